From an optimization exercise on the open Yosys and OpenROAD flow, aimed at small area and a short achievable clock period; shortcuts taken in it are not production practice.
At most, simulation tests tie the RTL to the original design; equivalence was not proved.
Order is by start time. A run may have started before the one above it ended, and the first run may already hold edits.
The series may have gaps, and a smaller design here may also do less where the tests do not look.
The RTL of runs 8 to 12 and 14 was laid out without a check of its function.
No activity file was given, so power comes from the tool's default toggle rates.

==> design/flow/design.v <==
module sensor_trace # (parameter DW=512)
(
    input clk, resetn,
    input[31:0] cycles_per_frame,
    input[31:0] frame_header,
    input[7:0]  tracer_value,
    input[7:0]  tracer_enable,
    input[2:0]  tracer_index,
    output[31:0] rd_tracer_cell,
    input[31:0] wr_tracer_cell,
    input       wr_tracer_cell_wstrobe,
    input      [DW-1:0] lvds_in,
    output reg [DW-1:0] lvds_out,
    output sof
);
localparam TRACER_COUNT = 8;
reg[31:0] tracer_cell[0:TRACER_COUNT-1];
assign rd_tracer_cell = tracer_cell[tracer_index];
always @(posedge clk) begin
    if (wr_tracer_cell_wstrobe)
        tracer_cell[tracer_index] <= wr_tracer_cell;
end
wire[31:0] tracer_cycle[0:TRACER_COUNT-1];
wire[10:0] tracer_offset[0:TRACER_COUNT-1];
genvar i;
for (i=0; i<TRACER_COUNT; i=i+1) begin
    assign tracer_cycle[i] = tracer_cell[i] / (DW/8);
    assign tracer_offset[i] = (tracer_cell[i] % (DW/8)) * 8;
end
wire[DW-1:0] fh0={(DW/8){frame_header[07:00]}};
wire[DW-1:0] fh1={(DW/8){frame_header[15:08]}};
wire[DW-1:0] fh2={(DW/8){frame_header[23:16]}};
wire[DW-1:0] fh3={(DW/8){frame_header[31:24]}};
reg [31:0] frame_cycle;
always @(posedge clk) begin
    if (resetn == 0) begin
        frame_cycle <= 0;
    end
    else case (frame_cycle)
        0:  frame_cycle <= (lvds_in == fh0) ? 1 : 0;
        1:  frame_cycle <= (lvds_in == fh1) ? 2 : 0;
        2:  frame_cycle <= (lvds_in == fh2) ? 3 : 0;
        3:  frame_cycle <= (lvds_in == fh3) ? 4 : 0;
        default:
            if (frame_cycle == cycles_per_frame - 1)
                frame_cycle <= 0;
            else
                frame_cycle <= frame_cycle + 1;
    endcase
end
always @* begin
    lvds_out = lvds_in;
    if (tracer_enable[0] && frame_cycle == tracer_cycle[0])
        lvds_out[tracer_offset[0] +: 8] = tracer_value;
    if (tracer_enable[1] && frame_cycle == tracer_cycle[1])
        lvds_out[tracer_offset[1] +: 8] = tracer_value;
    if (tracer_enable[2] && frame_cycle == tracer_cycle[2])
        lvds_out[tracer_offset[2] +: 8] = tracer_value;
    if (tracer_enable[3] && frame_cycle == tracer_cycle[3])
        lvds_out[tracer_offset[3] +: 8] = tracer_value;
    if (tracer_enable[4] && frame_cycle == tracer_cycle[4])
        lvds_out[tracer_offset[4] +: 8] = tracer_value;
    if (tracer_enable[5] && frame_cycle == tracer_cycle[5])
        lvds_out[tracer_offset[5] +: 8] = tracer_value;
    if (tracer_enable[6] && frame_cycle == tracer_cycle[6])
        lvds_out[tracer_offset[6] +: 8] = tracer_value;
    if (tracer_enable[7] && frame_cycle == tracer_cycle[7])
        lvds_out[tracer_offset[7] +: 8] = tracer_value;
end
assign sof = (frame_cycle == 4);
endmodule
==> design/flow/run.sh <==
#!/bin/bash
# synth_recipe.tcl (not shown) runs the flow's synth.tcl, then flattens the netlist and writes it again
# the make line also repeats each setting of config.mk as NAME=value (left out here)
make -C /OpenROAD-flow-scripts/flow DESIGN_CONFIG=/design/flow/config.mk WORK_HOME=/design/flow/orfs CLKGATE_MAP_FILE= SYNTH_SCRIPT=/design/flow/synth_recipe.tcl finish
==> design/flow/config.mk <==
export PLATFORM = sky130hd
export DESIGN_NAME = sensor_trace
export DESIGN_NICKNAME = sensor_trace
export VERILOG_FILES = /design/flow/design.v
export SDC_FILE = /design/flow/constraint.sdc
export NUM_CORES = 4
export LEC_CHECK = 0
export CAP_MARGIN = 20
export CORE_MARGIN = 2
export CORE_UTILIZATION = 20
export PLACE_DENSITY = 0.35
export SLEW_MARGIN = 20
==> design/flow/constraint.sdc <==
create_clock -name core_clock -period 10.0 [get_ports {clk}]
set_input_delay 2.0000 -clock core_clock [delete_from_list [all_inputs] [get_ports {clk}]]
set_output_delay 2.0000 -clock core_clock [all_outputs]
set_load 0.01 [all_outputs]
==> impl_summary.log, run 1 <==
[metrics] wire length of the first global-routing pass: between 700000 and 800000 µm
[metrics] hold buffer count at CTS: 0
[metrics] total number of nets in the final design: 7809
[metrics] total via count after detailed routing: between 60000 and 70000
[metrics] CTS HTree Levels: 1
[metrics] worst slack at placement: 1230 ps
[metrics] max cap viols: 0
[metrics] initial standard-cell utilization of the core: 0.201
[metrics] Die Wd: between 400 and 500 µm
[metrics] CP max FO: 8
[metrics] post-placement cell count: a little over 10000
[metrics] vias in the first global route: approximately 61000
[metrics] portion of total power attributed to sequential cells: 0.277
[metrics] status: complete, no violations
[metrics] GRT Max-Usage Layer: met2
[metrics] largest buffer count on any clock path: 3
[metrics] post-DP HPWL: 489000 µm
[metrics] synthesized instance count: 6126
[metrics] maximum ir drop on the vdd rail: approximately 0.13 mV
[metrics] hold violation count in the final report: 0
[metrics] sequential-to-total area share from yosys stat: 0.181
[metrics] setup slack after layout: roughly 1000 ps
[metrics] cell-internal power: 0.00281 W
[metrics] net switching power of the design: approximately 0.0022 W
[metrics] number of register bits inferred by synthesis: 288
[metrics] TritonCTS clock tree: yes
[metrics] number of buffer and inverter instances along the worst setup path: 3
[metrics] DR DRC count: 0
[metrics] clock latency on the worst-skew pair: 640 ps
[metrics] Max Clock Skew: between 6 and 7 ps
[metrics] # IOs: 1175
[metrics] met3 demand-to-capacity share in global routing: 0.130
[metrics] total track usage: 0.484
[metrics] starting DRC count in detailed routing: between 10000 and 15000
[metrics] Final setup viols: 0
[metrics] minimum clock period: about 9000 ps
[metrics] path type of the worst setup path: input pin to primary output
[metrics] share of the clock period used by the worst path after layout: 0.902
[metrics] area of the core: between 0.2 and 0.25 mm²
[metrics] Post-Synthesis Cell Area: between 0.04 and 0.05 mm²
[metrics] maximum number of pins on one net before global-route repair: 80
[metrics] total length of routed wires: slightly below 600000 µm
[metrics] Clock Pin Slew Worst Setup and Hold Paths: roughly 70 ps
[metrics] CP max-delay cell: sky130_fd_sc_hd__nor4_1
[metrics] Die Y: between 400 and 500 µm
[metrics] required time at the endpoint of the critical path: about 8000 ps
[metrics] dominant cell type by count on the critical path: sky130_fd_sc_hd__clkdlybuf4s50_1
[metrics] Pleak: roughly 21 nW
[metrics] # rows: 176
[metrics] port buffer count: between 1000 and 1500
[metrics] EDFF count, synth: around 260
[metrics] Slew Limit Headroom: 0.0753
[metrics] most frequent cells in the layout: sky130_fd_sc_hd__clkdlybuf4s50_1 (1155), sky130_fd_sc_hd__nor2_1 (500), sky130_fd_sc_hd__buf_4 (446)
[metrics] ratio of total power to cell area: approximately 77 mW/mm²
[metrics] Worst Hold Class: flop to flop
[metrics] Max Clk Rate: roughly 110 MHz
[metrics] most used flip-flop cell after synthesis: sky130_fd_sc_hd__edfxtp_1
[metrics] placer congestion estimate: between 1 and 1.5
[metrics] clock buffers created by TritonCTS: 28
[metrics] max-slew violation total from the final report: 0
[metrics] antenna violations before repair: roughly 120
[metrics] remaining global-route overflow: 0
[metrics] via/cell ratio: roughly 6.7
[metrics] crit-path max cell delay: around 940 ps
[metrics] power share of the clock group: 0.250
[metrics] post-cts resize count: 0
[metrics] area growth from synthesis to final layout: 39.6%
[metrics] met1 track utilization from global routing: 0.561
[metrics] Slew @ Worst Pin: between 1000 and 1500 ps
[metrics] core utilization of the finished layout: 0.280
[metrics] global-route track usage on met2: 0.729
[metrics] number of non-filler instances in the completed layout: 10300
[metrics] clock sinks: between 200 and 300
[metrics] proportion of total power due to net switching: 0.437
[metrics] mean instance size in the synthesized netlist: 7.53 µm²
[metrics] post-synthesis cell type count: 120
[metrics] routed wire length per instance: ~58 µm
[metrics] post-CTS setup repair buffer count: 0
[metrics] total negative setup slack: 0 ps
[metrics] Post-Synthesis Net Count: just under 7000
[metrics] leading cell type in the layout, fill and taps excluded: sky130_fd_sc_hd__clkdlybuf4s50_1
[metrics] Antenna Nets Post-Route: 0
[metrics] Async SR Flop Fraction: 0
[metrics] clock root buffer: sky130_fd_sc_hd__clkbuf_16
[metrics] fraction of layout cells with a size suffix above 1: 0.158
[metrics] dominant delay contributor by cell family on the critical path: simple AND/OR/NAND/NOR gates
[metrics] number of warnings printed during yosys synthesis: 1
[metrics] data arrival time of the critical path: 7020 ps
[metrics] RSZ-0062 raised after global routing: false
[metrics] Setup crit start kind: input pin
[metrics] total die area: roughly 0.23 mm²
[metrics] ordered list of cells on the worst path: clkdlybuf4s50_1 > o21ai_0 > or4_1 > nor4_1 > a222oi_1 > o2111ai_4 > a221o_1 > buf_4 > mux2_2 > clkdlybuf4s50_1
[metrics] combinational power share: 0.474
[metrics] total iterations of the first detailed-routing run: 8
[metrics] Crit. End Element: primary output
## cell usage after synthesis (44+ instances only)
cell / instances / area [µm²]
sky130_fd_sc_hd__or4_1: 234 / 1760
sky130_fd_sc_hd__a22oi_1: 65 / 488
sky130_fd_sc_hd__a21oi_1: 240 / 1200
sky130_fd_sc_hd__xor2_1: 175 / 1530
sky130_fd_sc_hd__nand4_1: 344 / 2150
sky130_fd_sc_hd__nand2_1: 408 / 1530
sky130_fd_sc_hd__mux2i_1: 44 / 440
sky130_fd_sc_hd__mux4_2: 64 / 1440
sky130_fd_sc_hd__clkbuf_1: 494 / 1850
sky130_fd_sc_hd__edfxtp_1: 256 / 7690
sky130_fd_sc_hd__a31oi_1: 50 / 313
sky130_fd_sc_hd__o2111ai_1: 47 / 412
sky130_fd_sc_hd__buf_2: 61 / 305
sky130_fd_sc_hd__inv_1: 111 / 417
sky130_fd_sc_hd__and4_1: 47 / 412
sky130_fd_sc_hd__o22ai_1: 129 / 807
sky130_fd_sc_hd__buf_1: 51 / 191
sky130_fd_sc_hd__nor2_1: 508 / 1910
sky130_fd_sc_hd__nor4_1: 350 / 2190
sky130_fd_sc_hd__mux2_2: 336 / 3780
sky130_fd_sc_hd__and3_1: 99 / 619
sky130_fd_sc_hd__a21o_1: 141 / 1060
sky130_fd_sc_hd__o21ai_0: 217 / 1090
sky130_fd_sc_hd__nor3_1: 291 / 1460
sky130_fd_sc_hd__xnor2_1: 179 / 1570
sky130_fd_sc_hd__or3_1: 87 / 544
sky130_fd_sc_hd__nand3_1: 343 / 1720
sky130_fd_sc_hd__a32oi_1: 45 / 394
## metrics by stage
stage               total power (W)  hold WS, ps  area (µm²)
finish                      0.00499          641       64400
CTS                         0.00490          644       64200
global placement            0.00366          618       63000
detailed placement          0.00365          624       63100
floorplan                   0.00213          566       46100
global route                0.00499          701       64300
## registers in the layout, summed over array words and instances (netlist names)
signal,flops
frame_cycle,32
tracer_cell,256
## layout make-up
cell class / instances / area (µm²)
Clock inverter: 22 / 333
Sequential cell: 288 / 8330
Multi-Input combinational cell: 5100 / 35500
Antenna cell: 74 / 185
Fill cell: 25000 / 165000
Tap cell: 3026 / 3790
Clock buffer: 30 / 708
Timing Repair Buffer: 1626 / 15100
Inverter: 114 / 428
## cells by family after synthesis
family,synth area share
flops,0.181
xor+xnor,0.0672
buf+inv,0.0635
fa+ha+maj,0.00570
mux,0.126
compound gates,0.203
simple gates,0.354
## worst min-delay path: cells and delay by family (launching register included)
family	cells	cell delay [ps]
AND/OR/NAND/NOR	1	70
flip-flops	1	390
XOR/XNOR	1	160
## metal layers
metal / routed length (µm) / vias to the layer above
li1: - / 26200
met5: 342 / -
met2: 253000 / 5971
met3: 56800 / 1681
met1: 221000 / 34900
met4: 65200 / 48
## power by group through the flow
| stage | Clock (W) | Combinational, W | Sequential (W) |
|---|---|---|---|
| floorplan | 0 | 0.000742 | 0.00139 |
| global placement | 0 | 0.00225 | 0.00141 |
| detailed placement | 0 | 0.00224 | 0.00141 |
| CTS | 0.00127 | 0.00225 | 0.00138 |
| global route | 0.00130 | 0.00232 | 0.00138 |
| finish | 0.00125 | 0.00236 | 0.00138 |
## path summary, 6_finish.rpt
check / from / endpoint / slack [ps] / depth (start not counted)
hold reg to reg: frame_cycle[29]$_SDFF_PN0_ / frame_cycle[29]$_SDFF_PN0_ / 640 / 2
setup / recovery: tracer_enable[4] / lvds_out[502] / 980 / 10
setup reg to reg: frame_cycle[0]$_SDFF_PN0_ / frame_cycle[1]$_SDFF_PN0_ / 5850 / 8
hold / removal: frame_cycle[29]$_SDFF_PN0_ / frame_cycle[29]$_SDFF_PN0_ / 640 / 2
==> inputs of run 2 (changes only) <==
==> design/flow/design.v (replaced) <==
module sensor_trace # (parameter DW=512)
(
    input clk, resetn,
    input[31:0] cycles_per_frame,
    input[31:0] frame_header,
    input[7:0]  tracer_value,
    input[7:0]  tracer_enable,
    input[2:0]  tracer_index,
    output[31:0] rd_tracer_cell,
    input[31:0] wr_tracer_cell,
    input       wr_tracer_cell_wstrobe,
    input      [DW-1:0] lvds_in,
    output reg [DW-1:0] lvds_out,
    output sof
);
localparam NB = DW/8;
reg [31:0] cell0, cell1, cell2, cell3, cell4, cell5, cell6, cell7;
wire [7:0] idx_hot = 8'd1 << tracer_index;
always @(posedge clk) begin
    if (wr_tracer_cell_wstrobe & idx_hot[0]) cell0 <= wr_tracer_cell;
    if (wr_tracer_cell_wstrobe & idx_hot[1]) cell1 <= wr_tracer_cell;
    if (wr_tracer_cell_wstrobe & idx_hot[2]) cell2 <= wr_tracer_cell;
    if (wr_tracer_cell_wstrobe & idx_hot[3]) cell3 <= wr_tracer_cell;
    if (wr_tracer_cell_wstrobe & idx_hot[4]) cell4 <= wr_tracer_cell;
    if (wr_tracer_cell_wstrobe & idx_hot[5]) cell5 <= wr_tracer_cell;
    if (wr_tracer_cell_wstrobe & idx_hot[6]) cell6 <= wr_tracer_cell;
    if (wr_tracer_cell_wstrobe & idx_hot[7]) cell7 <= wr_tracer_cell;
end
assign rd_tracer_cell = ({32{idx_hot[0]}} & cell0) | ({32{idx_hot[1]}} & cell1)
                      | ({32{idx_hot[2]}} & cell2) | ({32{idx_hot[3]}} & cell3)
                      | ({32{idx_hot[4]}} & cell4) | ({32{idx_hot[5]}} & cell5)
                      | ({32{idx_hot[6]}} & cell6) | ({32{idx_hot[7]}} & cell7);
reg [31:0] fc;
wire fc_lo = (fc[31:2] == 30'd0);
reg [7:0] hb;
always @* begin
    case (fc[1:0])
        2'd0: hb = frame_header[7:0];
        2'd1: hb = frame_header[15:8];
        2'd2: hb = frame_header[23:16];
        default: hb = frame_header[31:24];
    endcase
end
wire [7:0] lane_all1, lane_all0;
genvar k, b;
for (k = 0; k < 8; k = k + 1) begin : g_lane
    wire [NB-1:0] lane;
    for (b = 0; b < NB; b = b + 1) begin : g_bit
        assign lane[b] = lvds_in[8*b + k];
    end
    assign lane_all1[k] = &lane;
    assign lane_all0[k] = ~|lane;
end
wire hmatch = &((hb & lane_all1) | (~hb & lane_all0));
wire [31:0] fc_inc = fc + 32'd1;
wire fc_clear = fc_lo ? ~hmatch : (fc_inc == cycles_per_frame);
always @(posedge clk) begin
    if (~resetn | fc_clear)
        fc <= 32'd0;
    else
        fc <= fc_inc;
end
assign sof = (fc == 32'd4);
wire fc_hi0 = (fc[31:26] == 6'd0);
wire [31:0] cells [0:7];
assign cells[0] = cell0; assign cells[1] = cell1;
assign cells[2] = cell2; assign cells[3] = cell3;
assign cells[4] = cell4; assign cells[5] = cell5;
assign cells[6] = cell6; assign cells[7] = cell7;
wire [7:0] act;
wire [7:0] hi_hot [0:7];
wire [7:0] lo_hot [0:7];
genvar i;
for (i = 0; i < 8; i = i + 1) begin : g_tr
    assign act[i] = tracer_enable[i] & fc_hi0 & (fc[25:0] == cells[i][31:6]);
    assign hi_hot[i] = {8{act[i]}} & (8'd1 << cells[i][5:3]);
    assign lo_hot[i] = 8'd1 << cells[i][2:0];
end
wire [NB-1:0] sel;
for (b = 0; b < NB; b = b + 1) begin : g_sel
    assign sel[b] = (hi_hot[0][b/8] & lo_hot[0][b%8]) | (hi_hot[1][b/8] & lo_hot[1][b%8])
                  | (hi_hot[2][b/8] & lo_hot[2][b%8]) | (hi_hot[3][b/8] & lo_hot[3][b%8])
                  | (hi_hot[4][b/8] & lo_hot[4][b%8]) | (hi_hot[5][b/8] & lo_hot[5][b%8])
                  | (hi_hot[6][b/8] & lo_hot[6][b%8]) | (hi_hot[7][b/8] & lo_hot[7][b%8]);
end
integer j;
always @* begin
    for (j = 0; j < NB; j = j + 1)
        lvds_out[8*j +: 8] = sel[j] ? tracer_value : lvds_in[8*j +: 8];
end
endmodule
==> design/flow/flow/run.sh (new file) <==
#!/bin/bash
# Standard ORFS layout, with the port buffers made from the smallest buffer cell
# instead of the delay cell buffer_ports picks by default.
set -euo pipefail
export BUFFER_PORTS_ARGS="-buffer_cell sky130_fd_sc_hd__buf_1"
bash standard.sh > standard_flow.log 2>&1
==> design/flow/standard.sh (new file) <==
#!/bin/bash
# synth_recipe.tcl (not shown) runs the flow's synth.tcl, then flattens the netlist and writes it again
# the make line also repeats each setting of config.mk as NAME=value (left out here)
make -C /OpenROAD-flow-scripts/flow DESIGN_CONFIG=/design/flow/config.mk WORK_HOME=/design/flow/orfs CLKGATE_MAP_FILE= SYNTH_SCRIPT=/design/flow/synth_recipe.tcl "${@:-finish}"
--- a/design/flow/config.mk
+++ b/design/flow/config.mk
@@ -9,4 +9,4 @@
 export CORE_MARGIN = 2
-export CORE_UTILIZATION = 20
-export PLACE_DENSITY = 0.35
+export CORE_UTILIZATION = 40
+export PLACE_DENSITY = 0.55
 export SLEW_MARGIN = 20
removed: design/flow/run.sh
==> impl_summary.log, run 2 <==
[metrics] status: aborted with a tool error
[metrics] failing step: I/O pin placement (3_2_place_iop)
[metrics] Error Message: [ERROR PPL-0024] Number of IO pins (1175) exceeds maximum number of available positions (944). Increase the die perimeter from 1049.70um to 1598.00um.
[metrics] mean instance size in the synthesized netlist: around 10 µm²
[metrics] fraction of the mapped netlist area in compound gates: 0.132
[metrics] Synth Area in XOR/XNOR: 0.0829
[metrics] Die Y: between 200 and 300 µm
[metrics] dominant combinational cell family by area after synthesis: multiplexers
[metrics] Post-Synthesis Cell Area: 0.0267 mm²
[metrics] post-synthesis cell type count: 82
[metrics] fraction of synthesized area in multiplexers: 0.217
[metrics] number of register bits inferred by synthesis: 288
[metrics] Die Wd: between 200 and 300 µm
[metrics] most area-consuming cells after synthesis: sky130_fd_sc_hd__edfxtp_1 (29%), sky130_fd_sc_hd__mux2_2 (21%), sky130_fd_sc_hd__nand4_1 (6.4%)
[metrics] synthesized instance count: between 2000 and 3000
[metrics] proportion of netlist area held by the largest area contributor: 0.288
[metrics] EDFF count, synth: about 260
[metrics] most used flip-flop cell after synthesis: sky130_fd_sc_hd__edfxtp_1
[metrics] initial standard-cell utilization of the core: 0.405
[metrics] most used standard cells in the synthesized netlist: sky130_fd_sc_hd__mux2_2 (501), sky130_fd_sc_hd__nand4_1 (274), sky130_fd_sc_hd__edfxtp_1 (256), sky130_fd_sc_hd__nor4_1 (210), sky130_fd_sc_hd__xnor2_1 (195)
[metrics] Post-Synthesis Net Count: about 3300
[metrics] number of warnings printed during yosys synthesis: 1
[metrics] sequential-to-total area share from yosys stat: 0.312
[metrics] area share of fa/ha/maj cells after synthesis: 0.00234
[metrics] library cell with the largest summed area after synthesis: sky130_fd_sc_hd__edfxtp_1
[metrics] # rows: 94
[metrics] Post-Synth Simple-Gate Area: 0.216
[metrics] most numerous cell in the Yosys netlist: sky130_fd_sc_hd__mux2_2
[metrics] Async SR Flop Fraction: 0
## run 2: cell count changes after synthesis, sizes merged, moves of 206 or more
| cell | before | now |
|---|---|---|
| nor2 | 511 | 106 |
| clkbuf | 497 | 128 |
| nand2 | 411 | 97 |
| nand3 | 345 | 62 |
| nor3 | 295 | 42 |
| or4 | 237 | 11 |
| a21oi | 240 | 15 |
| o21ai | 222 | 16 |
## run 2: kinds of logic after synthesis
logic type      after synthesis
compound gates              404
xor+xnor                    248
fa+ha+maj                     5
buf+inv                     238
flops                       288
mux                         516
simple gates                953
==> inputs of run 3 (changes only) <==
==> design/flow/flow/run.sh (replaced) <==
#!/bin/bash
# Standard ORFS layout, with the port buffers made from the smallest buffer
# cell (buffer_ports otherwise picks a delay cell) and IO pins allowed on
# every routing track, so the die need not grow to fit 1175 pins.
set -euo pipefail
export BUFFER_PORTS_ARGS="-buffer_cell sky130_fd_sc_hd__buf_1"
export PLACE_PINS_ARGS="-min_distance 1 -min_distance_in_tracks"
bash standard.sh > standard_flow.log 2>&1
==> impl_summary.log, run 3 <==
[metrics] number of register bits inferred by synthesis: 288
[metrics] library cell with the largest summed area after synthesis: sky130_fd_sc_hd__edfxtp_1
[metrics] Post-Synthesis Net Count: roughly 3300
[metrics] proportion of netlist area held by the largest area contributor: 0.288
[metrics] hold buffer count at CTS: 0
[metrics] CTS HTree Levels: 1
[metrics] post-DP HPWL: around 200000 µm
[metrics] most numerous cell in the Yosys netlist: sky130_fd_sc_hd__mux2_2
[metrics] total track usage: 0.731
[metrics] port buffer count: 1174
[metrics] failing step: global routing (5_1_grt)
[metrics] Error Message: [ERROR GRT-0116] Global routing finished with congestion. Check the congestion regions in the DRC Viewer.
[metrics] post-CTS setup repair buffer count: 0
[metrics] most area-consuming cells after synthesis: sky130_fd_sc_hd__edfxtp_1 (29%), sky130_fd_sc_hd__mux2_2 (21%), sky130_fd_sc_hd__nand4_1 (6.4%)
[metrics] most used standard cells in the synthesized netlist: sky130_fd_sc_hd__mux2_2 (501), sky130_fd_sc_hd__nand4_1 (274), sky130_fd_sc_hd__edfxtp_1 (256), sky130_fd_sc_hd__nor4_1 (210), sky130_fd_sc_hd__xnor2_1 (195)
[metrics] clock root buffer: sky130_fd_sc_hd__clkbuf_16
[metrics] clock buffers created by TritonCTS: 26
[metrics] post-synthesis cell type count: 82
[metrics] worst slack at placement: roughly 2200 ps
[metrics] post-cts resize count: 0
[metrics] vias in the first global route: around 38000
[metrics] most used flip-flop cell after synthesis: sky130_fd_sc_hd__edfxtp_1
[metrics] # IOs: roughly 1200
[metrics] maximum number of pins on one net before global-route repair: 65
[metrics] # rows: 94
[metrics] Die Y: ~260 µm
[metrics] placer congestion estimate: 1.41
[metrics] clock sinks: 288
[metrics] remaining global-route overflow: 113
[metrics] Die Wd: about 260 µm
[metrics] wire length of the first global-routing pass: 343000 µm
[metrics] Async SR Flop Fraction: 0
[metrics] Post-Synthesis Cell Area: 0.0267 mm²
[metrics] sequential-to-total area share from yosys stat: 0.312
[metrics] EDFF count, synth: roughly 260
[metrics] synthesized instance count: approximately 2700
[metrics] mean instance size in the synthesized netlist: ~10 µm²
[metrics] largest buffer count on any clock path: 3
[metrics] number of warnings printed during yosys synthesis: 1
[metrics] status: aborted with a tool error
[metrics] initial standard-cell utilization of the core: 0.405
==> run 3: cell counts after synthesis <==
Identical to the previous run, type by type.
==> run 3: layer usage <==
metal,GRT overflow,track usage
met5,0,0.254
met4,32,0.709
met3,3,0.567
met2,74,0.873
met1,4,0.766
==> run 3: worst max-delay path by stage <==
stage                         end  depth (start not counted)
floorplan           lvds_out[249]                          8
global placement    lvds_out[238]                          8
detailed placement  lvds_out[375]                          9
CTS                 lvds_out[375]                          9
==> run 3: cells by family after synthesis <==
group	share of synthesized area
AOI/OAI and AO/OA	0.132
xor gates and xnor gates	0.0829
and+or+nand+nor	0.216
DFF	0.312
muxes	0.217
adders and majority gates	0.00234
buffers and inverters	0.0374
==> run 3: power by group through the flow <==
| stage | sequential, W | combinational, W | clock [W] |
|---|---|---|---|
| 2_1_floorplan | 0.00139 | 0.000318 | 0 |
| 3_3_place_gp | 0.00140 | 0.000836 | 0 |
| 3_5_place_dp | 0.00141 | 0.000833 | 0 |
| 4_1_cts | 0.00138 | 0.000842 | 0.00104 |
==> run 3: metrics by stage <==
step	area (µm²)	power [W]	util	std cells	hold slack, ps
2_1_floorplan	26700	0.00171	-	2652	562
3_3_place_gp	32000	0.00224	0.485	4562	581
4_1_cts	32900	0.00327	0.498	4609	623
3_5_place_dp	32000	0.00224	0.485	4562	608
==> inputs of run 4 (changes only) <==
--- a/design/flow/config.mk
+++ b/design/flow/config.mk
@@ -11,2 +11,3 @@
 export PLACE_DENSITY = 0.55
+export SETUP_SLACK_MARGIN = 4
 export SLEW_MARGIN = 20
==> impl_summary.log, run 4 <==
[metrics] status: aborted with a tool error
[metrics] failing step: global routing (5_1_grt)
[metrics] Error Message: [ERROR GRT-0116] Global routing finished with congestion. Check the congestion regions in the DRC Viewer.
[metrics] library cell with the largest summed area after synthesis: sky130_fd_sc_hd__edfxtp_1
[metrics] maximum number of pins on one net before global-route repair: between 60 and 70
[metrics] CTS HTree Levels: 1
[metrics] number of warnings printed during yosys synthesis: 1
[metrics] post-DP HPWL: just under 200000 µm
[metrics] number of register bits inferred by synthesis: about 290
[metrics] port buffer count: 1174
[metrics] # rows: 94
[metrics] Post-Synthesis Cell Area: 0.0267 mm²
[metrics] most area-consuming cells after synthesis: sky130_fd_sc_hd__edfxtp_1 (29%), sky130_fd_sc_hd__mux2_2 (21%), sky130_fd_sc_hd__nand4_1 (6.4%)
[metrics] # IOs: roughly 1200
[metrics] initial standard-cell utilization of the core: 0.405
[metrics] clock root buffer: sky130_fd_sc_hd__clkbuf_16
[metrics] vias in the first global route: ~39000
[metrics] largest buffer count on any clock path: 3
[metrics] post-synthesis cell type count: 82
[metrics] Post-Synthesis Net Count: ~3300
[metrics] EDFF count, synth: around 260
[metrics] total track usage: 0.754
[metrics] wire length of the first global-routing pass: about 350000 µm
[metrics] most numerous cell in the Yosys netlist: sky130_fd_sc_hd__mux2_2
[metrics] mean instance size in the synthesized netlist: roughly 10 µm²
[metrics] Die Y: approximately 260 µm
[metrics] placer congestion estimate: between 1.5 and 2
[metrics] clock sinks: approximately 290
[metrics] most used standard cells in the synthesized netlist: sky130_fd_sc_hd__mux2_2 (501), sky130_fd_sc_hd__nand4_1 (274), sky130_fd_sc_hd__edfxtp_1 (256), sky130_fd_sc_hd__nor4_1 (210), sky130_fd_sc_hd__xnor2_1 (195)
[metrics] most used flip-flop cell after synthesis: sky130_fd_sc_hd__edfxtp_1
[metrics] remaining global-route overflow: 94
[metrics] Async SR Flop Fraction: 0
[metrics] clock buffers created by TritonCTS: 27
[metrics] post-placement cell count: 4552
[metrics] proportion of netlist area held by the largest area contributor: 0.288
[metrics] Die Wd: between 200 and 300 µm
[metrics] synthesized instance count: ~2700
[metrics] sequential-to-total area share from yosys stat: 0.312
[run 4: routing by layer]
layer | GRT usage | overflow
met1 | 0.768 | 4
met2 | 0.888 | 63
met3 | 0.642 | 1
met4 | 0.712 | 26
met5 | 0.322 | 0
[run 4: power groups by stage]
stage | combinational, W | sequential (W) | clock, W
3_3_place_gp | 0.000858 | 0.00140 | 0
2_1_floorplan | 0.000352 | 0.00139 | 0
4_1_cts | 0.00101 | 0.00138 | 0.00117
3_5_place_dp | 0.000858 | 0.00141 | 0
[run 4: through the flow]
stage          cell area [µm²]  utilization  setup slack (ps)
3_5_place_dp             33200        0.503              2380
3_3_place_gp             33100        0.502              2300
4_1_cts                  39800        0.603              3070
2_1_floorplan            27900            -              3680
[run 4: cell families after synthesis]
group           share of synthesized area
simple gates                        0.216
flops                               0.312
buf+inv                            0.0374
compound gates                      0.132
fa+ha+maj                         0.00234
mux                                 0.217
xor+xnor                           0.0829
[run 4: how the worst min path moves through the flow]
stage | from | to | slack [ps] | cells after the start
2_1_floorplan | fc[28]$_SDFF_PP0_ | fc[28]$_SDFF_PP0_ | 560 | 2
3_3_place_gp | fc[6]$_SDFF_PP0_ | fc[6]$_SDFF_PP0_ | 560 | 3
3_5_place_dp | fc[6]$_SDFF_PP0_ | fc[6]$_SDFF_PP0_ | 570 | 3
4_1_cts | fc[6]$_SDFF_PP0_ | fc[6]$_SDFF_PP0_ | 590 | 3
[run 4: what timing repair did]
| item | CTS |
|---|---|
| pin swaps | 85 |
| gates cloned | 0 |
| resized for setup | 1189 |
| buffers inserted | 114 |
| setup endpoints to repair | 512 |
| hold buffers | 0 |
==> inputs of run 5 (changes only) <==
--- a/design/flow/design.v
+++ b/design/flow/design.v
@@ -74,3 +74,5 @@
 for (i = 0; i < 8; i = i + 1) begin : g_tr
-    assign act[i] = tracer_enable[i] & fc_hi0 & (fc[25:0] == cells[i][31:6]);
+    wire m;
+    sensor_trace_match u_match (.fc(fc[25:0]), .fc_hi0(fc_hi0), .c(cells[i][31:6]), .m(m));
+    assign act[i] = tracer_enable[i] & m;
     assign hi_hot[i] = {8{act[i]}} & (8'd1 << cells[i][5:3]);
@@ -91 +93,10 @@
 endmodule
+module sensor_trace_match
+(
+    input [25:0] fc,
+    input        fc_hi0,
+    input [25:0] c,
+    output       m
+);
+assign m = fc_hi0 & (fc == c);
+endmodule
--- a/design/flow/config.mk
+++ b/design/flow/config.mk
@@ -9,5 +9,7 @@
 export CORE_MARGIN = 2
-export CORE_UTILIZATION = 40
-export PLACE_DENSITY = 0.55
-export SETUP_SLACK_MARGIN = 4
+export CORE_UTILIZATION = 30
+export PLACE_DENSITY = 0.45
+export SETUP_SLACK_MARGIN = 3
 export SLEW_MARGIN = 20
+export SYNTH_HIERARCHICAL = 1
+export SYNTH_MINIMUM_KEEP_SIZE = 0
==> impl_summary.log, run 5 <==
[metrics] total track usage: 0.596
[metrics] failing step: global routing (5_1_grt)
[metrics] most used standard cells in the synthesized netlist: sky130_fd_sc_hd__mux2_2 (513), sky130_fd_sc_hd__nand4_1 (291), sky130_fd_sc_hd__a22oi_1 (258), sky130_fd_sc_hd__edfxtp_1 (256), sky130_fd_sc_hd__xnor2_1 (243)
[metrics] post-placement cell count: 4944
[metrics] clock root buffer: sky130_fd_sc_hd__clkbuf_16
[metrics] mean instance size in the synthesized netlist: approximately 9.8 µm²
[metrics] EDFF count, synth: around 260
[metrics] Async SR Flop Fraction: 0
[metrics] # IOs: between 1000 and 1500
[metrics] post-DP HPWL: 203000 µm
[metrics] largest buffer count on any clock path: 3
[metrics] library cell with the largest summed area after synthesis: sky130_fd_sc_hd__edfxtp_1
[metrics] remaining global-route overflow: between 80 and 90
[metrics] clock sinks: 288
[metrics] most used flip-flop cell after synthesis: sky130_fd_sc_hd__edfxtp_1
[metrics] Error Message: [ERROR GRT-0116] Global routing finished with congestion. Check the congestion regions in the DRC Viewer.
[metrics] synthesized instance count: between 2000 and 3000
[metrics] sequential-to-total area share from yosys stat: 0.316
[metrics] number of register bits inferred by synthesis: 288
[metrics] placed inst area: 0.0325 mm²
[metrics] proportion of netlist area held by the largest area contributor: 0.291
[metrics] Die Wd: 301 µm
[metrics] placer congestion estimate: approximately 1.2
[metrics] number of warnings printed during yosys synthesis: 7
[metrics] wire length of the first global-routing pass: approximately 360000 µm
[metrics] port buffer count: around 1200
[metrics] status: aborted with a tool error
[metrics] most area-consuming cells after synthesis: sky130_fd_sc_hd__edfxtp_1 (29%), sky130_fd_sc_hd__mux2_2 (22%), sky130_fd_sc_hd__xnor2_1 (8.1%)
[metrics] Post-Synthesis Net Count: approximately 3300
[metrics] maximum number of pins on one net before global-route repair: between 60 and 70
[metrics] initial standard-cell utilization of the core: 0.304
[metrics] # rows: ~110
[metrics] clock buffers created by TritonCTS: 30
[metrics] Post-Synthesis Cell Area: roughly 0.026 mm²
[metrics] vias in the first global route: roughly 36000
[metrics] Die Y: 301 µm
[metrics] most numerous cell in the Yosys netlist: sky130_fd_sc_hd__mux2_2
[metrics] CTS HTree Levels: 1
[metrics] post-synthesis cell type count: between 60 and 70
[metrics] hold buffer count at CTS: 0
[run 5: cell types whose count changed after synthesis, moves of 27 or more]
cell and change:
sky130_fd_sc_hd__o22ai_1 +126, sky130_fd_sc_hd__a222oi_1 -109, sky130_fd_sc_hd__a22oi_1 +72, sky130_fd_sc_hd__xnor2_1 +48, sky130_fd_sc_hd__buf_1 -34, sky130_fd_sc_hd__nor2_2 -28, sky130_fd_sc_hd__nor2_1 +27, sky130_fd_sc_hd__xor2_1 -27
[run 5: cells by family after synthesis]
logic type | after synthesis | share of synthesized area
AO/OA/AOI/OAI | 443 | 0.120
flip-flops | 288 | 0.316
multiplexers | 522 | 0.222
adder cells (fa/ha/maj) | 5 | 0.00237
XOR/XNOR | 267 | 0.0892
buffers and inverters | 178 | 0.0276
AND/OR/NAND/NOR | 987 | 0.223
[run 5: worst min-delay path by stage]
stage | slack (ps) | depth (start not counted) | to
after CTS | 610 | 3 | fc[31]$_SDFF_PP0_
after detailed placement | 600 | 3 | fc[31]$_SDFF_PP0_
after global placement | 580 | 3 | fc[28]$_SDFF_PP0_
after floorplan | 540 | 3 | fc[31]$_SDFF_PP0_
[run 5: per-layer routing]
metal,GRT overflow,track usage
met2,51,0.775
met3,3,0.409
met4,26,0.485
met5,0,0.0947
met1,3,0.651
[run 5: timing repair]
action	in CTS
gates resized for setup	45
setup buffers	61
setup endpoints to repair	509
hold endpoints to repair	0
pin swaps	24
[run 5: through the flow]
step / setup WS, ps / hold slack, ps
4_1_cts: 2620 / 612
3_5_place_dp: 2540 / 603
3_3_place_gp: 2570 / 585
2_1_floorplan: 4070 / 538
[run 5: power by group through the flow]
stage | registers [W] | clock network (W) | logic [W]
floorplan | 0.00139 | 0 | 0.000319
global placement | 0.00141 | 0 | 0.000821
detailed placement | 0.00141 | 0 | 0.000813
CTS | 0.00139 | 0.00108 | 0.000819
[run 5: per-module statistics from Yosys, one instance, submodules excluded]
module	area, µm²	cells inside	copies in the design	flops+latches
sensor_trace	24100	2410	1	288
sensor_trace_match	290	35	8	0
==> inputs of run 6 (changes only) <==
--- a/design/flow/config.mk
+++ b/design/flow/config.mk
@@ -11,3 +11,2 @@
 export PLACE_DENSITY = 0.45
-export SETUP_SLACK_MARGIN = 3
 export SLEW_MARGIN = 20
==> impl_summary.log, run 6 <==
[metrics] status: aborted with a tool error
[metrics] failing step: global routing (5_1_grt)
[metrics] Error Message: [ERROR GRT-0116] Global routing finished with congestion. Check the congestion regions in the DRC Viewer.
[metrics] Post-Synthesis Cell Area: between 0.02 and 0.03 mm²
[metrics] Async SR Flop Fraction: 0
[metrics] # rows: 108
[metrics] synthesized instance count: 2690
[metrics] vias in the first global route: 35300
[metrics] wire length of the first global-routing pass: around 350000 µm
[metrics] placer congestion estimate: between 1 and 1.5
[metrics] total track usage: 0.591
[metrics] maximum number of pins on one net before global-route repair: 65
[metrics] mean instance size in the synthesized netlist: ~9.8 µm²
[metrics] post-DP HPWL: between 200000 and 250000 µm
[metrics] largest buffer count on any clock path: 3
[metrics] proportion of netlist area held by the largest area contributor: 0.291
[metrics] initial standard-cell utilization of the core: 0.304
[metrics] Die Wd: 301 µm
[metrics] Post-Synthesis Net Count: 3325
[metrics] post-synthesis cell type count: 62
[metrics] CTS HTree Levels: 1
[metrics] most used standard cells in the synthesized netlist: sky130_fd_sc_hd__mux2_2 (513), sky130_fd_sc_hd__nand4_1 (291), sky130_fd_sc_hd__a22oi_1 (258), sky130_fd_sc_hd__edfxtp_1 (256), sky130_fd_sc_hd__xnor2_1 (243)
[metrics] clock sinks: about 290
[metrics] # IOs: 1175
[metrics] number of register bits inferred by synthesis: 288
[metrics] remaining global-route overflow: 83
[metrics] sequential-to-total area share from yosys stat: 0.316
[metrics] most numerous cell in the Yosys netlist: sky130_fd_sc_hd__mux2_2
[metrics] EDFF count, synth: about 260
[metrics] clock root buffer: sky130_fd_sc_hd__clkbuf_16
[metrics] number of warnings printed during yosys synthesis: 7
[metrics] clock buffers created by TritonCTS: 30
[metrics] library cell with the largest summed area after synthesis: sky130_fd_sc_hd__edfxtp_1
[metrics] Die Y: between 300 and 400 µm
[metrics] post-cts resize count: 0
[metrics] hold buffer count at CTS: 0
[metrics] most used flip-flop cell after synthesis: sky130_fd_sc_hd__edfxtp_1
[metrics] port buffer count: ~1200
[metrics] most area-consuming cells after synthesis: sky130_fd_sc_hd__edfxtp_1 (29%), sky130_fd_sc_hd__mux2_2 (22%), sky130_fd_sc_hd__xnor2_1 (8.1%)
[metrics] post-CTS setup repair buffer count: 0
[run 6: cell counts after synthesis]
No cell type changed its count.
[run 6: logic make-up after synthesis]
kind of cell	count (synthesis)	share of synthesized area
muxes	522	0.222
adders and majority gates	5	0.00237
and+or+nand+nor	987	0.223
xor gates and xnor gates	267	0.0892
buffers and inverters	178	0.0276
AOI/OAI and AO/OA	443	0.120
DFF	288	0.316
[run 6: layer usage]
layer	track usage	overflow
met5	0.0841	2
met4	0.502	27
met3	0.398	6
met2	0.765	40
met1	0.645	8
[run 6: stage by stage]
| step | hold WS [ps] | cell area [µm²] | util | std cells | worst slack, ps |
|---|---|---|---|---|---|
| floorplan | 538 | 26400 | - | 2690 | 4070 |
| global placement | 585 | 32400 | 0.373 | 4941 | 2570 |
| detailed placement | 603 | 32500 | 0.374 | 4944 | 2540 |
| CTS | 612 | 33500 | 0.385 | 4997 | 1920 |
[run 6: Yosys stat by module (local to each module, per instance)]
| module | flops+latches | cell area (µm²) | cells inside | copies in the design |
|---|---|---|---|---|
| sensor_trace | 288 | 24100 | 2410 | 1 |
| sensor_trace_match | 0 | 290 | 35 | 8 |
[run 6: how the worst max path moves through the flow]
| stage | to | slack [ps] | cells past startpoint |
|---|---|---|---|
| after floorplan | lvds_out[100] | 4070 | 6 |
| after global placement | lvds_out[208] | 2570 | 12 |
| after detailed placement | lvds_out[195] | 2540 | 12 |
| after CTS | lvds_out[195] | 1920 | 12 |
[run 6: power by group through the flow]
stage,clock [W],combinational [W],sequential (W)
after floorplan,0,0.000319,0.00139
after global placement,0,0.000821,0.00141
after detailed placement,0,0.000813,0.00141
after CTS,0.00108,0.000817,0.00139
==> inputs of run 7 (changes only) <==
==> design/flow/flow/run.sh (replaced) <==
#!/bin/bash
# Standard ORFS layout, with the port buffers made from the smallest buffer
# cell instead of the delay cell buffer_ports picks by default.
set -euo pipefail
export BUFFER_PORTS_ARGS="-buffer_cell sky130_fd_sc_hd__buf_1"
bash standard.sh > standard_flow.log 2>&1
--- a/design/flow/config.mk
+++ b/design/flow/config.mk
@@ -9,4 +9,5 @@
 export CORE_MARGIN = 2
-export CORE_UTILIZATION = 30
-export PLACE_DENSITY = 0.45
+export CORE_UTILIZATION = 20
+export PLACE_DENSITY = 0.35
+export SETUP_SLACK_MARGIN = 2.5
 export SLEW_MARGIN = 20
==> impl_summary.log, run 7 <==
[metrics] total non-filler cell area in the finished layout: between 0.03 and 0.04 mm²
[metrics] proportion of netlist area held by the largest area contributor: 0.291
[metrics] post-DP HPWL: roughly 280000 µm
[metrics] mean instance size in the synthesized netlist: roughly 9.8 µm²
[metrics] Post-Synthesis Cell Area: 0.0264 mm²
[metrics] hold violation count in the final report: 0
[metrics] share of the clock period used by the worst path after layout: 0.749
[metrics] area of the core: ~0.13 mm²
[metrics] max-slew violation total from the final report: 0
[metrics] most frequent cells in the layout: sky130_fd_sc_hd__buf_1 (1156), sky130_fd_sc_hd__mux2_2 (513), sky130_fd_sc_hd__nand4_1 (291)
[metrics] Slew @ Worst Pin: ~1300 ps
[metrics] antenna violations before repair: roughly 140
[metrics] # IOs: 1175
[metrics] worst hold slack: ~620 ps
[metrics] TritonCTS clock tree: yes
[metrics] clock root buffer: sky130_fd_sc_hd__clkbuf_16
[metrics] Setup crit start kind: flop
[metrics] Slew Limit Headroom: 0.145
[metrics] Die Wd: about 370 µm
[metrics] total via count after detailed routing: ~36000
[metrics] number of non-filler instances in the completed layout: roughly 5800
[metrics] maximum ir drop on the vdd rail: a little over 0.1 mV
[metrics] EDFF count, synth: around 260
[metrics] fraction of layout cells with a size suffix above 1: 0.230
[metrics] clock sinks: 288
[metrics] most used standard cells in the synthesized netlist: sky130_fd_sc_hd__mux2_2 (513), sky130_fd_sc_hd__nand4_1 (291), sky130_fd_sc_hd__a22oi_1 (258), sky130_fd_sc_hd__edfxtp_1 (256), sky130_fd_sc_hd__xnor2_1 (243)
[metrics] Antenna Nets Post-Route: 0
[metrics] number of register bits inferred by synthesis: between 200 and 300
[metrics] data arrival time of the critical path: about 5500 ps
[metrics] minimum clock period: 7490 ps
[metrics] total die area: 0.135 mm²
[metrics] hold buffer count at CTS: 0
[metrics] post-synthesis cell type count: 62
[metrics] # rows: roughly 130
[metrics] remaining global-route overflow: 0
[metrics] path type of the worst setup path: flop to primary output
[metrics] total iterations of the first detailed-routing run: 8
[metrics] Max Clock Skew: approximately 19 ps
[metrics] Clock Pin Slew Worst Setup and Hold Paths: roughly 50 ps
[metrics] total number of nets in the final design: approximately 4600
[metrics] initial standard-cell utilization of the core: 0.201
[metrics] ratio of total power to cell area: roughly 110 mW/mm²
[metrics] DR DRC count: 0
[metrics] Max Clk Rate: ~130 MHz
[metrics] Pleak: 10.3 nW
[metrics] post-placement cell count: 5596
[metrics] most numerous cell in the Yosys netlist: sky130_fd_sc_hd__mux2_2
[metrics] Async SR Flop Fraction: 0
[metrics] most area-consuming cells after synthesis: sky130_fd_sc_hd__edfxtp_1 (29%), sky130_fd_sc_hd__mux2_2 (22%), sky130_fd_sc_hd__xnor2_1 (8.1%)
[metrics] total length of routed wires: 329000 µm
[metrics] via/cell ratio: just over 6
[metrics] total negative setup slack: 0 ps
[metrics] routed wire length per instance: about 57 µm
[metrics] placer congestion estimate: 1.19
[metrics] area growth from synthesis to final layout: 35.8%
[metrics] core utilization of the finished layout: 0.273
[metrics] library cell with the largest summed area after synthesis: sky130_fd_sc_hd__edfxtp_1
[metrics] most used flip-flop cell after synthesis: sky130_fd_sc_hd__edfxtp_1
[metrics] CP max FO: 8
[metrics] filler cell count: about 15000
[metrics] leading cell type in the layout, fill and taps excluded: sky130_fd_sc_hd__buf_1
[metrics] clock buffers created by TritonCTS: 35
[metrics] port buffer count: ~1200
[metrics] starting DRC count in detailed routing: ~6000
[metrics] placed inst area: between 0.03 and 0.04 mm²
[metrics] status: complete, no violations
[metrics] synthesized instance count: ~2700
[metrics] clock latency on the worst-skew pair: 570 ps
[metrics] Worst Hold Class: flop to flop
[metrics] Die Y: about 370 µm
[metrics] largest buffer count on any clock path: 3
[metrics] RSZ-0062 raised after global routing: false
[metrics] vias in the first global route: 32900
[metrics] wire length of the first global-routing pass: around 400000 µm
[metrics] Crit. End Element: primary output
[metrics] Post-Synthesis Net Count: around 3300
[metrics] max cap viols: 0
[metrics] maximum number of pins on one net before global-route repair: 65
[metrics] sequential-to-total area share from yosys stat: 0.316
[metrics] number of warnings printed during yosys synthesis: 7
[metrics] CTS HTree Levels: 2
[metrics] Final setup viols: 0
[metrics] required time at the endpoint of the critical path: ~8000 ps
[metrics] total track usage: 0.464
run 7: routing by layer:
metal	track usage	share of wire
met5	0.0128	0.00088
met4	0.277	0.076
met3	0.228	0.13
met2	0.653	0.40
met1	0.563	0.39
run 7: path summary, 6_finish.rpt:
path	startpoint	slack, ps	cells after the start	endpoint
worst max-delay path	fc[28]$_SDFF_PP0_	2510	13	lvds_out[166]
worst min-delay path	fc[28]$_SDFF_PP0_	620	3	fc[28]$_SDFF_PP0_
worst max register to register	fc[0]$_SDFF_PP0_	5010	10	fc[0]$_SDFF_PP0_
worst min register to register	fc[28]$_SDFF_PP0_	620	3	fc[28]$_SDFF_PP0_
run 7: logic make-up after synthesis:
kind of cell | Yosys count | share of synthesized area
AO/OA/AOI/OAI | 443 | 0.120
XOR/XNOR | 267 | 0.0892
adder cells (fa/ha/maj) | 5 | 0.00237
buffers and inverters | 178 | 0.0276
flip-flops | 288 | 0.316
multiplexers | 522 | 0.222
AND/OR/NAND/NOR | 987 | 0.223
run 7: layout make-up:
cell class / instances / area, µm² / share of cell area
inverter: 15 / 56.3 / 0.00157
clock buffer: 42 / 912 / 0.0255
timing repair buffer: 1370 / 6080 / 0.170
clock inverter: 22 / 283 / 0.00789
tap: 1755 / 2200 / 0.0613
sequential: 288 / 8330 / 0.232
multi-input combinational: 2224 / 17800 / 0.498
antenna: 54 / 135 / 0.00377
run 7: power breakdown:
part           switching [W]  internal [W]
sequential         0.0000433       0.00135
clock               0.000575      0.000794
combinational       0.000828      0.000250
run 7: metrics by stage:
stage,setup slack [ps],total power [W]
6_report,2510,0.00384
5_1_grt,2530,0.00387
4_1_cts,2310,0.00378
3_5_place_dp,2480,0.00242
3_3_place_gp,2290,0.00243
2_1_floorplan,4070,0.00171
run 7: worst max-delay path, cell delays in order, from the launching register on:
cell                      delay (ps)
sky130_fd_sc_hd__dfxtp_1         340
sky130_fd_sc_hd__or4_1           510
sky130_fd_sc_hd__or3_1           410
sky130_fd_sc_hd__inv_2           210
sky130_fd_sc_hd__nand4_1          90
sky130_fd_sc_hd__or4_1           430
sky130_fd_sc_hd__nor4_2          550
sky130_fd_sc_hd__nand2_1         210
sky130_fd_sc_hd__or3_1           680
sky130_fd_sc_hd__o22ai_1         330
sky130_fd_sc_hd__nor4_4          160
sky130_fd_sc_hd__buf_4           220
sky130_fd_sc_hd__mux2_2          230
sky130_fd_sc_hd__buf_1           520
run 7: what timing repair did:
action	4_1_cts	5_1_grt
buffers inserted	52	4
pin swaps	22	2
endpoints found under the hold margin	0	0
endpoints found under the setup margin	348	258
resized for setup	30	23
run 7: Yosys stat by module (local to each module, per instance):
module	copies in the design	flip-flops and latches
sensor_trace	1	288
sensor_trace_match	8	0
==> inputs of run 8 (changes only) <==
--- a/design/flow/design.v
+++ b/design/flow/design.v
@@ -18,11 +18,12 @@
 wire [7:0] idx_hot = 8'd1 << tracer_index;
+wire [7:0] we = {8{wr_tracer_cell_wstrobe}} & idx_hot;
 always @(posedge clk) begin
-    if (wr_tracer_cell_wstrobe & idx_hot[0]) cell0 <= wr_tracer_cell;
-    if (wr_tracer_cell_wstrobe & idx_hot[1]) cell1 <= wr_tracer_cell;
-    if (wr_tracer_cell_wstrobe & idx_hot[2]) cell2 <= wr_tracer_cell;
-    if (wr_tracer_cell_wstrobe & idx_hot[3]) cell3 <= wr_tracer_cell;
-    if (wr_tracer_cell_wstrobe & idx_hot[4]) cell4 <= wr_tracer_cell;
-    if (wr_tracer_cell_wstrobe & idx_hot[5]) cell5 <= wr_tracer_cell;
-    if (wr_tracer_cell_wstrobe & idx_hot[6]) cell6 <= wr_tracer_cell;
-    if (wr_tracer_cell_wstrobe & idx_hot[7]) cell7 <= wr_tracer_cell;
+    if (we[0]) cell0 <= wr_tracer_cell;
+    if (we[1]) cell1 <= wr_tracer_cell;
+    if (we[2]) cell2 <= wr_tracer_cell;
+    if (we[3]) cell3 <= wr_tracer_cell;
+    if (we[4]) cell4 <= wr_tracer_cell;
+    if (we[5]) cell5 <= wr_tracer_cell;
+    if (we[6]) cell6 <= wr_tracer_cell;
+    if (we[7]) cell7 <= wr_tracer_cell;
 end
@@ -32,2 +33,7 @@
                       | ({32{idx_hot[6]}} & cell6) | ({32{idx_hot[7]}} & cell7);
+wire [31:0] cells [0:7];
+assign cells[0] = cell0; assign cells[1] = cell1;
+assign cells[2] = cell2; assign cells[3] = cell3;
+assign cells[4] = cell4; assign cells[5] = cell5;
+assign cells[6] = cell6; assign cells[7] = cell7;
 reg [31:0] fc;
@@ -55,25 +61,22 @@
 wire [31:0] fc_inc = fc + 32'd1;
-wire fc_clear = fc_lo ? ~hmatch : (fc_inc == cycles_per_frame);
-always @(posedge clk) begin
-    if (~resetn | fc_clear)
-        fc <= 32'd0;
-    else
-        fc <= fc_inc;
+wire fc_clear = ~resetn | (fc_lo ? ~hmatch : (fc_inc == cycles_per_frame));
+wire [31:0] fc_next = fc_clear ? 32'd0 : fc_inc;
+always @(posedge clk)
+    fc <= fc_next;
+assign sof = (fc == 32'd4);
+wire fcn_hi0 = (fc_next[31:26] == 6'd0);
+wire mw;
+sensor_trace_match u_match_wr (.fc(fc_next[25:0]), .fc_hi0(fcn_hi0), .c(wr_tracer_cell[31:6]), .m(mw));
+reg [7:0] mq;
+genvar i;
+for (i = 0; i < 8; i = i + 1) begin : g_mq
+    wire m;
+    sensor_trace_match u_match (.fc(fc_next[25:0]), .fc_hi0(fcn_hi0), .c(cells[i][31:6]), .m(m));
+    always @(posedge clk)
+        mq[i] <= we[i] ? mw : m;
 end
-assign sof = (fc == 32'd4);
-wire fc_hi0 = (fc[31:26] == 6'd0);
-wire [31:0] cells [0:7];
-assign cells[0] = cell0; assign cells[1] = cell1;
-assign cells[2] = cell2; assign cells[3] = cell3;
-assign cells[4] = cell4; assign cells[5] = cell5;
-assign cells[6] = cell6; assign cells[7] = cell7;
-wire [7:0] act;
 wire [7:0] hi_hot [0:7];
 wire [7:0] lo_hot [0:7];
-genvar i;
 for (i = 0; i < 8; i = i + 1) begin : g_tr
-    wire m;
-    sensor_trace_match u_match (.fc(fc[25:0]), .fc_hi0(fc_hi0), .c(cells[i][31:6]), .m(m));
-    assign act[i] = tracer_enable[i] & m;
-    assign hi_hot[i] = {8{act[i]}} & (8'd1 << cells[i][5:3]);
+    assign hi_hot[i] = {8{tracer_enable[i] & mq[i]}} & (8'd1 << cells[i][5:3]);
     assign lo_hot[i] = 8'd1 << cells[i][2:0];
==> design/flow/flow/run.sh (replaced) <==
#!/bin/bash
# Standard ORFS layout, with the port buffers made from the smallest buffer
# cell (buffer_ports otherwise picks a delay cell), IO pins allowed on every
# routing track, and the data bus pins ordered byte by byte (flow/pins.tcl).
set -euo pipefail
export BUFFER_PORTS_ARGS="-buffer_cell sky130_fd_sc_hd__buf_1"
export PLACE_PINS_ARGS="-min_distance 1 -min_distance_in_tracks"
export PRE_IO_PLACEMENT_TCL="$PWD/flow/pins.tcl"
bash standard.sh > standard_flow.log 2>&1
==> design/flow/flow/pins.tcl (new file) <==
# Byte-sliced IO pin order: 16 bytes of the data bus per die edge, each bit's
# input pin next to its output pin, so every byte's stamping mux can sit
# right behind its own pins.
set sides {bottom right top left}
for {set s 0} {$s < 4} {incr s} {
  set names {}
  for {set b [expr {16 * $s}]} {$b < 16 * ($s + 1)} {incr b} {
    for {set k 0} {$k < 8} {incr k} {
      set j [expr {8 * $b + $k}]
      lappend names "lvds_in\[$j\]" "lvds_out\[$j\]"
    }
  }
  set_io_pin_constraint -region [lindex $sides $s]:* -pin_names $names -group -order
}
--- a/design/flow/config.mk
+++ b/design/flow/config.mk
@@ -9,5 +9,5 @@
 export CORE_MARGIN = 2
-export CORE_UTILIZATION = 20
-export PLACE_DENSITY = 0.35
-export SETUP_SLACK_MARGIN = 2.5
+export CORE_UTILIZATION = 30
+export PLACE_DENSITY = 0.45
+export SETUP_SLACK_MARGIN = 5
 export SLEW_MARGIN = 20
==> impl_summary.log, run 8 <==
[metrics] post-DP HPWL: ~170000 µm
[metrics] initial standard-cell utilization of the core: 0.303
[metrics] # IOs: between 1000 and 1500
[metrics] sequential-to-total area share from yosys stat: 0.317
[metrics] Async SR Flop Fraction: 0
[metrics] largest buffer count on any clock path: 3
[metrics] post-synthesis cell type count: 60
[metrics] clock buffers created by TritonCTS: 35
[metrics] clock root buffer: sky130_fd_sc_hd__clkbuf_16
[metrics] remaining global-route overflow: 1
[metrics] total track usage: 0.473
[metrics] Post-Synthesis Cell Area: 0.0267 mm²
[metrics] number of warnings printed during yosys synthesis: 7
[metrics] Post-Synthesis Net Count: 3357
[metrics] Die Y: around 300 µm
[metrics] synthesized instance count: approximately 2700
[metrics] mean instance size in the synthesized netlist: between 9 and 10 µm²
[metrics] most area-consuming cells after synthesis: sky130_fd_sc_hd__edfxtp_1 (29%), sky130_fd_sc_hd__mux2_2 (22%), sky130_fd_sc_hd__xnor2_1 (9.0%)
[metrics] failing step: global routing (5_1_grt)
[metrics] clock sinks: around 300
[metrics] EDFF count, synth: ~260
[metrics] number of register bits inferred by synthesis: 296
[metrics] worst slack at placement: around 3000 ps
[metrics] most used flip-flop cell after synthesis: sky130_fd_sc_hd__edfxtp_1
[metrics] port buffer count: 1174
[metrics] Die Wd: between 300 and 400 µm
[metrics] most numerous cell in the Yosys netlist: sky130_fd_sc_hd__mux2_2
[metrics] # rows: roughly 110
[metrics] CTS HTree Levels: 2
[metrics] status: aborted with a tool error
[metrics] library cell with the largest summed area after synthesis: sky130_fd_sc_hd__edfxtp_1
[metrics] maximum number of pins on one net before global-route repair: 65
[metrics] placer congestion estimate: around 1.1
[metrics] proportion of netlist area held by the largest area contributor: 0.287
[metrics] most used standard cells in the synthesized netlist: sky130_fd_sc_hd__mux2_2 (521), sky130_fd_sc_hd__nand4_1 (304), sky130_fd_sc_hd__xnor2_1 (274), sky130_fd_sc_hd__a22oi_1 (260), sky130_fd_sc_hd__edfxtp_1 (256)
[metrics] Error Message: [ERROR GRT-0232] Routing congestion too high. Check the congestion heatmap in the GUI.
[metrics] hold buffer count at CTS: 0
[metrics] post-placement cell count: between 4000 and 5000
==> run 8: changes by cell type after synthesis, sizes merged, moves of 9 or more <==
cell,before,now
nand4,294,305
xnor2,243,274
nor4,213,223
nor3b,33,24
nand2,101,77
o22ai,130,121
==> run 8: power groups by stage <==
| stage | Combinational [W] | Sequential, W | Clock [W] |
|---|---|---|---|
| floorplan | 0.000339 | 0.00142 | 0 |
| global placement | 0.000829 | 0.00145 | 0 |
| detailed placement | 0.000822 | 0.00145 | 0 |
| CTS | 0.00104 | 0.00142 | 0.00133 |
==> run 8: kinds of logic after synthesis <==
group	count (synthesis)	share of synthesized area
and+or+nand+nor	978	0.216
buffers and inverters	176	0.0261
muxes	522	0.220
DFF	296	0.317
xor gates and xnor gates	299	0.0979
AOI/OAI and AO/OA	448	0.121
adders and majority gates	4	0.00187
==> run 8: through the flow <==
stage,utilization,cell area [µm²],power (W)
4_1_cts,0.490,43300,0.00379
3_3_place_gp,0.380,33600,0.00227
2_1_floorplan,-,28000,0.00176
3_5_place_dp,0.380,33600,0.00227
==> run 8: Yosys stat by module (local to each module, per instance) <==
| module | cells inside | copies in the design | flops+latches |
|---|---|---|---|
| sensor_trace | 2408 | 1 | 296 |
| sensor_trace_match | 35 | 9 | 0 |
==> run 8: how the worst max path moves through the flow <==
stage                         end  slack, ps  cells after the start
floorplan           lvds_out[100]       4590                      6
global placement    mq[2]$_DFF_P_       2980                     13
detailed placement  mq[2]$_DFF_P_       3050                     13
CTS                 lvds_out[316]       4200                      7
==> run 8: layer usage <==
metal / global-route usage / GRT overflow
met5: 0.00362 / 0
met4: 0.311 / 0
met2: 0.658 / 1
met3: 0.240 / 0
met1: 0.567 / 0
==> run 8: repair_timing <==
item | CTS
setup buffers | 189
cloned | 8
resized for setup | 1486
setup endpoints to repair | 553
pin swaps | 217
==> inputs of run 9 (changes only) <==
--- a/design/flow/design.v
+++ b/design/flow/design.v
@@ -12,3 +12,3 @@
     input      [DW-1:0] lvds_in,
-    output reg [DW-1:0] lvds_out,
+    output     [DW-1:0] lvds_out,
     output sof
@@ -66,5 +66,6 @@
 assign sof = (fc == 32'd4);
-wire fcn_hi0 = (fc_next[31:26] == 6'd0);
-wire mw;
-sensor_trace_match u_match_wr (.fc(fc_next[25:0]), .fc_hi0(fcn_hi0), .c(wr_tracer_cell[31:6]), .m(mw));
+wire fci_hi0 = (fc_inc[31:26] == 6'd0);
+wire mw_inc, mw_zero;
+sensor_trace_match u_match_wr (.fc(fc_inc[25:0]), .fc_hi0(fci_hi0), .c(wr_tracer_cell[31:6]), .m(mw_inc));
+assign mw_zero = (wr_tracer_cell[31:6] == 26'd0);
 reg [7:0] mq;
@@ -72,6 +73,7 @@
 for (i = 0; i < 8; i = i + 1) begin : g_mq
-    wire m;
-    sensor_trace_match u_match (.fc(fc_next[25:0]), .fc_hi0(fcn_hi0), .c(cells[i][31:6]), .m(m));
+    wire m_inc, m_zero;
+    sensor_trace_match u_match (.fc(fc_inc[25:0]), .fc_hi0(fci_hi0), .c(cells[i][31:6]), .m(m_inc));
+    assign m_zero = (cells[i][31:6] == 26'd0);
     always @(posedge clk)
-        mq[i] <= we[i] ? mw : m;
+        mq[i] <= we[i] ? (fc_clear ? mw_zero : mw_inc) : (fc_clear ? m_zero : m_inc);
 end
@@ -83,13 +85,10 @@
 end
-wire [NB-1:0] sel;
-for (b = 0; b < NB; b = b + 1) begin : g_sel
-    assign sel[b] = (hi_hot[0][b/8] & lo_hot[0][b%8]) | (hi_hot[1][b/8] & lo_hot[1][b%8])
-                  | (hi_hot[2][b/8] & lo_hot[2][b%8]) | (hi_hot[3][b/8] & lo_hot[3][b%8])
-                  | (hi_hot[4][b/8] & lo_hot[4][b%8]) | (hi_hot[5][b/8] & lo_hot[5][b%8])
-                  | (hi_hot[6][b/8] & lo_hot[6][b%8]) | (hi_hot[7][b/8] & lo_hot[7][b%8]);
-end
-integer j;
-always @* begin
-    for (j = 0; j < NB; j = j + 1)
-        lvds_out[8*j +: 8] = sel[j] ? tracer_value : lvds_in[8*j +: 8];
+for (b = 0; b < NB; b = b + 1) begin : g_byte
+    sensor_trace_byte u_byte (
+        .hi({hi_hot[7][b/8], hi_hot[6][b/8], hi_hot[5][b/8], hi_hot[4][b/8],
+             hi_hot[3][b/8], hi_hot[2][b/8], hi_hot[1][b/8], hi_hot[0][b/8]}),
+        .lo({lo_hot[7][b%8], lo_hot[6][b%8], lo_hot[5][b%8], lo_hot[4][b%8],
+             lo_hot[3][b%8], lo_hot[2][b%8], lo_hot[1][b%8], lo_hot[0][b%8]}),
+        .tv(tracer_value), .din(lvds_in[8*b +: 8]), .dout(lvds_out[8*b +: 8])
+    );
 end
@@ -105 +104,12 @@
 endmodule
+module sensor_trace_byte
+(
+    input [7:0] hi,
+    input [7:0] lo,
+    input [7:0] tv,
+    input [7:0] din,
+    output [7:0] dout
+);
+wire s = |(hi & lo);
+assign dout = s ? tv : din;
+endmodule
==> design/flow/flow/run.sh (replaced) <==
#!/bin/bash
# ORFS layout through standard.sh, with these changes:
# - synthesis: the standard script, with ABC's mapping script swapped
#   for an area-oriented one on some modules (flow/abc_override.tcl);
# - port buffers made from the smallest buffer cell (buffer_ports otherwise
#   picks a delay cell);
# - IO pins allowed on every routing track, and the data bus pins ordered
#   byte by byte (flow/pins.tcl).
set -euo pipefail
here=$PWD
export MY_ABC_AREA="$here/flow/abc_area.script"
export BUFFER_PORTS_ARGS="-buffer_cell sky130_fd_sc_hd__buf_1"
export PLACE_PINS_ARGS="-min_distance 1 -min_distance_in_tracks"
export PRE_IO_PLACEMENT_TCL="$here/flow/pins.tcl"
cat flow/abc_override.tcl synth_recipe.tcl > my_synth.tcl
sed "s#SYNTH_SCRIPT=[^ ]*#SYNTH_SCRIPT=$here/my_synth.tcl#" standard.sh > my_standard.sh
grep -q "SYNTH_SCRIPT=$here/my_synth.tcl" my_standard.sh
bash my_standard.sh > standard_flow.log 2>&1
==> design/flow/flow/abc_area.script (new file) <==
strash
dch
amap
topo
stime -c
==> design/flow/flow/abc_override.tcl (new file) <==
# Prepended to the standard synthesis script: the technology mapping of
# the combinational logic uses an area-oriented ABC script for the top module
# and the per-byte stamping module, and ORFS's own speed script for the
# frame-cycle comparators. Flip-flop mapping and everything else is unchanged.
proc abc {args} {
  set i [lsearch $args -script]
  if {$i < 0} { yosys abc {*}$args; return }
  foreach {sel script} [list \
      sensor_trace_match {} \
      sensor_trace_byte $::env(MY_ABC_AREA) \
      sensor_trace $::env(MY_ABC_AREA)] {
    set a $args
    if {$script ne {}} { lset a [expr {$i + 1}] $script }
    yosys abc {*}$a $sel
  }
}
--- a/design/flow/config.mk
+++ b/design/flow/config.mk
@@ -11,3 +11,3 @@
 export PLACE_DENSITY = 0.45
-export SETUP_SLACK_MARGIN = 5
+export SETUP_SLACK_MARGIN = 3.5
 export SLEW_MARGIN = 20
==> impl_summary.log, run 9 <==
[metrics] Crit. End Element: primary output
[metrics] RSZ-0062 raised after global routing: true
[metrics] Slew @ Worst Pin: around 1300 ps
[metrics] CP max-delay cell: sky130_fd_sc_hd__nand3_1
[metrics] total number of nets in the final design: around 4800
[metrics] TritonCTS clock tree: yes
[metrics] leading cell type in the layout, fill and taps excluded: sky130_fd_sc_hd__buf_1
[metrics] CP max FO: 9
[metrics] synthesized instance count: 2709
[metrics] fraction of layout cells with a size suffix above 1: 0.0980
[metrics] most numerous cell in the Yosys netlist: sky130_fd_sc_hd__a22o_1
[metrics] minimum clock period: about 6500 ps
[metrics] number of warnings printed during yosys synthesis: 7
[metrics] number of register bits inferred by synthesis: roughly 300
[metrics] area of the core: 0.0822 mm²
[metrics] clock root buffer: sky130_fd_sc_hd__clkbuf_16
[metrics] total track usage: 0.448
[metrics] library cell with the largest summed area after synthesis: sky130_fd_sc_hd__edfxtp_1
[metrics] clock latency on the worst-skew pair: roughly 580 ps
[metrics] # IOs: ~1200
[metrics] routed wire length per instance: roughly 39 µm
[metrics] data arrival time of the critical path: approximately 4500 ps
[metrics] share of the clock period used by the worst path after layout: 0.652
[metrics] total length of routed wires: 204000 µm
[metrics] most used flip-flop cell after synthesis: sky130_fd_sc_hd__edfxtp_1
[metrics] filler cell count: about 8600
[metrics] Pleak: 9.61 nW
[metrics] maximum number of pins on one net before global-route repair: 65
[metrics] vias in the first global route: roughly 32000
[metrics] ordered list of cells on the worst path: buf_1 > nand3_1 > nor2_4 > a22oi_1 > nand4_1 > clkinv_1 > a22o_1 > buf_1
[metrics] status: complete, no violations
[metrics] Max Clk Rate: about 150 MHz
[metrics] EDFF count, synth: ~260
[metrics] wire length of the first global-routing pass: 269000 µm
[metrics] total power draw: 0.00354 W
[metrics] path type of the worst setup path: input pin to primary output
[metrics] remaining global-route overflow: 0
[metrics] dominant cell type by count on the critical path: sky130_fd_sc_hd__buf_1
[metrics] ratio of total power to cell area: a little over 100 mW/mm²
[metrics] # rows: roughly 110
[metrics] required time at the endpoint of the critical path: 8000 ps
[metrics] most used standard cells in the synthesized netlist: sky130_fd_sc_hd__a22o_1 (514), sky130_fd_sc_hd__nand4_1 (289), sky130_fd_sc_hd__a22oi_1 (273), sky130_fd_sc_hd__edfxtp_1 (256), sky130_fd_sc_hd__xnor2_1 (234)
[metrics] clock buffers created by TritonCTS: 37
[metrics] Setup crit start kind: input pin
[metrics] antenna violations before repair: 29
[metrics] proportion of netlist area held by the largest area contributor: 0.308
[metrics] most area-consuming cells after synthesis: sky130_fd_sc_hd__edfxtp_1 (31%), sky130_fd_sc_hd__a22o_1 (18%), sky130_fd_sc_hd__a22oi_1 (8.2%)
[metrics] Async SR Flop Fraction: 0
[metrics] total negative setup slack: 0 ps
[metrics] maximum ir drop on the vdd rail: between 0.1 and 0.15 mV
[metrics] hold violation count in the final report: 0
[metrics] total die area: between 0.08 and 0.09 mm²
[metrics] CTS HTree Levels: 2
[metrics] crit-path max cell delay: 460 ps
[metrics] Antenna Nets Post-Route: 0
[metrics] Post-Synthesis Cell Area: 0.0250 mm²
[metrics] max-slew violation total from the final report: 0
[metrics] total via count after detailed routing: between 30000 and 40000
[metrics] Post-Synthesis Net Count: 3344
[metrics] starting DRC count in detailed routing: 5972
[metrics] most frequent cells in the layout: sky130_fd_sc_hd__buf_1 (1166), sky130_fd_sc_hd__a22o_1 (514), sky130_fd_sc_hd__nand4_1 (289)
[metrics] placer congestion estimate: around 1.1
[metrics] port buffer count: 1174
[metrics] mean instance size in the synthesized netlist: just over 9 µm²
[metrics] post-synthesis cell type count: 41
[metrics] max cap viols: 0
[metrics] Die Wd: just under 300 µm
[metrics] total non-filler cell area in the finished layout: 0.0344 mm²
[metrics] Worst Hold Class: flop to flop
[metrics] hold buffer count at CTS: 0
[metrics] area growth from synthesis to final layout: 37.9%
[metrics] Die Y: approximately 290 µm
[metrics] DR DRC count: 0
[metrics] Clock Pin Slew Worst Setup and Hold Paths: about 60 ps
[metrics] placed inst area: 0.0317 mm²
[metrics] Max Clock Skew: about 34 ps
[metrics] post-DP HPWL: ~160000 µm
[metrics] Slew Limit Headroom: 0.135
[metrics] clock sinks: 296
[metrics] sequential-to-total area share from yosys stat: 0.340
[metrics] total iterations of the first detailed-routing run: 14
[metrics] via/cell ratio: 6.90
[metrics] largest buffer count on any clock path: 3
[metrics] Final setup viols: 0
[metrics] initial standard-cell utilization of the core: 0.304
[run 9: cell types whose count changed after synthesis, moves of 40 or more]
cell / change
sky130_fd_sc_hd__nor4_1: -119
sky130_fd_sc_hd__a22o_1: +513
sky130_fd_sc_hd__clkinv_1: +167
sky130_fd_sc_hd__o22ai_1: -111
sky130_fd_sc_hd__or4_1: +140
sky130_fd_sc_hd__clkbuf_1: -142
sky130_fd_sc_hd__mux2_2: -521
sky130_fd_sc_hd__xnor2_1: -40
sky130_fd_sc_hd__nand2_1: +49
sky130_fd_sc_hd__nor3_1: +69
sky130_fd_sc_hd__a222oi_1: +49
sky130_fd_sc_hd__nor2_1: +75
[run 9: metal layers]
metal / track usage / up-vias / part of all wire
met5: 0 / - / 0.00078
met4: 0.288 / 20 / 0.081
met3: 0.162 / 868 / 0.14
met2: 0.664 / 3493 / 0.41
met1: 0.548 / 17200 / 0.37
li1: - / 14500 / -
[run 9: kinds of logic after synthesis]
| group | count (synthesis) | share of synthesized area |
|---|---|---|
| AO/OA/AOI/OAI | 966 | 0.316 |
| XOR/XNOR | 236 | 0.0827 |
| adder cells (fa/ha/maj) | 5 | 0.00250 |
| buffers and inverters | 167 | 0.0251 |
| flip-flops | 296 | 0.340 |
| AND/OR/NAND/NOR | 1039 | 0.234 |
[run 9: path summary, 6_finish.rpt]
path | start | end | slack (ps) | cells past startpoint
worst max-delay path | tracer_enable[0] | lvds_out[373] | 3480 | 8
worst min-delay path | fc[0]$_SDFF_PN0_ | fc[0]$_SDFF_PN0_ | 550 | 1
worst max register to register | fc[0]$_SDFF_PN0_ | mq[6]$_DFF_P_ | 4310 | 20
worst min register to register | fc[0]$_SDFF_PN0_ | fc[0]$_SDFF_PN0_ | 550 | 1
[run 9: critical path, delay by kind of cell]
| family | cells | cell delay, ps |
|---|---|---|
| simple gates | 3 | 1260 |
| buf+inv | 3 | 790 |
| compound gates | 2 | 450 |
[run 9: repair_timing]
| action | in CTS | in global routing |
|---|---|---|
| pin swaps | 24 | 30 |
| buffers inserted | 46 | 75 |
| setup endpoints to repair | 552 | 364 |
| resized for setup | 56 | 56 |
[run 9: modules after synthesis (local to each module, per instance)]
| module | area (µm²) | copies in the design | cells | flops+latches |
|---|---|---|---|---|
| sensor_trace | 15300 | 1 | 1498 | 296 |
| sensor_trace_byte | 110 | 64 | 14 | 0 |
| sensor_trace_match | 290 | 9 | 35 | 0 |
[run 9: layout make-up]
type                       count  area [µm²]  share of cell area
clock buffer                  45         977              0.0284
inverter                     167         634              0.0184
sequential                   296        8490               0.246
tap                         1070        1340              0.0389
antenna                       21        52.6             0.00153
timing repair buffer        1368        6160               0.179
clock inverter                21         174             0.00505
multi-input combinational   2246       16600               0.483
[run 9: stage by stage]
step                setup WS [ps]   util  std cells  hold slack, ps
floorplan                    3540      -       2709             475
global placement             2630  0.385       5025             501
detailed placement           2730  0.385       5026             512
CTS                          3190  0.408       5138             526
global route                 3480  0.418       5220             611
finish                       3480  0.419       5234             547
[run 9: power by group]
group	leakage, nW	switching, W	internal, W
registers	2.65	0.0000566	0.00138
logic	6.42	0.000547	0.000255
clock network	0.541	0.000575	0.000729
total	9.61	0.00118	0.00237
==> inputs of run 10 (changes only) <==
--- a/design/flow/design.v
+++ b/design/flow/design.v
@@ -29,6 +29,8 @@
 end
-assign rd_tracer_cell = ({32{idx_hot[0]}} & cell0) | ({32{idx_hot[1]}} & cell1)
-                      | ({32{idx_hot[2]}} & cell2) | ({32{idx_hot[3]}} & cell3)
-                      | ({32{idx_hot[4]}} & cell4) | ({32{idx_hot[5]}} & cell5)
-                      | ({32{idx_hot[6]}} & cell6) | ({32{idx_hot[7]}} & cell7);
+sensor_trace_rdmux u_rdmux (
+    .hot(idx_hot),
+    .c0(cell0), .c1(cell1), .c2(cell2), .c3(cell3),
+    .c4(cell4), .c5(cell5), .c6(cell6), .c7(cell7),
+    .rd(rd_tracer_cell)
+);
 wire [31:0] cells [0:7];
@@ -49,12 +51,5 @@
 end
+genvar b;
 wire [7:0] lane_all1, lane_all0;
-genvar k, b;
-for (k = 0; k < 8; k = k + 1) begin : g_lane
-    wire [NB-1:0] lane;
-    for (b = 0; b < NB; b = b + 1) begin : g_bit
-        assign lane[b] = lvds_in[8*b + k];
-    end
-    assign lane_all1[k] = &lane;
-    assign lane_all0[k] = ~|lane;
-end
+sensor_trace_lanes u_lanes (.w(lvds_in), .all1(lane_all1), .all0(lane_all0));
 wire hmatch = &((hb & lane_all1) | (~hb & lane_all0));
@@ -115 +110,28 @@
 endmodule
+module sensor_trace_lanes
+(
+    input  [511:0] w,
+    output [7:0]   all1,
+    output [7:0]   all0
+);
+genvar k, b;
+for (k = 0; k < 8; k = k + 1) begin : g_lane
+    wire [63:0] lane;
+    for (b = 0; b < 64; b = b + 1) begin : g_bit
+        assign lane[b] = w[8*b + k];
+    end
+    assign all1[k] = &lane;
+    assign all0[k] = ~|lane;
+end
+endmodule
+module sensor_trace_rdmux
+(
+    input  [7:0]  hot,
+    input  [31:0] c0, c1, c2, c3, c4, c5, c6, c7,
+    output [31:0] rd
+);
+assign rd = ({32{hot[0]}} & c0) | ({32{hot[1]}} & c1)
+          | ({32{hot[2]}} & c2) | ({32{hot[3]}} & c3)
+          | ({32{hot[4]}} & c4) | ({32{hot[5]}} & c5)
+          | ({32{hot[6]}} & c6) | ({32{hot[7]}} & c7);
+endmodule
--- a/design/flow/flow/run.sh
+++ b/design/flow/flow/run.sh
@@ -3,3 +3,3 @@
 # - synthesis: the standard script, with ABC's mapping script swapped
-#   for an area-oriented one on some modules (flow/abc_override.tcl);
+#   per module (flow/abc_override.tcl);
 # - port buffers made from the smallest buffer cell (buffer_ports otherwise
@@ -11,2 +11,3 @@
 export MY_ABC_AREA="$here/flow/abc_area.script"
+export MY_ABC_MAP="$here/flow/abc_map.script"
 export BUFFER_PORTS_ARGS="-buffer_cell sky130_fd_sc_hd__buf_1"
==> design/flow/flow/abc_map.script (new file) <==
&get -n
&st
&dch
&nf
&put
topo
stime -c
==> design/flow/flow/abc_override.tcl (replaced) <==
# Prepended to the standard synthesis script: the technology mapping of
# the combinational logic uses an area-oriented ABC script (MY_ABC_AREA) for
# the top module, the read mux and the per-byte stamping module, a plain
# delay-oriented mapping without gate sizing (MY_ABC_MAP) for the header
# lane trees, and ORFS's own speed script for the comparators. Flip-flop
# mapping and everything else is unchanged.
proc abc {args} {
  set i [lsearch $args -script]
  if {$i < 0} { yosys abc {*}$args; return }
  foreach {sel script} [list \
      sensor_trace_match {} \
      sensor_trace_lanes $::env(MY_ABC_MAP) \
      sensor_trace_rdmux $::env(MY_ABC_AREA) \
      sensor_trace_byte $::env(MY_ABC_AREA) \
      sensor_trace $::env(MY_ABC_AREA)] {
    set a $args
    if {$script ne {}} { lset a [expr {$i + 1}] $script }
    yosys abc {*}$a $sel
  }
}
--- a/design/flow/config.mk
+++ b/design/flow/config.mk
@@ -11,3 +11,3 @@
 export PLACE_DENSITY = 0.45
-export SETUP_SLACK_MARGIN = 3.5
+export SETUP_SLACK_MARGIN = 4
 export SLEW_MARGIN = 20
==> impl_summary.log, run 10 <==
[metrics] ordered list of cells on the worst path: buf_1 > nand4_1 > nor4_1 > and4_1 > o22ai_1 > nor4_1 > a21boi_0 > nand3b_1 > buf_4 > clkinv_1 > nor4_1 > o32a_1
[metrics] ratio of total power to cell area: approximately 100 mW/mm²
[metrics] CP max FO: 22
[metrics] Setup crit start kind: input pin
[metrics] Max Clock Skew: between 30 and 40 ps
[metrics] Antenna Nets Post-Route: 0
[metrics] total negative setup slack: 0 ps
[metrics] port buffer count: around 1200
[metrics] number of warnings printed during yosys synthesis: 7
[metrics] area growth from synthesis to final layout: 40.7%
[metrics] Clock Pin Slew Worst Setup and Hold Paths: 60 ps
[metrics] Post-Synthesis Cell Area: between 0.02 and 0.025 mm²
[metrics] worst-case hold path end point: fc[0]$_SDFF_PN0_
[metrics] Max Clk Rate: roughly 170 MHz
[metrics] total track usage: 0.424
[metrics] Worst Hold Class: flop to flop
[metrics] post-placement cell count: 5002
[metrics] setup slack of the worst register-to-register path: about 4700 ps
[metrics] required time at the endpoint of the critical path: between 10000 and 15000 ps
[metrics] net switching power of the design: 0.00117 W
[metrics] share of the clock period used by the worst path after layout: 0.602
[metrics] mean instance size in the synthesized netlist: around 9.3 µm²
[metrics] number of register bits inferred by synthesis: about 300
[metrics] largest buffer count on any clock path: 3
[metrics] max cap viols: 0
[metrics] proportion of total power due to net switching: 0.330
[metrics] fraction of layout cells with a size suffix above 1: 0.112
[metrics] leading cell type in the layout, fill and taps excluded: sky130_fd_sc_hd__buf_1
[metrics] sequential-to-total area share from yosys stat: 0.342
[metrics] area of the core: 0.0820 mm²
[metrics] wire length of the first global-routing pass: roughly 260000 µm
[metrics] total number of nets in the final design: 4742
[metrics] filler cell count: 8454
[metrics] via/cell ratio: between 6 and 7
[metrics] dominant cell type by count on the critical path: sky130_fd_sc_hd__nor4_1
[metrics] total iterations of the first detailed-routing run: 9
[metrics] Die Wd: roughly 290 µm
[metrics] Pleak: 9.89 nW
[metrics] CP max-delay cell: sky130_fd_sc_hd__nor4_1
[metrics] portion of total power attributed to sequential cells: 0.404
[metrics] cell-internal power: 0.00238 W
[metrics] synthesized instance count: between 2000 and 3000
[metrics] EDFF count, synth: approximately 260
[metrics] dominant delay contributor by cell family on the critical path: simple AND/OR/NAND/NOR gates
[metrics] hold violation count in the final report: 0
[metrics] vias in the first global route: 32300
[metrics] RSZ-0062 raised after global routing: true
[metrics] clock buffers created by TritonCTS: 36
[metrics] clock sinks: a little under 300
[metrics] remaining global-route overflow: 0
[metrics] startpoint of the worst register-to-register path: fc[0]$_SDFF_PN0_
[metrics] # rows: 105
[metrics] number of non-filler instances in the completed layout: 5212
[metrics] minimum clock period: 6020 ps
[metrics] library cell with the largest summed area after synthesis: sky130_fd_sc_hd__edfxtp_1
[metrics] Async SR Flop Fraction: 0
[metrics] maximum ir drop on the vdd rail: between 0.1 and 0.15 mV
[metrics] # IOs: ~1200
[metrics] Die Y: a little under 300 µm
[metrics] hold-critical path depth: 1
[metrics] most frequent cells in the layout: sky130_fd_sc_hd__buf_1 (1158), sky130_fd_sc_hd__a22o_1 (552), sky130_fd_sc_hd__a22oi_1 (326)
[metrics] Worst Reg-to-Reg Cells: 19
[metrics] most area-consuming cells after synthesis: sky130_fd_sc_hd__edfxtp_1 (31%), sky130_fd_sc_hd__a22o_1 (19%), sky130_fd_sc_hd__a22oi_1 (9.9%)
[metrics] post-synthesis cell type count: 37
[metrics] Crit. End Element: flop
[metrics] most numerous cell in the Yosys netlist: sky130_fd_sc_hd__a22o_1
[metrics] R2R Path End: mq[1]$_DFF_P_
[metrics] power share of the clock group: 0.371
[metrics] status: complete, no violations
[metrics] CTS HTree Levels: 2
[metrics] core utilization of the finished layout: 0.426
[metrics] Slew Limit Headroom: 0.0276
[metrics] number of buffer and inverter instances along the worst setup path: 3
[metrics] total die area: roughly 0.085 mm²
[metrics] hold buffer count at CTS: 0
[metrics] initial standard-cell utilization of the core: 0.303
[metrics] routed wire length per instance: about 37 µm
[metrics] proportion of netlist area held by the largest area contributor: 0.309
[metrics] max-slew violation total from the final report: 0
[metrics] post-DP HPWL: ~150000 µm
[metrics] DR DRC count: 0
[metrics] worst hold slack: 549 ps
[metrics] total length of routed wires: between 150000 and 200000 µm
[metrics] crit-path max cell delay: ~1200 ps
[metrics] starting DRC count in detailed routing: ~5400
[metrics] most used standard cells in the synthesized netlist: sky130_fd_sc_hd__a22o_1 (552), sky130_fd_sc_hd__a22oi_1 (326), sky130_fd_sc_hd__nand4_1 (305), sky130_fd_sc_hd__edfxtp_1 (256), sky130_fd_sc_hd__nor4_1 (235)
[metrics] combinational power share: 0.225
[metrics] Slew @ Worst Pin: roughly 1400 ps
[metrics] maximum number of pins on one net before global-route repair: 65
[metrics] most used flip-flop cell after synthesis: sky130_fd_sc_hd__edfxtp_1
[metrics] placer congestion estimate: between 1 and 1.5
[metrics] hold path startpoint: fc[0]$_SDFF_PN0_
[metrics] total via count after detailed routing: approximately 36000
[metrics] TritonCTS clock tree: yes
[metrics] antenna violations before repair: 18
[metrics] clock root buffer: sky130_fd_sc_hd__clkbuf_16
[metrics] path type of the worst setup path: input pin to flop
[metrics] clock latency on the worst-skew pair: 590 ps
[metrics] Final setup viols: 0
[metrics] Post-Synthesis Net Count: roughly 3300
[metrics] data arrival time of the critical path: 6450 ps
==> run 10: changes by cell type after synthesis, moves of 16 or more <==
| cell | before | now |
|---|---|---|
| sky130_fd_sc_hd__nand3_1 | 35 | 55 |
| sky130_fd_sc_hd__or4_1 | 155 | 20 |
| sky130_fd_sc_hd__nand2_1 | 126 | 71 |
| sky130_fd_sc_hd__a22o_1 | 514 | 552 |
| sky130_fd_sc_hd__a221oi_1 | 6 | 32 |
| sky130_fd_sc_hd__nor4_1 | 93 | 235 |
| sky130_fd_sc_hd__a222oi_1 | 57 | 0 |
| sky130_fd_sc_hd__nor2_1 | 187 | 147 |
| sky130_fd_sc_hd__a22oi_1 | 273 | 326 |
| sky130_fd_sc_hd__nand4_1 | 289 | 305 |
==> run 10: how the worst max path moves through the flow <==
stage                     start       endpoint  slack (ps)  depth (start not counted)
6_report           lvds_in[384]  mq[0]$_DFF_P_        3980                         12
5_1_grt        tracer_enable[4]  lvds_out[105]        3930                         10
4_1_cts        tracer_enable[5]  lvds_out[194]        3750                          8
3_5_place_dp   fc[0]$_SDFF_PN0_  mq[5]$_DFF_P_        2580                         20
3_3_place_gp   fc[0]$_SDFF_PN0_  mq[2]$_DFF_P_        2700                         21
2_1_floorplan  fc[0]$_SDFF_PN0_  mq[1]$_DFF_P_        4040                         18
==> run 10: stage by stage <==
step	setup slack (ps)	total power, W	instance area [µm²]
after CTS	3750	0.00352	34300
after global placement	2700	0.00222	31600
after floorplan	4040	0.00173	24900
after detailed placement	2580	0.00221	31700
final	3980	0.00355	35000
after global routing	3930	0.00363	34900
==> run 10: cells by family after synthesis <==
group | after synthesis | share of synthesized area
XOR/XNOR | 235 | 0.0829
AND/OR/NAND/NOR | 984 | 0.224
AO/OA/AOI/OAI | 997 | 0.326
buffers and inverters | 153 | 0.0231
adder cells (fa/ha/maj) | 5 | 0.00252
flip-flops | 296 | 0.342
==> run 10: cell type report <==
cell class              instances  area, µm²  area share
diodes                          7       17.5    0.000501
inverters                     153        602      0.0172
flip-flops and latches        296       8490       0.243
well taps                    1070       1340      0.0383
clock buffers                  45        986      0.0282
clock inverters                21        175     0.00501
repair buffers               1398       6620       0.189
multi-input cells            2222      16700       0.479
==> run 10: what timing repair did <==
item / in CTS / in global routing
gates resized for setup: 124 / 51
pin swaps: 56 / 25
setup buffers: 103 / 32
cloned: 1 / 0
endpoints found under the setup margin: 565 / 512
==> run 10: routing by layer <==
layer	track usage	routed length [µm]	vias up
met5	0.00624	176	-
met4	0.232	12700	18
met3	0.187	30500	703
met2	0.588	75600	3333
met1	0.547	72700	17100
li1	-	-	14400
==> run 10: Yosys stat by module, one instance, submodules excluded <==
module | area (µm²) | flip-flops and latches | cells | copies in the design
sensor_trace_lanes | 2130 | 0 | 337 | 1
sensor_trace_match | 290 | 0 | 35 | 9
sensor_trace_byte | 110 | 0 | 14 | 64
sensor_trace_rdmux | 1200 | 0 | 160 | 1
sensor_trace | 11900 | 296 | 962 | 1
==> run 10: power by group through the flow <==
stage	clock network, W	registers [W]	logic, W
after floorplan	0	0.00143	0.000302
after global placement	0	0.00146	0.000765
after detailed placement	0	0.00146	0.000754
after CTS	0.00132	0.00143	0.000764
after global routing	0.00137	0.00143	0.000824
final	0.00132	0.00143	0.000801
==> inputs of run 11 (changes only) <==
--- a/design/flow/config.mk
+++ b/design/flow/config.mk
@@ -10,2 +10,3 @@
 export CORE_UTILIZATION = 30
+export CTS_BUF_LIST = sky130_fd_sc_hd__clkbuf_8
 export PLACE_DENSITY = 0.45
==> impl_summary.log, run 11 <==
[metrics] Worst Reg-to-Reg Cells: 19
[metrics] worst-case hold path end point: fc[0]$_SDFF_PN0_
[metrics] Die Y: 292 µm
[metrics] startpoint of the worst register-to-register path: fc[0]$_SDFF_PN0_
[metrics] most frequent cells in the layout: sky130_fd_sc_hd__buf_1 (1157), sky130_fd_sc_hd__a22o_1 (552), sky130_fd_sc_hd__a22oi_1 (326)
[metrics] number of warnings printed during yosys synthesis: 7
[metrics] share of the clock period used by the worst path after layout: 0.600
[metrics] Post-Synthesis Net Count: roughly 3300
[metrics] antenna violations before repair: 18
[metrics] EDFF count, synth: ~260
[metrics] minimum clock period: between 6000 and 7000 ps
[metrics] dominant combinational cell family by area after synthesis: compound AO/OA/AOI/OAI gates
[metrics] starting DRC count in detailed routing: 5300
[metrics] fraction of the mapped netlist area in compound gates: 0.326
[metrics] Pleak: 9.93 nW
[metrics] max-slew violation total from the final report: 0
[metrics] area share of fa/ha/maj cells after synthesis: 0.00252
[metrics] sequential-to-total area share from yosys stat: 0.342
[metrics] port buffer count: around 1200
[metrics] hold path startpoint: fc[0]$_SDFF_PN0_
[metrics] Slew @ Worst Pin: about 1300 ps
[metrics] number of register bits inferred by synthesis: just under 300
[metrics] most used standard cells in the synthesized netlist: sky130_fd_sc_hd__a22o_1 (552), sky130_fd_sc_hd__a22oi_1 (326), sky130_fd_sc_hd__nand4_1 (305), sky130_fd_sc_hd__edfxtp_1 (256), sky130_fd_sc_hd__nor4_1 (235)
[metrics] Max Clk Rate: between 150 and 200 MHz
[metrics] largest buffer count on any clock path: 3
[metrics] Crit. End Element: primary output
[metrics] mean instance size in the synthesized netlist: just over 9 µm²
[metrics] leading cell type in the layout, fill and taps excluded: sky130_fd_sc_hd__buf_1
[metrics] synthesized instance count: 2670
[metrics] metal3 WL: approximately 30000 µm
[metrics] top layer reached by signal wires: met5
[metrics] met2 layer wire length in the routed design: 76200 µm
[metrics] setup slack of the worst register-to-register path: 4690 ps
[metrics] most used flip-flop cell after synthesis: sky130_fd_sc_hd__edfxtp_1
[metrics] routed wire length per instance: around 37 µm
[metrics] Setup crit start kind: input pin
[metrics] TritonCTS clock tree: yes
[metrics] placer congestion estimate: between 1 and 1.5
[metrics] R2R Path End: mq[1]$_DFF_P_
[metrics] Post-Synthesis Cell Area: between 0.02 and 0.025 mm²
[metrics] required time at the endpoint of the critical path: approximately 8000 ps
[metrics] post-DP HPWL: approximately 150000 µm
[metrics] proportion of netlist area held by the largest area contributor: 0.309
[metrics] Async SR Flop Fraction: 0
[metrics] Final setup viols: 0
[metrics] area of the core: 0.0820 mm²
[metrics] Post-Synth Simple-Gate Area: 0.224
[metrics] clock sinks: approximately 300
[metrics] fraction of layout cells with a size suffix above 1: 0.118
[metrics] Die Wd: about 290 µm
[metrics] total number of nets in the final design: 4757
[metrics] total track usage: 0.425
[metrics] data arrival time of the critical path: ~4000 ps
[metrics] Max Clock Skew: about 70 ps
[metrics] ratio of total power to cell area: roughly 100 mW/mm²
[metrics] # rows: roughly 110
[metrics] clock latency on the worst-skew pair: about 690 ps
[metrics] # IOs: ~1200
[metrics] M1 wire length: ~73000 µm
[metrics] CP max FO: 8
[metrics] most area-consuming cells after synthesis: sky130_fd_sc_hd__edfxtp_1 (31%), sky130_fd_sc_hd__a22o_1 (19%), sky130_fd_sc_hd__a22oi_1 (9.9%)
[metrics] DR DRC count: 0
[metrics] hold-critical path depth: 1
[metrics] most numerous cell in the Yosys netlist: sky130_fd_sc_hd__a22o_1
[metrics] total iterations of the first detailed-routing run: 9
[metrics] worst hold slack: around 550 ps
[metrics] filler cell count: around 8500
[metrics] Worst Hold Class: flop to flop
[metrics] wire length of the first global-routing pass: 258000 µm
[metrics] vias in the first global route: 32600
[metrics] Slew Limit Headroom: 0.108
[metrics] clock root buffer: sky130_fd_sc_hd__clkbuf_8
[metrics] post-synthesis cell type count: 37
[metrics] initial standard-cell utilization of the core: 0.303
[metrics] via/cell ratio: 6.80
[metrics] total length of routed wires: 192000 µm
[metrics] CTS HTree Levels: 2
[metrics] maximum ir drop on the vdd rail: roughly 0.09 mV
[metrics] Clock Pin Slew Worst Setup and Hold Paths: approximately 60 ps
[metrics] library cell with the largest summed area after synthesis: sky130_fd_sc_hd__edfxtp_1
[metrics] fraction of synthesized area in multiplexers: 0
[metrics] total die area: between 0.08 and 0.09 mm²
[metrics] RSZ-0062 raised after global routing: true
[metrics] hold violation count in the final report: 0
[metrics] maximum number of pins on one net before global-route repair: 65
[metrics] status: complete, no violations
[metrics] max cap viols: 0
[metrics] Antenna Nets Post-Route: 0
[metrics] clock buffers created by TritonCTS: 53
[metrics] Synth Area in XOR/XNOR: 0.0829
[metrics] total via count after detailed routing: approximately 36000
[metrics] area growth from synthesis to final layout: 40.6%
[metrics] path type of the worst setup path: input pin to primary output
[metrics] total negative setup slack: 0 ps
[metrics] remaining global-route overflow: 0
## run 11: layer usage
| metal | GRT usage | up-vias |
|---|---|---|
| met5 | 0.00624 | - |
| met4 | 0.225 | 26 |
| met3 | 0.186 | 710 |
| met2 | 0.595 | 3323 |
| met1 | 0.545 | 17100 |
| li1 | - | 14500 |
## run 11: per-stage QoR
step | setup slack (ps) | utilization | instances | total power, W | cell area, µm²
floorplan | 4040 | - | 2670 | 0.00173 | 24900
finish | 4000 | 0.426 | 5243 | 0.00349 | 34900
global placement | 2700 | 0.386 | 5001 | 0.00222 | 31600
detailed placement | 2580 | 0.386 | 5002 | 0.00221 | 31700
CTS | 3750 | 0.418 | 5204 | 0.00346 | 34300
global route | 3940 | 0.426 | 5236 | 0.00357 | 34900
## run 11: timing repair
action | 4_1_cts | 5_1_grt
pin swaps | 56 | 27
setup endpoints to repair | 565 | 512
gates cloned | 1 | 0
hold buffers | 0 | 0
hold endpoints to repair | 0 | 0
resized for setup | 123 | 58
setup buffers | 104 | 29
## run 11: kinds of logic (layout without fill, tap and decap cells)
logic type      Yosys count  count (layout)
xor+xnor                235             235
flops                   296             296
other cells               0               9
fa+ha+maj                 5               5
simple gates            984             985
buf+inv                 153            1646
compound gates          997             997
## run 11: where the power goes
part           internal [W]  switching (W)  leakage (nW)
Combinational      0.000263       0.000538          6.67
Sequential          0.00138      0.0000537          2.65
Clock              0.000675       0.000579         0.614
Total               0.00232        0.00117          9.93
## run 11: area by class of cell
type,count,area [µm²],area share
clock buffers,59,812,0.0232
clock inverters,38,314,0.00899
well taps,1070,1340,0.0383
multi-input cells,2222,16700,0.479
inverters,153,609,0.0174
repair buffers,1396,6600,0.189
flip-flops and latches,296,8490,0.243
diodes,9,22.5,0.000645
## run 11: worst max-delay path, stage by stage
cell,delay [ps]
sky130_fd_sc_hd__buf_1,110
sky130_fd_sc_hd__nand3_2,280
sky130_fd_sc_hd__nor2_4,370
sky130_fd_sc_hd__a22oi_1,140
sky130_fd_sc_hd__nand4_1,250
sky130_fd_sc_hd__clkinv_1,320
sky130_fd_sc_hd__a22o_1,340
sky130_fd_sc_hd__buf_1,170
## run 11: modules after synthesis (local to each module, per instance)
module	copies in the design	cells inside	flip-flops and latches
sensor_trace	1	962	296
sensor_trace_rdmux	1	160	0
sensor_trace_lanes	1	337	0
sensor_trace_match	9	35	0
sensor_trace_byte	64	14	0
## run 11: how the worst max path moves through the flow
stage,start,end,slack [ps],cells after the start
after floorplan,fc[0]$_SDFF_PN0_,mq[1]$_DFF_P_,4040,18
after global placement,fc[0]$_SDFF_PN0_,mq[2]$_DFF_P_,2700,21
after detailed placement,fc[0]$_SDFF_PN0_,mq[5]$_DFF_P_,2580,20
after CTS,tracer_enable[5],lvds_out[194],3750,8
after global routing,tracer_enable[6],lvds_out[156],3940,10
final,tracer_enable[0],lvds_out[371],4000,8
==> inputs of run 12 (changes only) <==
--- a/design/flow/config.mk
+++ b/design/flow/config.mk
@@ -9,5 +9,5 @@
 export CORE_MARGIN = 2
-export CORE_UTILIZATION = 30
+export CORE_UTILIZATION = 40
 export CTS_BUF_LIST = sky130_fd_sc_hd__clkbuf_8
-export PLACE_DENSITY = 0.45
+export PLACE_DENSITY = 0.55
 export SETUP_SLACK_MARGIN = 4
==> impl_summary.log, run 12 <==
[metrics] status: aborted with a tool error
[metrics] failing step: global routing (5_1_grt)
[metrics] Error Message: [ERROR GRT-0116] Global routing finished with congestion. Check the congestion regions in the DRC Viewer.
[metrics] # IOs: approximately 1200
[metrics] Die Y: 253 µm
[metrics] clock buffers created by TritonCTS: between 40 and 50
[metrics] fraction of the mapped netlist area in compound gates: 0.326
[metrics] library cell with the largest summed area after synthesis: sky130_fd_sc_hd__edfxtp_1
[metrics] clock root buffer: sky130_fd_sc_hd__clkbuf_8
[metrics] mean instance size in the synthesized netlist: around 9.3 µm²
[metrics] CTS HTree Levels: 2
[metrics] hold buffer count at CTS: 0
[metrics] most used standard cells in the synthesized netlist: sky130_fd_sc_hd__a22o_1 (552), sky130_fd_sc_hd__a22oi_1 (326), sky130_fd_sc_hd__nand4_1 (305), sky130_fd_sc_hd__edfxtp_1 (256), sky130_fd_sc_hd__nor4_1 (235)
[metrics] Post-Synthesis Net Count: roughly 3300
[metrics] Async SR Flop Fraction: 0
[metrics] synthesized instance count: approximately 2700
[metrics] Post-Synth Simple-Gate Area: 0.224
[metrics] sequential-to-total area share from yosys stat: 0.342
[metrics] most numerous cell in the Yosys netlist: sky130_fd_sc_hd__a22o_1
[metrics] Post-Synthesis Cell Area: approximately 0.025 mm²
[metrics] wire length of the first global-routing pass: ~250000 µm
[metrics] EDFF count, synth: about 260
[metrics] most used flip-flop cell after synthesis: sky130_fd_sc_hd__edfxtp_1
[metrics] vias in the first global route: approximately 36000
[metrics] maximum number of pins on one net before global-route repair: 65
[metrics] total track usage: 0.552
[metrics] Synth Area in XOR/XNOR: 0.0829
[metrics] port buffer count: around 1200
[metrics] number of warnings printed during yosys synthesis: 7
[metrics] number of register bits inferred by synthesis: 296
[metrics] post-DP HPWL: approximately 140000 µm
[metrics] initial standard-cell utilization of the core: 0.403
[metrics] post-synthesis cell type count: 37
[metrics] placer congestion estimate: approximately 1.2
[metrics] area share of fa/ha/maj cells after synthesis: 0.00252
[metrics] dominant combinational cell family by area after synthesis: compound AO/OA/AOI/OAI gates
[metrics] most area-consuming cells after synthesis: sky130_fd_sc_hd__edfxtp_1 (31%), sky130_fd_sc_hd__a22o_1 (19%), sky130_fd_sc_hd__a22oi_1 (9.9%)
[metrics] Die Wd: 253 µm
[metrics] fraction of synthesized area in multiplexers: 0
[metrics] remaining global-route overflow: 10
[metrics] # rows: 91
[metrics] largest buffer count on any clock path: 3
[metrics] proportion of netlist area held by the largest area contributor: 0.309
[metrics] clock sinks: between 200 and 300
[run 12: cell counts after synthesis]
No cell type changed its count.
[run 12: logic make-up after synthesis]
family          Yosys count
buf+inv                 153
compound gates          997
simple gates            984
flops                   296
xor+xnor                235
fa+ha+maj                 5
[run 12: power by group through the flow]
stage / Combinational [W] / Clock (W) / Sequential [W]
2_1_floorplan: 0.000302 / 0 / 0.00143
3_3_place_gp: 0.000745 / 0 / 0.00145
3_5_place_dp: 0.000745 / 0 / 0.00145
4_1_cts: 0.000753 / 0.00112 / 0.00143
[run 12: worst max path at each step]
stage,from,endpoint,slack [ps]
floorplan,fc[0]$_SDFF_PN0_,mq[1]$_DFF_P_,4040
global placement,tracer_enable[5],lvds_out[334],3340
detailed placement,tracer_enable[0],lvds_out[134],3350
CTS,tracer_enable[7],lvds_out[93],3620
[run 12: stage by stage]
stage           util  setup WS [ps]  instance area, µm²  instances  hold slack, ps
2_1_floorplan      -           4040               24900       2670             475
3_3_place_gp   0.507           3340               31200       4765             532
3_5_place_dp   0.507           3350               31200       4765             547
4_1_cts        0.538           3620               33100       4937             571
[run 12: modules after synthesis, one instance, submodules excluded]
module	flip-flops and latches	cell area, µm²	cells	times used
sensor_trace_match	0	290	35	9
sensor_trace_rdmux	0	1200	160	1
sensor_trace_byte	0	110	14	64
sensor_trace_lanes	0	2130	337	1
sensor_trace	296	11900	962	1
[run 12: what timing repair did]
item,CTS
pin swaps,32
endpoints found under the hold margin,0
gates resized for setup,95
setup endpoints to repair,552
buffers inserted,80
[run 12: routing by layer]
metal  overflow  track usage
met2          7        0.727
met1          1        0.625
met5          0       0.0494
met3          0        0.333
met4          2        0.453
==> inputs of run 13 (changes only) <==
--- a/design/flow/design.v
+++ b/design/flow/design.v
@@ -66,3 +66,3 @@
 reg [7:0] mq;
-genvar i;
+genvar i, h;
 for (i = 0; i < 8; i = i + 1) begin : g_mq
@@ -74,15 +74,15 @@
 end
-wire [7:0] hi_hot [0:7];
-wire [7:0] lo_hot [0:7];
+wire [63:0] nhi, nlo;
 for (i = 0; i < 8; i = i + 1) begin : g_tr
-    assign hi_hot[i] = {8{tracer_enable[i] & mq[i]}} & (8'd1 << cells[i][5:3]);
-    assign lo_hot[i] = 8'd1 << cells[i][2:0];
+    for (h = 0; h < 8; h = h + 1) begin : g_hl
+        wire grp = mq[i] & (cells[i][5:3] == h);
+        assign nhi[8*h + i] = ~(tracer_enable[i] & grp);
+        assign nlo[8*h + i] = ~(cells[i][2:0] == h);
+    end
 end
+wire [7:0] ntv = ~tracer_value;
 for (b = 0; b < NB; b = b + 1) begin : g_byte
     sensor_trace_byte u_byte (
-        .hi({hi_hot[7][b/8], hi_hot[6][b/8], hi_hot[5][b/8], hi_hot[4][b/8],
-             hi_hot[3][b/8], hi_hot[2][b/8], hi_hot[1][b/8], hi_hot[0][b/8]}),
-        .lo({lo_hot[7][b%8], lo_hot[6][b%8], lo_hot[5][b%8], lo_hot[4][b%8],
-             lo_hot[3][b%8], lo_hot[2][b%8], lo_hot[1][b%8], lo_hot[0][b%8]}),
-        .tv(tracer_value), .din(lvds_in[8*b +: 8]), .dout(lvds_out[8*b +: 8])
+        .nhi(nhi[8*(b/8) +: 8]), .nlo(nlo[8*(b%8) +: 8]),
+        .ntv(ntv), .din(lvds_in[8*b +: 8]), .dout(lvds_out[8*b +: 8])
     );
@@ -101,5 +101,5 @@
 (
-    input [7:0] hi,
-    input [7:0] lo,
-    input [7:0] tv,
+    input [7:0] nhi,
+    input [7:0] nlo,
+    input [7:0] ntv,
     input [7:0] din,
@@ -107,4 +107,4 @@
 );
-wire s = |(hi & lo);
-assign dout = s ? tv : din;
+wire s = |(~nhi & ~nlo);
+assign dout = s ? ~ntv : din;
 endmodule
--- a/design/flow/config.mk
+++ b/design/flow/config.mk
@@ -9,5 +9,5 @@
 export CORE_MARGIN = 2
-export CORE_UTILIZATION = 40
+export CORE_UTILIZATION = 30
 export CTS_BUF_LIST = sky130_fd_sc_hd__clkbuf_8
-export PLACE_DENSITY = 0.55
+export PLACE_DENSITY = 0.45
 export SETUP_SLACK_MARGIN = 4
==> impl_summary.log, run 13 <==
[metrics] ratio of total power to cell area: roughly 100 mW/mm²
[metrics] CTS HTree Levels: 2
[metrics] Async SR Flop Fraction: 0
[metrics] most numerous cell in the Yosys netlist: sky130_fd_sc_hd__nor2_1
[metrics] wire length of the first global-routing pass: between 200000 and 250000 µm
[metrics] ordered list of cells on the worst path: buf_1 > nand3b_1 > or3_1 > o22ai_1 > or4_4 > nor2_1 > a21oi_1 > buf_1
[metrics] Final setup viols: 0
[metrics] cell-internal power: approximately 0.0022 W
[metrics] hold path startpoint: fc[31]$_SDFF_PN0_
[metrics] mean instance size in the synthesized netlist: between 7 and 8 µm²
[metrics] Antenna Nets Post-Route: 0
[metrics] fraction of layout cells with a size suffix above 1: 0.0632
[metrics] worst-case hold path end point: fc[31]$_SDFF_PN0_
[metrics] hold violation count in the final report: 0
[metrics] dominant cell type by count on the critical path: sky130_fd_sc_hd__buf_1
[metrics] total length of routed wires: between 150000 and 200000 µm
[metrics] most area-consuming cells after synthesis: sky130_fd_sc_hd__edfxtp_1 (31%), sky130_fd_sc_hd__a21oi_1 (11%), sky130_fd_sc_hd__nor2_1 (9.0%)
[metrics] library cell with the largest summed area after synthesis: sky130_fd_sc_hd__edfxtp_1
[metrics] port buffer count: between 1000 and 1500
[metrics] core utilization of the finished layout: 0.402
[metrics] area share of fa/ha/maj cells after synthesis: 0.00256
[metrics] post-DP HPWL: about 140000 µm
[metrics] maximum number of pins on one net before global-route repair: 65
[metrics] clock latency on the worst-skew pair: between 600 and 700 ps
[metrics] # rows: approximately 100
[metrics] sequential-to-total area share from yosys stat: 0.347
[metrics] Clock Pin Slew Worst Setup and Hold Paths: 50 ps
[metrics] placer congestion estimate: 1.12
[metrics] Die Wd: 289 µm
[metrics] via/cell ratio: 6.42
[metrics] clock sinks: between 200 and 300
[metrics] Pleak: about 8.9 nW
[metrics] hold buffer count at CTS: 0
[metrics] Setup crit start kind: input pin
[metrics] RSZ-0062 raised after global routing: true
[metrics] number of warnings printed during yosys synthesis: 7
[metrics] R2R Path End: mq[5]$_DFF_P_
[metrics] clock buffers created by TritonCTS: between 50 and 60
[metrics] CP max-delay cell: sky130_fd_sc_hd__or3_1
[metrics] Synth Area in XOR/XNOR: 0.0846
[metrics] Crit. End Element: primary output
[metrics] synthesized instance count: roughly 3100
[metrics] largest buffer count on any clock path: 3
[metrics] net switching power of the design: roughly 0.0011 W
[metrics] setup slack after layout: ~4000 ps
[metrics] Post-Synthesis Net Count: 3719
[metrics] post-placement cell count: 5375
[metrics] Die Y: a little under 300 µm
[metrics] required time at the endpoint of the critical path: ~8000 ps
[metrics] post-synthesis cell type count: 39
[metrics] CP max FO: 16
[metrics] area growth from synthesis to final layout: 32.3%
[metrics] antenna violations before repair: 17
[metrics] dominant combinational cell family by area after synthesis: simple AND/OR/NAND/NOR gates
[metrics] Slew @ Worst Pin: roughly 1300 ps
[metrics] remaining global-route overflow: 0
[metrics] maximum ir drop on the vdd rail: about 0.081 mV
[metrics] most frequent cells in the layout: sky130_fd_sc_hd__buf_1 (1168), sky130_fd_sc_hd__nor2_1 (584), sky130_fd_sc_hd__a21oi_1 (533)
[metrics] portion of total power attributed to sequential cells: 0.429
[metrics] status: complete, no violations
[metrics] initial standard-cell utilization of the core: 0.303
[metrics] max-slew violation total from the final report: 0
[metrics] routed wire length per instance: approximately 33 µm
[metrics] power share of the clock group: 0.343
[metrics] filler cell count: 8690
[metrics] most used standard cells in the synthesized netlist: sky130_fd_sc_hd__nor2_1 (584), sky130_fd_sc_hd__a21oi_1 (538), sky130_fd_sc_hd__o22ai_1 (268), sky130_fd_sc_hd__edfxtp_1 (256), sky130_fd_sc_hd__nand4_1 (238)
[metrics] leading cell type in the layout, fill and taps excluded: sky130_fd_sc_hd__buf_1
[metrics] combinational power share: 0.228
[metrics] path type of the worst setup path: input pin to primary output
[metrics] Post-Synth Simple-Gate Area: 0.311
[metrics] max cap viols: 0
[metrics] total die area: 0.0838 mm²
[metrics] most used flip-flop cell after synthesis: sky130_fd_sc_hd__edfxtp_1
[metrics] setup slack of the worst register-to-register path: roughly 4500 ps
[metrics] DR DRC count: 0
[metrics] proportion of netlist area held by the largest area contributor: 0.314
[metrics] Slew Limit Headroom: 0.135
[metrics] minimum clock period: between 6000 and 7000 ps
[metrics] total via count after detailed routing: 35200
[metrics] crit-path max cell delay: 550 ps
[metrics] Worst Reg-to-Reg Cells: 18
[metrics] EDFF count, synth: around 260
[metrics] total iterations of the first detailed-routing run: 9
[metrics] clock root buffer: sky130_fd_sc_hd__clkbuf_8
[metrics] Max Clk Rate: approximately 170 MHz
[metrics] share of the clock period used by the worst path after layout: 0.602
[metrics] fraction of the mapped netlist area in compound gates: 0.240
[metrics] # IOs: ~1200
[metrics] total number of nets in the final design: 5006
[metrics] Worst Hold Class: flop to flop
[metrics] starting DRC count in detailed routing: just over 5000
[metrics] number of non-filler instances in the completed layout: between 5000 and 6000
[metrics] hold-critical path depth: 3
[metrics] worst slack at placement: roughly 3200 ps
[metrics] vias in the first global route: about 31000
[metrics] Post-Synthesis Cell Area: 0.0244 mm²
[metrics] Max Clock Skew: between 30 and 40 ps
[metrics] area of the core: between 0.08 and 0.09 mm²
[metrics] total negative setup slack: 0 ps
[metrics] proportion of total power due to net switching: 0.342
[metrics] fraction of synthesized area in multiplexers: 0
[metrics] total track usage: 0.399
[metrics] number of register bits inferred by synthesis: 296
[metrics] data arrival time of the critical path: roughly 4000 ps
[metrics] TritonCTS clock tree: yes
[metrics] startpoint of the worst register-to-register path: fc[0]$_SDFF_PN0_
run 13: cell count changes after synthesis, moves of 67 or more:
cell                      previous run  this run
sky130_fd_sc_hd__a22o_1            552        40
sky130_fd_sc_hd__a21oi_1            31       538
sky130_fd_sc_hd__nor2_1            147       584
sky130_fd_sc_hd__o22ai_1            12       268
sky130_fd_sc_hd__a22oi_1           326        73
sky130_fd_sc_hd__or3_1               5        80
sky130_fd_sc_hd__nand4_1           305       238
run 13: per-module statistics from Yosys, one instance, submodules excluded:
module | cells | area [µm²]
sensor_trace_match | 35 | 290
sensor_trace_lanes | 337 | 2130
sensor_trace | 928 | 11900
sensor_trace_rdmux | 160 | 1200
sensor_trace_byte | 21 | 103
run 13: kinds of logic (layout without fill, tap and decap cells):
group,after synthesis,count (layout)
AND/OR/NAND/NOR,1456,1457
XOR/XNOR,236,236
flip-flops,296,296
buffers and inverters,95,1422
AO/OA/AOI/OAI,996,996
other,0,15
adder cells (fa/ha/maj),5,5
run 13: layout make-up:
| class | instances | area (µm²) | share of cell area |
|---|---|---|---|
| multi-input cells | 2694 | 16200 | 0.502 |
| flip-flops and latches | 296 | 8490 | 0.262 |
| repair buffers | 1231 | 4870 | 0.151 |
| well taps | 1060 | 1330 | 0.0410 |
| clock buffers | 55 | 757 | 0.0234 |
| inverters | 95 | 363 | 0.0112 |
| clock inverters | 41 | 267 | 0.00824 |
| diodes | 15 | 37.5 | 0.00116 |
run 13: critical path: cells and delay by family:
kind,cells,cell delay [ps]
AO/OA/AOI/OAI,2,350
AND/OR/NAND/NOR,4,1130
buffers and inverters,2,520
run 13: repair_timing:
item | in CTS | in global routing
endpoints found under the setup margin | 486 | 135
buffers inserted | 0 | 0
cloned | 0 | 1
pin swaps | 0 | 4
hold endpoints to repair | 0 | 0
resized for setup | 79 | 39
run 13: power by group through the flow:
| stage | Sequential [W] | Combinational, W | Clock, W |
|---|---|---|---|
| 3_5_place_dp | 0.00146 | 0.000724 | 0 |
| 4_1_cts | 0.00143 | 0.000730 | 0.00115 |
| 2_1_floorplan | 0.00143 | 0.000311 | 0 |
| 5_1_grt | 0.00143 | 0.000802 | 0.00120 |
| 6_report | 0.00143 | 0.000762 | 0.00115 |
| 3_3_place_gp | 0.00146 | 0.000725 | 0 |
run 13: stage by stage:
stage                     area (µm²)  hold WS [ps]  total power, W
after global placement         30700           583         0.00218
after detailed placement       30800           589         0.00218
after CTS                      32100           603         0.00331
final                          32300           606         0.00334
after floorplan                24500           486         0.00174
after global routing           32300           655         0.00344
run 13: worst max path at each step:
stage	start	end	slack, ps
after global placement	fc[0]$_SDFF_PN0_	mq[4]$_DFF_P_	3450
after floorplan	fc[0]$_SDFF_PN0_	mq[2]$_DFF_P_	4100
after CTS	tracer_enable[5]	lvds_out[184]	4000
after detailed placement	fc[0]$_SDFF_PN0_	mq[2]$_DFF_P_	3230
final	tracer_enable[5]	lvds_out[69]	3980
after global routing	tracer_enable[5]	lvds_out[357]	3960
run 13: routing by layer:
metal	vias up	GRT usage	routed length [µm]
li1	15000	-	-
met3	771	0.144	26200
met2	3250	0.584	73700
met4	12	0.246	13500
met1	16100	0.499	66000
met5	-	0	100
==> inputs of run 14 (changes only) <==
--- a/design/flow/design.v
+++ b/design/flow/design.v
@@ -56,3 +56,5 @@
 wire [31:0] fc_inc = fc + 32'd1;
-wire fc_clear = ~resetn | (fc_lo ? ~hmatch : (fc_inc == cycles_per_frame));
+wire fc_end;
+sensor_trace_eq32 u_end (.a(fc_inc), .b(cycles_per_frame), .eq(fc_end));
+wire fc_clear = ~resetn | (fc_lo ? ~hmatch : fc_end);
 wire [31:0] fc_next = fc_clear ? 32'd0 : fc_inc;
@@ -61,14 +63,7 @@
 assign sof = (fc == 32'd4);
-wire fci_hi0 = (fc_inc[31:26] == 6'd0);
-wire mw_inc, mw_zero;
-sensor_trace_match u_match_wr (.fc(fc_inc[25:0]), .fc_hi0(fci_hi0), .c(wr_tracer_cell[31:6]), .m(mw_inc));
-assign mw_zero = (wr_tracer_cell[31:6] == 26'd0);
-reg [7:0] mq;
+wire fc_hi0 = (fc[31:26] == 6'd0);
+wire [7:0] mq;
 genvar i, h;
 for (i = 0; i < 8; i = i + 1) begin : g_mq
-    wire m_inc, m_zero;
-    sensor_trace_match u_match (.fc(fc_inc[25:0]), .fc_hi0(fci_hi0), .c(cells[i][31:6]), .m(m_inc));
-    assign m_zero = (cells[i][31:6] == 26'd0);
-    always @(posedge clk)
-        mq[i] <= we[i] ? (fc_clear ? mw_zero : mw_inc) : (fc_clear ? m_zero : m_inc);
+    sensor_trace_match u_match (.fc(fc[25:0]), .fc_hi0(fc_hi0), .c(cells[i][31:6]), .m(mq[i]));
 end
@@ -78,3 +73,3 @@
         wire grp = mq[i] & (cells[i][5:3] == h);
-        assign nhi[8*h + i] = ~(tracer_enable[i] & grp);
+        sensor_trace_gate u_gate (.en(tracer_enable[i]), .grp(grp), .nhi(nhi[8*h + i]));
         assign nlo[8*h + i] = ~(cells[i][2:0] == h);
@@ -107,4 +102,22 @@
 );
-wire s = |(~nhi & ~nlo);
-assign dout = s ? ~ntv : din;
+wire ns;
+sensor_trace_bsel u_sel (.nhi(nhi), .nlo(nlo), .ns(ns));
+sensor_trace_bmux u_mux (.ns(ns), .ntv(ntv), .din(din), .dout(dout));
+endmodule
+module sensor_trace_bsel
+(
+    input [7:0] nhi,
+    input [7:0] nlo,
+    output ns
+);
+assign ns = ~|(~nhi & ~nlo);
+endmodule
+module sensor_trace_bmux
+(
+    input ns,
+    input [7:0] ntv,
+    input [7:0] din,
+    output [7:0] dout
+);
+assign dout = ns ? din : ~ntv;
 endmodule
@@ -137 +150,17 @@
 endmodule
+module sensor_trace_gate
+(
+    input  en,
+    input  grp,
+    output nhi
+);
+assign nhi = ~(en & grp);
+endmodule
+module sensor_trace_eq32
+(
+    input  [31:0] a,
+    input  [31:0] b,
+    output        eq
+);
+assign eq = (a == b);
+endmodule
==> design/flow/flow/abc_override.tcl (replaced) <==
# Prepended to the standard synthesis script: the technology mapping of
# the combinational logic uses an area-oriented ABC script (MY_ABC_AREA) for
# the top module and the per-byte stamping modules, a plain delay-oriented
# mapping without gate sizing (MY_ABC_MAP) for the header lane trees, the
# read mux and the enable gates, and ORFS's own speed script for the
# equality comparators. Flip-flop mapping and everything else is unchanged.
proc abc {args} {
  set i [lsearch $args -script]
  if {$i < 0} { yosys abc {*}$args; return }
  foreach {sel script} [list \
      sensor_trace_match {} \
      sensor_trace_eq32 {} \
      sensor_trace_lanes $::env(MY_ABC_MAP) \
      sensor_trace_rdmux $::env(MY_ABC_MAP) \
      sensor_trace_gate $::env(MY_ABC_MAP) \
      sensor_trace_bsel $::env(MY_ABC_AREA) \
      sensor_trace_bmux $::env(MY_ABC_AREA) \
      sensor_trace_byte $::env(MY_ABC_AREA) \
      sensor_trace $::env(MY_ABC_AREA)] {
    set a $args
    if {$script ne {}} { lset a [expr {$i + 1}] $script }
    yosys abc {*}$a $sel
  }
}
--- a/design/flow/config.mk
+++ b/design/flow/config.mk
@@ -12,3 +12,3 @@
 export PLACE_DENSITY = 0.45
-export SETUP_SLACK_MARGIN = 4
+export SETUP_SLACK_MARGIN = 4.2
 export SLEW_MARGIN = 20
==> impl_summary.log, run 14 <==
[metrics] CTS HTree Levels: 2
[metrics] Post-Synthesis Cell Area: between 0.02 and 0.025 mm²
[metrics] Async SR Flop Fraction: 0
[metrics] post-synthesis cell type count: 27
[metrics] wire length of the first global-routing pass: about 240000 µm
[metrics] number of warnings printed during yosys synthesis: 7
[metrics] post-DP HPWL: approximately 130000 µm
[metrics] sequential-to-total area share from yosys stat: 0.358
[metrics] hold buffer count at CTS: 0
[metrics] most numerous cell in the Yosys netlist: sky130_fd_sc_hd__nand2_1
[metrics] mean instance size in the synthesized netlist: just under 8 µm²
[metrics] clock buffers created by TritonCTS: 49
[metrics] most used flip-flop cell after synthesis: sky130_fd_sc_hd__edfxtp_1
[metrics] EDFF count, synth: roughly 260
[metrics] vias in the first global route: 33200
[metrics] remaining global-route overflow: 1
[metrics] library cell with the largest summed area after synthesis: sky130_fd_sc_hd__edfxtp_1
[metrics] most area-consuming cells after synthesis: sky130_fd_sc_hd__edfxtp_1 (33%), sky130_fd_sc_hd__o21ai_0 (11%), sky130_fd_sc_hd__nand2_1 (10%)
[metrics] maximum number of pins on one net before global-route repair: 65
[metrics] clock root buffer: sky130_fd_sc_hd__clkbuf_8
[metrics] clock sinks: 288
[metrics] # IOs: between 1000 and 1500
[metrics] port buffer count: between 1000 and 1500
[metrics] status: aborted with a tool error
[metrics] Error Message: [ERROR GRT-0116] Global routing finished with congestion. Check the congestion regions in the DRC Viewer.
[metrics] total track usage: 0.422
[metrics] placer congestion estimate: approximately 1.2
[metrics] largest buffer count on any clock path: 3
[metrics] Post-Synthesis Net Count: roughly 3600
[metrics] number of register bits inferred by synthesis: 288
[metrics] failing step: global routing (5_1_grt)
[metrics] # rows: approximately 100
[metrics] most used standard cells in the synthesized netlist: sky130_fd_sc_hd__nand2_1 (633), sky130_fd_sc_hd__o21ai_0 (522), sky130_fd_sc_hd__o22ai_1 (267), sky130_fd_sc_hd__nor4_1 (258), sky130_fd_sc_hd__edfxtp_1 (256)
[metrics] synthesized instance count: 2984
[metrics] Die Y: approximately 280 µm
[metrics] initial standard-cell utilization of the core: 0.302
[metrics] proportion of netlist area held by the largest area contributor: 0.330
[metrics] Die Wd: around 280 µm
[run 14: how the worst min path moves through the flow]
stage	to	slack, ps
global placement	fc[28]$_SDFF_PP0_	550
detailed placement	fc[30]$_SDFF_PP0_	560
CTS	fc[28]$_SDFF_PP0_	570
floorplan	fc[28]$_SDFF_PP0_	530
[run 14: power by group through the flow]
stage	Sequential (W)	Clock, W	Combinational, W
2_1_floorplan	0.00139	0	0.000272
3_3_place_gp	0.00141	0	0.000678
3_5_place_dp	0.00140	0	0.000678
4_1_cts	0.00138	0.00107	0.000727
[run 14: stage by stage]
stage / instance area (µm²) / util / setup slack [ps] / cells / hold WS, ps
3_5_place_dp: 30200 / 0.392 / 3120 / 5292 / 560
3_3_place_gp: 30200 / 0.392 / 3190 / 5291 / 547
2_1_floorplan: 23300 / - / 4100 / 2984 / 528
4_1_cts: 34500 / 0.447 / 3970 / 5411 / 575
[run 14: cell families after synthesis]
family | Yosys count | share of synthesized area
AND/OR/NAND/NOR | 1404 | 0.298
adder cells (fa/ha/maj) | 4 | 0.00215
XOR/XNOR | 243 | 0.0915
flip-flops | 288 | 0.358
AO/OA/AOI/OAI | 949 | 0.235
buffers and inverters | 96 | 0.0155
[run 14: Yosys stat by module, one instance, submodules excluded, excerpt]
| module | cell area (µm²) | times used | cells inside |
|---|---|---|---|
| sensor_trace_gate | 3.75 | 64 | 1 |
| sensor_trace_bsel | 31.3 | 64 | 5 |
| sensor_trace_match | 290 | 8 | 35 |
| sensor_trace_eq32 | 347 | 1 | 43 |
| sensor_trace_lanes | 2130 | 1 | 337 |
| sensor_trace_rdmux | 1160 | 1 | 160 |
| sensor_trace_bmux | 70.1 | 64 | 16 |
| sensor_trace | 10600 | 1 | 756 |
[run 14: what timing repair did]
item                        CTS
pin swaps                   130
setup endpoints to repair   575
gates cloned                 25
gates resized for setup    1119
buffers inserted              5
[run 14: metal layers]
layer / overflow / GRT usage
met4: 0 / 0.299
met2: 1 / 0.640
met3: 0 / 0.164
met5: 0 / 0.00244
met1: 0 / 0.485
==> inputs of run 15 (changes only) <==
--- a/design/flow/design.v
+++ b/design/flow/design.v
@@ -63,7 +63,14 @@
 assign sof = (fc == 32'd4);
-wire fc_hi0 = (fc[31:26] == 6'd0);
-wire [7:0] mq;
+wire fci_hi0 = (fc_inc[31:26] == 6'd0);
+wire mw_inc, mw_zero;
+sensor_trace_match u_match_wr (.fc(fc_inc[25:0]), .fc_hi0(fci_hi0), .c(wr_tracer_cell[31:6]), .m(mw_inc));
+assign mw_zero = (wr_tracer_cell[31:6] == 26'd0);
+reg [7:0] mq;
 genvar i, h;
 for (i = 0; i < 8; i = i + 1) begin : g_mq
-    sensor_trace_match u_match (.fc(fc[25:0]), .fc_hi0(fc_hi0), .c(cells[i][31:6]), .m(mq[i]));
+    wire m_inc, m_zero;
+    sensor_trace_match u_match (.fc(fc_inc[25:0]), .fc_hi0(fci_hi0), .c(cells[i][31:6]), .m(m_inc));
+    assign m_zero = (cells[i][31:6] == 26'd0);
+    always @(posedge clk)
+        mq[i] <= we[i] ? (fc_clear ? mw_zero : mw_inc) : (fc_clear ? m_zero : m_inc);
 end
--- a/design/flow/config.mk
+++ b/design/flow/config.mk
@@ -7,3 +7,3 @@
 export LEC_CHECK = 0
-export CAP_MARGIN = 20
+export CAP_MARGIN = 30
 export CORE_MARGIN = 2
@@ -12,3 +12,3 @@
 export PLACE_DENSITY = 0.45
-export SETUP_SLACK_MARGIN = 4.2
+export SETUP_SLACK_MARGIN = 4
 export SLEW_MARGIN = 20
==> impl_summary.log, run 15 <==
[metrics] Die Y: between 200 and 300 µm
[metrics] Die Wd: approximately 290 µm
[metrics] Slew Limit Headroom: 0.218
[metrics] clock buffers created by TritonCTS: between 50 and 60
[metrics] starting DRC count in detailed routing: 5657
[metrics] setup slack of the worst register-to-register path: about 4500 ps
[metrics] Max Clk Rate: 162 MHz
[metrics] mean instance size in the synthesized netlist: between 7 and 8 µm²
[metrics] Pleak: 10.2 nW
[metrics] dominant delay contributor by cell family on the critical path: simple AND/OR/NAND/NOR gates
[metrics] Crit. End Element: primary output
[metrics] clock sinks: just under 300
[metrics] ratio of total power to cell area: about 100 mW/mm²
[metrics] post-synthesis cell type count: 29
[metrics] DR DRC count: 0
[metrics] minimum clock period: ~6000 ps
[metrics] port buffer count: between 1000 and 1500
[metrics] Antenna Nets Post-Route: 0
[metrics] worst hold slack: between 500 and 600 ps
[metrics] net switching power of the design: 0.00119 W
[metrics] power share of the clock group: 0.355
[metrics] most frequent cells in the layout: sky130_fd_sc_hd__buf_1 (1171), sky130_fd_sc_hd__nand2_1 (645), sky130_fd_sc_hd__o21ai_0 (519)
[metrics] crit-path max cell delay: ~530 ps
[metrics] total iterations of the first detailed-routing run: 8
[metrics] Max Clock Skew: 39.3 ps
[metrics] required time at the endpoint of the critical path: ~8000 ps
[metrics] Async SR Flop Fraction: 0
[metrics] total length of routed wires: 195000 µm
[metrics] post-DP HPWL: between 150000 and 200000 µm
[metrics] EDFF count, synth: around 260
[metrics] core utilization of the finished layout: 0.410
[metrics] TritonCTS clock tree: yes
[metrics] portion of total power attributed to sequential cells: 0.422
[metrics] largest buffer count on any clock path: 3
[metrics] number of gates on the worst path with buffers counted: 8
[metrics] Critical Path End: lvds_out[112]
[metrics] antenna violations before repair: 21
[metrics] hold violation count in the final report: 0
[metrics] total die area: roughly 0.084 mm²
[metrics] startpoint of the worst register-to-register path: fc[0]$_SDFF_PN0_
[metrics] clock root buffer: sky130_fd_sc_hd__clkbuf_8
[metrics] number of buffer and inverter instances along the worst setup path: 3
[metrics] share of the clock period used by the worst path after layout: 0.617
[metrics] Worst Hold Class: flop to flop
[metrics] most used standard cells in the synthesized netlist: sky130_fd_sc_hd__nand2_1 (648), sky130_fd_sc_hd__o21ai_0 (524), sky130_fd_sc_hd__nor4_1 (303), sky130_fd_sc_hd__o22ai_1 (269), sky130_fd_sc_hd__nand4_1 (263)
[metrics] CP startpoint: tracer_enable[1]
[metrics] most area-consuming cells after synthesis: sky130_fd_sc_hd__edfxtp_1 (32%), sky130_fd_sc_hd__o21ai_0 (11%), sky130_fd_sc_hd__nand2_1 (10%)
[metrics] proportion of total power due to net switching: 0.348
[metrics] library cell with the largest summed area after synthesis: sky130_fd_sc_hd__edfxtp_1
[metrics] CP max-delay cell: sky130_fd_sc_hd__nor4_2
[metrics] RSZ-0062 raised after global routing: true
[metrics] cell-internal power: around 0.0022 W
[metrics] Clock Pin Slew Worst Setup and Hold Paths: ~60 ps
[metrics] routed wire length per instance: between 30 and 40 µm
[metrics] Post-Synthesis Cell Area: roughly 0.024 mm²
[metrics] total negative setup slack: 0 ps
[metrics] total number of nets in the final design: 5136
[metrics] wire length of the first global-routing pass: around 260000 µm
[metrics] total via count after detailed routing: 36000
[metrics] status: complete, no violations
[metrics] via/cell ratio: about 6.4
[metrics] area of the core: 0.0805 mm²
[metrics] path type of the worst setup path: input pin to primary output
[metrics] CP max FO: 16
[metrics] most numerous cell in the Yosys netlist: sky130_fd_sc_hd__nand2_1
[metrics] max-slew violation total from the final report: 0
[metrics] max cap viols: 0
[metrics] Slew @ Worst Pin: about 1200 ps
[metrics] # rows: 104
[metrics] # IOs: 1175
[metrics] area growth from synthesis to final layout: 35.4%
[metrics] initial standard-cell utilization of the core: 0.303
[metrics] CTS HTree Levels: 2
[metrics] number of register bits inferred by synthesis: about 300
[metrics] ordered list of cells on the worst path: buf_1 > nand2_1 > o22ai_1 > nor4_2 > buf_4 > nand2_1 > o21ai_0 > buf_1
[metrics] hold-critical path depth: 1
[metrics] sequential-to-total area share from yosys stat: 0.348
[metrics] Final setup viols: 0
[metrics] fraction of layout cells with a size suffix above 1: 0.0746
[metrics] synthesized instance count: approximately 3100
[metrics] combinational power share: 0.224
[metrics] hold buffer count at CTS: 0
[metrics] number of warnings printed during yosys synthesis: 7
[metrics] leading cell type in the layout, fill and taps excluded: sky130_fd_sc_hd__buf_1
[metrics] placer congestion estimate: around 1.2
[metrics] clock latency on the worst-skew pair: ~700 ps
[metrics] maximum ir drop on the vdd rail: ~0.11 mV
[metrics] vias in the first global route: roughly 32000
[metrics] total track usage: 0.440
[metrics] maximum number of pins on one net before global-route repair: 65
[metrics] remaining global-route overflow: 0
[metrics] R2R Path End: mq[0]$_DFF_P_
[metrics] Post-Synthesis Net Count: around 3800
[metrics] Setup crit start kind: input pin
[metrics] most used flip-flop cell after synthesis: sky130_fd_sc_hd__edfxtp_1
[metrics] data arrival time of the critical path: 4170 ps
[metrics] Worst Reg-to-Reg Cells: 27
[metrics] number of non-filler instances in the completed layout: between 5000 and 6000
[metrics] proportion of netlist area held by the largest area contributor: 0.315
[metrics] post-placement cell count: approximately 5500
==> run 15: Yosys stat by module, one instance, submodules excluded, excerpt <==
module	copies in the design	flops+latches	cells
sensor_trace_eq32	1	0	43
sensor_trace	1	296	882
sensor_trace_bmux	64	0	16
sensor_trace_bsel	64	0	5
sensor_trace_lanes	1	0	337
sensor_trace_rdmux	1	0	160
sensor_trace_gate	64	0	1
sensor_trace_match	9	0	35
==> run 15: cells by family (layout without fill, tap and decap cells) <==
logic type / Yosys count / after routing / share of synthesized area
simple gates: 1512 / 1512 / 0.309
compound gates: 962 / 962 / 0.228
flops: 296 / 296 / 0.348
xor+xnor: 268 / 268 / 0.0962
buf+inv: 103 / 1503 / 0.0158
fa+ha+maj: 4 / 4 / 0.00205
other cells: 0 / 15 / 0
==> run 15: how the worst min path moves through the flow <==
| stage | startpoint | end | slack (ps) |
|---|---|---|---|
| 3_3_place_gp | fc[0]$_SDFF_PN0_ | fc[0]$_SDFF_PN0_ | 470 |
| 3_5_place_dp | fc[0]$_SDFF_PN0_ | fc[0]$_SDFF_PN0_ | 460 |
| 4_1_cts | fc[0]$_SDFF_PN0_ | fc[0]$_SDFF_PN0_ | 510 |
| 5_1_grt | fc[0]$_SDFF_PN0_ | fc[0]$_SDFF_PN0_ | 550 |
| 2_1_floorplan | fc[0]$_SDFF_PN0_ | fc[0]$_SDFF_PN0_ | 440 |
| 6_report | fc[0]$_SDFF_PN0_ | fc[0]$_SDFF_PN0_ | 510 |
==> run 15: final cells by class <==
class                           count  area (µm²)
Clock buffer                       57         785
Antenna cell                       15        37.5
Clock inverter                     42         298
Sequential cell                   296        8490
Multi-Input combinational cell   2746       16300
Inverter                          103         403
Tap cell                         1060        1330
Timing Repair Buffer             1301        5440
Fill cell                        8807       47500
==> run 15: metal layers <==
metal  vias up  wire [µm]  track usage
met5         -        391       0.0244
met4        20      12900        0.234
met3       777      29600        0.191
met1     16800      73900        0.554
met2      3259      78700        0.629
li1      15200          -            -
==> run 15: stage by stage <==
step                area (µm²)  total power, W  worst slack [ps]
floorplan                24400         0.00172              4230
global placement         31400         0.00220              3170
detailed placement       31600         0.00219              3300
CTS                      32800         0.00339              3970
global route             33000         0.00351              3880
finish                   33000         0.00342              3830
==> run 15: power by group through the flow <==
stage,Combinational [W],Sequential [W],Clock [W]
after floorplan,0.000287,0.00143,0
after global placement,0.000730,0.00147,0
after detailed placement,0.000727,0.00146,0
after CTS,0.000732,0.00144,0.00122
after global routing,0.000800,0.00144,0.00127
final,0.000765,0.00144,0.00121
==> run 15: timing repair <==
action,4_1_cts,5_1_grt
endpoints found under the setup margin,89,136
setup buffers,0,5
pin swaps,0,3
gates resized for setup,23,24
endpoints found under the hold margin,0,0
==> inputs of run 16 (changes only) <==
--- a/design/flow/flow/run.sh
+++ b/design/flow/flow/run.sh
@@ -6,3 +6,4 @@
 #   picks a delay cell);
-# - IO pins allowed on every routing track, and the data bus pins ordered
+# - IO pins at least 0.68 um apart (every met3 track, every second met2
+#   track), and the data bus pins ordered
 #   byte by byte (flow/pins.tcl).
@@ -13,3 +14,3 @@
 export BUFFER_PORTS_ARGS="-buffer_cell sky130_fd_sc_hd__buf_1"
-export PLACE_PINS_ARGS="-min_distance 1 -min_distance_in_tracks"
+export PLACE_PINS_ARGS="-min_distance 0.68"
 export PRE_IO_PLACEMENT_TCL="$here/flow/pins.tcl"
--- a/design/flow/config.mk
+++ b/design/flow/config.mk
@@ -9,5 +9,5 @@
 export CORE_MARGIN = 2
-export CORE_UTILIZATION = 30
+export CORE_UTILIZATION = 40
 export CTS_BUF_LIST = sky130_fd_sc_hd__clkbuf_8
-export PLACE_DENSITY = 0.45
+export PLACE_DENSITY = 0.55
 export SETUP_SLACK_MARGIN = 4
==> impl_summary.log, run 16 <==
[metrics] antenna violations before repair: 23
[metrics] data arrival time of the critical path: 4100 ps
[metrics] CP max-delay cell: sky130_fd_sc_hd__nand2_1
[metrics] Worst Hold Class: flop to flop
[metrics] setup slack of the worst register-to-register path: approximately 4300 ps
[metrics] proportion of total power due to net switching: 0.338
[metrics] post-placement cell count: between 5000 and 6000
[metrics] clock sinks: roughly 300
[metrics] Setup crit start kind: input pin
[metrics] core utilization of the finished layout: 0.541
[metrics] area growth from synthesis to final layout: 33.9%
[metrics] path type of the worst setup path: input pin to primary output
[metrics] fraction of layout cells with a size suffix above 1: 0.0737
[metrics] clock root buffer: sky130_fd_sc_hd__clkbuf_8
[metrics] starting DRC count in detailed routing: approximately 7000
[metrics] total length of routed wires: about 170000 µm
[metrics] clock latency on the worst-skew pair: ~670 ps
[metrics] hold violation count in the final report: 0
[metrics] share of the clock period used by the worst path after layout: 0.610
[metrics] Final setup viols: 0
[metrics] area of the core: approximately 0.060 mm²
[metrics] most numerous cell in the Yosys netlist: sky130_fd_sc_hd__nand2_1
[metrics] remaining global-route overflow: 0
[metrics] proportion of netlist area held by the largest area contributor: 0.315
[metrics] number of buffer and inverter instances along the worst setup path: 3
[metrics] Clock Pin Slew Worst Setup and Hold Paths: approximately 70 ps
[metrics] Max Clk Rate: about 160 MHz
[metrics] sequential-to-total area share from yosys stat: 0.348
[metrics] routed wire length per instance: between 30 and 40 µm
[metrics] filler cell count: between 6000 and 7000
[metrics] number of warnings printed during yosys synthesis: 7
[metrics] EDFF count, synth: roughly 260
[metrics] Die Wd: around 250 µm
[metrics] met1 track utilization from global routing: 0.659
[metrics] Max Clock Skew: 25.9 ps
[metrics] maximum number of pins on one net before global-route repair: 65
[metrics] ordered list of cells on the worst path: buf_1 > nand2_1 > o22ai_1 > nor4_2 > buf_4 > o21ai_0 > buf_1
[metrics] total area of sequential cells: between 0.008 and 0.009 mm²
[metrics] Worst Reg-to-Reg Cells: 22
[metrics] number of register bits inferred by synthesis: between 200 and 300
[metrics] Pleak: 10.2 nW
[metrics] most used standard cells in the synthesized netlist: sky130_fd_sc_hd__nand2_1 (648), sky130_fd_sc_hd__o21ai_0 (524), sky130_fd_sc_hd__nor4_1 (303), sky130_fd_sc_hd__o22ai_1 (269), sky130_fd_sc_hd__nand4_1 (263)
[metrics] crit-path max cell delay: approximately 500 ps
[metrics] portion of total power attributed to sequential cells: 0.420
[metrics] RSZ-0062 raised after global routing: true
[metrics] hold-critical path depth: 1
[metrics] total iterations of the first detailed-routing run: 9
[metrics] TritonCTS clock tree: yes
[metrics] Crit. End Element: primary output
[metrics] number of non-filler instances in the completed layout: 5346
[metrics] net switching power of the design: roughly 0.0012 W
[metrics] total die area: approximately 0.063 mm²
[metrics] Post-Synthesis Net Count: 3779
[metrics] # rows: 90
[metrics] post-synthesis cell type count: 29
[metrics] clock buffers created by TritonCTS: between 50 and 60
[metrics] wire length of the first global-routing pass: 232000 µm
[metrics] worst-case hold path end point: fc[0]$_SDFF_PN0_
[metrics] # IOs: around 1200
[metrics] total number of nets in the final design: around 5100
[metrics] largest buffer count on any clock path: 3
[metrics] vias in the first global route: around 31000
[metrics] placer congestion estimate: between 1 and 1.5
[metrics] met3 demand-to-capacity share in global routing: 0.290
[metrics] maximum ir drop on the vdd rail: 0.0982 mV
[metrics] global-route track usage on met2: 0.686
[metrics] combinational power share: 0.222
[metrics] required time at the endpoint of the critical path: around 8000 ps
[metrics] R2R Path End: mq[0]$_DFF_P_
[metrics] port buffer count: 1174
[metrics] ratio of total power to cell area: 104 mW/mm²
[metrics] most frequent cells in the layout: sky130_fd_sc_hd__buf_1 (1171), sky130_fd_sc_hd__nand2_1 (640), sky130_fd_sc_hd__o21ai_0 (519)
[metrics] minimum clock period: around 6100 ps
[metrics] total negative setup slack: 0 ps
[metrics] initial standard-cell utilization of the core: 0.404
[metrics] hold path startpoint: fc[0]$_SDFF_PN0_
[metrics] dominant cell type by count on the critical path: sky130_fd_sc_hd__buf_1
[metrics] startpoint of the worst register-to-register path: fc[0]$_SDFF_PN0_
[metrics] Slew @ Worst Pin: ~1200 ps
[metrics] CTS HTree Levels: 2
[metrics] library cell with the largest summed area after synthesis: sky130_fd_sc_hd__edfxtp_1
[metrics] max-slew violation total from the final report: 0
[metrics] most used flip-flop cell after synthesis: sky130_fd_sc_hd__edfxtp_1
[metrics] synthesized instance count: ~3100
[metrics] CP max FO: 16
[metrics] post-DP HPWL: about 130000 µm
[metrics] total via count after detailed routing: 36400
[metrics] Post-Synthesis Cell Area: between 0.02 and 0.025 mm²
[metrics] hold buffer count at CTS: 0
[metrics] Async SR Flop Fraction: 0
[metrics] DR DRC count: 0
[metrics] Slew Limit Headroom: 0.220
[metrics] GRT Max-Usage Layer: met2
[metrics] total area of multi-input combinational cells: around 0.016 mm²
[metrics] power share of the clock group: 0.358
[metrics] total track usage: 0.517
[metrics] most area-consuming cells after synthesis: sky130_fd_sc_hd__edfxtp_1 (32%), sky130_fd_sc_hd__o21ai_0 (11%), sky130_fd_sc_hd__nand2_1 (10%)
[metrics] max cap viols: 0
[metrics] via/cell ratio: 6.82
[metrics] cell-internal power: 0.00226 W
[metrics] Die Y: 251 µm
[metrics] status: complete, no violations
[metrics] mean instance size in the synthesized netlist: between 7 and 8 µm²
[metrics] dominant delay contributor by cell family on the critical path: buffers and inverters
[metrics] leading cell type in the layout, fill and taps excluded: sky130_fd_sc_hd__buf_1
[metrics] Antenna Nets Post-Route: 0
[run 16: cell counts after synthesis]
No cell type changed its count.
[run 16: through the flow]
stage / setup WS (ps) / hold WS [ps] / power, W / instance area, µm²
after floorplan: 4230 / 437 / 0.00172 / 24400
after global placement: 3480 / 452 / 0.00216 / 31000
after detailed placement: 3420 / 467 / 0.00216 / 31200
after CTS: 4030 / 492 / 0.00335 / 32400
after global routing: 3880 / 535 / 0.00348 / 32600
final: 3900 / 511 / 0.00341 / 32700
[run 16: repair_timing]
action,4_1_cts,5_1_grt
buffers inserted,0,4
endpoints found under the setup margin,68,178
resized for setup,26,24
pin swaps,0,4
[run 16: cells by family (layout without fill, tap and decap cells)]
logic type	count (synthesis)	in the layout	share of synthesized area
AO/OA/AOI/OAI	962	962	0.228
flip-flops	296	296	0.348
other	0	21	0
adder cells (fa/ha/maj)	4	4	0.00205
XOR/XNOR	268	268	0.0962
buffers and inverters	103	1501	0.0158
AND/OR/NAND/NOR	1512	1512	0.309
[run 16: metal layers]
metal	vias to the layer above	share of wire
li1	15200	-
met1	16800	0.36
met2	3782	0.37
met3	695	0.20
met4	8	0.069
met5	-	0.00094
[run 16: worst max path at each step]
stage	from	end	slack (ps)	cells after the start
2_1_floorplan	tracer_enable[0]	lvds_out[0]	4230	4
3_3_place_gp	fc[0]$_SDFF_PN0_	mq[5]$_DFF_P_	3480	22
3_5_place_dp	fc[0]$_SDFF_PN0_	mq[6]$_DFF_P_	3420	21
4_1_cts	tracer_enable[2]	lvds_out[194]	4030	8
5_1_grt	tracer_enable[0]	lvds_out[196]	3880	8
6_report	tracer_enable[0]	lvds_out[457]	3900	7
[run 16: worst reg2reg max path: cells and delay by family, from the launching register on]
family                   cells  cell delay (ps)
AO/OA/AOI/OAI                3              450
adder cells (fa/ha/maj)      1              350
buffers and inverters        4              730
flip-flops                   1              430
AND/OR/NAND/NOR             14             3630
[run 16: final cells by class]
class	count	area share
antenna	21	0.00161
clock buffer	54	0.0228
clock inverter	41	0.0108
inverter	103	0.0123
multi-input combinational	2746	0.497
sequential	296	0.260
tap	782	0.0300
timing repair buffer	1303	0.165
[run 16: power by group through the flow]
stage                     combinational, W  clock, W  sequential, W
after detailed placement          0.000709         0        0.00145
final                             0.000758   0.00122        0.00143
after floorplan                   0.000287         0        0.00143
after global routing              0.000784   0.00126        0.00143
after global placement            0.000706         0        0.00145
after CTS                         0.000714   0.00121        0.00143
[run 16: Yosys stat by module (local to each module, per instance), a selection]
module | copies in the design | flip-flops and latches
sensor_trace_lanes | 1 | 0
sensor_trace_bsel | 64 | 0
sensor_trace_rdmux | 1 | 0
sensor_trace_match | 9 | 0
sensor_trace_bmux | 64 | 0
sensor_trace_eq32 | 1 | 0
==> inputs of run 17 (changes only) <==
--- a/design/flow/config.mk
+++ b/design/flow/config.mk
@@ -9,6 +9,6 @@
 export CORE_MARGIN = 2
-export CORE_UTILIZATION = 40
+export CORE_UTILIZATION = 30
 export CTS_BUF_LIST = sky130_fd_sc_hd__clkbuf_8
-export PLACE_DENSITY = 0.55
-export SETUP_SLACK_MARGIN = 4
+export PLACE_DENSITY = 0.45
+export SETUP_SLACK_MARGIN = 4.5
 export SLEW_MARGIN = 20
@@ -16 +16,2 @@
 export SYNTH_MINIMUM_KEEP_SIZE = 0
+export TNS_END_PERCENT = 5
==> impl_summary.log, run 17 <==
[metrics] Max Clk Rate: about 180 MHz
[metrics] vias in the first global route: 31500
[metrics] CTS HTree Levels: 2
[metrics] remaining global-route overflow: 0
[metrics] mean instance size in the synthesized netlist: between 7 and 8 µm²
[metrics] routed wire length per instance: ~35 µm
[metrics] number of warnings printed during yosys synthesis: 7
[metrics] dominant combinational cell family by area after synthesis: simple AND/OR/NAND/NOR gates
[metrics] synthesized instance count: roughly 3100
[metrics] data arrival time of the critical path: approximately 3600 ps
[metrics] number of buffer and inverter instances along the worst setup path: 5
[metrics] Max Clock Skew: 76.6 ps
[metrics] required time at the endpoint of the critical path: 8000 ps
[metrics] number of register bits inferred by synthesis: approximately 300
[metrics] dominant cell type by count on the critical path: sky130_fd_sc_hd__buf_12
[metrics] clock buffers created by TritonCTS: 54
[metrics] total via count after detailed routing: between 30000 and 40000
[metrics] area of the core: 0.0805 mm²
[metrics] minimum clock period: 5610 ps
[metrics] Post-Synthesis Cell Area: about 0.024 mm²
[metrics] Final setup viols: 0
[metrics] core utilization of the finished layout: 0.437
[metrics] Die Y: between 200 and 300 µm
[metrics] placer congestion estimate: between 1 and 1.5
[metrics] Setup crit start kind: input pin
[metrics] clock sinks: just under 300
[metrics] Slew @ Worst Pin: around 1300 ps
[metrics] Die Wd: 289 µm
[metrics] setup slack after layout: between 4000 and 5000 ps
[metrics] area growth from synthesis to final layout: 44.4%
[metrics] Antenna Nets Post-Route: 0
[metrics] post-DP HPWL: ~150000 µm
[metrics] worst slack at placement: 3060 ps
[metrics] status: complete, no violations
[metrics] area share of fa/ha/maj cells after synthesis: 0.00205
[metrics] most used flip-flop cell after synthesis: sky130_fd_sc_hd__edfxtp_1
[metrics] most numerous cell in the Yosys netlist: sky130_fd_sc_hd__nand2_1
[metrics] proportion of netlist area held by the largest area contributor: 0.315
[metrics] total negative setup slack: 0 ps
[metrics] maximum number of pins on one net before global-route repair: 65
[metrics] Synth Area in XOR/XNOR: 0.0962
[metrics] DR DRC count: 0
[metrics] starting DRC count in detailed routing: about 5200
[metrics] total number of nets in the final design: just over 5000
[metrics] Post-Synth Simple-Gate Area: 0.309
[metrics] Async SR Flop Fraction: 0
[metrics] CP max-delay cell: sky130_fd_sc_hd__nand4_1
[metrics] maximum ir drop on the vdd rail: around 0.095 mV
[metrics] most used standard cells in the synthesized netlist: sky130_fd_sc_hd__nand2_1 (648), sky130_fd_sc_hd__o21ai_0 (524), sky130_fd_sc_hd__nor4_1 (303), sky130_fd_sc_hd__o22ai_1 (269), sky130_fd_sc_hd__nand4_1 (263)
[metrics] ratio of total power to cell area: 99.5 mW/mm²
[metrics] dominant delay contributor by cell family on the critical path: buffers and inverters
[metrics] initial standard-cell utilization of the core: 0.303
[metrics] path type of the worst setup path: input pin to primary output
[metrics] share of the clock period used by the worst path after layout: 0.561
[metrics] # rows: between 100 and 150
[metrics] Slew Limit Headroom: 0.120
[metrics] Clock Pin Slew Worst Setup and Hold Paths: approximately 60 ps
[metrics] fraction of layout cells with a size suffix above 1: 0.121
[metrics] antenna violations before repair: 26
[metrics] post-synthesis cell type count: 29
[metrics] Worst Hold Class: flop to flop
[metrics] max-slew violation total from the final report: 0
[metrics] Post-Synthesis Net Count: 3779
[metrics] ordered list of cells on the worst path: buf_12 > clkinv_8 > nor3_4 > buf_12 > buf_16 > a22oi_2 > nand4_1 > buf_2
[metrics] hold violation count in the final report: 0
[metrics] sequential-to-total area share from yosys stat: 0.348
[metrics] wire length of the first global-routing pass: approximately 260000 µm
[metrics] total length of routed wires: around 200000 µm
[metrics] Crit. End Element: primary output
[metrics] port buffer count: ~1200
[metrics] max cap viols: 0
[metrics] RSZ-0062 raised after global routing: true
[metrics] # IOs: 1175
[metrics] EDFF count, synth: between 200 and 300
[metrics] most frequent cells in the layout: sky130_fd_sc_hd__buf_1 (1125), sky130_fd_sc_hd__nand2_1 (583), sky130_fd_sc_hd__o21ai_0 (516)
[metrics] clock root buffer: sky130_fd_sc_hd__clkbuf_8
[metrics] most area-consuming cells after synthesis: sky130_fd_sc_hd__edfxtp_1 (32%), sky130_fd_sc_hd__o21ai_0 (11%), sky130_fd_sc_hd__nand2_1 (10%)
[metrics] leading cell type in the layout, fill and taps excluded: sky130_fd_sc_hd__buf_1
[metrics] total iterations of the first detailed-routing run: 8
[metrics] total track usage: 0.442
[metrics] largest buffer count on any clock path: 3
[metrics] crit-path max cell delay: roughly 530 ps
[metrics] Pleak: roughly 11 nW
[metrics] TritonCTS clock tree: yes
[metrics] clock latency on the worst-skew pair: a little under 700 ps
[metrics] library cell with the largest summed area after synthesis: sky130_fd_sc_hd__edfxtp_1
[metrics] total die area: 0.0836 mm²
[metrics] fraction of the mapped netlist area in compound gates: 0.228
[metrics] fraction of synthesized area in multiplexers: 0
[metrics] via/cell ratio: around 6.3
[metrics] CP max FO: 8
## run 17: final timing paths
kind                     from            endpoint  slack, ps  cells past startpoint
min reg2reg  fc[0]$_SDFF_PN0_    fc[0]$_SDFF_PN0_        500                      1
max           tracer_index[2]  rd_tracer_cell[30]       4390                      8
max reg2reg  fc[0]$_SDFF_PN0_       mq[0]$_DFF_P_       4920                     22
min          fc[0]$_SDFF_PN0_    fc[0]$_SDFF_PN0_        500                      1
## run 17: modules after synthesis, one instance, submodules excluded, excerpt
module | flip-flops and latches | copies in the design | cells | cell area, µm²
sensor_trace_eq32 | 0 | 1 | 43 | 347
sensor_trace_lanes | 0 | 1 | 337 | 2130
sensor_trace_match | 0 | 9 | 35 | 290
sensor_trace_bmux | 0 | 64 | 16 | 70.1
sensor_trace_rdmux | 0 | 1 | 160 | 1160
sensor_trace_bsel | 0 | 64 | 5 | 31.3
sensor_trace_gate | 0 | 64 | 1 | 3.75
sensor_trace | 296 | 1 | 882 | 11400
## run 17: per-layer routing
metal	wire length [µm]	GRT usage
met2	78600	0.616
met3	32100	0.203
met4	11700	0.217
met1	75500	0.573
met5	212	0.00114
## run 17: cell families (layout without fill, tap and decap cells)
logic type                 after synthesis  count (layout)
and+or+nand+nor                       1512            1514
AOI/OAI and AO/OA                      962             962
DFF                                    296             296
xor gates and xnor gates               268             268
buffers and inverters                  103            1559
adders and majority gates                4               4
other                                    0              14
## run 17: cell type report
class	count	area (µm²)
antenna	14	35.0
clock buffer	58	798
clock inverter	39	337
fill	8600	45300
inverter	103	434
multi-input combinational	2748	17400
sequential	296	8490
tap	1060	1330
timing repair buffer	1359	6440
## run 17: power breakdown
part	internal [W]	leakage, nW	switching [W]	total (W)
registers	0.00138	2.65	0.0000603	0.00144
logic	0.000240	8.17	0.000570	0.000810
clock network	0.000692	0.649	0.000560	0.00125
total	0.00231	11.5	0.00119	0.00350
## run 17: timing repair
item,CTS,global route
resized for setup,233,187
pin swaps,38,17
cloned,16,8
hold buffers,0,0
endpoints found under the setup margin,584,541
setup buffers,25,14
## run 17: through the flow
step	total power [W]	hold WS (ps)	instance area [µm²]	std cells
3_5_place_dp	0.00219	473	31500	5493
4_1_cts	0.00346	505	34200	5631
6_report	0.00350	503	35200	5677
5_1_grt	0.00359	516	35200	5666
2_1_floorplan	0.00172	437	24500	3145
3_3_place_gp	0.00219	465	31400	5480
==> inputs of run 18 (changes only) <==
--- a/design/flow/config.mk
+++ b/design/flow/config.mk
@@ -12,3 +12,3 @@
 export PLACE_DENSITY = 0.45
-export SETUP_SLACK_MARGIN = 4.5
+export SETUP_SLACK_MARGIN = 4.25
 export SLEW_MARGIN = 20
@@ -16,2 +16 @@
 export SYNTH_MINIMUM_KEEP_SIZE = 0
-export TNS_END_PERCENT = 5
==> impl_summary.log, run 18 <==
[metrics] status: complete, no violations
[metrics] most used flip-flop cell after synthesis: sky130_fd_sc_hd__edfxtp_1
[metrics] Slew Limit Headroom: 0.174
[metrics] Worst Hold Class: flop to flop
[metrics] antenna violations before repair: 18
[metrics] hold-critical path depth: 1
[metrics] mean instance size in the synthesized netlist: just under 8 µm²
[metrics] most frequent cells in the layout: sky130_fd_sc_hd__buf_1 (1163), sky130_fd_sc_hd__nand2_1 (586), sky130_fd_sc_hd__o21ai_0 (519)
[metrics] port buffer count: 1174
[metrics] largest buffer count on any clock path: 3
[metrics] path type of the worst setup path: input pin to primary output
[metrics] library cell with the largest summed area after synthesis: sky130_fd_sc_hd__edfxtp_1
[metrics] Pleak: ~11 nW
[metrics] most numerous cell in the Yosys netlist: sky130_fd_sc_hd__nand2_1
[metrics] data arrival time of the critical path: between 3000 and 4000 ps
[metrics] post-synthesis cell type count: 29
[metrics] vias in the first global route: between 30000 and 40000
[metrics] total track usage: 0.429
[metrics] total negative setup slack: 0 ps
[metrics] number of non-filler instances in the completed layout: 5634
[metrics] hold violation count in the final report: 0
[metrics] Async SR Flop Fraction: 0
[metrics] ratio of total power to cell area: between 100 and 150 mW/mm²
[metrics] filler cell count: about 8700
[metrics] area growth from synthesis to final layout: 38.5%
[metrics] max cap viols: 0
[metrics] area of the core: 0.0805 mm²
[metrics] wire length of the first global-routing pass: roughly 250000 µm
[metrics] Crit. End Element: primary output
[metrics] DR DRC count: 0
[metrics] total area of multi-input combinational cells: ~0.017 mm²
[metrics] leading cell type in the layout, fill and taps excluded: sky130_fd_sc_hd__buf_1
[metrics] synthesized instance count: ~3100
[metrics] total number of nets in the final design: 5152
[metrics] remaining global-route overflow: 0
[metrics] Die Y: about 290 µm
[metrics] core utilization of the finished layout: 0.419
[metrics] cell-internal power: between 0.002 and 0.0025 W
[metrics] CP max FO: 33
[metrics] total area of sequential cells: 0.00849 mm²
[metrics] required time at the endpoint of the critical path: 8000 ps
[metrics] # rows: roughly 100
[metrics] proportion of netlist area held by the largest area contributor: 0.315
[metrics] number of warnings printed during yosys synthesis: 7
[metrics] Die Wd: 289 µm
[metrics] # IOs: 1175
[metrics] RSZ-0062 raised after global routing: true
[metrics] max-slew violation total from the final report: 0
[metrics] TritonCTS clock tree: yes
[metrics] clock sinks: 296
[metrics] Setup crit start kind: input pin
[metrics] total iterations of the first detailed-routing run: 8
[metrics] post-placement cell count: about 5500
[metrics] power share of the clock group: 0.347
[metrics] sequential-to-total area share from yosys stat: 0.348
[metrics] total length of routed wires: roughly 190000 µm
[metrics] maximum ir drop on the vdd rail: ~0.084 mV
[metrics] clock root buffer: sky130_fd_sc_hd__clkbuf_8
[metrics] Post-Synthesis Net Count: roughly 3800
[metrics] share of the clock period used by the worst path after layout: 0.577
[metrics] CTS HTree Levels: 2
[metrics] starting DRC count in detailed routing: 4855
[metrics] most used standard cells in the synthesized netlist: sky130_fd_sc_hd__nand2_1 (648), sky130_fd_sc_hd__o21ai_0 (524), sky130_fd_sc_hd__nor4_1 (303), sky130_fd_sc_hd__o22ai_1 (269), sky130_fd_sc_hd__nand4_1 (263)
[metrics] maximum number of pins on one net before global-route repair: 65
[metrics] EDFF count, synth: roughly 260
[metrics] hold buffer count at CTS: 0
[metrics] Max Clock Skew: ~65 ps
[metrics] Slew @ Worst Pin: roughly 1200 ps
[metrics] initial standard-cell utilization of the core: 0.303
[metrics] Final setup viols: 0
[metrics] total die area: 0.0836 mm²
[metrics] Max Clk Rate: 173 MHz
[metrics] clock buffers created by TritonCTS: 53
[metrics] minimum clock period: roughly 5800 ps
[metrics] most area-consuming cells after synthesis: sky130_fd_sc_hd__edfxtp_1 (32%), sky130_fd_sc_hd__o21ai_0 (11%), sky130_fd_sc_hd__nand2_1 (10%)
[metrics] proportion of total power due to net switching: 0.347
[metrics] clock latency on the worst-skew pair: 690 ps
[metrics] placer congestion estimate: around 1.1
[metrics] Clock Pin Slew Worst Setup and Hold Paths: around 60 ps
[metrics] routed wire length per instance: ~34 µm
[metrics] Antenna Nets Post-Route: 0
[metrics] portion of total power attributed to sequential cells: 0.424
[metrics] Worst Reg-to-Reg Cells: 17
[metrics] net switching power of the design: between 0.001 and 0.0015 W
[metrics] post-DP HPWL: 150000 µm
[metrics] combinational power share: 0.229
[metrics] Post-Synthesis Cell Area: ~0.024 mm²
[metrics] total via count after detailed routing: between 30000 and 40000
[metrics] fraction of layout cells with a size suffix above 1: 0.0899
[metrics] via/cell ratio: roughly 6.3
[metrics] number of register bits inferred by synthesis: roughly 300
-- run 18: cell counts after synthesis --
No cell type changed its count.
-- run 18: path summary, 6_finish.rpt --
kind                          from            endpoint  slack, ps
setup / recovery   tracer_index[0]  rd_tracer_cell[31]       4230
hold / removal    fc[0]$_SDFF_PN0_    fc[0]$_SDFF_PN0_        500
setup reg to reg  fc[2]$_SDFF_PN0_       mq[3]$_DFF_P_       4600
hold reg to reg   fc[0]$_SDFF_PN0_    fc[0]$_SDFF_PN0_        500
-- run 18: logic make-up (layout without fill, tap and decap cells) --
logic type	Yosys count	in the layout	synth area share
buffers and inverters	103	1519	0.0158
XOR/XNOR	268	268	0.0962
other	0	13	0
flip-flops	296	296	0.348
AO/OA/AOI/OAI	962	962	0.228
adder cells (fa/ha/maj)	4	4	0.00205
AND/OR/NAND/NOR	1512	1512	0.309
-- run 18: routing by layer --
metal  GRT usage  wire, µm  up-vias
met5      0.0125        68        -
met4       0.185      9760       10
met3       0.177     30400      437
met2       0.604     76900     2929
met1       0.571     74800    16700
li1            -         -    15200
-- run 18: critical path, cell delays in order --
cell and delay (ps):
sky130_fd_sc_hd__buf_2 230, sky130_fd_sc_hd__clkinv_2 200, sky130_fd_sc_hd__nor3_4 250, sky130_fd_sc_hd__buf_12 260, sky130_fd_sc_hd__a22oi_1 110, sky130_fd_sc_hd__nand4_1 440, sky130_fd_sc_hd__buf_1 210
-- run 18: metrics by stage --
| stage | setup slack (ps) | hold WS (ps) | cell area (µm²) | total power (W) |
|---|---|---|---|---|
| 2_1_floorplan | 4400 | 437 | 24800 | 0.00172 |
| 4_1_cts | 4180 | 510 | 33200 | 0.00335 |
| 3_5_place_dp | 3300 | 462 | 31700 | 0.00219 |
| 5_1_grt | 4220 | 511 | 33800 | 0.00348 |
| 6_report | 4230 | 496 | 33800 | 0.00339 |
| 3_3_place_gp | 3360 | 464 | 31500 | 0.00219 |
-- run 18: layout make-up --
| type | count | area share |
|---|---|---|
| Antenna cell | 13 | 0.000963 |
| Timing Repair Buffer | 1318 | 0.173 |
| Tap cell | 1060 | 0.0393 |
| Clock buffer | 58 | 0.0236 |
| Inverter | 103 | 0.0123 |
| Multi-Input combinational cell | 2746 | 0.492 |
| Sequential cell | 296 | 0.251 |
| Clock inverter | 40 | 0.00770 |
-- run 18: power groups by stage --
stage               combinational (W)  sequential, W  clock (W)
finish                       0.000776        0.00144    0.00118
global route                 0.000813        0.00144    0.00123
CTS                          0.000735        0.00144    0.00118
detailed placement           0.000728        0.00146          0
global placement             0.000730        0.00146          0
floorplan                    0.000288        0.00143          0
-- run 18: modules after synthesis (local to each module, per instance), a selection --
module | cell area (µm²) | cells
sensor_trace | 11400 | 882
sensor_trace_lanes | 2130 | 337
sensor_trace_rdmux | 1160 | 160
sensor_trace_eq32 | 347 | 43
sensor_trace_match | 290 | 35
sensor_trace_bmux | 70.1 | 16
sensor_trace_bsel | 31.3 | 5
sensor_trace_gate | 3.75 | 1
-- run 18: timing repair --
action | 4_1_cts | 5_1_grt
endpoints found under the setup margin | 238 | 485
cloned | 0 | 3
gates resized for setup | 48 | 96
pin swaps | 20 | 11
buffers inserted | 16 | 12
==> inputs of run 19 (changes only) <==
--- a/design/flow/config.mk
+++ b/design/flow/config.mk
@@ -11,2 +11,4 @@
 export CTS_BUF_LIST = sky130_fd_sc_hd__clkbuf_8
+export CTS_CLUSTER_DIAMETER = 60
+export CTS_CLUSTER_SIZE = 12
 export PLACE_DENSITY = 0.45
==> impl_summary.log, run 19 <==
[metrics] status: complete, no violations
[metrics] synthesized instance count: 3145
[metrics] library cell with the largest summed area after synthesis: sky130_fd_sc_hd__edfxtp_1
[metrics] hold violation count in the final report: 0
[metrics] share of the clock period used by the worst path after layout: 0.589
[metrics] minimum clock period: ~6000 ps
[metrics] Crit. End Element: primary output
[metrics] filler cell count: about 9000
[metrics] Post-Synth Simple-Gate Area: 0.309
[metrics] fraction of synthesized area in multiplexers: 0
[metrics] area growth from synthesis to final layout: 36.7%
[metrics] number of non-filler instances in the completed layout: about 5600
[metrics] via/cell ratio: around 6.3
[metrics] total number of nets in the final design: slightly above 5000
[metrics] TritonCTS clock tree: yes
[metrics] Post-Synthesis Net Count: approximately 3800
[metrics] port buffer count: 1174
[metrics] largest buffer count on any clock path: 3
[metrics] max-slew violation total from the final report: 0
[metrics] fraction of the mapped netlist area in compound gates: 0.228
[metrics] total via count after detailed routing: approximately 35000
[metrics] data arrival time of the critical path: 3890 ps
[metrics] vias in the first global route: approximately 31000
[metrics] proportion of netlist area held by the largest area contributor: 0.315
[metrics] path type of the worst setup path: input pin to primary output
[metrics] clock sinks: about 300
[metrics] Clock Pin Slew Worst Setup and Hold Paths: around 80 ps
[metrics] antenna violations before repair: 16
[metrics] total die area: about 0.084 mm²
[metrics] most numerous cell in the Yosys netlist: sky130_fd_sc_hd__nand2_1
[metrics] max cap viols: 0
[metrics] post-DP HPWL: about 150000 µm
[metrics] CP max-delay cell: sky130_fd_sc_hd__nor4_4
[metrics] total power draw: around 0.0031 W
[metrics] most used flip-flop cell after synthesis: sky130_fd_sc_hd__edfxtp_1
[metrics] mean instance size in the synthesized netlist: slightly below 8 µm²
[metrics] post-placement cell count: between 5000 and 6000
[metrics] area of the core: around 0.081 mm²
[metrics] # rows: 104
[metrics] routed wire length per instance: between 30 and 40 µm
[metrics] total iterations of the first detailed-routing run: 6
[metrics] number of warnings printed during yosys synthesis: 7
[metrics] core utilization of the finished layout: 0.414
[metrics] post-synthesis cell type count: 29
[metrics] most used standard cells in the synthesized netlist: sky130_fd_sc_hd__nand2_1 (648), sky130_fd_sc_hd__o21ai_0 (524), sky130_fd_sc_hd__nor4_1 (303), sky130_fd_sc_hd__o22ai_1 (269), sky130_fd_sc_hd__nand4_1 (263)
[metrics] setup slack after layout: a little over 4000 ps
[metrics] placer congestion estimate: ~1.1
[metrics] total length of routed wires: between 150000 and 200000 µm
[metrics] Critical Path End: lvds_out[12]
[metrics] Pleak: between 10 and 15 nW
[metrics] starting DRC count in detailed routing: approximately 4900
[metrics] Slew Limit Headroom: 0.190
[metrics] most frequent cells in the layout: sky130_fd_sc_hd__buf_1 (1167), sky130_fd_sc_hd__nand2_1 (608), sky130_fd_sc_hd__o21ai_0 (519)
[metrics] most area-consuming cells after synthesis: sky130_fd_sc_hd__edfxtp_1 (32%), sky130_fd_sc_hd__o21ai_0 (11%), sky130_fd_sc_hd__nand2_1 (10%)
[metrics] required time at the endpoint of the critical path: around 8000 ps
[metrics] maximum ir drop on the vdd rail: roughly 0.077 mV
[metrics] Final setup viols: 0
[metrics] Max Clock Skew: between 70 and 80 ps
[metrics] CTS HTree Levels: 2
[metrics] number of register bits inferred by synthesis: 296
[metrics] clock latency on the worst-skew pair: 660 ps
[metrics] hold buffer count at CTS: 0
[metrics] remaining global-route overflow: 0
[metrics] wire length of the first global-routing pass: roughly 250000 µm
[metrics] sequential-to-total area share from yosys stat: 0.348
[metrics] leading cell type in the layout, fill and taps excluded: sky130_fd_sc_hd__buf_1
[metrics] total track usage: 0.429
[metrics] setup slack of the worst register-to-register path: approximately 4600 ps
[metrics] Async SR Flop Fraction: 0
[metrics] worst slack at placement: approximately 3300 ps
[metrics] R2R Path End: mq[2]$_DFF_P_
[metrics] total negative setup slack: 0 ps
[metrics] fraction of layout cells with a size suffix above 1: 0.0813
[metrics] area share of fa/ha/maj cells after synthesis: 0.00205
[metrics] Worst Reg-to-Reg Cells: 17
[metrics] CP startpoint: tracer_enable[0]
[metrics] maximum number of pins on one net before global-route repair: 65
[metrics] Antenna Nets Post-Route: 0
[metrics] Slew @ Worst Pin: 1200 ps
[metrics] RSZ-0062 raised after global routing: true
[metrics] initial standard-cell utilization of the core: 0.303
[metrics] ratio of total power to cell area: between 90 and 100 mW/mm²
[metrics] Die Y: approximately 290 µm
[metrics] clock buffers created by TritonCTS: 36
[metrics] Max Clk Rate: between 150 and 200 MHz
[metrics] Worst Hold Class: flop to flop
[metrics] ordered list of cells on the worst path: buf_1 > nand2_1 > o22ai_1 > nor4_4 > buf_4 > nand2_1 > o21ai_0 > buf_1
[metrics] dominant combinational cell family by area after synthesis: simple AND/OR/NAND/NOR gates
[metrics] startpoint of the worst register-to-register path: fc[2]$_SDFF_PN0_
[metrics] Post-Synthesis Cell Area: 0.0244 mm²
[metrics] Synth Area in XOR/XNOR: 0.0962
[metrics] crit-path max cell delay: just over 400 ps
[metrics] Setup crit start kind: input pin
[metrics] CP max FO: 16
[metrics] EDFF count, synth: between 200 and 300
[metrics] DR DRC count: 0
[metrics] clock root buffer: sky130_fd_sc_hd__clkbuf_8
[metrics] # IOs: roughly 1200
[metrics] Die Wd: a little under 300 µm
run 19: area by class of cell:
type                            count  area, µm²  share of cell area
Clock buffer                       38        523              0.0157
Tap cell                         1060       1330              0.0398
Antenna cell                       12       30.0            0.000900
Clock inverter                     26        211             0.00634
Timing Repair Buffer             1318       5840               0.175
Inverter                          103        414              0.0124
Multi-Input combinational cell   2746      16500               0.495
Sequential cell                   296       8490               0.255
run 19: cells by family (layout without fill, tap and decap cells):
group | Yosys count | in the layout
AO/OA/AOI/OAI | 962 | 962
XOR/XNOR | 268 | 268
adder cells (fa/ha/maj) | 4 | 4
buffers and inverters | 103 | 1485
flip-flops | 296 | 296
other | 0 | 12
AND/OR/NAND/NOR | 1512 | 1512
run 19: per-module statistics from Yosys (local to each module, per instance), excerpt:
module	cell area (µm²)	copies in the design	flops+latches
sensor_trace_bmux	70.1	64	0
sensor_trace_eq32	347	1	0
sensor_trace_bsel	31.3	64	0
sensor_trace_gate	3.75	64	0
sensor_trace_match	290	9	0
sensor_trace_lanes	2130	1	0
sensor_trace	11400	1	296
sensor_trace_rdmux	1160	1	0
run 19: routing by layer:
metal  GRT usage  vias up  part of all wire  wire [µm]
li1            -    15200                 -          -
met1       0.571    16700              0.39      75000
met2       0.608     2809              0.40      76600
met3       0.172      434              0.16      29600
met4       0.181        6             0.051       9790
met5      0.0153        -           0.00020         38
run 19: power breakdown:
| group | internal [W] | leakage (nW) | switching (W) | total (W) |
|---|---|---|---|---|
| Combinational | 0.000221 | 7.34 | 0.000552 | 0.000773 |
| Sequential | 0.00138 | 2.65 | 0.0000584 | 0.00144 |
| Clock | 0.000419 | 0.401 | 0.000519 | 0.000938 |
| Total | 0.00202 | 10.4 | 0.00113 | 0.00315 |
run 19: metrics by stage:
stage,hold slack (ps),area [µm²]
6_report,498,33300
5_1_grt,516,33300
4_1_cts,516,32900
3_5_place_dp,462,31700
3_3_place_gp,464,31500
2_1_floorplan,437,24800
run 19: worst max-delay path, delay by kind of cell:
family	cells	cell delay, ps
AO/OA/AOI/OAI	2	280
buffers and inverters	3	700
AND/OR/NAND/NOR	3	870
run 19: repair_timing:
item,4_1_cts,5_1_grt
pin swaps,20,8
gates cloned,0,3
setup endpoints to repair,238,491
buffers inserted,16,11
gates resized for setup,49,56
run 19: worst min path at each step:
| stage | from | to | slack, ps | cells after the start |
|---|---|---|---|---|
| 2_1_floorplan | fc[0]$_SDFF_PN0_ | fc[0]$_SDFF_PN0_ | 440 | 1 |
| 3_3_place_gp | fc[0]$_SDFF_PN0_ | fc[0]$_SDFF_PN0_ | 460 | 1 |
| 5_1_grt | fc[0]$_SDFF_PN0_ | fc[0]$_SDFF_PN0_ | 520 | 1 |
| 6_report | fc[0]$_SDFF_PN0_ | fc[0]$_SDFF_PN0_ | 500 | 1 |
| 3_5_place_dp | fc[0]$_SDFF_PN0_ | fc[0]$_SDFF_PN0_ | 460 | 1 |
| 4_1_cts | fc[0]$_SDFF_PN0_ | fc[0]$_SDFF_PN0_ | 520 | 1 |
==> inputs of run 20 (changes only) <==
--- a/design/flow/flow/run.sh
+++ b/design/flow/flow/run.sh
@@ -6,2 +6,4 @@
 #   picks a delay cell);
+# - power recovery (gate downsizing off the critical paths) after global
+#   routing;
 # - IO pins at least 0.68 um apart (every met3 track, every second met2
@@ -15,2 +17,3 @@
 export PLACE_PINS_ARGS="-min_distance 0.68"
+export RECOVER_POWER=50
 export PRE_IO_PLACEMENT_TCL="$here/flow/pins.tcl"
--- a/design/flow/config.mk
+++ b/design/flow/config.mk
@@ -11,4 +11,2 @@
 export CTS_BUF_LIST = sky130_fd_sc_hd__clkbuf_8
-export CTS_CLUSTER_DIAMETER = 60
-export CTS_CLUSTER_SIZE = 12
 export PLACE_DENSITY = 0.45
==> impl_summary.log, run 20 <==
[metrics] # IOs: approximately 1200
[metrics] total via count after detailed routing: ~35000
[metrics] clock root buffer: sky130_fd_sc_hd__clkbuf_8
[metrics] Setup crit start kind: input pin
[metrics] total number of nets in the final design: approximately 5200
[metrics] data arrival time of the critical path: between 5000 and 6000 ps
[metrics] Post-Synthesis Net Count: approximately 3800
[metrics] antenna violations before repair: 18
[metrics] sequential-to-total area share from yosys stat: 0.348
[metrics] maximum ir drop on the vdd rail: approximately 0.084 mV
[metrics] CP startpoint: tracer_index[2]
[metrics] clock buffers created by TritonCTS: 53
[metrics] max-slew violation total from the final report: between 500 and 600
[metrics] total track usage: 0.429
[metrics] total non-filler cell area in the finished layout: around 0.033 mm²
[metrics] hold path startpoint: fc[0]$_SDFF_PN0_
[metrics] # rows: 104
[metrics] total die area: ~0.084 mm²
[metrics] proportion of netlist area held by the largest area contributor: 0.315
[metrics] total length of routed wires: about 190000 µm
[metrics] clock latency on the worst-skew pair: around 690 ps
[metrics] mean instance size in the synthesized netlist: just under 8 µm²
[metrics] remaining global-route overflow: 0
[metrics] Pleak: approximately 11 nW
[metrics] vias in the first global route: 31400
[metrics] most used flip-flop cell after synthesis: sky130_fd_sc_hd__edfxtp_1
[metrics] Crit. End Element: primary output
[metrics] Clock Pin Slew Worst Setup and Hold Paths: 60 ps
[metrics] synthesized instance count: 3145
[metrics] initial standard-cell utilization of the core: 0.303
[metrics] starting DRC count in detailed routing: approximately 5000
[metrics] number of warnings printed during yosys synthesis: 7
[metrics] RSZ-0062 raised after global routing: true
[metrics] CTS HTree Levels: 2
[metrics] area growth from synthesis to final layout: 37.3%
[metrics] status: failed layout checks
[metrics] wire length of the first global-routing pass: 250000 µm
[metrics] ratio of total power to cell area: approximately 100 mW/mm²
[metrics] Fail Reasons: capacitance limit, slew limit
[metrics] required time at the endpoint of the critical path: about 8000 ps
[metrics] worst hold slack: 496 ps
[metrics] Async SR Flop Fraction: 0
[metrics] max cap viols: 17
[metrics] total area of sequential cells: around 0.0085 mm²
[metrics] hold violation count in the final report: 0
[metrics] total iterations of the first detailed-routing run: 6
[metrics] EDFF count, synth: 256
[metrics] most frequent cells in the layout: sky130_fd_sc_hd__buf_1 (1133), sky130_fd_sc_hd__nand2_1 (587), sky130_fd_sc_hd__o21ai_0 (519)
[metrics] crit-path max cell delay: 1830 ps
[metrics] Die Y: ~290 µm
[metrics] library cell with the largest summed area after synthesis: sky130_fd_sc_hd__edfxtp_1
[metrics] hold buffer count at CTS: 0
[metrics] placed inst area: approximately 0.032 mm²
[metrics] largest buffer count on any clock path: 3
[metrics] Max Clock Skew: roughly 62 ps
[metrics] Antenna Nets Post-Route: 0
[metrics] total area of multi-input combinational cells: 0.0165 mm²
[metrics] via/cell ratio: between 6 and 7
[metrics] filler cell count: a little under 9000
[metrics] fraction of layout cells with a size suffix above 1: 0.0818
[metrics] total negative setup slack: 0 ps
[metrics] clock sinks: roughly 300
[metrics] dominant cell type by count on the critical path: sky130_fd_sc_hd__clkbuf_1
[metrics] maximum number of pins on one net before global-route repair: 65
[metrics] number of register bits inferred by synthesis: 296
[metrics] minimum clock period: 7890 ps
[metrics] DR DRC count: 0
[metrics] most used standard cells in the synthesized netlist: sky130_fd_sc_hd__nand2_1 (648), sky130_fd_sc_hd__o21ai_0 (524), sky130_fd_sc_hd__nor4_1 (303), sky130_fd_sc_hd__o22ai_1 (269), sky130_fd_sc_hd__nand4_1 (263)
[metrics] startpoint of the worst register-to-register path: fc[0]$_SDFF_PN0_
[metrics] share of the clock period used by the worst path after layout: 0.789
[metrics] placer congestion estimate: 1.07
[metrics] Slew @ Worst Pin: approximately 3100 ps
[metrics] routed wire length per instance: 34.0 µm
[metrics] Final setup viols: 0
[metrics] Die Wd: 289 µm
[metrics] Post-Synthesis Cell Area: 0.0244 mm²
[metrics] Worst Hold Class: flop to flop
[metrics] CP max FO: 33
[metrics] area of the core: just over 0.08 mm²
[metrics] most numerous cell in the Yosys netlist: sky130_fd_sc_hd__nand2_1
[metrics] post-DP HPWL: between 150000 and 200000 µm
[metrics] ordered list of cells on the worst path: clkbuf_1 > clkinvlp_2 > nor3_1 > clkbuf_1 > a22oi_1 > nand4_1 > buf_1
[metrics] TritonCTS clock tree: yes
[metrics] post-synthesis cell type count: 29
[metrics] port buffer count: 1174
[metrics] leading cell type in the layout, fill and taps excluded: sky130_fd_sc_hd__buf_1
[metrics] most area-consuming cells after synthesis: sky130_fd_sc_hd__edfxtp_1 (32%), sky130_fd_sc_hd__o21ai_0 (11%), sky130_fd_sc_hd__nand2_1 (10%)
[metrics] path type of the worst setup path: input pin to primary output
[metrics] CP max-delay cell: sky130_fd_sc_hd__clkbuf_1
[metrics] Slew Limit Headroom: -1.08
[metrics] Max Clk Rate: 127 MHz
[metrics] core utilization of the finished layout: 0.416
==> run 20: cell count changes in the layout (fill, tap and decap cells not counted), moves of 5 or more <==
cell                       before   now
sky130_fd_sc_hd__nor3_1        10    19
sky130_fd_sc_hd__nand2_4        1    11
sky130_fd_sc_hd__inv_1          9    15
sky130_fd_sc_hd__buf_1       1167  1133
sky130_fd_sc_hd__nand2_1      608   587
sky130_fd_sc_hd__clkbuf_2      10    15
sky130_fd_sc_hd__clkinv_1      88    99
sky130_fd_sc_hd__nor3_4         9     3
sky130_fd_sc_hd__nand2_2       39    50
sky130_fd_sc_hd__clkbuf_1       0    55
sky130_fd_sc_hd__clkbuf_8      38    58
sky130_fd_sc_hd__buf_4         92    75
==> run 20: cell families (layout without fill, tap and decap cells) <==
| kind of cell | after synthesis | in the layout | share of synthesized area |
|---|---|---|---|
| xor+xnor | 268 | 268 | 0.0962 |
| fa+ha+maj | 4 | 4 | 0.00205 |
| other cells | 0 | 14 | 0 |
| simple gates | 1512 | 1512 | 0.309 |
| buf+inv | 103 | 1519 | 0.0158 |
| compound gates | 962 | 962 | 0.228 |
| flops | 296 | 296 | 0.348 |
==> run 20: what timing repair did <==
action                                  CTS  global route
gates resized for setup                  48            96
pin swaps                                20            11
endpoints found under the setup margin  238           485
buffers inserted                         16            12
hold endpoints to repair                  0             0
gates cloned                              0             3
==> run 20: stage by stage <==
| step | total power (W) | worst slack, ps | std cells |
|---|---|---|---|
| after floorplan | 0.00172 | 4400 | 3145 |
| after global placement | 0.00219 | 3360 | 5465 |
| after detailed placement | 0.00219 | 3300 | 5485 |
| after CTS | 0.00335 | 4180 | 5599 |
| after global routing | 0.00348 | 2200 | 5626 |
| final | 0.00338 | 2110 | 5635 |
==> run 20: modules after synthesis (local to each module, per instance), excerpt <==
module | cell area [µm²] | flip-flops and latches | cells inside | times used
sensor_trace_lanes | 2130 | 0 | 337 | 1
sensor_trace_rdmux | 1160 | 0 | 160 | 1
sensor_trace | 11400 | 296 | 882 | 1
sensor_trace_match | 290 | 0 | 35 | 9
sensor_trace_bmux | 70.1 | 0 | 16 | 64
sensor_trace_eq32 | 347 | 0 | 43 | 1
sensor_trace_bsel | 31.3 | 0 | 5 | 64
sensor_trace_gate | 3.75 | 0 | 1 | 64
==> run 20: path summary, 6_finish.rpt <==
kind | endpoint | cells after the start | slack, ps
max | rd_tracer_cell[28] | 7 | 2110
min | fc[0]$_SDFF_PN0_ | 1 | 500
max reg2reg | mq[5]$_DFF_P_ | 21 | 2940
min reg2reg | fc[0]$_SDFF_PN0_ | 1 | 500
==> run 20: cell type report <==
class                           count  area share
Multi-Input combinational cell   2746       0.494
Sequential cell                   296       0.253
Timing Repair Buffer             1318       0.168
Tap cell                         1060      0.0396
Clock buffer                       58      0.0238
Inverter                          103      0.0123
Clock inverter                     40     0.00777
Antenna cell                       14     0.00105
==> run 20: power breakdown <==
part           internal [W]  leakage, nW  switching, W  total, W
combinational      0.000216         7.28      0.000552  0.000767
clock              0.000614        0.600      0.000562   0.00118
sequential          0.00138         2.65     0.0000587   0.00144
==> run 20: layer usage <==
layer  wire (µm)  track usage  part of all wire
met5          38       0.0125           0.00020
met4       10500        0.185             0.055
met3       31000        0.177              0.16
met2       76200        0.604              0.40
met1       73900        0.571              0.39
==> run 20: worst max-delay path: cells and delay by family <==
kind            cells  cell delay [ps]
compound gates      1              380
simple gates        2              760
buf+inv             4             2680
==> inputs of run 21 (changes only) <==
--- a/design/flow/flow/run.sh
+++ b/design/flow/flow/run.sh
@@ -6,4 +6,2 @@
 #   picks a delay cell);
-# - power recovery (gate downsizing off the critical paths) after global
-#   routing;
 # - IO pins at least 0.68 um apart (every met3 track, every second met2
@@ -17,3 +15,2 @@
 export PLACE_PINS_ARGS="-min_distance 0.68"
-export RECOVER_POWER=50
 export PRE_IO_PLACEMENT_TCL="$here/flow/pins.tcl"
--- a/design/flow/config.mk
+++ b/design/flow/config.mk
@@ -12,3 +12,3 @@
 export PLACE_DENSITY = 0.45
-export SETUP_SLACK_MARGIN = 4.25
+export SETUP_SLACK_MARGIN = 4.4
 export SLEW_MARGIN = 20
@@ -16 +16,2 @@
 export SYNTH_MINIMUM_KEEP_SIZE = 0
+export TNS_END_PERCENT = 5
==> impl_summary.log, run 21 <==
[metrics] status: complete, no violations
[metrics] share of the clock period used by the worst path after layout: 0.566
[metrics] placer congestion estimate: between 1 and 1.5
[metrics] maximum number of pins on one net before global-route repair: 65
[metrics] worst hold slack: between 400 and 500 ps
[metrics] clock latency on the worst-skew pair: between 600 and 700 ps
[metrics] required time at the endpoint of the critical path: ~8000 ps
[metrics] DR DRC count: 0
[metrics] ratio of total power to cell area: roughly 95 mW/mm²
[metrics] area of the core: 0.0805 mm²
[metrics] remaining global-route overflow: 0
[metrics] total area of multi-input combinational cells: approximately 0.017 mm²
[metrics] cell-internal power: 0.00212 W
[metrics] Async SR Flop Fraction: 0
[metrics] number of register bits inferred by synthesis: roughly 300
[metrics] Die Y: just under 300 µm
[metrics] proportion of total power due to net switching: 0.354
[metrics] # rows: approximately 100
[metrics] filler cell count: a little under 9000
[metrics] maximum ir drop on the vdd rail: ~0.1 mV
[metrics] Slew @ Worst Pin: between 1000 and 1500 ps
[metrics] hold violation count in the final report: 0
[metrics] data arrival time of the critical path: roughly 3700 ps
[metrics] Pleak: around 11 nW
[metrics] hold path startpoint: fc[0]$_SDFF_PN0_
[metrics] clock buffers created by TritonCTS: ~50
[metrics] Critical Path End: lvds_out[92]
[metrics] Worst Reg-to-Reg Cells: 17
[metrics] Post-Synthesis Cell Area: between 0.02 and 0.025 mm²
[metrics] # IOs: 1175
[metrics] starting DRC count in detailed routing: ~5500
[metrics] TritonCTS clock tree: yes
[metrics] Antenna Nets Post-Route: 0
[metrics] synthesized instance count: 3145
[metrics] Setup crit start kind: input pin
[metrics] portion of total power attributed to sequential cells: 0.438
[metrics] CTS HTree Levels: 2
[metrics] total area of sequential cells: between 0.008 and 0.009 mm²
[metrics] port buffer count: 1174
[metrics] max-slew violation total from the final report: 0
[metrics] fraction of layout cells with a size suffix above 1: 0.101
[metrics] CP max FO: 8
[metrics] post-synthesis cell type count: 29
[metrics] power share of the clock group: 0.319
[metrics] mean instance size in the synthesized netlist: 7.76 µm²
[metrics] leading cell type in the layout, fill and taps excluded: sky130_fd_sc_hd__buf_1
[metrics] area growth from synthesis to final layout: 40.9%
[metrics] total number of nets in the final design: slightly above 5000
[metrics] most used standard cells in the synthesized netlist: sky130_fd_sc_hd__nand2_1 (648), sky130_fd_sc_hd__o21ai_0 (524), sky130_fd_sc_hd__nor4_1 (303), sky130_fd_sc_hd__o22ai_1 (269), sky130_fd_sc_hd__nand4_1 (263)
[metrics] most frequent cells in the layout: sky130_fd_sc_hd__buf_1 (1146), sky130_fd_sc_hd__nand2_1 (583), sky130_fd_sc_hd__o21ai_0 (519)
[metrics] startpoint of the worst register-to-register path: fc[2]$_SDFF_PN0_
[metrics] number of warnings printed during yosys synthesis: 7
[metrics] most used flip-flop cell after synthesis: sky130_fd_sc_hd__edfxtp_1
[metrics] library cell with the largest summed area after synthesis: sky130_fd_sc_hd__edfxtp_1
[metrics] vias in the first global route: slightly above 30000
[metrics] total iterations of the first detailed-routing run: 8
[metrics] proportion of netlist area held by the largest area contributor: 0.315
[metrics] post-DP HPWL: between 150000 and 200000 µm
[metrics] most area-consuming cells after synthesis: sky130_fd_sc_hd__edfxtp_1 (32%), sky130_fd_sc_hd__o21ai_0 (11%), sky130_fd_sc_hd__nand2_1 (10%)
[metrics] total length of routed wires: between 150000 and 200000 µm
[metrics] R2R Path End: mq[3]$_DFF_P_
[metrics] setup slack of the worst register-to-register path: approximately 4800 ps
[metrics] most numerous cell in the Yosys netlist: sky130_fd_sc_hd__nand2_1
[metrics] combinational power share: 0.242
[metrics] Die Wd: 289 µm
[metrics] Clock Pin Slew Worst Setup and Hold Paths: around 60 ps
[metrics] via/cell ratio: between 6 and 7
[metrics] EDFF count, synth: 256
[metrics] initial standard-cell utilization of the core: 0.303
[metrics] sequential-to-total area share from yosys stat: 0.348
[metrics] wire length of the first global-routing pass: around 250000 µm
[metrics] max cap viols: 0
[metrics] minimum clock period: approximately 5700 ps
[metrics] antenna violations before repair: 21
[metrics] Final setup viols: 0
[metrics] net switching power of the design: about 0.0012 W
[metrics] total track usage: 0.433
[metrics] Post-Synthesis Net Count: approximately 3800
[metrics] largest buffer count on any clock path: 3
[metrics] Max Clk Rate: between 150 and 200 MHz
[metrics] clock sinks: between 200 and 300
[metrics] path type of the worst setup path: input pin to primary output
[metrics] total via count after detailed routing: approximately 36000
[metrics] total negative setup slack: 0 ps
[metrics] total die area: between 0.08 and 0.09 mm²
[metrics] CP startpoint: tracer_enable[7]
[metrics] hold buffer count at CTS: 0
[metrics] RSZ-0062 raised after global routing: true
[metrics] clock root buffer: sky130_fd_sc_hd__clkbuf_8
[metrics] Max Clock Skew: 71.1 ps
[metrics] routed wire length per instance: 34.4 µm
[metrics] Crit. End Element: primary output
[metrics] Slew Limit Headroom: 0.174
[metrics] Worst Hold Class: flop to flop
==> run 21: worst min path at each step <==
stage / end / slack, ps / cells after the start
after CTS: fc[0]$_SDFF_PN0_ / 480 / 1
after floorplan: fc[0]$_SDFF_PN0_ / 440 / 1
final: fc[0]$_SDFF_PN0_ / 490 / 1
after global placement: fc[0]$_SDFF_PN0_ / 470 / 1
after global routing: fc[0]$_SDFF_PN0_ / 530 / 1
after detailed placement: fc[0]$_SDFF_PN0_ / 460 / 1
==> run 21: power by group through the flow <==
stage	Clock, W	Sequential [W]	Combinational (W)
3_5_place_dp	0	0.00146	0.000728
2_1_floorplan	0	0.00143	0.000287
4_1_cts	0.00105	0.00143	0.000748
5_1_grt	0.00111	0.00144	0.000829
3_3_place_gp	0	0.00146	0.000729
6_report	0.00105	0.00144	0.000794
==> run 21: critical path, stage by stage <==
cell and delay [ps]:
sky130_fd_sc_hd__clkbuf_4 250, sky130_fd_sc_hd__nand2_4 180, sky130_fd_sc_hd__o22ai_1 300, sky130_fd_sc_hd__nor4_4 80
sky130_fd_sc_hd__buf_4 180, sky130_fd_sc_hd__clkdlybuf4s15_2 270, sky130_fd_sc_hd__o21ai_0 180, sky130_fd_sc_hd__buf_1 210
==> run 21: through the flow <==
stage / util / setup WS (ps) / cell area (µm²) / std cells / power [W]
finish: 0.427 / 4340 / 34400 / 5654 / 0.00328
global route: 0.426 / 4260 / 34300 / 5640 / 0.00337
CTS: 0.411 / 4210 / 33100 / 5606 / 0.00324
detailed placement: 0.392 / 3240 / 31600 / 5499 / 0.00219
global placement: 0.390 / 3350 / 31400 / 5481 / 0.00219
floorplan: - / 4230 / 24400 / 3145 / 0.00172
==> run 21: cell type report <==
cell class / count / area share
Multi-Input combinational cell: 2746 / 0.496
Sequential cell: 296 / 0.247
Timing Repair Buffer: 1341 / 0.179
Tap cell: 1060 / 0.0386
Clock buffer: 55 / 0.0220
Inverter: 103 / 0.0120
Clock inverter: 38 / 0.00510
Antenna cell: 15 / 0.00109
==> run 21: cell families (layout without fill, tap and decap cells) <==
logic type	Yosys count	count (layout)	share of synthesized area
other	0	15	0
AOI/OAI and AO/OA	962	962	0.228
DFF	296	296	0.348
adders and majority gates	4	4	0.00205
buffers and inverters	103	1537	0.0158
and+or+nand+nor	1512	1512	0.309
xor gates and xnor gates	268	268	0.0962
==> run 21: per-module statistics from Yosys (local to each module, per instance), a selection <==
module	cells inside	times used	flops+latches	area, µm²
sensor_trace	882	1	296	11400
sensor_trace_bmux	16	64	0	70.1
sensor_trace_bsel	5	64	0	31.3
sensor_trace_eq32	43	1	0	347
sensor_trace_gate	1	64	0	3.75
sensor_trace_lanes	337	1	0	2130
sensor_trace_match	35	9	0	290
sensor_trace_rdmux	160	1	0	1160
==> run 21: what timing repair did <==
action                                 CTS  global route
endpoints found under the hold margin    0             0
pin swaps                               14            28
gates cloned                             4            11
gates resized for setup                 88           226
setup endpoints to repair              584           556
buffers inserted                        10            16
==> run 21: routing by layer <==
layer,wire length (µm),track usage
met1,75300,0.579
met2,78600,0.625
met3,30700,0.168
met4,9690,0.165
met5,106,0
==> inputs of run 22 (changes only) <==
--- a/design/flow/config.mk
+++ b/design/flow/config.mk
@@ -12,3 +12,3 @@
 export PLACE_DENSITY = 0.45
-export SETUP_SLACK_MARGIN = 4.4
+export SETUP_SLACK_MARGIN = 4.25
 export SLEW_MARGIN = 20
==> impl_summary.log, run 22 <==
[metrics] EDFF count, synth: approximately 260
[metrics] fraction of layout cells with a size suffix above 1: 0.0867
[metrics] path type of the worst setup path: input pin to primary output
[metrics] clock root buffer: sky130_fd_sc_hd__clkbuf_8
[metrics] status: complete, no violations
[metrics] share of the clock period used by the worst path after layout: 0.583
[metrics] CP max-delay cell: sky130_fd_sc_hd__nor4_4
[metrics] total length of routed wires: around 190000 µm
[metrics] Die Y: a little under 300 µm
[metrics] max cap viols: 0
[metrics] initial standard-cell utilization of the core: 0.303
[metrics] required time at the endpoint of the critical path: about 8000 ps
[metrics] antenna violations before repair: 19
[metrics] total non-filler cell area in the finished layout: 0.0332 mm²
[metrics] worst hold slack: 498 ps
[metrics] Clock Pin Slew Worst Setup and Hold Paths: about 60 ps
[metrics] sequential-to-total area share from yosys stat: 0.348
[metrics] post-synthesis cell type count: 29
[metrics] TritonCTS clock tree: yes
[metrics] maximum ir drop on the vdd rail: between 0.1 and 0.15 mV
[metrics] minimum clock period: approximately 5800 ps
[metrics] ratio of total power to cell area: slightly below 100 mW/mm²
[metrics] total area of multi-input combinational cells: ~0.016 mm²
[metrics] Crit. End Element: primary output
[metrics] Max Clk Rate: approximately 170 MHz
[metrics] Setup crit start kind: input pin
[metrics] port buffer count: 1174
[metrics] Slew Limit Headroom: 0.209
[metrics] Max Clock Skew: about 70 ps
[metrics] routed wire length per instance: around 34 µm
[metrics] synthesized instance count: approximately 3100
[metrics] hold violation count in the final report: 0
[metrics] setup slack of the worst register-to-register path: around 4600 ps
[metrics] area of the core: a little over 0.08 mm²
[metrics] most numerous cell in the Yosys netlist: sky130_fd_sc_hd__nand2_1
[metrics] most used flip-flop cell after synthesis: sky130_fd_sc_hd__edfxtp_1
[metrics] maximum number of pins on one net before global-route repair: 65
[metrics] crit-path max cell delay: ~470 ps
[metrics] Slew @ Worst Pin: roughly 1200 ps
[metrics] largest buffer count on any clock path: 3
[metrics] most area-consuming cells after synthesis: sky130_fd_sc_hd__edfxtp_1 (32%), sky130_fd_sc_hd__o21ai_0 (11%), sky130_fd_sc_hd__nand2_1 (10%)
[metrics] total area of sequential cells: between 0.008 and 0.009 mm²
[metrics] leading cell type in the layout, fill and taps excluded: sky130_fd_sc_hd__buf_1
[metrics] total via count after detailed routing: around 35000
[metrics] Worst Hold Class: flop to flop
[metrics] filler cell count: between 8000 and 9000
[metrics] hold buffer count at CTS: 0
[metrics] via/cell ratio: roughly 6.3
[metrics] clock buffers created by TritonCTS: 51
[metrics] CP max FO: 16
[metrics] most frequent cells in the layout: sky130_fd_sc_hd__buf_1 (1164), sky130_fd_sc_hd__nand2_1 (595), sky130_fd_sc_hd__o21ai_0 (519)
[metrics] RSZ-0062 raised after global routing: true
[metrics] CTS HTree Levels: 2
[metrics] total iterations of the first detailed-routing run: 8
[metrics] clock sinks: slightly below 300
[metrics] fraction of synthesized area in multiplexers: 0
[metrics] remaining global-route overflow: 0
[metrics] placed inst area: 0.0316 mm²
[metrics] area growth from synthesis to final layout: 36.2%
[metrics] number of warnings printed during yosys synthesis: 7
[metrics] area share of fa/ha/maj cells after synthesis: 0.00205
[metrics] # IOs: between 1000 and 1500
[metrics] Synth Area in XOR/XNOR: 0.0962
[metrics] dominant combinational cell family by area after synthesis: simple AND/OR/NAND/NOR gates
[metrics] Final setup viols: 0
[metrics] most used standard cells in the synthesized netlist: sky130_fd_sc_hd__nand2_1 (648), sky130_fd_sc_hd__o21ai_0 (524), sky130_fd_sc_hd__nor4_1 (303), sky130_fd_sc_hd__o22ai_1 (269), sky130_fd_sc_hd__nand4_1 (263)
[metrics] Pleak: 10.4 nW
[metrics] total number of nets in the final design: about 5100
[metrics] data arrival time of the critical path: 3830 ps
[metrics] Die Wd: ~290 µm
[metrics] Async SR Flop Fraction: 0
[metrics] library cell with the largest summed area after synthesis: sky130_fd_sc_hd__edfxtp_1
[metrics] Antenna Nets Post-Route: 0
[metrics] vias in the first global route: a little over 30000
[metrics] wire length of the first global-routing pass: around 250000 µm
[metrics] total power draw: between 0.003 and 0.004 W
[metrics] post-DP HPWL: about 150000 µm
[metrics] starting DRC count in detailed routing: between 5000 and 6000
[metrics] max-slew violation total from the final report: 0
[metrics] mean instance size in the synthesized netlist: between 7 and 8 µm²
[metrics] Post-Synthesis Net Count: 3779
[metrics] # rows: about 100
[metrics] DR DRC count: 0
[metrics] clock latency on the worst-skew pair: roughly 670 ps
[metrics] fraction of the mapped netlist area in compound gates: 0.228
[metrics] Post-Synthesis Cell Area: 0.0244 mm²
[metrics] Post-Synth Simple-Gate Area: 0.309
[metrics] proportion of netlist area held by the largest area contributor: 0.315
[metrics] ordered list of cells on the worst path: clkbuf_2 > nand2_2 > o22ai_1 > nor4_4 > buf_6 > nand2_1 > o21ai_0 > buf_1
[metrics] total track usage: 0.430
[metrics] number of register bits inferred by synthesis: between 200 and 300
[metrics] total negative setup slack: 0 ps
[metrics] placer congestion estimate: about 1.0
[metrics] total die area: around 0.084 mm²
[run 22: changes by cell type in the layout (fill, tap and decap cells not counted), moves of 8 or more]
cell                       before   now
sky130_fd_sc_hd__buf_1       1146  1164
sky130_fd_sc_hd__buf_12        17     8
sky130_fd_sc_hd__buf_4         96   105
sky130_fd_sc_hd__buf_6         28     2
sky130_fd_sc_hd__clkbuf_2      20    12
sky130_fd_sc_hd__diode_2       15     6
sky130_fd_sc_hd__nand2_1      583   595
sky130_fd_sc_hd__nand2_2        3    49
sky130_fd_sc_hd__nand2_4       47     4
sky130_fd_sc_hd__nand2_8       15     0
sky130_fd_sc_hd__nor4_2        59    71
sky130_fd_sc_hd__nor4_4        21    10
sky130_fd_sc_hd__o22ai_1      256   267
sky130_fd_sc_hd__o22ai_2       12     1
[run 22: layer usage]
layer | vias to the layer above | routed length [µm] | GRT usage
li1 | 15200 | - | -
met2 | 3002 | 77600 | 0.619
met1 | 16800 | 74600 | 0.577
met4 | 18 | 8850 | 0.166
met5 | - | 130 | 0
met3 | 436 | 29700 | 0.168
[run 22: stage by stage]
step | setup slack, ps | std cells | utilization
after floorplan | 4230 | 3145 | -
after global placement | 3350 | 5481 | 0.390
after detailed placement | 3240 | 5499 | 0.392
after CTS | 4060 | 5596 | 0.407
after global routing | 4120 | 5615 | 0.412
final | 4170 | 5620 | 0.413
[run 22: kinds of logic after synthesis]
family | Yosys count
and+or+nand+nor | 1512
AOI/OAI and AO/OA | 962
DFF | 296
xor gates and xnor gates | 268
buffers and inverters | 103
adders and majority gates | 4
[run 22: final timing paths]
| kind | startpoint | endpoint | cells past startpoint |
|---|---|---|---|
| setup / recovery | tracer_enable[0] | lvds_out[16] | 8 |
| hold reg to reg | fc[0]$_SDFF_PN0_ | fc[0]$_SDFF_PN0_ | 1 |
| setup reg to reg | fc[2]$_SDFF_PN0_ | mq[3]$_DFF_P_ | 17 |
| hold / removal | fc[0]$_SDFF_PN0_ | fc[0]$_SDFF_PN0_ | 1 |
[run 22: repair_timing]
action,4_1_cts,5_1_grt
resized for setup,44,80
buffers inserted,2,11
gates cloned,2,0
endpoints found under the setup margin,569,563
pin swaps,8,6
[run 22: layout make-up]
class | count | share of cell area
antenna | 6 | 0.000452
inverter | 103 | 0.0120
multi-input combinational | 2746 | 0.494
sequential | 296 | 0.255
clock inverter | 38 | 0.00527
timing repair buffer | 1316 | 0.170
tap | 1060 | 0.0399
clock buffer | 55 | 0.0228
[run 22: power by group]
group          total, W  internal, W  switching, W
Combinational  0.000772     0.000222      0.000551
Clock           0.00105     0.000508      0.000540
Sequential      0.00144      0.00138     0.0000572
Total           0.00326      0.00211       0.00115
[run 22: modules after synthesis (local to each module, per instance), excerpt]
module,flops+latches,cells,times used
sensor_trace_eq32,0,43,1
sensor_trace_gate,0,1,64
sensor_trace_lanes,0,337,1
sensor_trace_rdmux,0,160,1
sensor_trace,296,882,1
sensor_trace_bsel,0,5,64
sensor_trace_bmux,0,16,64
sensor_trace_match,0,35,9
[run 22: worst max-delay path: cells and delay by family]
| kind | cells | cell delay, ps |
|---|---|---|
| buf+inv | 3 | 720 |
| simple gates | 3 | 810 |
| compound gates | 2 | 280 |

[afterwards: timing with drivers on the ports]
No port has a modelled driver above. Below, the same layouts with a new extraction and two added sets of constraints.
Step 1: set_driving_cell puts a clkbuf_16 on clk and a buf_2 on each other input, an assumption about the parent block.
Step 2 also shifts input and output timing later by t, the mid clock arrival at the registers, as if the neighbouring blocks saw the same clock.
Slacks: ideal ports / drivers / drivers and shift; pairs: ideal ports / drivers.
run | shift t [ns] | setup WS [ns] | latest minus earliest clock arrival (ns) | worst register clock-pin slew, ns | worst data-port slew with drivers (ns)
run 1 | 0.702 | 0.980 / 0.956 / 0.956 | 0.036 / 0.036 | 0.08 / 0.08 | 0.40
run 7 | 0.615 | 2.511 / 2.460 / 2.837 | 0.027 / 0.027 | 0.07 / 0.07 | 0.61
run 9 | 0.632 | 3.485 / 3.434 / 3.133 | 0.038 / 0.038 | 0.06 / 0.06 | 0.17
run 10 | 0.636 | 3.984 / 3.870 / 3.385 | 0.042 / 0.042 | 0.07 / 0.07 | 0.14
run 11 | 0.723 | 3.998 / 3.860 / 3.770 | 0.071 / 0.071 | 0.07 / 0.07 | 0.14
run 13 | 0.723 | 3.979 / 3.857 / 3.857 | 0.058 / 0.058 | 0.07 / 0.07 | 0.22
run 15 | 0.746 | 3.831 / 3.735 / 3.735 | 0.042 / 0.041 | 0.07 / 0.07 | 0.21
run 16 | 0.716 | 3.899 / 3.791 / 3.791 | 0.027 / 0.027 | 0.07 / 0.07 | 0.22
run 17 | 0.720 | 4.388 / 4.290 / 3.811 | 0.098 / 0.098 | 0.07 / 0.07 | 0.20
run 18 | 0.720 | 4.227 / 4.175 / 3.971 | 0.064 / 0.065 | 0.07 / 0.07 | 0.20
run 19 | 0.683 | 4.109 / 4.010 / 3.952 | 0.082 / 0.082 | 0.09 / 0.09 | 0.19
run 20 | 0.724 | 2.112 / 2.081 / 2.081 | 0.064 / 0.064 | 0.07 / 0.07 | 0.21
run 21 | 0.702 | 4.344 / 4.168 / 4.000 | 0.072 / 0.072 | 0.07 / 0.07 | 0.19
run 22 | 0.701 | 4.169 / 4.043 / 4.011 | 0.071 / 0.071 | 0.07 / 0.07 | 0.18
The setup slack of run 10, which loses most, moves by -0.114 ns with the drivers and by -0.599 ns with both steps.
